From an optimization exercise on the open Yosys and OpenROAD flow, aimed at small area; shortcuts taken in it are not production practice.
At most, simulation tests tie the RTL to the original design; equivalence was not proved.
Runs are listed by start time; runs that overlapped did not see each other's results, and the first one shown may already differ from the original design.
Not every run is shown, and edits may drop behaviour that the tests do not exercise.
No functional check of the RTL was part of runs 3, 4, 7 and 10.
Power figures rest on the tool's default switching activity, not on a simulated workload.

File: design.v
module dso100fb_registers (
    input CLK,
    input RST_N,
    input      [31:0] PADDR,
    input             PENABLE,
    output reg [31:0] PRDATA,
    output            PREADY,
    output            PSLVERR,    
    input             PSEL,
    input      [31:0] PWDATA,
    input             PWRITE,
    output            INTR,
    output reg        START,
    output reg        STOP,
    input             STARTED,
    input             STOPPED,
    input       [1:0] STATE,
    output reg [31:0] FETCH_FB_BASE,
    output reg [22:0] FETCH_FB_LENGTH,
    output reg [11:0] TIMING_WIDTHBEFOREOVERLAY,
    output reg [11:0] TIMING_WIDTHOVERLAY,
    output reg [11:0] TIMING_WIDTHAFTEROVERLAY,
    output reg [11:0] TIMING_HFRONTPORCH,
    output reg [11:0] TIMING_HSYNCPULSE,
    output reg [11:0] TIMING_HBACKPORCH,
    output reg [11:0] TIMING_HEIGHTBEFOREOVERLAY,
    output reg [11:0] TIMING_HEIGHTOVERLAY,
    output reg [11:0] TIMING_HEIGHTAFTEROVERLAY,
    output reg [11:0] TIMING_VFRONTPORCH,
    output reg [11:0] TIMING_VSYNCPULSE,
    output reg [11:0] TIMING_VBACKPORCH,
    output reg        HSYNC_POLARITY,
    output reg        VSYNC_POLARITY,
    output reg        DE_POLARITY
);
    reg [1:0] isr;
    reg [1:0] imr;
    assign PREADY = 1'b1;
    assign PSLVERR = 1'b0;
    always @ (posedge CLK or negedge RST_N)
        if(!RST_N)
        begin
            PRDATA <= 32'b0;
            START <= 1'b0;
            STOP <= 1'b0;
            isr <= 2'b00;
            imr <= 2'b00;
            FETCH_FB_BASE <= 32'b0;
            FETCH_FB_LENGTH <= 23'b0;
            TIMING_WIDTHBEFOREOVERLAY <= 12'b0;
            TIMING_WIDTHOVERLAY <= 12'b0;
            TIMING_WIDTHAFTEROVERLAY <= 12'b0;
            TIMING_HFRONTPORCH <= 12'b0;
            TIMING_HSYNCPULSE <= 12'b0;
            TIMING_HBACKPORCH <= 12'b0;
            TIMING_HEIGHTBEFOREOVERLAY <= 12'b0;
            TIMING_HEIGHTOVERLAY <= 12'b0;
            TIMING_HEIGHTAFTEROVERLAY <= 12'b0;
            TIMING_VFRONTPORCH <= 12'b0;
            TIMING_VSYNCPULSE <= 12'b0;
            TIMING_VBACKPORCH <= 12'b0;
            HSYNC_POLARITY <= 1'b0;
            VSYNC_POLARITY <= 1'b0;
            DE_POLARITY <= 1'b0;
        end
        else
        begin
            isr[0] <= isr[0] | STARTED;
            isr[1] <= isr[1] | STOPPED;
            START <= 1'b0;
            STOP <= 1'b0;
            if(PSEL)
            begin
                PRDATA <= 32'b0;
                case(PADDR[5:2])                
                4'd0:
                    PRDATA[3:2] <= STATE;
                4'd1:
                    PRDATA[1:0] <= isr;
                4'd2:
                    PRDATA[1:0] <= imr;
                4'd3:
                    PRDATA <= FETCH_FB_BASE;
                4'd4:
                    PRDATA[22:0] <= FETCH_FB_LENGTH;
                4'd5:
                begin
                    PRDATA[11:0] <= TIMING_WIDTHBEFOREOVERLAY;
                    PRDATA[27:16] <= TIMING_WIDTHOVERLAY;
                end
               4'd6:
               begin
                   PRDATA[11:0] <= TIMING_WIDTHAFTEROVERLAY;
                   PRDATA[27:16] <= TIMING_HFRONTPORCH;
               end
                4'd7:
                begin
                    PRDATA[11:0] <= TIMING_HSYNCPULSE;
                    PRDATA[27:16] <= TIMING_HBACKPORCH;
                end
                4'd8:
                begin
                    PRDATA[11:0] <= TIMING_HEIGHTBEFOREOVERLAY;
                    PRDATA[27:16] <= TIMING_HEIGHTOVERLAY;
                end
               4'd9:
               begin
                   PRDATA[11:0] <= TIMING_HEIGHTAFTEROVERLAY;
                   PRDATA[27:16] <= TIMING_VFRONTPORCH;
               end
                4'd10:
                begin
                    PRDATA[11:0] <= TIMING_VSYNCPULSE;
                    PRDATA[27:16] <= TIMING_VBACKPORCH;
                end
                4'd11:
                begin
                    PRDATA[1] <= HSYNC_POLARITY;
                    PRDATA[2] <= VSYNC_POLARITY;
                    PRDATA[0] <= DE_POLARITY;
                end
                default: ;
                endcase
                if(PWRITE & PENABLE)
                begin
                    case(PADDR[5:2])
                    4'd0:
                    begin
                        START <= PWDATA[0];
                        STOP <= PWDATA[1];
                    end
                    4'd1:
                        isr <= isr & PWDATA[1:0];
                    4'd2:
                        imr <= PWDATA[1:0];
                    4'd3:
                        FETCH_FB_BASE <= PWDATA;
                    4'd4:
                        FETCH_FB_LENGTH <= PWDATA[22:0];
                    4'd5:
                    begin
                        TIMING_WIDTHBEFOREOVERLAY <= PWDATA[11:0];
                        TIMING_WIDTHOVERLAY <= PWDATA[27:16];
                    end
                    4'd6:
                    begin
                        TIMING_WIDTHAFTEROVERLAY <= PWDATA[11:0];
                        TIMING_HFRONTPORCH <= PWDATA[27:16];
                    end
                    4'd7:
                    begin
                        TIMING_HSYNCPULSE <= PWDATA[11:0];
                        TIMING_HBACKPORCH <= PWDATA[27:16];
                    end
                    4'd8:
                    begin
                        TIMING_HEIGHTBEFOREOVERLAY <= PWDATA[11:0];
                        TIMING_HEIGHTOVERLAY <= PWDATA[27:16];
                    end
                    4'd9:
                    begin
                        TIMING_HEIGHTAFTEROVERLAY <= PWDATA[11:0];
                        TIMING_VFRONTPORCH <= PWDATA[27:16];
                    end
                    4'd10:
                    begin
                        TIMING_VSYNCPULSE <= PWDATA[11:0];
                        TIMING_VBACKPORCH <= PWDATA[27:16];
                    end
                    4'd11:
                    begin
                        HSYNC_POLARITY <= PWDATA[1];
                        VSYNC_POLARITY <= PWDATA[2];
                        DE_POLARITY <= PWDATA[0];
                    end
                    default: ;
                    endcase            
                end
            end
        end
    assign INTR = |(isr & imr);
endmodule
module dso100fb_startstop (
  input CLK,
  input RST_N,
  input START,
  input STOP,
  output reg STARTED,
  output reg STOPPED,
  output reg [1:0] STATE,
  output reg FETCH_EN,
  output reg LCD_ENABLE,
  output reg SYNC_ENABLE,
  input FRAME,
  output reg BL_ENABLE
);
    reg [2:0] internal_state;
    always @ (posedge CLK or negedge RST_N)
        if(!RST_N)
        begin
            STATE <= 2'b00;
            internal_state <= 3'b000;
            FETCH_EN <= 1'b0;
            LCD_ENABLE <= 1'b0;
            SYNC_ENABLE <= 1'b0;
            STARTED <= 1'b0;
            STOPPED <= 1'b0;
            BL_ENABLE <= 1'b0;
        end
        else
        begin
            STARTED <= 1'b0;
            STOPPED <= 1'b0;
            case(internal_state)
            3'b000:
                if(START)
                begin
                    STATE <= 2'b01;
                    FETCH_EN <= 1'b1;
                    internal_state <= 3'b001;
                    LCD_ENABLE <= 1'b1;
                    SYNC_ENABLE <= 1'b1;
                end
            3'b001:
                if(FRAME)
                    internal_state <= 3'b010;
            3'b010:
                if(FRAME)
                begin
                    BL_ENABLE <= 1'b1;
                    internal_state <= 3'b011;
                    STATE <= 2'b10;
                    STARTED <= 1'b1;
                end
            3'b011:
                if(STOP)
                begin
                    STATE <= 2'b11;
                    internal_state <= 3'b100;
                    BL_ENABLE <= 1'b0;
                end
            3'b100:
                if(FRAME)
                    internal_state <= 3'b101;
            3'b101:
                if(FRAME)
                begin
                    FETCH_EN <= 1'b0;
                    internal_state <= 3'b110;
                end
            3'b110:
                if(FRAME)
                begin
                    STATE <= 2'b00;
                    FETCH_EN <= 1'b0;
                    internal_state <= 3'b000;
                    LCD_ENABLE <= 1'b0;
                    SYNC_ENABLE <= 1'b0;
                    STOPPED <= 1'b1;
                end
            endcase
        end
endmodule
module dso100fb_fetch (
  input             CLK,
  input             RST_N,
  input             FETCH_EN,
  input      [31:0] FETCH_FB_BASE,
  input      [22:0] FETCH_FB_LENGTH,
  output        [71:0] MCMD_TDATA,
  input                MCMD_TREADY,
  output reg           MCMD_TVALID,
  input          [7:0] MSTS_TDATA,
  output               MSTS_TREADY,
  input                MSTS_TVALID
);
    assign MCMD_TDATA = {
        16'b0,
        FETCH_FB_BASE,
        9'b010000001,
        FETCH_FB_LENGTH
    };
    assign MSTS_TREADY = 1'b1;
    always @ (posedge CLK or negedge RST_N)
        if(!RST_N)
            MCMD_TVALID <= 1'b0;
        else
            MCMD_TVALID <= FETCH_EN && MCMD_TREADY;
endmodule
module async_fifo #(
    parameter WIDTH = 8,
    parameter DEPTH = 11,
    parameter WR_THRESHOLD = 1'b0,
    localparam WORDS = 1 << DEPTH
) (
    input                     RD_CLK,
    input                     RD_RST_N,
    input                     RD,
    output reg                RD_EMPTY,
    output reg [WIDTH - 1: 0] RD_DATA,
    input                     WR_CLK,
    input                     WR_RST_N,
    input                     WR,
    output reg                WR_FULL,
    input      [WIDTH - 1:0]  WR_DATA,
    output                    WR_LESS_THAN_HALF_FULL,
    output reg                WR_ABOVE_THRESHOLD
);
    reg [DEPTH:0] rptr;
    reg [DEPTH:0] wptr;
    wire [DEPTH - 1:0] wr_addr;
    wire [DEPTH - 1:0] rd_addr;
    reg [WIDTH - 1:0] mem [0:WORDS - 1];
    reg [DEPTH:0] wq1_rptr;
    reg [DEPTH:0] wq2_rptr;
    reg [DEPTH:0] rq1_wptr;
    reg [DEPTH:0] rq2_wptr;
    reg [DEPTH:0] rbin;
    wire [DEPTH:0] rgraynext, rbinnext;
    wire rempty_val;
    reg [DEPTH:0] wbin;
    wire [DEPTH:0] wgraynext, wbinnext;
    wire wfull_val;
    wire [DEPTH:0] wq2_rptr_bin;
    wire [DEPTH:0] wq2_rptr_fullval;        
    wire [DEPTH:0] wr_available;
    always @ (posedge WR_CLK)
    begin
        if(WR && !WR_FULL)
            mem[wr_addr] <= WR_DATA;
    end
    always @ (posedge RD_CLK)
        RD_DATA <= mem[rd_addr];
    always @ (posedge WR_CLK or negedge WR_RST_N)
        if(!WR_RST_N)
            { wq2_rptr, wq1_rptr } <= 0;
        else
            { wq2_rptr, wq1_rptr } <= { wq1_rptr, rptr };
    always @ (posedge RD_CLK or negedge RD_RST_N)
        if(!RD_RST_N)
            { rq2_wptr, rq1_wptr } <= 0;
        else
            { rq2_wptr, rq1_wptr } <= { rq1_wptr, wptr };
    always @ (posedge RD_CLK or negedge RD_RST_N)
        if(!RD_RST_N)
            { rbin, rptr } <= 0;
        else
            { rbin, rptr } <= { rbinnext, rgraynext };
    assign rd_addr = rbin[DEPTH - 1:0];
    assign rbinnext = rbin + (RD & ~RD_EMPTY);
    assign rgraynext = (rbinnext >> 1) ^ rbinnext;
    assign rempty_val = (rgraynext == rq2_wptr);
    always @ (posedge RD_CLK or negedge RD_RST_N)
        if(!RD_RST_N)
            RD_EMPTY <= 1'b1;
        else
            RD_EMPTY <= rempty_val;
    always @ (posedge WR_CLK or negedge WR_RST_N)
        if(!WR_RST_N)
            { wbin, wptr } <= 0;
        else
            { wbin, wptr } <= { wbinnext, wgraynext };
    assign wr_addr = wbin[DEPTH - 1:0];
    assign wbinnext = wbin + (WR & ~WR_FULL);
    assign wgraynext = (wbinnext >> 1) ^ wbinnext;
    assign wq2_rptr_fullval = { ~wq2_rptr[DEPTH:DEPTH - 1], wq2_rptr[DEPTH - 2:0] };
    assign wfull_val = wgraynext == wq2_rptr_fullval;
    assign WR_LESS_THAN_HALF_FULL = (wgraynext[DEPTH] ^ wq2_rptr[DEPTH]) == 1'b0;
    always @ (posedge WR_CLK or negedge WR_RST_N)
        if(!WR_RST_N)
            WR_FULL <= 1'b0;
        else
            WR_FULL <= wfull_val;
    genvar i;
    generate
        for(i = 0; i <= DEPTH; i = i + 1)
        begin : gray2bin
            assign wq2_rptr_bin[i] = ^(wq2_rptr_fullval >> i);
        end
    endgenerate
    assign wr_available = wq2_rptr_bin - wbin;
    always @ (posedge WR_CLK or negedge WR_RST_N)
        if(!WR_RST_N)
            WR_ABOVE_THRESHOLD <= 1'b0;
        else
            WR_ABOVE_THRESHOLD <= wr_available > WR_THRESHOLD;
endmodule
module dso100fb_sync (
    input        CLK,
    input        VIDCLK,
    input        RST_N,
    input        VID_RST_N,
    input        EN,
    output reg   VID_DE,
    output reg   VID_HSYNC,
    output reg   VID_VSYNC,
    output       VIDEO_FETCH,
    output       OVERLAY_EN,
    output       OVERLAY_SYNC,
    input [11:0] WIDTHBEFOREOVERLAY,
    input [11:0] WIDTHOVERLAY,
    input [11:0] WIDTHAFTEROVERLAY,
    input [11:0] HFRONTPORCH,
    input [11:0] HSYNCPULSE,
    input [11:0] HBACKPORCH,
    input [11:0] HEIGHTBEFOREOVERLAY,
    input [11:0] HEIGHTOVERLAY,
    input [11:0] HEIGHTAFTEROVERLAY,
    input [11:0] VFRONTPORCH,
    input [11:0] VSYNCPULSE,
    input [11:0] VBACKPORCH,
    input        HSYNC_POLARITY,
    input        VSYNC_POLARITY,
    input        DE_POLARITY,
    output       FRAME
);
    reg en_sync, en_video;
    reg [2:0] hstate;
    reg [2:0] vstate;
    reg frame;
    reg line;
    reg [11:0] hcounter;
    reg [11:0] vcounter;
    wire hcounter_end;
    wire vcounter_end;
    wire de;
    reg hde;
    reg vde;
    reg hsync;
    reg vsync;
    reg v_overlay_en;
    reg h_overlay_en;
    wire de_pol;
    wire hsync_pol;
    wire vsync_pol;
    reg frame_req;
    reg frame_sync, frame_main, frame_delayed;
    reg frame_ack_sync, frame_ack_video;
    reg [11:0] WIDTHBEFOREOVERLAY_vid;
    reg [11:0] WIDTHOVERLAY_vid;
    reg [11:0] WIDTHAFTEROVERLAY_vid;
    reg [11:0] HFRONTPORCH_vid;
    reg [11:0] HSYNCPULSE_vid;
    reg [11:0] HBACKPORCH_vid;
    reg [11:0] HEIGHTBEFOREOVERLAY_vid;
    reg [11:0] HEIGHTOVERLAY_vid;
    reg [11:0] HEIGHTAFTEROVERLAY_vid;
    reg [11:0] VFRONTPORCH_vid;
    reg [11:0] VSYNCPULSE_vid;
    reg [11:0] VBACKPORCH_vid;
    reg        HSYNC_POLARITY_vid;
    reg        VSYNC_POLARITY_vid;
    reg        DE_POLARITY_vid;
    always @ (posedge VIDCLK or negedge VID_RST_N)
        if(!VID_RST_N)
        begin
            WIDTHBEFOREOVERLAY_vid <= 12'b0;
            WIDTHOVERLAY_vid <= 12'b0;
            WIDTHAFTEROVERLAY_vid <= 12'b0;
            HFRONTPORCH_vid <= 12'b0;
            HSYNCPULSE_vid <= 12'b0;
            HBACKPORCH_vid <= 12'b0;
            HEIGHTBEFOREOVERLAY_vid <= 12'b0;
            HEIGHTOVERLAY_vid <= 12'b0;
            HEIGHTAFTEROVERLAY_vid <= 12'b0;
            VFRONTPORCH_vid <= 12'b0;
            VSYNCPULSE_vid <= 12'b0;
            VBACKPORCH_vid <= 12'b0;
            HSYNC_POLARITY_vid <= 1'b0;
            VSYNC_POLARITY_vid <= 1'b0;
            DE_POLARITY_vid <= 1'b0;
        end
        else
        begin
            WIDTHBEFOREOVERLAY_vid <= WIDTHBEFOREOVERLAY;
            WIDTHOVERLAY_vid <= WIDTHOVERLAY;
            WIDTHAFTEROVERLAY_vid <= WIDTHAFTEROVERLAY;
            HFRONTPORCH_vid <= HFRONTPORCH;
            HSYNCPULSE_vid <= HSYNCPULSE;
            HBACKPORCH_vid <= HBACKPORCH;
            HEIGHTBEFOREOVERLAY_vid <= HEIGHTBEFOREOVERLAY;
            HEIGHTOVERLAY_vid <= HEIGHTOVERLAY;
            HEIGHTAFTEROVERLAY_vid <= HEIGHTAFTEROVERLAY;
            VFRONTPORCH_vid <= VFRONTPORCH;
            VSYNCPULSE_vid <= VSYNCPULSE;
            VBACKPORCH_vid <= VBACKPORCH;
            HSYNC_POLARITY_vid <= HSYNC_POLARITY;
            VSYNC_POLARITY_vid <= VSYNC_POLARITY;
            DE_POLARITY_vid <= DE_POLARITY;
        end
    always @ (posedge VIDCLK or negedge VID_RST_N)
        if(!VID_RST_N)
            frame_req <= 1'b0;
        else
            frame_req <= (frame_req || frame) && !frame_ack_video;
    always @ (posedge CLK or negedge RST_N)
        if(!RST_N)
            { frame_delayed, frame_main, frame_sync } <= 3'b000;
        else
            { frame_delayed, frame_main, frame_sync } <= { frame_main, frame_sync, frame_req };
    always @ (posedge VIDCLK or negedge VID_RST_N)
        if(!VID_RST_N)
            { frame_ack_video, frame_ack_sync } <= 2'b00;
        else
            { frame_ack_video, frame_ack_sync } <= { frame_ack_sync, frame_main };
    assign FRAME = frame_main && !frame_delayed;
    assign de = hde && vde;
    assign OVERLAY_EN = h_overlay_en && v_overlay_en;
    always @ (posedge VIDCLK or negedge VID_RST_N)
        if(!VID_RST_N)
            { en_video, en_sync } <= 2'b00;
        else
            { en_video, en_sync } <= { en_sync, EN };
    always @ (posedge VIDCLK or negedge VID_RST_N)
        if(!VID_RST_N)
        begin
            hstate <= 3'b000;
            hcounter <= 12'b0;
            hsync <= 1'b0;
            hde <= 1'b0;
            h_overlay_en <= 1'b0;
            line <= 1'b0;
        end
        else
        begin
            line <= 1'b0; 
            if(hcounter_end || !en_video)
                case(hstate)
                3'b000:
                    if(en_video)
                    begin
                        hstate <= 3'b001;
                        hcounter <= HFRONTPORCH_vid;
                    end
                3'b001:
                    if(en_video)
                    begin
                        hstate <= 3'b010;
                        hsync <= 1'b1;
                        hcounter <= HSYNCPULSE_vid;
                        line <= 1'b1;
                    end
                    else
                    begin
                        hstate <= 3'b000;
                    end
                3'b010:
                begin
                    hstate <= 3'b011;
                    hsync <= 1'b0;
                    hcounter <= HBACKPORCH_vid;
                end
                3'b011:
                begin
                    hde <= 1'b1;
                    if(|WIDTHBEFOREOVERLAY_vid)
                    begin
                        hstate <= 3'b100;
                        hcounter <= WIDTHBEFOREOVERLAY_vid;
                    end
                    else if(|WIDTHOVERLAY_vid)
                    begin
                        hstate <= 3'b101;
                        hcounter <= WIDTHOVERLAY_vid;
                        h_overlay_en <= 1'b1;                    
                    end
                    else
                    begin
                        hstate <= 3'b110;
                        hcounter <= WIDTHAFTEROVERLAY_vid;                    
                    end
                end
                3'b100:
                    if(|WIDTHOVERLAY_vid)
                    begin
                        hstate <= 3'b101;
                        hcounter <= WIDTHOVERLAY_vid;
                        h_overlay_en <= 1'b1;
                    end
                    else if(|WIDTHAFTEROVERLAY_vid)
                    begin
                        hstate <= 3'b110;
                        hcounter <= WIDTHAFTEROVERLAY_vid;     
                    end
                    else
                    begin
                        hde <= 1'b0;
                        hstate <= 3'b001;
                        hcounter <= HFRONTPORCH_vid;                        
                    end
                3'b101:
                begin
                    h_overlay_en <= 1'b0;
                    if(|WIDTHAFTEROVERLAY_vid)
                    begin
                        hstate <= 3'b110;
                        hcounter <= WIDTHAFTEROVERLAY_vid;     
                    end
                    else
                    begin
                        hde <= 1'b0;
                        hstate <= 3'b001;
                        hcounter <= HFRONTPORCH_vid;                        
                    end
                end
                3'b110:
                begin
                    hde <= 1'b0;
                    hstate <= 3'b001;
                    hcounter <= HFRONTPORCH_vid;    
                end
            endcase
            else
                hcounter <= hcounter - 1'b1;
        end
    always @ (posedge VIDCLK or negedge VID_RST_N)
    if(!VID_RST_N)
    begin
        vstate <= 3'b000;
        vcounter <= 12'b0;
        vsync <= 1'b0;
        vde <= 1'b0;
        v_overlay_en <= 1'b0;
        frame <= 1'b0;
    end
    else
    begin
        frame <= 1'b0; 
        if(line || !en_video)
        begin           
            if(vcounter_end || !en_video)
                case(vstate)
                3'b000:
                    if(en_video)
                    begin
                        vstate <= 3'b001;
                        vcounter <= HFRONTPORCH_vid;
                    end
                3'b001:
                begin
                    frame <= 1'b1;
                    if(en_video)
                    begin
                        vstate <= 3'b010;
                        vsync <= 1'b1;
                        vcounter <= VSYNCPULSE_vid;
                    end
                    else
                    begin
                        vstate <= 3'b000;
                    end
                end
                3'b010:
                begin
                    vstate <= 3'b011;
                    vsync <= 1'b0;
                    vcounter <= VBACKPORCH_vid;
                end
                3'b011:
                begin
                    vde <= 1'b1;
                    if(|HEIGHTBEFOREOVERLAY_vid)
                    begin
                        vstate <= 3'b100;
                        vcounter <= HEIGHTBEFOREOVERLAY_vid;
                    end
                    else if(|HEIGHTOVERLAY_vid)
                    begin
                        vstate <= 3'b101;
                        vcounter <= HEIGHTOVERLAY_vid;
                        v_overlay_en <= 1'b1;                    
                    end
                    else
                    begin
                        vstate <= 3'b110;
                        vcounter <= HEIGHTAFTEROVERLAY_vid;                    
                    end
                end
                3'b100:
                    if(|HEIGHTOVERLAY_vid)
                    begin
                        vstate <= 3'b101;
                        vcounter <= HEIGHTOVERLAY_vid;
                        v_overlay_en <= 1'b1;
                    end
                    else if(|HEIGHTAFTEROVERLAY_vid)
                    begin
                        vstate <= 3'b110;
                        vcounter <= HEIGHTAFTEROVERLAY_vid;     
                    end
                    else
                    begin
                        vde <= 1'b0;
                        vstate <= 3'b001;
                        vcounter <= VFRONTPORCH_vid;                        
                    end
                3'b101:
                begin
                    v_overlay_en <= 1'b0;
                    if(|HEIGHTAFTEROVERLAY_vid)
                    begin
                        vstate <= 3'b110;
                        vcounter <= HEIGHTAFTEROVERLAY_vid;     
                    end
                    else
                    begin
                        vde <= 1'b0;
                        vstate <= 3'b001;
                        vcounter <= VFRONTPORCH_vid;                        
                    end
                end
                3'b110:
                begin
                    vde <= 1'b0;
                    vstate <= 3'b001;
                    vcounter <= VFRONTPORCH_vid;    
                end
                endcase
            else
              vcounter <= vcounter - 1'b1;
        end
    end
    assign hcounter_end = !(|hcounter[11:1]);
    assign vcounter_end = !(|vcounter[11:1]);
    assign de_pol = de ^ DE_POLARITY_vid; 
    assign hsync_pol = hsync ^ HSYNC_POLARITY_vid;
    assign vsync_pol = vsync ^ VSYNC_POLARITY_vid;
    always @ (posedge VIDCLK or negedge VID_RST_N)
        if(!VID_RST_N)
        begin
            VID_DE <= 1'b0;
            VID_HSYNC <= 1'b0;
            VID_VSYNC <= 1'b0;
        end
        else
        begin
            VID_DE <= de_pol;
            VID_HSYNC <= hsync_pol;
            VID_VSYNC <= vsync_pol;
        end
    assign VIDEO_FETCH = de;
    assign OVERLAY_SYNC = frame;
endmodule
module dso100fb_video_mix_saturating_add (
    input [7:0] A,
    input [7:0] B,
    output [7:0] O
);
    wire [8:0] sum;
    assign sum = { 1'b0, A } + { 1'b0, B };
    assign O = sum[7:0] | { 8 { sum[8] } };
endmodule
module dso100fb_video_mix (
    input             VIDCLK,
    input             RST_N,
    input             VIDEO_FETCH,
    input             VIDEO_EMPTY,
    input      [31:0] VIDEO_DATA,
    input             OVERLAY_EN,
    input             OVERLAY_VALID,
    input      [31:0] OVERLAY_DATA,
    input             DE,
    input             HSYNC,
    input             VSYNC,
    output reg [31:0] VID_DATA,
    output reg        VID_DE,
    output reg        VID_HSYNC,
    output reg        VID_VSYNC
);
    reg video_valid, video_valid2;
    reg [31:0] video_data_delayed;
    wire [31:0] video_data;
    reg overlay_valid, overlay_valid2;
    reg [31:0] overlay_data_delayed;
    wire [31:0] overlay_data;
    wire [31:0] mixed_data;
    reg de2, hsync2, vsync2;
    always @ (posedge VIDCLK or negedge RST_N)
        if(!RST_N)
            { video_valid2, video_valid } <= 2'b0;
        else
            { video_valid2, video_valid } <= { video_valid, VIDEO_FETCH && !VIDEO_EMPTY };
    always @ (posedge VIDCLK or negedge RST_N)
        if(!RST_N)
            { overlay_valid2, overlay_valid } <= 2'b00;
        else
            { overlay_valid2, overlay_valid } <= { overlay_valid, OVERLAY_EN && OVERLAY_VALID };
    always @ (posedge VIDCLK or negedge RST_N)
        if(!RST_N)
            video_data_delayed <= 32'b0;
        else
            video_data_delayed <= VIDEO_DATA;
    always @ (posedge VIDCLK or negedge RST_N)
        if(!RST_N)
            overlay_data_delayed <= 32'b0;
        else
            overlay_data_delayed <= OVERLAY_DATA;
    assign video_data = (video_valid2 && de2) ? video_data_delayed : 32'b0;
    assign overlay_data = (overlay_valid2 && de2) ? overlay_data_delayed : 32'b0;
    genvar byte_i;
    generate
        for(byte_i = 0; byte_i < 4; byte_i = byte_i + 1)
        begin : add_byte
            dso100fb_video_mix_saturating_add add (
                .A(video_data[(byte_i + 1) * 8 - 1:(byte_i * 8)]),
                .B(overlay_data[(byte_i + 1) * 8 - 1:(byte_i * 8)]),
                .O(mixed_data[(byte_i + 1) * 8 - 1:(byte_i * 8)])
            );
        end
    endgenerate
    always @ (posedge VIDCLK or negedge RST_N)
        if(!RST_N)
        begin
            VID_DATA <= 32'b0;
            { VID_DE, de2 } <= 2'b0;
            { VID_HSYNC, hsync2 } <= 2'b0;
            { VID_VSYNC, vsync2 } <= 2'b0;
        end
        else
        begin
            VID_DATA <= mixed_data;
            { VID_DE, de2 } <= { de2, DE };
            { VID_HSYNC, hsync2 } <= { hsync2, HSYNC };
            { VID_VSYNC, vsync2 } <= { vsync2, VSYNC };
        end
endmodule
module dso100fb (
    (* X_INTERFACE_INFO = "xilinx.com:signal:clock:1.0 clock_intf CLK" *)
    (* X_INTERFACE_PARAMETER = "ASSOCIATED_ASYNC_RESET RST_N, ASSOCIATED_BUSIF MCMD_AXIS:MSTS_AXIS:MDATA_AXIS" *)
    input         CLK,
    (* X_INTERFACE_INFO = "xilinx.com:signal:reset:1.0 reset_intf RST" *)
    input         RST_N,
    (* X_INTERFACE_INFO = "xilinx.com:interface:apb:1.0 APB PADDR" *)
    input  [31:0] PADDR,
    (* X_INTERFACE_INFO = "xilinx.com:interface:apb:1.0 APB PENABLE" *)
    input         PENABLE,
    (* X_INTERFACE_INFO = "xilinx.com:interface:apb:1.0 APB PRDATA" *)
    output [31:0] PRDATA,
    (* X_INTERFACE_INFO = "xilinx.com:interface:apb:1.0 APB PREADY" *)
    output        PREADY,
    (* X_INTERFACE_INFO = "xilinx.com:interface:apb:1.0 APB PSLVERR" *)
    output        PSLVERR,        
    (* X_INTERFACE_INFO = "xilinx.com:interface:apb:1.0 APB PSEL" *)
    input         PSEL,
    (* X_INTERFACE_INFO = "xilinx.com:interface:apb:1.0 APB PWDATA" *)
    input  [31:0] PWDATA,
    (* X_INTERFACE_INFO = "xilinx.com:interface:apb:1.0 APB PWRITE" *)
    input         PWRITE,
    (* X_INTERFACE_INFO = "xilinx.com:interface:axis:1.0 MCMD_AXIS TDATA" *)
    output        [71:0] MCMD_TDATA,
    (* X_INTERFACE_INFO = "xilinx.com:interface:axis:1.0 MCMD_AXIS TREADY" *)
    input                MCMD_TREADY,
    (* X_INTERFACE_INFO = "xilinx.com:interface:axis:1.0 MCMD_AXIS TVALID" *)
    output               MCMD_TVALID,
    (* X_INTERFACE_INFO = "xilinx.com:interface:axis:1.0 MSTS_AXIS TDATA" *)
    input          [7:0] MSTS_TDATA,
    (* X_INTERFACE_INFO = "xilinx.com:interface:axis:1.0 MSTS_AXIS TREADY" *)
    output               MSTS_TREADY,
    (* X_INTERFACE_INFO = "xilinx.com:interface:axis:1.0 MSTS_AXIS TVALID" *)
    input                MSTS_TVALID,
    (* X_INTERFACE_INFO = "xilinx.com:interface:axis:1.0 MDATA_AXIS TDATA" *)
    input         [31:0] MDATA_TDATA,
    (* X_INTERFACE_INFO = "xilinx.com:interface:axis:1.0 MDATA_AXIS TREADY" *)
    output               MDATA_TREADY,
    (* X_INTERFACE_INFO = "xilinx.com:interface:axis:1.0 MDATA_AXIS TVALID" *)
    input                MDATA_TVALID,
    (* X_INTERFACE_INFO = "xilinx.com:interface:vid_io_rtl:1.0 VIDEO DATA" *)
    output [31:0] VID_DATA,
    (* X_INTERFACE_INFO = "xilinx.com:interface:vid_io_rtl:1.0 VIDEO ACTIVE_VIDEO" *)
    output        VID_DE,
    (* X_INTERFACE_INFO = "xilinx.com:interface:vid_io_rtl:1.0 VIDEO HSYNC" *)
    output        VID_HSYNC,
    (* X_INTERFACE_INFO = "xilinx.com:interface:vid_io_rtl:1.0 VIDEO VSYNC" *)
    output        VID_VSYNC,
    (* X_INTERFACE_INFO = "xilinx.com:signal:interrupt_rtl:1.0 INTR INTERRUPT" *)
    (* X_INTERFACE_PARAMETER = "SENSITIVITY LEVEL_HIGH" *)
    output        INTR,
    output        LCD_ENABLE,
    output        BL_ENABLE,
    output        OVERLAY_EN,
    input         OVERLAY_VALID,
    input  [31:0] OVERLAY_DATA,
    output        OVERLAY_SYNC,
    output        VID_RST_N          
);
    wire start;
    wire stop;
    wire started;
    wire stopped;
    wire [1:0] state;
    wire fetch_en;
    wire [31:0] fetch_fb_base;
    wire [22:0] fetch_fb_length;
    wire fifo_full;
    wire [11:0] timing_widthbeforeoverlay;
    wire [11:0] timing_widthoverlay;
    wire [11:0] timing_widthafteroverlay;
    wire [11:0] timing_hfrontporch;
    wire [11:0] timing_hsyncpulse;
    wire [11:0] timing_hbackporch;
    wire [11:0] timing_heightbeforeoverlay;
    wire [11:0] timing_heightoverlay;
    wire [11:0] timing_heightafteroverlay;
    wire [11:0] timing_vfrontporch;
    wire [11:0] timing_vsyncpulse;
    wire [11:0] timing_vbackporch;
    wire hsync_polarity;
    wire vsync_polarity;
    wire de_polarity;    
    wire sync_enable;
    wire video_fetch;
    wire frame;
    wire video_empty;
    wire [31:0] video_pixel;
    wire de;
    wire hsync;
    wire vsync;
    wire VIDCLK = CLK;
    reg vid_rst_n;
    reg vid_rst_sync;
    always @ (posedge VIDCLK or negedge RST_N)
        if(!RST_N)
            { vid_rst_n, vid_rst_sync } <= 2'b00;
        else
            { vid_rst_n, vid_rst_sync } <= { vid_rst_sync, 1'b1 };
    assign VID_RST_N = vid_rst_n;
    dso100fb_registers regs (
        .CLK(CLK),
        .RST_N(RST_N),
        .PADDR(PADDR),
        .PENABLE(PENABLE),
        .PRDATA(PRDATA),
        .PREADY(PREADY),
        .PSEL(PSEL),
        .PSLVERR(PSLVERR),
        .PWDATA(PWDATA),
        .PWRITE(PWRITE),
        .INTR(INTR),
        .START(start),
        .STOP(stop),
        .STARTED(started),
        .STOPPED(stopped),
        .STATE(state),
        .FETCH_FB_BASE(fetch_fb_base),
        .FETCH_FB_LENGTH(fetch_fb_length),
        .TIMING_WIDTHBEFOREOVERLAY(timing_widthbeforeoverlay),
        .TIMING_WIDTHOVERLAY(timing_widthoverlay),
        .TIMING_WIDTHAFTEROVERLAY(timing_widthafteroverlay),
        .TIMING_HFRONTPORCH(timing_hfrontporch),
        .TIMING_HSYNCPULSE(timing_hsyncpulse),
        .TIMING_HBACKPORCH(timing_hbackporch),
        .TIMING_HEIGHTBEFOREOVERLAY(timing_heightbeforeoverlay),
        .TIMING_HEIGHTOVERLAY(timing_heightoverlay),
        .TIMING_HEIGHTAFTEROVERLAY(timing_heightafteroverlay),
        .TIMING_VFRONTPORCH(timing_vfrontporch),
        .TIMING_VSYNCPULSE(timing_vsyncpulse),
        .TIMING_VBACKPORCH(timing_vbackporch),
        .HSYNC_POLARITY(hsync_polarity),
        .VSYNC_POLARITY(vsync_polarity),
        .DE_POLARITY(de_polarity)
    );
    dso100fb_startstop startstop (
        .CLK(CLK),
        .RST_N(RST_N),
        .START(start),
        .STOP(stop),
        .STARTED(started),
        .STOPPED(stopped),
        .STATE(state),
        .FETCH_EN(fetch_en),
        .LCD_ENABLE(LCD_ENABLE),
        .SYNC_ENABLE(sync_enable),
        .FRAME(frame),
        .BL_ENABLE(BL_ENABLE)
    );
    dso100fb_fetch fetch (
        .CLK(CLK),
        .RST_N(RST_N),
        .FETCH_EN(fetch_en),
        .FETCH_FB_BASE(fetch_fb_base),
        .FETCH_FB_LENGTH(fetch_fb_length),
        .MCMD_TDATA(MCMD_TDATA),
        .MCMD_TREADY(MCMD_TREADY),
        .MCMD_TVALID(MCMD_TVALID),
        .MSTS_TDATA(MSTS_TDATA),
        .MSTS_TVALID(MSTS_TVALID),
        .MSTS_TREADY(MSTS_TREADY)
    );
    async_fifo #(
        .WIDTH(32),
        .DEPTH(5),
        .WR_THRESHOLD(9'd16)
    ) fb_fifo (
        .RD_CLK(VIDCLK),
        .RD_RST_N(vid_rst_n),
        .RD(video_fetch),
        .RD_EMPTY(video_empty),
        .RD_DATA(video_pixel),
        .WR_CLK(CLK),
        .WR_RST_N(RST_N),
        .WR(MDATA_TVALID),
        .WR_FULL(fifo_full),
        .WR_DATA(MDATA_TDATA),
        .WR_LESS_THAN_HALF_FULL(),
        .WR_ABOVE_THRESHOLD()
    );
    assign MDATA_TREADY = !fifo_full;
    dso100fb_sync sync (
        .CLK(CLK),
        .VIDCLK(VIDCLK),
        .RST_N(RST_N),
        .VID_RST_N(vid_rst_n),
        .EN(sync_enable),
        .VID_DE(de),
        .VID_HSYNC(hsync),
        .VID_VSYNC(vsync),
        .VIDEO_FETCH(video_fetch),
        .OVERLAY_EN(OVERLAY_EN),
        .OVERLAY_SYNC(OVERLAY_SYNC),
        .WIDTHBEFOREOVERLAY(timing_widthbeforeoverlay),
        .WIDTHOVERLAY(timing_widthoverlay),
        .WIDTHAFTEROVERLAY(timing_widthafteroverlay),
        .HFRONTPORCH(timing_hfrontporch),
        .HSYNCPULSE(timing_hsyncpulse),
        .HBACKPORCH(timing_hbackporch),
        .HEIGHTBEFOREOVERLAY(timing_heightbeforeoverlay),
        .HEIGHTOVERLAY(timing_heightoverlay),
        .HEIGHTAFTEROVERLAY(timing_heightafteroverlay),
        .VFRONTPORCH(timing_vfrontporch),
        .VSYNCPULSE(timing_vsyncpulse),
        .VBACKPORCH(timing_vbackporch),
        .HSYNC_POLARITY(hsync_polarity),
        .VSYNC_POLARITY(vsync_polarity),
        .DE_POLARITY(de_polarity),
        .FRAME(frame)
    );
    dso100fb_video_mix mixer (
        .VIDCLK(VIDCLK),
        .RST_N(vid_rst_n),
        .VIDEO_FETCH(video_fetch),
        .VIDEO_EMPTY(video_empty),
        .VIDEO_DATA(video_pixel),
        .OVERLAY_EN(OVERLAY_EN),
        .OVERLAY_VALID(OVERLAY_VALID),
        .OVERLAY_DATA(OVERLAY_DATA),
        .DE(de),
        .HSYNC(hsync),
        .VSYNC(vsync),
        .VID_DATA(VID_DATA),
        .VID_DE(VID_DE),
        .VID_HSYNC(VID_HSYNC),
        .VID_VSYNC(VID_VSYNC)
    );
endmodule
File: run.sh
#!/bin/bash
# synth_recipe.tcl (not shown) runs the flow's synth.tcl, then flattens the netlist and writes it again
# the make line also repeats each setting of config.mk as NAME=value (left out here)
make -C /OpenROAD-flow-scripts/flow DESIGN_CONFIG=/design/flow/config.mk WORK_HOME=/design/flow/orfs CLKGATE_MAP_FILE= SYNTH_SCRIPT=/design/flow/synth_recipe.tcl finish
File: config.mk
export PLATFORM = sky130hd
export DESIGN_NAME = dso100fb
export DESIGN_NICKNAME = dso100fb
export VERILOG_FILES = /design/flow/design.v
export SDC_FILE = /design/flow/constraint.sdc
export NUM_CORES = 4
export LEC_CHECK = 0
export CAP_MARGIN = 20
export CORE_MARGIN = 2
export CORE_UTILIZATION = 40
export SLEW_MARGIN = 20
File: constraint.sdc
create_clock -name core_clock -period 10.0 [get_ports {CLK}]
set_input_delay 2.0000 -clock core_clock [delete_from_list [all_inputs] [get_ports {CLK}]]
set_output_delay 2.0000 -clock core_clock [all_outputs]
set_load 0.01 [all_outputs]
==> results of run 1 <==
[registers in the layout, summed over array words and instances, names as in the netlist, 23 cells and up]
name                        flops
mixer.video_data_delayed       32
mixer.VID_DATA                 32
regs.FETCH_FB_LENGTH           23
regs.PRDATA                    32
regs.FETCH_FB_BASE             32
mixer.overlay_data_delayed     32
fb_fifo.RD_DATA                32
fb_fifo.mem                  1024
[how the worst max path moves through the flow]
stage          cells past startpoint         start  slack, ns                   to
2_1_floorplan                      0     vid_rst_n       0.19      fb_fifo.rbin[0]
3_3_place_gp                       5  MDATA_TVALID       4.41  fb_fifo.mem[12][16]
3_5_place_dp                       5  MDATA_TVALID       4.38  fb_fifo.mem[12][18]
4_1_cts                            5  MDATA_TVALID       5.22  fb_fifo.mem[12][13]
5_1_grt                            5  MDATA_TVALID       5.10  fb_fifo.mem[12][13]
6_report                           5  MDATA_TVALID       5.31  fb_fifo.mem[12][15]
[cells in the mapped netlist, types with 42 or more instances]
cell type	count
a21oi_1	62
a22oi_1	92
and3_1	82
buf_2	49
clkbuf_1	135
dfrtp_1	602
edfxtp_1	1024
ha_1	42
inv_1	68
mux2_2	245
mux4_2	320
nand2_1	80
nor2_1	118
nor3_1	42
o21ai_0	125
[layout make-up]
cell class / count / area [sq um] / area share
repair buffers: 316 / 2970 / 0.0394
clock inverters: 76 / 825 / 0.0109
flip-flops and latches: 1659 / 46500 / 0.616
diodes: 2 / 5.00 / 0.0000663
clock buffers: 240 / 4910 / 0.0650
well taps: 2160 / 2700 / 0.0358
multi-input cells: 1677 / 17400 / 0.230
inverters: 69 / 259 / 0.00343
[power breakdown]
group	internal (uW)	switching, uW	leakage, uW
Sequential	7930	445	0.0174
Clock	3770	2660	0.00281
Combinational	885	1250	0.00707
[metrics by stage]
stage	util	hold slack (ns)	setup slack [ns]	area (sq um)	cells
floorplan	-	0.316	0.191	64900	3624
global placement	0.434	0.320	4.41	69800	5880
detailed placement	0.434	0.320	4.38	69800	5880
CTS	0.470	0.309	5.22	75500	6196
global route	0.470	0.321	5.10	75500	6197
finish	0.470	0.312	5.31	75500	6199
[placed cells by master (no fill, tap or decap), types with 20 or more instances in the layout]
cell type | Yosys | final
ha_1 | 42 | 42
clkbuf_16 | 0 | 177
inv_1 | 68 | 68
a21oi_1 | 62 | 62
o21a_1 | 27 | 27
clkdlybuf4s50_1 | 0 | 229
conb_1 | 2 | 21
o21ai_0 | 125 | 125
clkbuf_1 | 135 | 39
clkbuf_8 | 2 | 24
nor2b_1 | 24 | 24
clkinv_2 | 0 | 22
and3_1 | 82 | 78
mux4_2 | 320 | 320
xor2_1 | 22 | 22
dfrtp_1 | 602 | 595
nor2_4 | 0 | 28
edfxtp_1 | 1024 | 1024
nor2_1 | 118 | 90
nand3_1 | 40 | 40
a22oi_1 | 92 | 92
dfxtp_1 | 32 | 32
nor4_1 | 20 | 20
nor3_1 | 42 | 38
mux2_2 | 245 | 245
buf_4 | 22 | 76
nand2_1 | 80 | 80
clkinv_1 | 1 | 26
[cell families (layout without fill, tap and decap cells)]
logic type	after synthesis	after routing	synth area share
adders and majority gates	47	47	0.00950
AOI/OAI and AO/OA	508	508	0.0538
other	2	23	0.000116
xor gates and xnor gates	37	37	0.00500
and+or+nand+nor	487	487	0.0390
muxes	577	577	0.156
buffers and inverters	288	701	0.0196
DFF	1659	1659	0.717
[metal layers]
metal  GRT usage  wire length [um]  vias to the layer above  share of wire
li1            -                 -                    14800              -
met4      0.0654              4840                       12          0.028
met2       0.325             80800                     1196           0.47
met5           0                77                        -        0.00045
met1       0.300             75800                    18800           0.44
met3      0.0378             10700                      280          0.062
[critical path: cells and delay by family]
family | cells | cell delay [ns]
buffers and inverters | 2 | 1.10
AND/OR/NAND/NOR | 3 | 1.97
==> flow_summary.toml, run 1 <==
[outcome]
status = "finished clean"

[logic_synthesis]
synthesis.area_sq_um = 64800
ys_warn_count = 7
async_flop_share = 0.363
yosys.area.top_type = "edfxtp_1"
yosysTopAreaCellShare = 0.475
synth-seq-cells = 1659
yosysUniqueCellTypes = 85
synth_area_per_cell_sq_um = 18.0
netlist_instances = 3605
synth_ff_type = "edfxtp_1"
ys_top_cells_by_area = "edfxtp_1 (47%), dfrtp_1 (23%), mux4_2 (11%)"
yosysSeqAreaShare = 0.717
synth_edf_count = 1024

[critical_path]
rr_worst_depth = 6
cp.arrival_ns = 5.11
path_cells = "clkdlybuf4s50_1 -> nor2b_1 -> or3b_2 -> nor3_2 -> buf_4"
crit_path_max_fanout = 24
worst-setup-path-type = "in -> reg"
crit_path_end_kind = "flop"
r2r_start = "fb_fifo.rbin[0]"
worst_r2r_endpoint = "fb_fifo.RD_DATA[26]"
rrSetupSlack_ns = 5.86
worstPathRequired_ns = 10.42
cp_slowest_cell = "nor3_2"
cp-start-kind = "primary input"
slowest_delay_ns = 0.81

[global_route]
grt-ovfl-total = 0
grt_pass1_vias = 35500
antenna_found_initial = 16
grt_pass1_wl_um = 250000
groute.usage.overall = 0.209
grt_max_degree = 150

[timing]
finalSetupTns_ns = 0
skew_ns = 0.0461
min_period_over_period = 0.469
fmax_ghz = 0.213
worst_pin_slew_ns = 1.10
finalMaxSlewViolations = 0
hold_viol_final = 0
setup_viol = 0
rsz0062_at_grt = "false"
slew_headroom = 0.267
post-route-min-period_ns = 4.69

[power_and_ir_drop]
p_leak_uw = 0.0272
ir_drop_mv = 0.190
pwr_density_cell_nw_per_um2 = 224
power_uw = 16900

[clock_network]
post_cts.repair.setup_buffers = 0
cts_made_buffers = 170
root_buffer = "clkbuf_16"
h-tree-depth = 4
clk_pin_slew_worst_paths_ns = 0.07
clockBufferDepth = 3
clock_latency_ns = 0.81
post_cts_resized = 0
hold_buffers = 0
clkSinkCount = 1659
cts_tree = "yes"

[detailed_routing]
drt-initial-drc-count = 3794
ant_nets = 0
wire_per_inst_um = 27.8
drt-total-wl_um = 172000
drcViolationCount = 0
vias = 35100
first_pass_iters = 6
vias_per_cell = 5.66

[final_layout]
fillCellCount = 13600
syn_to_final_growth_pct = 16.6
drive_gt1_frac = 0.241
layout.nets = 4084

[floorplan]
dieArea_sq_um = 165000
fp.coreArea_sq_um = 161000
rows = 147
die_y_um = 406
ios = 295
start_util = 0.403
die_w_um = 406

[flow_run]
maxCapViolCount = 0

[worst_hold_path]
min_delay_worst_endpoint = "mixer.video_data_delayed[8]"
min_from = "fb_fifo.RD_DATA[8]"
hold_depth = 0
holdCritPathClass = "reg -> reg"

[placement]
hpwl_um = 104000
place_congestion = 0.924
numPortBuffers = 237
==> run 2: changes to the inputs <==
==> design.v (replaced) <==
module dso100fb_registers (
    input CLK,
    input RST_N,
    input      [31:0] PADDR,
    input             PENABLE,
    output reg [31:0] PRDATA,
    output            PREADY,
    output            PSLVERR,
    input             PSEL,
    input      [31:0] PWDATA,
    input             PWRITE,
    output            INTR,
    output reg        START,
    output reg        STOP,
    input             STARTED,
    input             STOPPED,
    input       [1:0] STATE,
    output reg [31:0] FETCH_FB_BASE,
    output reg [22:0] FETCH_FB_LENGTH,
    output    [143:0] TIMING,
    output reg  [2:0] POL
);
    reg [1:0] isr;
    reg [1:0] imr;
    reg [23:0] creg [0:5];
    reg [23:0] pend_data;
    reg  [2:0] pcode;
    assign PREADY = 1'b1;
    assign PSLVERR = 1'b0;
    wire [3:0] idx = PADDR[5:2];
    wire       wr = PSEL & PENABLE & PWRITE;
    wire       idx_timing = (idx >= 4'd5) && (idx <= 4'd10);
    wire       phit = idx_timing && (pcode == idx[2:0]);
    genvar j;
    generate
        for(j = 0; j < 6; j = j + 1)
        begin : tregs
            localparam [2:0] CODE = (j + 5) & 7;
            always @ (posedge CLK or negedge RST_N)
                if(!RST_N)
                    creg[j] <= 24'b0;
                else if(pcode == CODE)
                    creg[j] <= pend_data;
            assign TIMING[24 * j +: 24] = creg[j];
        end
    endgenerate
    always @ (posedge CLK)
        pend_data <= { PWDATA[27:16], PWDATA[11:0] };
    always @ (posedge CLK or negedge RST_N)
        if(!RST_N)
            pcode <= 3'd3;
        else if(wr && idx_timing)
            pcode <= idx[2:0];
        else
            pcode <= 3'd3;
    reg [2:0] jsel;
    always @*
        case(idx[2:0])
        3'd5: jsel = 3'd0;
        3'd6: jsel = 3'd1;
        3'd7: jsel = 3'd2;
        3'd0: jsel = 3'd3;
        3'd1: jsel = 3'd4;
        default: jsel = 3'd5;
        endcase
    wire [23:0] tv = phit ? pend_data : creg[jsel];
    reg [31:0] rd;
    always @*
    begin
        rd = 32'b0;
        case(idx)
        4'd0: rd[3:2] = STATE;
        4'd1: rd[1:0] = isr;
        4'd2: rd[1:0] = imr;
        4'd3: rd = FETCH_FB_BASE;
        4'd4: rd[22:0] = FETCH_FB_LENGTH;
        4'd5, 4'd6, 4'd7, 4'd8, 4'd9, 4'd10:
            rd = { 4'b0, tv[23:12], 4'b0, tv[11:0] };
        4'd11: rd[2:0] = POL;
        default: ;
        endcase
    end
    always @ (posedge CLK or negedge RST_N)
        if(!RST_N)
        begin
            PRDATA <= 32'b0;
            START <= 1'b0;
            STOP <= 1'b0;
            isr <= 2'b00;
            imr <= 2'b00;
            FETCH_FB_BASE <= 32'b0;
            FETCH_FB_LENGTH <= 23'b0;
            POL <= 3'b0;
        end
        else
        begin
            START <= wr && (idx == 4'd0) && PWDATA[0];
            STOP <= wr && (idx == 4'd0) && PWDATA[1];
            if(PSEL)
                PRDATA <= rd;
            if(wr && idx == 4'd1)
                isr <= isr & PWDATA[1:0];
            else
                isr <= isr | { STOPPED, STARTED };
            if(wr && idx == 4'd2)
                imr <= PWDATA[1:0];
            if(wr && idx == 4'd3)
                FETCH_FB_BASE <= PWDATA;
            if(wr && idx == 4'd4)
                FETCH_FB_LENGTH <= PWDATA[22:0];
            if(wr && idx == 4'd11)
                POL <= PWDATA[2:0];
        end
    assign INTR = |(isr & imr);
endmodule
module dso100fb_startstop (
  input CLK,
  input RST_N,
  input START,
  input STOP,
  output STARTED,
  output STOPPED,
  output reg [1:0] STATE,
  output FETCH_EN,
  output LCD_ENABLE,
  output SYNC_ENABLE,
  input FRAME,
  output BL_ENABLE
);
    localparam S_IDLE     = 3'd0;
    localparam S_PU1      = 3'd1;
    localparam S_PU2      = 3'd2;
    localparam S_RUN      = 3'd3;
    localparam S_PD1      = 3'd4;
    localparam S_PD2      = 3'd5;
    localparam S_RUNDOWN  = 3'd6;
    reg [2:0] st;
    reg pulse;
    always @ (posedge CLK or negedge RST_N)
        if(!RST_N)
        begin
            st <= S_IDLE;
            pulse <= 1'b0;
        end
        else
        begin
            pulse <= 1'b0;
            case(st)
            S_IDLE:    if(START) st <= S_PU1;
            S_PU1:     if(FRAME) st <= S_PU2;
            S_PU2:     if(FRAME) begin st <= S_RUN; pulse <= 1'b1; end
            S_RUN:     if(STOP)  st <= S_PD1;
            S_PD1:     if(FRAME) st <= S_PD2;
            S_PD2:     if(FRAME) st <= S_RUNDOWN;
            S_RUNDOWN: if(FRAME) begin st <= S_IDLE; pulse <= 1'b1; end
            default: ;
            endcase
        end
    always @*
        case(st)
        S_IDLE:         STATE = 2'd0;
        S_PU1, S_PU2:   STATE = 2'd1;
        S_RUN:          STATE = 2'd2;
        default:        STATE = 2'd3;
        endcase
    assign LCD_ENABLE = (st != S_IDLE);
    assign SYNC_ENABLE = (st != S_IDLE);
    assign FETCH_EN = (st != S_IDLE) && (st != S_RUNDOWN);
    assign BL_ENABLE = (st == S_RUN);
    assign STARTED = pulse && (st != S_IDLE);
    assign STOPPED = pulse && (st == S_IDLE);
endmodule
module dso100fb_fetch (
  input             CLK,
  input             RST_N,
  input             FETCH_EN,
  input      [31:0] FETCH_FB_BASE,
  input      [22:0] FETCH_FB_LENGTH,
  output     [71:0] MCMD_TDATA,
  input             MCMD_TREADY,
  output reg        MCMD_TVALID,
  input       [7:0] MSTS_TDATA,
  output            MSTS_TREADY,
  input             MSTS_TVALID
);
    assign MCMD_TDATA = { 16'b0, FETCH_FB_BASE, 9'b010000001, FETCH_FB_LENGTH };
    assign MSTS_TREADY = 1'b1;
    always @ (posedge CLK or negedge RST_N)
        if(!RST_N)
            MCMD_TVALID <= 1'b0;
        else
            MCMD_TVALID <= FETCH_EN && MCMD_TREADY;
endmodule
module async_fifo (
    input             CLK,
    input             RD_RST_N,
    input             RD,
    output reg        RD_EMPTY,
    output reg        RD_VALID,
    output     [31:0] RD_DATA,
    input             WR_RST_N,
    input             WR,
    output reg        WR_FULL,
    input      [31:0] WR_DATA
);
    reg [5:0] rbin, wbin;
    reg [5:0] wq1_rbin, wq2_rbin;
    reg [5:0] rq1_wbin, rq2_wbin;
    wire wr_en = WR & ~WR_FULL;
    wire rd_en = RD & ~RD_EMPTY;
    wire [5:0] wbinnext = wbin + wr_en;
    wire [5:0] rbinnext = rbin + rd_en;
    always @ (posedge CLK or negedge WR_RST_N)
        if(!WR_RST_N)
        begin
            wbin <= 6'b0;
            { wq2_rbin, wq1_rbin } <= 12'b0;
            WR_FULL <= 1'b0;
        end
        else
        begin
            wbin <= wbinnext;
            { wq2_rbin, wq1_rbin } <= { wq1_rbin, rbin };
            WR_FULL <= (wbinnext == { ~wq2_rbin[5], wq2_rbin[4:0] });
        end
    always @ (posedge CLK or negedge RD_RST_N)
        if(!RD_RST_N)
        begin
            rbin <= 6'b0;
            { rq2_wbin, rq1_wbin } <= 12'b0;
            RD_EMPTY <= 1'b1;
            RD_VALID <= 1'b0;
        end
        else
        begin
            rbin <= rbinnext;
            { rq2_wbin, rq1_wbin } <= { rq1_wbin, wbin };
            RD_EMPTY <= (rbinnext == rq2_wbin);
            RD_VALID <= rd_en;
        end
    reg [31:0] mem [0:31];
    wire [4:0] wslot = wbin[4:0] + 5'd1;
    genvar p;
    generate
        for(p = 0; p < 32; p = p + 1)
        begin : slot
            always @ (posedge CLK)
                if(wr_en && wslot == p)
                    mem[p] <= WR_DATA;
        end
    endgenerate
    reg [31:0] rdata;
    integer k;
    always @*
    begin
        rdata = 32'b0;
        for(k = 0; k < 32; k = k + 1)
            rdata = rdata | (mem[k] & {32{RD_VALID && rbin[4:0] == k}});
    end
    assign RD_DATA = rdata;
endmodule
module dso100fb_sync (
    input        CLK,
    input        RST_N,
    input        VID_RST_N,
    input        EN,
    output reg   VID_DE,
    output reg   VID_HSYNC,
    output reg   VID_VSYNC,
    output       VIDEO_FETCH,
    output       OVERLAY_EN,
    output       OVERLAY_SYNC,
    input [143:0] TIMING,
    input   [2:0] POL,
    output       FRAME
);
    localparam H_IDLE    = 3'd0;
    localparam H_FP      = 3'd1;
    localparam H_SYNC    = 3'd2;
    localparam H_BP      = 3'd3;
    localparam H_BEFORE  = 3'd4;
    localparam H_OVERLAY = 3'd5;
    localparam H_AFTER   = 3'd6;
    localparam H_SYNC1   = 3'd7;
    localparam V_IDLE    = 3'd0;
    localparam V_FP      = 3'd1;
    localparam V_SYNC    = 3'd2;
    localparam V_BP      = 3'd3;
    localparam V_BEFORE  = 3'd4;
    localparam V_OVERLAY = 3'd5;
    localparam V_AFTER   = 3'd6;
    wire [11:0] WIDTHBEFOREOVERLAY  = TIMING[0   +: 12];
    wire [11:0] WIDTHOVERLAY        = TIMING[12  +: 12];
    wire [11:0] WIDTHAFTEROVERLAY   = TIMING[24  +: 12];
    wire [11:0] HFRONTPORCH         = TIMING[36  +: 12];
    wire [11:0] HSYNCPULSE          = TIMING[48  +: 12];
    wire [11:0] HBACKPORCH          = TIMING[60  +: 12];
    wire [11:0] HEIGHTBEFOREOVERLAY = TIMING[72  +: 12];
    wire [11:0] HEIGHTOVERLAY       = TIMING[84  +: 12];
    wire [11:0] HEIGHTAFTEROVERLAY  = TIMING[96  +: 12];
    wire [11:0] VFRONTPORCH         = TIMING[108 +: 12];
    wire [11:0] VSYNCPULSE          = TIMING[120 +: 12];
    wire [11:0] VBACKPORCH          = TIMING[132 +: 12];
    reg en_sync, en_video;
    reg [2:0] hstate;
    reg [2:0] vstate;
    reg frame;
    reg [11:0] hcounter;
    reg [11:0] vcounter;
    reg [2:0] pol_vid;
    reg frame_req;
    reg frame_sync, frame_main, frame_delayed;
    reg frame_ack_sync, frame_ack_video;
    wire line = (hstate == H_SYNC1);
    wire hsync = (hstate == H_SYNC) || (hstate == H_SYNC1);
    wire hde = hstate[2] && (hstate != H_SYNC1);
    wire h_overlay_en = (hstate == H_OVERLAY);
    wire vsync = (vstate == V_SYNC);
    wire vde = vstate[2];
    wire v_overlay_en = (vstate == V_OVERLAY);
    wire hcounter_end = !(|hcounter[11:1]);
    wire vcounter_end = !(|vcounter[11:1]);
    wire de = hde && vde;
    always @ (posedge CLK or negedge VID_RST_N)
        if(!VID_RST_N)
            pol_vid <= 3'b0;
        else
            pol_vid <= POL;
    always @ (posedge CLK or negedge VID_RST_N)
        if(!VID_RST_N)
            frame_req <= 1'b0;
        else
            frame_req <= (frame_req || frame) && !frame_ack_video;
    always @ (posedge CLK or negedge RST_N)
        if(!RST_N)
            { frame_delayed, frame_main, frame_sync } <= 3'b000;
        else
            { frame_delayed, frame_main, frame_sync } <= { frame_main, frame_sync, frame_req };
    always @ (posedge CLK or negedge VID_RST_N)
        if(!VID_RST_N)
            { frame_ack_video, frame_ack_sync } <= 2'b00;
        else
            { frame_ack_video, frame_ack_sync } <= { frame_ack_sync, frame_main };
    assign FRAME = frame_main && !frame_delayed;
    assign OVERLAY_EN = h_overlay_en && v_overlay_en;
    always @ (posedge CLK or negedge VID_RST_N)
        if(!VID_RST_N)
            { en_video, en_sync } <= 2'b00;
        else
            { en_video, en_sync } <= { en_sync, EN };
    always @ (posedge CLK or negedge VID_RST_N)
        if(!VID_RST_N)
        begin
            hstate <= H_IDLE;
            hcounter <= 12'b0;
        end
        else
        begin
            if(hcounter_end || !en_video)
                case(hstate)
                H_IDLE:
                    if(en_video)
                    begin
                        hstate <= H_FP;
                        hcounter <= HFRONTPORCH;
                    end
                H_FP:
                    if(en_video)
                    begin
                        hstate <= H_SYNC1;
                        hcounter <= HSYNCPULSE;
                    end
                    else
                        hstate <= H_IDLE;
                H_SYNC, H_SYNC1:
                begin
                    hstate <= H_BP;
                    hcounter <= HBACKPORCH;
                end
                H_BP:
                    if(|WIDTHBEFOREOVERLAY)
                    begin
                        hstate <= H_BEFORE;
                        hcounter <= WIDTHBEFOREOVERLAY;
                    end
                    else if(|WIDTHOVERLAY)
                    begin
                        hstate <= H_OVERLAY;
                        hcounter <= WIDTHOVERLAY;
                    end
                    else
                    begin
                        hstate <= H_AFTER;
                        hcounter <= WIDTHAFTEROVERLAY;
                    end
                H_BEFORE:
                    if(|WIDTHOVERLAY)
                    begin
                        hstate <= H_OVERLAY;
                        hcounter <= WIDTHOVERLAY;
                    end
                    else if(|WIDTHAFTEROVERLAY)
                    begin
                        hstate <= H_AFTER;
                        hcounter <= WIDTHAFTEROVERLAY;
                    end
                    else
                    begin
                        hstate <= H_FP;
                        hcounter <= HFRONTPORCH;
                    end
                H_OVERLAY:
                    if(|WIDTHAFTEROVERLAY)
                    begin
                        hstate <= H_AFTER;
                        hcounter <= WIDTHAFTEROVERLAY;
                    end
                    else
                    begin
                        hstate <= H_FP;
                        hcounter <= HFRONTPORCH;
                    end
                default:  
                begin
                    hstate <= H_FP;
                    hcounter <= HFRONTPORCH;
                end
                endcase
            else
            begin
                hcounter <= hcounter - 1'b1;
                if(hstate == H_SYNC1)
                    hstate <= H_SYNC;
            end
        end
    always @ (posedge CLK or negedge VID_RST_N)
        if(!VID_RST_N)
        begin
            vstate <= V_IDLE;
            vcounter <= 12'b0;
            frame <= 1'b0;
        end
        else
        begin
            frame <= 1'b0;
            if(line || !en_video)
            begin
                if(vcounter_end || !en_video)
                    case(vstate)
                    V_IDLE:
                        if(en_video)
                        begin
                            vstate <= V_FP;
                            vcounter <= HFRONTPORCH;
                        end
                    V_FP:
                    begin
                        frame <= 1'b1;
                        if(en_video)
                        begin
                            vstate <= V_SYNC;
                            vcounter <= VSYNCPULSE;
                        end
                        else
                            vstate <= V_IDLE;
                    end
                    V_SYNC:
                    begin
                        vstate <= V_BP;
                        vcounter <= VBACKPORCH;
                    end
                    V_BP:
                        if(|HEIGHTBEFOREOVERLAY)
                        begin
                            vstate <= V_BEFORE;
                            vcounter <= HEIGHTBEFOREOVERLAY;
                        end
                        else if(|HEIGHTOVERLAY)
                        begin
                            vstate <= V_OVERLAY;
                            vcounter <= HEIGHTOVERLAY;
                        end
                        else
                        begin
                            vstate <= V_AFTER;
                            vcounter <= HEIGHTAFTEROVERLAY;
                        end
                    V_BEFORE:
                        if(|HEIGHTOVERLAY)
                        begin
                            vstate <= V_OVERLAY;
                            vcounter <= HEIGHTOVERLAY;
                        end
                        else if(|HEIGHTAFTEROVERLAY)
                        begin
                            vstate <= V_AFTER;
                            vcounter <= HEIGHTAFTEROVERLAY;
                        end
                        else
                        begin
                            vstate <= V_FP;
                            vcounter <= VFRONTPORCH;
                        end
                    V_OVERLAY:
                        if(|HEIGHTAFTEROVERLAY)
                        begin
                            vstate <= V_AFTER;
                            vcounter <= HEIGHTAFTEROVERLAY;
                        end
                        else
                        begin
                            vstate <= V_FP;
                            vcounter <= VFRONTPORCH;
                        end
                    V_AFTER:
                    begin
                        vstate <= V_FP;
                        vcounter <= VFRONTPORCH;
                    end
                    default: ;
                    endcase
                else
                    vcounter <= vcounter - 1'b1;
            end
        end
    always @ (posedge CLK or negedge VID_RST_N)
        if(!VID_RST_N)
        begin
            VID_DE <= 1'b0;
            VID_HSYNC <= 1'b0;
            VID_VSYNC <= 1'b0;
        end
        else
        begin
            VID_DE <= de ^ pol_vid[0];
            VID_HSYNC <= hsync ^ pol_vid[1];
            VID_VSYNC <= vsync ^ pol_vid[2];
        end
    assign VIDEO_FETCH = de;
    assign OVERLAY_SYNC = frame;
endmodule
module dso100fb_video_mix_saturating_add (
    input [7:0] A,
    input [7:0] B,
    output [7:0] O
);
    wire [8:0] sum;
    assign sum = { 1'b0, A } + { 1'b0, B };
    assign O = sum[7:0] | { 8 { sum[8] } };
endmodule
module dso100fb_video_mix (
    input             VIDCLK,
    input             RST_N,
    input             VIDEO_VALID,
    input      [31:0] VIDEO_DATA,
    input             OVERLAY_EN,
    input             OVERLAY_VALID,
    input      [31:0] OVERLAY_DATA,
    input             DE,
    input             HSYNC,
    input             VSYNC,
    output reg [31:0] VID_DATA,
    output reg        VID_DE,
    output reg        VID_HSYNC,
    output reg        VID_VSYNC
);
    reg overlay_valid;
    reg [31:0] mix;
    wire [31:0] video_data;
    wire [31:0] overlay_data;
    wire [31:0] mixed_data;
    reg de2, hsync2, vsync2;
    always @ (posedge VIDCLK or negedge RST_N)
        if(!RST_N)
            overlay_valid <= 1'b0;
        else
            overlay_valid <= OVERLAY_EN && OVERLAY_VALID;
    assign video_data = VIDEO_DATA;
    assign overlay_data = overlay_valid ? OVERLAY_DATA : 32'b0;
    genvar byte_i;
    generate
        for(byte_i = 0; byte_i < 4; byte_i = byte_i + 1)
        begin : add_byte
            dso100fb_video_mix_saturating_add add (
                .A(video_data[(byte_i + 1) * 8 - 1:(byte_i * 8)]),
                .B(overlay_data[(byte_i + 1) * 8 - 1:(byte_i * 8)]),
                .O(mixed_data[(byte_i + 1) * 8 - 1:(byte_i * 8)])
            );
        end
    endgenerate
    always @ (posedge VIDCLK)
        mix <= mixed_data;
    always @ (posedge VIDCLK or negedge RST_N)
        if(!RST_N)
        begin
            VID_DATA <= 32'b0;
            { VID_DE, de2 } <= 2'b0;
            { VID_HSYNC, hsync2 } <= 2'b0;
            { VID_VSYNC, vsync2 } <= 2'b0;
        end
        else
        begin
            VID_DATA <= de2 ? mix : 32'b0;
            { VID_DE, de2 } <= { de2, DE };
            { VID_HSYNC, hsync2 } <= { hsync2, HSYNC };
            { VID_VSYNC, vsync2 } <= { vsync2, VSYNC };
        end
endmodule
module dso100fb (
    input         CLK,
    input         RST_N,
    input  [31:0] PADDR,
    input         PENABLE,
    output [31:0] PRDATA,
    output        PREADY,
    output        PSLVERR,
    input         PSEL,
    input  [31:0] PWDATA,
    input         PWRITE,
    output [71:0] MCMD_TDATA,
    input         MCMD_TREADY,
    output        MCMD_TVALID,
    input   [7:0] MSTS_TDATA,
    output        MSTS_TREADY,
    input         MSTS_TVALID,
    input  [31:0] MDATA_TDATA,
    output        MDATA_TREADY,
    input         MDATA_TVALID,
    output [31:0] VID_DATA,
    output        VID_DE,
    output        VID_HSYNC,
    output        VID_VSYNC,
    output        INTR,
    output        LCD_ENABLE,
    output        BL_ENABLE,
    output        OVERLAY_EN,
    input         OVERLAY_VALID,
    input  [31:0] OVERLAY_DATA,
    output        OVERLAY_SYNC,
    output        VID_RST_N
);
    wire start, stop, started, stopped;
    wire [1:0] state;
    wire fetch_en, sync_enable, frame;
    wire [31:0] fetch_fb_base;
    wire [22:0] fetch_fb_length;
    wire [143:0] timing;
    wire [2:0] pol;
    wire fifo_full, video_empty, video_fetch;
    wire de, hsync, vsync;
    wire [4:0] rd_slot;
    wire [31:0] video_pixel;
    wire video_valid;
    reg vid_rst_n;
    reg vid_rst_sync;
    always @ (posedge CLK or negedge RST_N)
        if(!RST_N)
            { vid_rst_n, vid_rst_sync } <= 2'b00;
        else
            { vid_rst_n, vid_rst_sync } <= { vid_rst_sync, 1'b1 };
    assign VID_RST_N = vid_rst_n;
    dso100fb_registers regs (
        .CLK(CLK), .RST_N(RST_N),
        .PADDR(PADDR), .PENABLE(PENABLE), .PRDATA(PRDATA), .PREADY(PREADY),
        .PSEL(PSEL), .PSLVERR(PSLVERR), .PWDATA(PWDATA), .PWRITE(PWRITE),
        .INTR(INTR),
        .START(start), .STOP(stop), .STARTED(started), .STOPPED(stopped), .STATE(state),
        .FETCH_FB_BASE(fetch_fb_base), .FETCH_FB_LENGTH(fetch_fb_length),
        .TIMING(timing), .POL(pol)
    );
    dso100fb_startstop startstop (
        .CLK(CLK), .RST_N(RST_N),
        .START(start), .STOP(stop), .STARTED(started), .STOPPED(stopped), .STATE(state),
        .FETCH_EN(fetch_en), .LCD_ENABLE(LCD_ENABLE), .SYNC_ENABLE(sync_enable),
        .FRAME(frame), .BL_ENABLE(BL_ENABLE)
    );
    dso100fb_fetch fetch (
        .CLK(CLK), .RST_N(RST_N),
        .FETCH_EN(fetch_en), .FETCH_FB_BASE(fetch_fb_base), .FETCH_FB_LENGTH(fetch_fb_length),
        .MCMD_TDATA(MCMD_TDATA), .MCMD_TREADY(MCMD_TREADY), .MCMD_TVALID(MCMD_TVALID),
        .MSTS_TDATA(MSTS_TDATA), .MSTS_TVALID(MSTS_TVALID), .MSTS_TREADY(MSTS_TREADY)
    );
    async_fifo fb_fifo (
        .CLK(CLK),
        .RD_RST_N(vid_rst_n),
        .RD(video_fetch),
        .RD_EMPTY(video_empty),
        .RD_VALID(video_valid),
        .RD_DATA(video_pixel),
        .WR_RST_N(RST_N),
        .WR(MDATA_TVALID),
        .WR_FULL(fifo_full),
        .WR_DATA(MDATA_TDATA)
    );
    assign MDATA_TREADY = !fifo_full;
    dso100fb_sync sync (
        .CLK(CLK), .RST_N(RST_N), .VID_RST_N(vid_rst_n), .EN(sync_enable),
        .VID_DE(de), .VID_HSYNC(hsync), .VID_VSYNC(vsync),
        .VIDEO_FETCH(video_fetch), .OVERLAY_EN(OVERLAY_EN), .OVERLAY_SYNC(OVERLAY_SYNC),
        .TIMING(timing), .POL(pol),
        .FRAME(frame)
    );
    dso100fb_video_mix mixer (
        .VIDCLK(CLK), .RST_N(vid_rst_n),
        .VIDEO_VALID(video_valid), .VIDEO_DATA(video_pixel),
        .OVERLAY_EN(OVERLAY_EN), .OVERLAY_VALID(OVERLAY_VALID), .OVERLAY_DATA(OVERLAY_DATA),
        .DE(de), .HSYNC(hsync), .VSYNC(vsync),
        .VID_DATA(VID_DATA), .VID_DE(VID_DE), .VID_HSYNC(VID_HSYNC), .VID_VSYNC(VID_VSYNC)
    );
endmodule
==> flow_summary.toml, run 2 <==
[outcome]
status = "finished clean"

[worst_hold_path]
holdCritPathClass = "reg -> reg"

[final_layout]
reg_top3 = "fb_fifo.mem (1024), regs.creg (144)"
largest_reg_flops = 1024
layout.nets = 4377
seq_area_sq_um = 41200
final_common_cell = "edfxtp_1"
fillCellCount = 12300
fin_cells = 6221
multi_input_comb_area_sq_um = 15600
max_flop_register = "fb_fifo.mem"
syn_to_final_growth_pct = 17.8
finalCoreUtilization = 0.473
post-route-cell-area_sq_um = 67700
drive_gt1_frac = 0.148
layout_common_cells = "edfxtp_1 (1,024), a22oi_1 (534), dfrtp_1 (369)"

[timing]
worst_pin_slew_ns = 1.10
finalSetupTns_ns = 0
finalMaxSlewViolations = 0
post-route-min-period_ns = 5.44
fmax_ghz = 0.184
setup_ws_ns = 4.56
rsz0062_at_grt = "false"
skew_ns = 0.0606
hold_viol_final = 0
min_period_over_period = 0.544
setup_viol = 0
slew_headroom = 0.264

[power_and_ir_drop]
p_leak_uw = 0.0241
clock_power_share = 0.367
p_seq_frac = 0.484
power_frac_comb = 0.149
ir_drop_mv = 0.212
internal_power_uw = 11000
power_switching_uw = 4340
switching_share = 0.283
pwr_density_cell_nw_per_um2 = 227

[placement]
place_area_sq_um = 62600
dpl_worst_slack_ns = 4.70
hpwl_um = 116000
place_congestion = 0.942
dp.cells = 5937
numPortBuffers = 237

[clock_network]
post_cts.repair.setup_buffers = 0
clkSinkCount = 1453
h-tree-depth = 4
clockBufferDepth = 3
clock_latency_ns = 0.81
clk_pin_slew_worst_paths_ns = 0.06
post_cts_resized = 0
root_buffer = "clkbuf_16"
cts_made_buffers = 154
cts_tree = "yes"
hold_buffers = 0

[logic_synthesis]
ys_top_cells_by_area = "edfxtp_1 (54%), dfrtp_1 (16%), a22oi_1 (7.0%)"
synth_compound_area_frac = 0.127
yosysTopAreaCellShare = 0.535
synth_area_per_cell_sq_um = 14.7
synth-seq-cells = 1453
async_flop_share = 0.257
yosysSeqAreaShare = 0.718
synth_mux_area_frac = 0.0438
ys_warn_count = 9
synthesis.area_sq_um = 57400
synth-xor-area-share = 0.00732
synth_top_family_by_area = "compound AO/OA/AOI/OAI gates"
yosys.area_share.adder = 0.00985
synth_ff_type = "edfxtp_1"
netlist_instances = 3895
yosysUniqueCellTypes = 90
ys_top_cells_by_count = "edfxtp_1 (1,024), a22oi_1 (534), dfrtp_1 (370)"
yosys.area.top_type = "edfxtp_1"
yosysMostFrequentCell = "edfxtp_1"
synth-simple-area-share = 0.0734
synth_edf_count = 1024

[global_route]
groute.usage.overall = 0.274
grt_pass1_wl_um = 285000
grt-ovfl-total = 0
grt_max_degree = 96
grt_pass1_vias = 36500
antenna_found_initial = 21

[floorplan]
die_w_um = 383
dieArea_sq_um = 147000
rows = 139
ios = 295
start_util = 0.401
fp.coreArea_sq_um = 143000
die_y_um = 383

[detailed_routing]
drt-total-wl_um = 203000
vias_per_cell = 6.20
vias = 38600
wire_per_inst_um = 32.6
first_pass_iters = 6
ant_nets = 0
drt-initial-drc-count = 5313
drcViolationCount = 0

[critical_path]
cp.arrival_ns = 3.44
cp-start-kind = "flop"
crit_path_max_fanout = 28
worst-setup-path-type = "reg -> out"
crit_path_end_kind = "primary output"
worstPathRequired_ns = 8.00

[flow_run]
maxCapViolCount = 0
-- run 2: changes by cell type after synthesis, sizes merged, moves of 44 or more --
cell	delta
a22oi	+442
mux4	-320
dfrtp	-232
nand4	+126
nor2	+120
nand2	+77
and3	-70
and2	+57
a21oi	+44
-- run 2: area by class of cell --
class / count / area share
multi-input cells: 2166 / 0.230
repair buffers: 355 / 0.0478
diodes: 4 / 0.000148
clock inverters: 76 / 0.0127
inverters: 60 / 0.00333
clock buffers: 204 / 0.0617
well taps: 1903 / 0.0352
flip-flops and latches: 1453 / 0.609
-- run 2: path summary, 6_finish.rpt --
path,from,endpoint,slack [ns],depth (start not counted)
worst min-delay path,mixer.vsync2,mixer.VID_VSYNC,0.34,0
worst max register to register,fb_fifo.rbin[2],mixer.mix[13],4.68,15
max in group asynchronous,RST_N,regs.creg[0][23],6.79,3
worst min register to register,mixer.vsync2,mixer.VID_VSYNC,0.34,0
worst max-delay path,sync.vstate[2],OVERLAY_EN,4.56,5
min in group asynchronous,vid_rst_n,fb_fifo.rbin[1],0.41,0
-- run 2: worst max-delay path, stage by stage, from the launching register on --
cell and delay [ns]:
dfrtp_1 0.32, buf_4 0.33, inv_1 0.31, nor2_1 0.69
and3_1 0.41, clkdlybuf4s50_1 0.58
-- run 2: cell families (layout without fill, tap and decap cells) --
| family | count (synthesis) | count (layout) |
|---|---|---|
| DFF | 1453 | 1453 |
| AOI/OAI and AO/OA | 1006 | 1006 |
| and+or+nand+nor | 823 | 823 |
| buffers and inverters | 295 | 695 |
| muxes | 225 | 225 |
| xor gates and xnor gates | 48 | 48 |
| adders and majority gates | 43 | 43 |
| other | 2 | 25 |
-- run 2: power by group through the flow --
stage | logic (uW) | registers [uW] | clock network [uW]
6_report | 2280 | 7420 | 5630
5_1_grt | 2420 | 7480 | 5940
4_1_cts | 2250 | 7410 | 5700
3_5_place_dp | 2240 | 7530 | 0
3_3_place_gp | 2220 | 7510 | 0
2_1_floorplan | 1250 | 7420 | 0
-- run 2: metrics by stage --
stage | hold WS, ns | total power, uW
after floorplan | 0.331 | 8670
after global placement | 0.333 | 9740
after detailed placement | 0.335 | 9770
after CTS | 0.345 | 15400
after global routing | 0.354 | 15800
final | 0.339 | 15300
-- run 2: metal layers --
metal	global-route usage	up-vias	wire, um
met2	0.423	2405	92200
met3	0.0594	376	22900
met4	0.0847	16	6720
li1	-	15900	-
met5	0	-	108
met1	0.387	19900	81200
==> run 3: changes to the inputs <==
--- a/design.v
+++ b/design.v
@@ -36,11 +36,9 @@
         for(j = 0; j < 6; j = j + 1)
         begin : tregs
             localparam [2:0] CODE = (j + 5) & 7;
-            always @ (posedge CLK or negedge RST_N)
-                if(!RST_N)
-                    creg[j] <= 24'b0;
-                else if(pcode == CODE)
-                    creg[j] <= pend_data;
+            always @ (posedge CLK)
+                if(pcode == CODE || !RST_N)
+                    creg[j] <= pend_data & {24{RST_N}};
             assign TIMING[24 * j +: 24] = creg[j];
         end
     endgenerate
==> flow/run.sh (new file) <==
#!/bin/bash
set -euo pipefail
export BUFFER_PORTS_ARGS="-buffer_cell sky130_fd_sc_hd__buf_1"
bash standard.sh finish > standard_flow.log 2>&1
==> standard.sh (new file) <==
#!/bin/bash
# synth_recipe.tcl (not shown) runs the flow's synth.tcl, then flattens the netlist and writes it again
# the make line also repeats each setting of config.mk as NAME=value (left out here)
make -C /OpenROAD-flow-scripts/flow DESIGN_CONFIG=/design/flow/config.mk WORK_HOME=/design/flow/orfs CLKGATE_MAP_FILE= SYNTH_SCRIPT=/design/flow/synth_recipe.tcl "${@:-finish}"
removed: run.sh
==> flow_summary.toml, run 3 <==
[outcome]
status = "finished clean"

[critical_path]
cp.arrival_ns = 5.92
critPathBufInv = 1
slowest_delay_ns = 0.68
worst-setup-path-type = "reg -> reg"
critPathLaunch = "fb_fifo.rbin[3]"
path_cells = "nand4b_1 -> nor2_4 -> buf_4 -> a22o_1 -> a221oi_1 -> nand3_1 -> or4_1 -> ha_1 -> fa_1 -> a21o_1 -> a21oi_1 -> o21bai_1 -> a21oi_1 -> o21a_1 -> o21ai_0"
crit_path_max_fanout = 22
crit_top_cell = "a21oi_1"
crit_path_end_kind = "flop"
r2r_start = "fb_fifo.rbin[3]"
cp_top_family = "compound AO/OA/AOI/OAI gates"
cp_slowest_cell = "or4_1"
cp-start-kind = "flop"
rrSetupSlack_ns = 4.71
worstPathRequired_ns = 10.63

[logic_synthesis]
yosysSeqAreaShare = 0.742
netlist_instances = 3678
ys_warn_count = 9
synthesis.area_sq_um = 56500
synth_area_per_cell_sq_um = 15.4
yosysUniqueCellTypes = 90
async_flop_share = 0.158
yosys.area.top_type = "edfxtp_1"
synth_ff_type = "edfxtp_1"
yosysMostFrequentCell = "edfxtp_1"
ys_top_cells_by_area = "edfxtp_1 (62%), dfrtp_1 (10%), a22oi_1 (6.6%)"
synth-seq-cells = 1453
synth_edf_count = 1168
ys_top_cells_by_count = "edfxtp_1 (1,168), a22oi_1 (494), dfrtp_1 (226)"
yosysTopAreaCellShare = 0.620

[detailed_routing]
drcViolationCount = 0
vias = 37300
wl_met1_um = 76800
dr_wl_met2_um = 90300
drt-initial-drc-count = 5235
dr.max_layer_used = "met5"
ant_nets = 0
drt-total-wl_um = 193000
vias_per_cell = 6.25
wire_per_inst_um = 32.3
first_pass_iters = 9
wl_met3_um = 20200

[placement]
numPortBuffers = 237
dp.cells = 5691
place_congestion = 0.960
place_area_sq_um = 60200
dpl_worst_slack_ns = 4.60
hpwl_um = 110000

[final_layout]
post-route-cell-area_sq_um = 65000
max_flop_register = "fb_fifo.mem"
final_common_cell = "edfxtp_1"
finalCoreUtilization = 0.465
layout.nets = 4157
fin_cells = 5970
largest_reg_flops = 1024
syn_to_final_growth_pct = 15.0
layout_common_cells = "edfxtp_1 (1,168), a22oi_1 (494), dfrtp_1 (225)"
fillCellCount = 12200
reg_top3 = "fb_fifo.mem (1024), regs.creg (144)"
drive_gt1_frac = 0.127

[floorplan]
fp.coreArea_sq_um = 140000
rows = 137
start_util = 0.404
die_y_um = 380
ios = 295
die_w_um = 380
dieArea_sq_um = 144000

[clock_network]
root_buffer = "clkbuf_16"
clkSinkCount = 1453
clk_pin_slew_worst_paths_ns = 0.06
post_cts_resized = 0
hold_buffers = 0
cts_tree = "yes"
clock_latency_ns = 0.80
post_cts.repair.setup_buffers = 0
clockBufferDepth = 3
h-tree-depth = 4
cts_made_buffers = 151

[timing]
hold_viol_final = 0
setup_ws_ns = 4.71
skew_ns = 0.0616
worst_pin_slew_ns = 1.14
finalSetupTns_ns = 0
slew_headroom = 0.241
min_period_over_period = 0.529
finalMaxSlewViolations = 0
post-route-min-period_ns = 5.29
fmax_ghz = 0.189
setup_viol = 0
rsz0062_at_grt = "false"

[global_route]
antenna_found_initial = 14
grt_max_degree = 81
grt_pass1_wl_um = 269000
grt_pass1_vias = 35300
grt-ovfl-total = 0
groute.usage.overall = 0.261

[flow_run]
maxCapViolCount = 0

[worst_hold_path]
holdCritPathClass = "reg -> async"

[power_and_ir_drop]
pwr_density_cell_nw_per_um2 = 222
ir_drop_mv = 0.143
p_leak_uw = 0.0221
==> run 3: cell types whose count changed in the layout (fill, tap and decap cells not counted), moves of 66 or more <==
cell             change
clkdlybuf4s50_1    -231
buf_1              +202
dfrtp_1            -144
edfxtp_1           +144
mux2_2             -129
nand2_1             -66
==> run 3: cells by family (layout without fill, tap and decap cells) <==
logic type,after synthesis,after routing,share of synthesized area
adders and majority gates,42,42,0.00983
DFF,1453,1453,0.742
buffers and inverters,285,678,0.0214
AOI/OAI and AO/OA,1019,1019,0.131
xor gates and xnor gates,50,50,0.00775
and+or+nand+nor,731,731,0.0700
muxes,96,96,0.0186
other,2,25,0.000133
==> run 3: worst reg2reg max path: stages, from the launching register on <==
cell	delay, ns
dfrtp_1	0.53
nand4b_1	0.45
nor2_4	0.24
buf_4	0.38
a22o_1	0.25
a221oi_1	0.29
nand3_1	0.17
or4_1	0.68
ha_1	0.29
fa_1	0.46
a21o_1	0.23
a21oi_1	0.26
o21bai_1	0.09
a21oi_1	0.28
o21a_1	0.41
o21ai_0	0.17
==> run 3: worst paths after layout <==
path / to / depth (start not counted)
worst max register to register: mixer.mix[5] / 15
max in group asynchronous: startstop.st[0] / 3
min in group core_clock: sync.frame_ack_video / 0
worst max-delay path: mixer.mix[5] / 15
worst min register to register: fb_fifo.rq1_wbin[5] / 0
worst min-delay path: fb_fifo.rq1_wbin[5] / 0
==> run 3: power by group <==
group	internal, uW	switching (uW)
Clock	2970	2410
Sequential	7110	299
Combinational	458	1180
Total	10500	3890
==> run 3: metal layers <==
| metal | vias to the layer above | track usage |
|---|---|---|
| met5 | - | 0 |
| met1 | 19300 | 0.364 |
| met2 | 2310 | 0.416 |
| met3 | 380 | 0.0504 |
| li1 | 15300 | - |
| met4 | 6 | 0.0761 |
==> run 3: cell type report <==
cell class	instances	area, sq um	share of cell area
sequential	1453	41900	0.645
multi-input combinational	1959	14000	0.215
clock buffer	203	4140	0.0637
tap	1876	2350	0.0361
timing repair buffer	348	1800	0.0276
clock inverter	70	593	0.00913
inverter	57	214	0.00329
antenna	4	10.0	0.000154
==> run 3: per-stage QoR <==
| stage | total power, uW | hold slack [ns] |
|---|---|---|
| global placement | 9090 | 0.291 |
| finish | 14400 | 0.248 |
| global route | 14900 | 0.288 |
| detailed placement | 9130 | 0.294 |
| floorplan | 8360 | 0.331 |
| CTS | 14400 | 0.268 |
==> run 4: changes to the inputs <==
--- a/config.mk
+++ b/config.mk
@@ -8,4 +8,5 @@
 export CAP_MARGIN = 20
 export CORE_MARGIN = 2
 export CORE_UTILIZATION = 40
+export CTS_BUF_LIST = sky130_fd_sc_hd__clkbuf_8
 export SLEW_MARGIN = 20
==> flow_summary.toml, run 4 <==
[floorplan]
fp.coreArea_sq_um = 140000
start_util = 0.404
die_w_um = 380
dieArea_sq_um = 144000
ios = 295
rows = 137
die_y_um = 380

[detailed_routing]
drt-total-wl_um = 194000
ant_nets = 0
drt-initial-drc-count = 4987
vias = 37700
drcViolationCount = 0
wire_per_inst_um = 31.7
vias_per_cell = 6.17
first_pass_iters = 9

[critical_path]
cp.arrival_ns = 6.10
crit_path_end_kind = "flop"
worst_r2r_endpoint = "mixer.mix[5]"
cp-start-kind = "flop"
crit_path_max_fanout = 22
worstPathRequired_ns = 10.81
r2r_start = "fb_fifo.rbin[3]"
worst-setup-path-type = "reg -> reg"
rr_worst_depth = 15
rrSetupSlack_ns = 4.71

[logic_synthesis]
synthesis.area_sq_um = 56500
yosysSeqAreaShare = 0.742
yosysMostFrequentCell = "edfxtp_1"
synth_area_per_cell_sq_um = 15.4
yosysUniqueCellTypes = 90
netlist_instances = 3678
synth-seq-cells = 1453
synth_edf_count = 1168
async_flop_share = 0.158
ys_top_cells_by_area = "edfxtp_1 (62%), dfrtp_1 (10%), a22oi_1 (6.6%)"
ys_top_cells_by_count = "edfxtp_1 (1,168), a22oi_1 (494), dfrtp_1 (226)"
ys_warn_count = 9
synth_ff_type = "edfxtp_1"
yosysTopAreaCellShare = 0.620
yosys.area.top_type = "edfxtp_1"

[worst_hold_path]
holdCritPathClass = "reg -> async"

[power_and_ir_drop]
clock_power_share = 0.341
switching_share = 0.283
ir_drop_mv = 0.110
p_leak_uw = 0.0223
pwr_density_cell_nw_per_um2 = 213
power_switching_uw = 3880
power_frac_comb = 0.119
p_seq_frac = 0.540
internal_power_uw = 9840

[clock_network]
clockBufferDepth = 3
cts_tree = "yes"
root_buffer = "clkbuf_8"
clk_pin_slew_worst_paths_ns = 0.07
post_cts_resized = 0
post_cts.repair.setup_buffers = 0
clock_latency_ns = 0.97
h-tree-depth = 4
clkSinkCount = 1453
cts_made_buffers = 229
hold_buffers = 0

[final_layout]
max_flop_register = "fb_fifo.mem"
layout_common_cells = "edfxtp_1 (1,168), a22oi_1 (494), clkbuf_8 (240)"
drive_gt1_frac = 0.139
largest_reg_flops = 1024
reg_top3 = "fb_fifo.mem (1024), regs.creg (144)"
syn_to_final_growth_pct = 14.1
layout.nets = 4234
final_common_cell = "edfxtp_1"

[timing]
finalSetupTns_ns = 0
fmax_ghz = 0.189
min_period_over_period = 0.529
finalMaxSlewViolations = 0
worst_pin_slew_ns = 1.17
setup_viol = 0
hold_viol_final = 0
post-route-min-period_ns = 5.29
skew_ns = 0.0844
rsz0062_at_grt = "false"
hold_ws_ns = 0.232
slew_headroom = 0.221

[global_route]
groute.usage.overall = 0.262
grt_pass1_wl_um = 270000
grt_max_degree = 81
antenna_found_initial = 16
grt-ovfl-total = 0
grt_pass1_vias = 35900

[placement]
place_congestion = 0.960
numPortBuffers = 237
hpwl_um = 110000

[flow_run]
maxCapViolCount = 0

[outcome]
status = "finished clean"
[run 4: cell type report]
cell class / count / area, sq um
antenna: 6 / 15.0
clock buffer: 240 / 3300
clock inverter: 170 / 942
fill: 12300 / 75400
inverter: 57 / 214
multi-input combinational: 1959 / 14000
sequential: 1453 / 41900
tap: 1876 / 2350
timing repair buffer: 347 / 1780
[run 4: cells by family after synthesis]
group / synth area share
other: 0.000133
multiplexers: 0.0186
flip-flops: 0.742
AO/OA/AOI/OAI: 0.131
adder cells (fa/ha/maj): 0.00983
AND/OR/NAND/NOR: 0.0700
XOR/XNOR: 0.00775
buffers and inverters: 0.0214
[run 4: power by group through the flow]
| stage | Clock (uW) | Sequential [uW] | Combinational (uW) |
|---|---|---|---|
| 6_report | 4680 | 7410 | 1640 |
| 5_1_grt | 4990 | 7450 | 1740 |
| 4_1_cts | 4730 | 7400 | 1610 |
| 3_5_place_dp | 0 | 7520 | 1610 |
| 3_3_place_gp | 0 | 7500 | 1590 |
| 2_1_floorplan | 0 | 7440 | 919 |
[run 4: per-stage QoR]
| step | util | total power [uW] | cell area (sq um) | worst slack (ns) | cells |
|---|---|---|---|---|---|
| 6_report | 0.461 | 13700 | 64500 | 4.71 | 6108 |
| 5_1_grt | 0.461 | 14200 | 64500 | 4.49 | 6106 |
| 4_1_cts | 0.460 | 13700 | 64400 | 4.62 | 6101 |
| 3_5_place_dp | 0.430 | 9130 | 60200 | 4.60 | 5691 |
| 3_3_place_gp | 0.430 | 9090 | 60200 | 4.48 | 5691 |
| 2_1_floorplan | - | 8360 | 56600 | 4.76 | 3697 |
[run 4: worst max-delay path, stage by stage, from the launching register on]
cell and delay (ns):
dfrtp_1 0.53, nand4b_1 0.45, nor2_4 0.24, buf_4 0.38, a22o_1 0.24, a221oi_1 0.29
nand3_1 0.16, or4_1 0.69, ha_1 0.29, fa_1 0.46, a21o_1 0.23, a21oi_1 0.26
o21bai_1 0.09, a21oi_1 0.28, o21a_1 0.40, o21ai_0 0.17
[run 4: worst max path at each step]
stage / start / end / depth (start not counted)
6_report: fb_fifo.rbin[3] / mixer.mix[5] / 15
5_1_grt: fb_fifo.rbin[3] / mixer.mix[5] / 15
4_1_cts: fb_fifo.rbin[3] / mixer.mix[5] / 15
3_5_place_dp: PADDR[2] / regs.PRDATA[4] / 9
3_3_place_gp: PADDR[2] / regs.PRDATA[5] / 8
2_1_floorplan: MDATA_TVALID / fb_fifo.mem[4][0] / 4
[run 4: routing by layer]
| layer | vias up | track usage | share of wire |
|---|---|---|---|
| li1 | 15500 | - | - |
| met1 | 19400 | 0.362 | 0.39 |
| met2 | 2442 | 0.413 | 0.46 |
| met3 | 386 | 0.0541 | 0.11 |
| met4 | 10 | 0.0850 | 0.032 |
| met5 | - | 0 | 0.00035 |
==> run 5: changes to the inputs <==
--- a/design.v
+++ b/design.v
@@ -542,9 +542,18 @@
     input [7:0] B,
     output [7:0] O
 );
-    wire [8:0] sum;
-    assign sum = { 1'b0, A } + { 1'b0, B };
-    assign O = sum[7:0] | { 8 { sum[8] } };
+    wire [8:0] c;
+    wire [7:0] s;
+    assign c[0] = 1'b0;
+    genvar i;
+    generate
+        for(i = 0; i < 8; i = i + 1)
+        begin : rca
+            assign s[i] = A[i] ^ B[i] ^ c[i];
+            assign c[i + 1] = (A[i] & B[i]) | (c[i] & (A[i] ^ B[i]));
+        end
+    endgenerate
+    assign O = s | { 8 { c[8] } };
 endmodule
 module dso100fb_video_mix (
     input             VIDCLK,
--- a/config.mk
+++ b/config.mk
@@ -8,5 +8,7 @@
 export CAP_MARGIN = 20
 export CORE_MARGIN = 2
 export CORE_UTILIZATION = 40
-export CTS_BUF_LIST = sky130_fd_sc_hd__clkbuf_8
+export CTS_BUF_LIST = sky130_fd_sc_hd__clkbuf_16
+export CTS_CLUSTER_DIAMETER = 80
+export CTS_CLUSTER_SIZE = 26
 export SLEW_MARGIN = 20
==> flow_summary.toml, run 5 <==
[global_route]
grt_pass1_vias = 33700
grt_pass1_wl_um = 260000
antenna_found_initial = 15
grt-ovfl-total = 0
groute.usage.overall = 0.257
grt_max_degree = 76

[detailed_routing]
drt-initial-drc-count = 4994
first_pass_iters = 7
vias_per_cell = 6.27
wire_per_inst_um = 32.5
drcViolationCount = 0
drt-total-wl_um = 188000
vias = 36200
ant_nets = 0

[logic_synthesis]
yosys.area.top_type = "edfxtp_1"
ys_top_cells_by_area = "edfxtp_1 (63%), dfrtp_1 (10%), a22oi_1 (7.1%)"
synth-seq-cells = 1453
yosysSeqAreaShare = 0.749
async_flop_share = 0.158
synthesis.area_sq_um = 56000
synth_area_per_cell_sq_um = 15.5
netlist_instances = 3616
yosysTopAreaCellShare = 0.627
synth_ff_type = "edfxtp_1"
ys_warn_count = 9
synth_edf_count = 1168
yosysUniqueCellTypes = 86
ys_top_cells_by_count = "edfxtp_1 (1,168), a22oi_1 (531), nor2_1 (228)"
yosysMostFrequentCell = "edfxtp_1"

[clock_network]
post_cts_resized = 0
h-tree-depth = 3
clock_latency_ns = 0.72
clkSinkCount = 1453
cts_tree = "yes"
clockBufferDepth = 3
post_cts.repair.setup_buffers = 0
clk_pin_slew_worst_paths_ns = 0.09
root_buffer = "clkbuf_16"
cts_made_buffers = 74
hold_buffers = 0

[floorplan]
rows = 137
start_util = 0.402
die_y_um = 378
die_w_um = 378
dieArea_sq_um = 143000
fp.coreArea_sq_um = 139000
ios = 295

[final_layout]
layout.nets = 4033
reg_top3 = "fb_fifo.mem (1024), regs.creg (144)"
layout_common_cells = "edfxtp_1 (1,168), a22oi_1 (531), dfrtp_1 (224)"
finalCoreUtilization = 0.448
final_common_cell = "edfxtp_1"
syn_to_final_growth_pct = 11.4
fin_cells = 5778
largest_reg_flops = 1024
max_flop_register = "fb_fifo.mem"
drive_gt1_frac = 0.120
fillCellCount = 12400

[timing]
min_period_over_period = 0.685
fmax_ghz = 0.146
finalSetupTns_ns = 0
skew_ns = 0.0605
hold_viol_final = 0
hold_ws_ns = 0.303
slew_headroom = 0.243
setup_viol = 0
finalMaxSlewViolations = 0
rsz0062_at_grt = "false"
worst_pin_slew_ns = 1.13
post-route-min-period_ns = 6.85

[power_and_ir_drop]
pwr_density_cell_nw_per_um2 = 203
power_uw = 12700
ir_drop_mv = 0.122
p_leak_uw = 0.0208

[placement]
hpwl_um = 110000
dp.cells = 5649
numPortBuffers = 237
place_congestion = 0.979

[critical_path]
crit_path_max_fanout = 19
crit_path_end_kind = "flop"
worstPathRequired_ns = 10.61
cp.arrival_ns = 7.47
worst-setup-path-type = "reg -> reg"
cp-start-kind = "flop"

[flow_run]
maxCapViolCount = 0

[outcome]
status = "finished clean"

[worst_hold_path]
holdCritPathClass = "reg -> async"
run 5: cell count changes after synthesis, moves of 19 or more:
cell / before / now
a22oi_1: 494 / 531
nand4_1: 113 / 132
nor2_1: 166 / 228
or2_2: 4 / 36
a22o_1: 33 / 4
xnor2_1: 35 / 16
ha_1: 38 / 10
a222oi_1: 19 / 0
fa_1: 4 / 28
run 5: layout make-up:
type	count	area [sq um]	share of cell area
antenna	6	15.0	0.000241
clock buffer	75	1880	0.0301
clock inverter	47	576	0.00923
inverter	39	146	0.00235
multi-input combinational	1919	13600	0.217
sequential	1453	41900	0.672
tap	1876	2350	0.0376
timing repair buffer	363	1900	0.0305
run 5: metal layers:
metal | wire length (um) | global-route usage | share of wire
met1 | 75400 | 0.369 | 0.40
met2 | 84500 | 0.394 | 0.45
met3 | 21400 | 0.0498 | 0.11
met4 | 6320 | 0.0820 | 0.034
met5 | 7 | 0 | 0.000037
run 5: worst max-delay path, cell delays in order, from the launching register on:
cell,delay [ns]
dfrtp_1,0.46
nand2b_1,0.73
nor2_4,0.40
buf_4,0.37
a22oi_1,0.18
nand4_1,0.10
or4_1,0.74
ha_1,0.31
fa_1,0.46
fa_1,0.46
fa_1,0.46
fa_1,0.46
fa_1,0.42
inv_1,0.09
fa_1,0.18
inv_1,0.06
fa_1,0.51
or2_2,0.32
run 5: path summary, 6_finish.rpt:
| kind | from | end | slack [ns] | cells past startpoint |
|---|---|---|---|---|
| setup / recovery | fb_fifo.rbin[4] | mixer.mix[13] | 3.15 | 17 |
| hold / removal | vid_rst_n | fb_fifo.rq2_wbin[5] | 0.30 | 0 |
| setup reg to reg | fb_fifo.rbin[4] | mixer.mix[13] | 3.15 | 17 |
| hold reg to reg | vid_rst_n | fb_fifo.rq2_wbin[5] | 0.30 | 0 |
| max in group asynchronous | RST_N | regs.FETCH_FB_BASE[1] | 7.41 | 2 |
| min in group core_clock | fb_fifo.rq1_wbin[5] | fb_fifo.rq2_wbin[5] | 0.35 | 0 |
run 5: power breakdown:
group | switching, uW | internal [uW]
Clock | 2060 | 1530
Combinational | 1210 | 477
Sequential | 327 | 7060
run 5: cell families (layout without fill, tap and decap cells):
family / count (synthesis) / after routing / share of synthesized area
fa+ha+maj: 38 / 38 / 0.0123
other cells: 2 / 27 / 0.000134
xor+xnor: 30 / 30 / 0.00469
flops: 1453 / 1453 / 0.749
compound gates: 954 / 954 / 0.122
mux: 85 / 85 / 0.0168
simple gates: 791 / 791 / 0.0747
buf+inv: 263 / 524 / 0.0199
run 5: per-stage QoR:
step / worst slack (ns) / cell area, sq um
finish: 3.15 / 62400
global route: 2.85 / 62300
CTS: 3.11 / 62300
detailed placement: 3.14 / 59800
global placement: 3.20 / 59800
floorplan: 4.25 / 56000
==> run 6: changes to the inputs <==
--- a/config.mk
+++ b/config.mk
@@ -8,7 +8,7 @@
 export CAP_MARGIN = 20
 export CORE_MARGIN = 2
 export CORE_UTILIZATION = 40
-export CTS_BUF_LIST = sky130_fd_sc_hd__clkbuf_16
-export CTS_CLUSTER_DIAMETER = 80
-export CTS_CLUSTER_SIZE = 26
+export CTS_BUF_LIST = sky130_fd_sc_hd__clkbuf_8
+export CTS_CLUSTER_DIAMETER = 70
+export CTS_CLUSTER_SIZE = 15
 export SLEW_MARGIN = 20
==> flow_summary.toml, run 6 <==
[outcome]
status = "finished clean"

[final_layout]
drive_gt1_frac = 0.125
syn_to_final_growth_pct = 10.5
final_common_cell = "edfxtp_1"
layout.nets = 4070
reg_top3 = "fb_fifo.mem (1024), regs.creg (144)"
layout_common_cells = "edfxtp_1 (1,168), a22oi_1 (531), dfrtp_1 (224)"
max_flop_register = "fb_fifo.mem"
largest_reg_flops = 1024
post-route-cell-area_sq_um = 61800

[placement]
place_area_sq_um = 59800
hpwl_um = 110000
place_congestion = 0.979
numPortBuffers = 237

[clock_network]
clock_latency_ns = 0.87
cts_made_buffers = 111
hold_buffers = 0
h-tree-depth = 3
post_cts.repair.setup_buffers = 0
root_buffer = "clkbuf_8"
cts_tree = "yes"
post_cts_resized = 0
clkSinkCount = 1453
clockBufferDepth = 3
clk_pin_slew_worst_paths_ns = 0.11

[critical_path]
slowest_delay_ns = 0.77
worst-setup-path-type = "reg -> reg"
worstPathRequired_ns = 10.76
rrSetupSlack_ns = 3.11
cp-start-kind = "flop"
r2r_start = "fb_fifo.rbin[4]"
crit_end = "mixer.mix[13]"
cp.arrival_ns = 7.66
critPathBufInv = 3
cp.depth = 17
crit_top_cell = "fa_1"
rr_worst_depth = 17
path_cells = "nand2b_1 -> nor2_4 -> buf_4 -> a22oi_1 -> nand4_1 -> or4_1 -> ha_1 -> fa_1 -> fa_1 -> fa_1 -> fa_1 -> fa_1 -> inv_1 -> fa_1 -> inv_1 -> fa_1 -> or2_2"
cp_slowest_cell = "or4_1"
crit_path_max_fanout = 19
worst_r2r_endpoint = "mixer.mix[13]"
critPathLaunch = "fb_fifo.rbin[4]"
crit_path_end_kind = "flop"
cp_top_family = "adder cells"

[floorplan]
dieArea_sq_um = 143000
ios = 295
rows = 137
start_util = 0.402
die_y_um = 378
fp.coreArea_sq_um = 139000
die_w_um = 378

[worst_hold_path]
holdCritPathClass = "reg -> async"

[timing]
min_period_over_period = 0.689
skew_ns = 0.0784
worst_pin_slew_ns = 1.14
slew_headroom = 0.238
finalSetupTns_ns = 0
setup_viol = 0
hold_ws_ns = 0.281
rsz0062_at_grt = "false"
hold_viol_final = 0
fmax_ghz = 0.145
finalMaxSlewViolations = 0
post-route-min-period_ns = 6.89

[logic_synthesis]
async_flop_share = 0.158
yosys.area.top_type = "edfxtp_1"
yosysMostFrequentCell = "edfxtp_1"
ys_top_cells_by_area = "edfxtp_1 (63%), dfrtp_1 (10%), a22oi_1 (7.1%)"
synth_area_per_cell_sq_um = 15.5
synthesis.area_sq_um = 56000
netlist_instances = 3616
synth-seq-cells = 1453
yosysUniqueCellTypes = 86
ys_top_cells_by_count = "edfxtp_1 (1,168), a22oi_1 (531), nor2_1 (228)"
yosysTopAreaCellShare = 0.627
synth_edf_count = 1168
yosysSeqAreaShare = 0.749
ys_warn_count = 9
synth_ff_type = "edfxtp_1"

[power_and_ir_drop]
pwr_density_cell_nw_per_um2 = 196
clock_power_share = 0.252
power_frac_comb = 0.139
p_seq_frac = 0.609
ir_drop_mv = 0.101
switching_share = 0.290
internal_power_uw = 8610
p_leak_uw = 0.0207
power_switching_uw = 3520

[global_route]
grt_pass1_wl_um = 262000
groute.usage.overall = 0.258
antenna_found_initial = 14
grt-ovfl-total = 0
grt_pass1_vias = 34100
grt_max_degree = 76

[flow_run]
maxCapViolCount = 0

[detailed_routing]
drcViolationCount = 0
vias = 36500
ant_nets = 0
vias_per_cell = 6.27
drt-total-wl_um = 189000
first_pass_iters = 8
drt-initial-drc-count = 5075
wire_per_inst_um = 32.4
-- run 6: through the flow --
stage                     total power, uW  std cells  worst slack (ns)  utilization
after detailed placement             9160       5649              3.14        0.430
final                               12100       5831              3.11        0.444
after CTS                           12100       5825              3.11        0.444
after floorplan                      8350       3635              4.25            -
after global routing                12500       5828              2.85        0.444
after global placement               9130       5648              3.20        0.430
-- run 6: layer usage --
layer,GRT usage,part of all wire,vias up,wire (um)
met5,0,0,-,0
met4,0.0831,0.034,0,6500
met3,0.0515,0.12,390,22000
met2,0.394,0.45,2450,84600
met1,0.372,0.40,18900,75600
li1,-,-,14800,-
-- run 6: worst reg2reg max path, delay by kind of cell (launching register included) --
kind            cells  cell delay, ns
compound gates      1            0.19
fa+ha+maj           8            3.29
buf+inv             3            0.52
flops               1            0.47
simple gates        5            2.32
-- run 6: how the worst min path moves through the flow --
stage / slack, ns / end
6_report: 0.28 / fb_fifo.rq1_wbin[1]
5_1_grt: 0.34 / fb_fifo.rq2_wbin[2]
4_1_cts: 0.32 / fb_fifo.rq2_wbin[2]
3_5_place_dp: 0.32 / fb_fifo.rq1_wbin[5]
3_3_place_gp: 0.32 / fb_fifo.rq1_wbin[5]
2_1_floorplan: 0.33 / fb_fifo.rq2_wbin[0]
-- run 6: power by group through the flow --
stage | Clock [uW] | Sequential (uW) | Combinational (uW)
after floorplan | 0 | 7400 | 951
after global placement | 0 | 7500 | 1630
after detailed placement | 0 | 7520 | 1650
after CTS | 3090 | 7380 | 1650
after global routing | 3300 | 7440 | 1790
final | 3060 | 7390 | 1690
-- run 6: logic make-up after synthesis --
group | synth area share
XOR/XNOR | 0.00469
other | 0.000134
adder cells (fa/ha/maj) | 0.0123
buffers and inverters | 0.0199
flip-flops | 0.749
AND/OR/NAND/NOR | 0.0747
multiplexers | 0.0168
AO/OA/AOI/OAI | 0.122
-- run 6: cell type report --
class                           count  area [sq um]
Fill cell                       12400         77400
Sequential cell                  1453         41900
Multi-Input combinational cell   1919         13600
Tap cell                         1876          2350
Timing Repair Buffer              363          1900
Clock buffer                      113          1560
Clock inverter                     63           374
Inverter                           39           146
Antenna cell                        5          12.5
==> run 7: changes to the inputs <==
--- a/design.v
+++ b/design.v
@@ -238,13 +238,20 @@
         end
     reg [31:0] mem [0:31];
     wire [4:0] wslot = wbin[4:0] + 5'd1;
+    reg [4:0] wslot2;
+    always @ (posedge CLK or negedge WR_RST_N)
+        if(!WR_RST_N)
+            wslot2 <= 5'd1;
+        else
+            wslot2 <= wslot2 + wr_en;
     genvar p;
     generate
         for(p = 0; p < 32; p = p + 1)
         begin : slot
+            wire we = wr_en && wslot == p;
+            wire hold = ~(wr_en && wslot2 == p);
             always @ (posedge CLK)
-                if(wr_en && wslot == p)
-                    mem[p] <= WR_DATA;
+                mem[p] <= (WR_DATA & {32{we}}) | (mem[p] & {32{hold}});
         end
     endgenerate
     reg [31:0] rdata;
==> flow_summary.toml, run 7 <==
[logic_synthesis]
synth-seq-cells = 1458
yosysMostFrequentCell = "dfxtp_1"
yosysTopAreaCellShare = 0.383
synth_area_per_cell_sq_um = 11.2
ys_top_cells_by_area = "dfxtp_1 (38%), a22o_1 (16%), dfrtp_1 (10%)"
synthesis.area_sq_um = 56500
async_flop_share = 0.160
yosysUniqueCellTypes = 85
ys_top_cells_by_count = "dfxtp_1 (1,080), a22o_1 (1,043), a22oi_1 (524)"
synth_ff_type = "dfxtp_1"
yosysSeqAreaShare = 0.563
synth_edf_count = 144
ys_warn_count = 9
netlist_instances = 5037
yosys.area.top_type = "dfxtp_1"

[power_and_ir_drop]
pwr_density_cell_nw_per_um2 = 264
p_leak_uw = 0.0236
ir_drop_mv = 0.126

[flow_run]
maxCapViolCount = 0

[timing]
post-route-min-period_ns = 6.74
skew_ns = 0.117
finalMaxSlewViolations = 0
setup_ws_ns = 3.26
hold_ws_ns = 0.226
fmax_ghz = 0.148
setup_viol = 0
slew_headroom = 0.124
worst_pin_slew_ns = 1.31
hold_viol_final = 0
min_period_over_period = 0.674
rsz0062_at_grt = "false"
finalSetupTns_ns = 0

[detailed_routing]
ant_nets = 0
vias_per_cell = 6.83
wire_per_inst_um = 34.4
drt-initial-drc-count = 7590
first_pass_iters = 6
drt-total-wl_um = 241000
vias = 47700
drcViolationCount = 0

[final_layout]
reg_top3 = "fb_fifo.mem (1024), regs.creg (144)"
layout.nets = 5244
syn_to_final_growth_pct = 9.14
layout_common_cells = "dfxtp_1 (1,080), a22o_1 (1,043), a22oi_1 (524)"
post-route-cell-area_sq_um = 61600
largest_reg_flops = 1024
finalCoreUtilization = 0.441
final_common_cell = "dfxtp_1"
drive_gt1_frac = 0.107
max_flop_register = "fb_fifo.mem"
fillCellCount = 13300

[clock_network]
cts_made_buffers = 111
clk_pin_slew_worst_paths_ns = 0.10
clkSinkCount = 1458
clockBufferDepth = 3
post_cts.repair.setup_buffers = 0
root_buffer = "clkbuf_8"
hold_buffers = 0
cts_tree = "yes"
post_cts_resized = 0
h-tree-depth = 3
clock_latency_ns = 0.96

[critical_path]
crit_path_end_kind = "flop"
worst-setup-path-type = "reg -> reg"
cp.arrival_ns = 7.59
crit_path_max_fanout = 17
cp_slowest_cell = "nand2b_1"
slowest_delay_ns = 0.70
crit_top_cell = "fa_1"
worstPathRequired_ns = 10.85
cp-start-kind = "flop"
path_cells = "nand2b_1 -> nor2_4 -> buf_4 -> a22oi_1 -> nand4_1 -> nor2_1 -> nand2_1 -> ha_1 -> fa_1 -> fa_1 -> fa_1 -> fa_1 -> fa_1 -> inv_1 -> fa_1 -> inv_1 -> fa_1 -> or2_2"

[global_route]
grt_max_degree = 66
grt_pass1_vias = 44600
antenna_found_initial = 8
grt_pass1_wl_um = 336000
groute.usage.overall = 0.319
grt-ovfl-total = 0

[floorplan]
die_w_um = 380
dieArea_sq_um = 144000
ios = 295
start_util = 0.404
fp.coreArea_sq_um = 140000
die_y_um = 380
rows = 137

[outcome]
status = "finished clean"

[placement]
place_congestion = 0.929
numPortBuffers = 237
place_area_sq_um = 59700
hpwl_um = 135000
dpl_worst_slack_ns = 3.28

[worst_hold_path]
holdCritPathClass = "reg -> async"
==> run 7: changes by cell type in the layout (fill, tap and decap cells not counted), moves of 24 or more <==
cell and delta:
o22ai_1 +34, clkbuf_2 -27, buf_1 +28, nand2_2 +24, a22o_1 +1039, edfxtp_1 -1024, dfxtp_1 +1024, a221oi_1 -24
buf_4 +48
==> run 7: logic make-up (layout without fill, tap and decap cells) <==
logic type	after synthesis	after routing	share of synthesized area
multiplexers	86	86	0.0170
AO/OA/AOI/OAI	1978	1978	0.281
XOR/XNOR	31	31	0.00481
AND/OR/NAND/NOR	857	857	0.0792
adder cells (fa/ha/maj)	40	40	0.0126
buffers and inverters	585	631	0.0417
flip-flops	1458	1458	0.563
other	2	26	0.000133
==> run 7: final cells by class <==
type / instances / area (sq um) / area share
diodes: 5 / 12.5 / 0.000203
flip-flops and latches: 1458 / 31800 / 0.516
inverters: 64 / 240 / 0.00390
clock inverters: 43 / 402 / 0.00652
well taps: 1876 / 2350 / 0.0381
multi-input cells: 3013 / 23000 / 0.374
repair buffers: 411 / 2220 / 0.0361
clock buffers: 113 / 1560 / 0.0252
==> run 7: metrics by stage <==
step | instances | total power [uW]
floorplan | 5056 | 11700
global placement | 6820 | 12900
detailed placement | 6822 | 13000
CTS | 6978 | 16100
global route | 6979 | 17000
finish | 6983 | 16300
==> run 7: path summary, 6_finish.rpt <==
check	slack, ns	endpoint	startpoint	cells after the start
min in group core_clock	0.34	vid_rst_n	vid_rst_sync	0
max in group asynchronous	7.54	vid_rst_n	RST_N	2
worst max-delay path	3.26	mixer.mix[29]	fb_fifo.rbin[2]	18
worst min-delay path	0.23	mixer.VID_DATA[30]	vid_rst_n	0
worst max register to register	3.26	mixer.mix[29]	fb_fifo.rbin[2]	18
worst min register to register	0.23	mixer.VID_DATA[30]	vid_rst_n	0
==> run 7: where the power goes <==
group          internal [uW]  switching, uW
combinational           1920           2000
clock                   1180           2040
sequential              7940           1200
==> run 7: worst max-delay path, delay by kind of cell, from the launching register on <==
family	cells	cell delay, ns
adder cells (fa/ha/maj)	8	3.30
AO/OA/AOI/OAI	1	0.29
buffers and inverters	3	0.56
flip-flops	1	0.49
AND/OR/NAND/NOR	6	2.06
==> run 7: routing by layer <==
layer / vias up / wire [um] / global-route usage
met4: 6 / 14200 / 0.163
met5: - / 296 / 0.0129
met1: 23800 / 93500 / 0.434
met3: 885 / 33500 / 0.0964
li1: 19300 / - / -
met2: 3679 / 99100 / 0.456
==> run 8: changes to the inputs <==
--- a/design.v
+++ b/design.v
@@ -238,20 +238,13 @@
         end
     reg [31:0] mem [0:31];
     wire [4:0] wslot = wbin[4:0] + 5'd1;
-    reg [4:0] wslot2;
-    always @ (posedge CLK or negedge WR_RST_N)
-        if(!WR_RST_N)
-            wslot2 <= 5'd1;
-        else
-            wslot2 <= wslot2 + wr_en;
     genvar p;
     generate
         for(p = 0; p < 32; p = p + 1)
         begin : slot
-            wire we = wr_en && wslot == p;
-            wire hold = ~(wr_en && wslot2 == p);
             always @ (posedge CLK)
-                mem[p] <= (WR_DATA & {32{we}}) | (mem[p] & {32{hold}});
+                if(wr_en && wslot == p)
+                    mem[p] <= WR_DATA;
         end
     endgenerate
     reg [31:0] rdata;
--- a/config.mk
+++ b/config.mk
@@ -5,10 +5,10 @@
 export SDC_FILE = /design/flow/constraint.sdc
 export NUM_CORES = 4
 export LEC_CHECK = 0
-export CAP_MARGIN = 20
+export CAP_MARGIN = 5
 export CORE_MARGIN = 2
 export CORE_UTILIZATION = 40
 export CTS_BUF_LIST = sky130_fd_sc_hd__clkbuf_8
 export CTS_CLUSTER_DIAMETER = 70
 export CTS_CLUSTER_SIZE = 15
-export SLEW_MARGIN = 20
+export SLEW_MARGIN = 5
==> flow_summary.toml, run 8 <==
[detailed_routing]
drt-initial-drc-count = 5037
drt-total-wl_um = 188000
ant_nets = 0
vias_per_cell = 6.25
wire_per_inst_um = 32.2
first_pass_iters = 6
drcViolationCount = 0
vias = 36400

[timing]
worst_pin_slew_ns = 1.31
hold_ws_ns = 0.235
finalSetupTns_ns = 0
min_period_over_period = 0.691
skew_ns = 0.110
hold_viol_final = 0
fmax_ghz = 0.145
post-route-min-period_ns = 6.91
setup_viol = 0
finalMaxSlewViolations = 0
slew_headroom = 0.130
rsz0062_at_grt = "false"

[critical_path]
critPathBufInv = 3
cp-start-kind = "flop"
worst-setup-path-type = "reg -> reg"
rrSetupSlack_ns = 3.09
cp.arrival_ns = 7.62
worstPathRequired_ns = 10.71
crit_path_max_fanout = 19
crit_top_cell = "fa_1"
crit_path_end_kind = "flop"
path_cells = "nand2b_1 -> nor2_4 -> buf_4 -> a22oi_1 -> nand4_1 -> or4_1 -> ha_1 -> fa_1 -> fa_1 -> fa_1 -> fa_1 -> fa_1 -> inv_1 -> fa_1 -> inv_1 -> fa_1 -> or2_2"
cp_top_family = "adder cells"
slowest_delay_ns = 0.78
cp_slowest_cell = "or4_1"

[final_layout]
layout_common_cells = "edfxtp_1 (1,168), a22oi_1 (531), buf_1 (231)"
syn_to_final_growth_pct = 10.5
seq_area_sq_um = 41900
max_flop_register = "fb_fifo.mem"
layout.nets = 4070
multi_input_comb_area_sq_um = 13600
drive_gt1_frac = 0.118
largest_reg_flops = 1024
reg_top3 = "fb_fifo.mem (1024), regs.creg (144)"
final_common_cell = "edfxtp_1"
fillCellCount = 12500

[clock_network]
root_buffer = "clkbuf_8"
clkSinkCount = 1453
clk_pin_slew_worst_paths_ns = 0.09
clockBufferDepth = 3
post_cts_resized = 0
cts_made_buffers = 112
cts_tree = "yes"
post_cts.repair.setup_buffers = 0
hold_buffers = 0
clock_latency_ns = 0.93
h-tree-depth = 3

[global_route]
groute.usage.overall = 0.258
grt_pass1_wl_um = 261000
grt-ovfl-total = 0
grt_pass1_vias = 33900
antenna_found_initial = 19
grt_max_degree = 76

[placement]
place_congestion = 0.979
numPortBuffers = 237
hpwl_um = 110000

[power_and_ir_drop]
ir_drop_mv = 0.112
power_uw = 12200
p_leak_uw = 0.0207
pwr_density_cell_nw_per_um2 = 197

[logic_synthesis]
synth_ff_type = "edfxtp_1"
synth-seq-cells = 1453
ys_top_cells_by_area = "edfxtp_1 (63%), dfrtp_1 (10%), a22oi_1 (7.1%)"
netlist_instances = 3616
async_flop_share = 0.158
ys_top_cells_by_count = "edfxtp_1 (1,168), a22oi_1 (531), nor2_1 (228)"
yosysSeqAreaShare = 0.749
yosysTopAreaCellShare = 0.627
yosys.area.top_type = "edfxtp_1"
synthesis.area_sq_um = 56000
yosysUniqueCellTypes = 86
yosysMostFrequentCell = "edfxtp_1"
synth_edf_count = 1168
ys_warn_count = 9
synth_area_per_cell_sq_um = 15.5

[floorplan]
start_util = 0.402
die_w_um = 378
dieArea_sq_um = 143000
ios = 295
rows = 137
die_y_um = 378
fp.coreArea_sq_um = 139000

[worst_hold_path]
holdCritPathClass = "reg -> async"

[outcome]
status = "finished clean"

[flow_run]
maxCapViolCount = 0
-- run 8: metal layers --
layer	track usage	routed length, um
met1	0.370	75100
met2	0.391	84100
met3	0.0565	22000
met4	0.0831	6740
met5	0	34
-- run 8: final cells by class --
| cell class | count | share of cell area |
|---|---|---|
| Sequential cell | 1453 | 0.678 |
| Multi-Input combinational cell | 1919 | 0.219 |
| Tap cell | 1876 | 0.0379 |
| Timing Repair Buffer | 362 | 0.0300 |
| Clock buffer | 115 | 0.0256 |
| Clock inverter | 63 | 0.00670 |
| Inverter | 39 | 0.00237 |
| Antenna cell | 7 | 0.000283 |
-- run 8: logic make-up (layout without fill, tap and decap cells) --
family,after synthesis,count (layout),share of synthesized area
buf+inv,263,579,0.0199
xor+xnor,30,30,0.00469
compound gates,954,954,0.122
simple gates,791,791,0.0747
mux,85,85,0.0168
flops,1453,1453,0.749
other cells,2,28,0.000134
fa+ha+maj,38,38,0.0123
-- run 8: power by group --
part           total (uW)  switching, uW  internal [uW]
sequential           7390            325           7060
clock                3100           1980           1120
combinational        1680           1200            475
total               12200           3510           8660
-- run 8: stage by stage --
| step | std cells | instance area (sq um) | util | setup WS [ns] |
|---|---|---|---|---|
| finish | 5834 | 61900 | 0.444 | 3.09 |
| global route | 5830 | 61800 | 0.444 | 2.80 |
| floorplan | 3635 | 56000 | - | 4.25 |
| CTS | 5826 | 61800 | 0.444 | 3.10 |
| global placement | 5648 | 59800 | 0.430 | 3.20 |
| detailed placement | 5648 | 59800 | 0.430 | 3.13 |
-- run 8: worst register-to-register path, cell delays in order, from the launching register on --
cell	delay [ns]
dfrtp_1	0.48
nand2b_1	0.73
nor2_4	0.39
buf_4	0.38
a22oi_1	0.18
nand4_1	0.10
or4_1	0.78
ha_1	0.33
fa_1	0.46
fa_1	0.46
fa_1	0.46
fa_1	0.46
fa_1	0.42
inv_1	0.09
fa_1	0.17
inv_1	0.06
fa_1	0.52
or2_2	0.32
-- run 8: worst paths after layout --
path,start,to,cells past startpoint
worst max-delay path,fb_fifo.rbin[4],mixer.mix[15],17
worst min-delay path,vid_rst_n,mixer.VID_DATA[29],0
worst max register to register,fb_fifo.rbin[4],mixer.mix[15],17
worst min register to register,vid_rst_n,mixer.VID_DATA[29],0
max in group asynchronous,RST_N,regs.FETCH_FB_BASE[3],2
min in group core_clock,fb_fifo.rq1_wbin[5],fb_fifo.rq2_wbin[5],0
==> run 9: changes to the inputs <==
==> config.mk (replaced) <==
export PLATFORM = sky130hd
export DESIGN_NAME = dso100fb
export DESIGN_NICKNAME = dso100fb
export VERILOG_FILES = /design/flow/design.v
export SDC_FILE = /design/flow/constraint.sdc
export NUM_CORES = 4
export LEC_CHECK = 0
export CAP_MARGIN = 20
export CORE_MARGIN = 2
export CORE_UTILIZATION = 60
export CTS_BUF_LIST = sky130_fd_sc_hd__clkbuf_8
export CTS_CLUSTER_DIAMETER = 70
export CTS_CLUSTER_SIZE = 15
export PLACE_DENSITY = 0.75
export SLEW_MARGIN = 20
==> flow_summary.toml, run 9 <==
[global_route]
grt_pass1_wl_um = 249000
groute.usage.overall = 0.371
grt-ovfl-total = 0
antenna_found_initial = 17
grt_max_degree = 90
grt_pass1_vias = 35100

[logic_synthesis]
ys_warn_count = 9
netlist_instances = 3616
synth_edf_count = 1168
ys_top_cells_by_area = "edfxtp_1 (63%), dfrtp_1 (10%), a22oi_1 (7.1%)"
yosys.area.top_type = "edfxtp_1"
synth_ff_type = "edfxtp_1"
synthesis.area_sq_um = 56000
async_flop_share = 0.158
ys_top_cells_by_count = "edfxtp_1 (1,168), a22oi_1 (531), nor2_1 (228)"
yosysSeqAreaShare = 0.749
yosysTopAreaCellShare = 0.627
synth_area_per_cell_sq_um = 15.5
synth-seq-cells = 1453
yosysUniqueCellTypes = 86
yosysMostFrequentCell = "edfxtp_1"

[floorplan]
start_util = 0.602
die_w_um = 309
dieArea_sq_um = 95700
die_y_um = 309
ios = 295
rows = 112
fp.coreArea_sq_um = 92900

[final_layout]
post-route-cell-area_sq_um = 60800
multi_input_comb_area_sq_um = 13500
syn_to_final_growth_pct = 8.65
max_flop_register = "fb_fifo.mem"
drive_gt1_frac = 0.121
final_common_cell = "edfxtp_1"
reg_top3 = "fb_fifo.mem (1024), regs.creg (144)"
largest_reg_flops = 1024
fillCellCount = 6437
layout.nets = 4057
layout_common_cells = "edfxtp_1 (1,168), a22oi_1 (531), dfrtp_1 (224)"
seq_area_sq_um = 41900

[clock_network]
post_cts_resized = 0
root_buffer = "clkbuf_8"
h-tree-depth = 3
clockBufferDepth = 3
cts_tree = "yes"
clkSinkCount = 1453
cts_made_buffers = 108
post_cts.repair.setup_buffers = 0
clock_latency_ns = 0.86
clk_pin_slew_worst_paths_ns = 0.11
hold_buffers = 0

[timing]
setup_ws_ns = 2.96
finalSetupTns_ns = 0
slew_headroom = 0.226
rsz0062_at_grt = "false"
hold_viol_final = 0
min_period_over_period = 0.704
post-route-min-period_ns = 7.04
worst_pin_slew_ns = 1.16
fmax_ghz = 0.142
skew_ns = 0.0699
finalMaxSlewViolations = 0
setup_viol = 0

[critical_path]
critPathLaunch = "fb_fifo.rbin[4]"
critPathBufInv = 3
r2r_start = "fb_fifo.rbin[4]"
crit_path_end_kind = "flop"
cp-start-kind = "flop"
path_cells = "nand2b_1 -> nor2_4 -> buf_4 -> a22oi_1 -> nand4_1 -> or4_1 -> ha_1 -> fa_1 -> fa_1 -> fa_1 -> fa_1 -> fa_1 -> inv_1 -> fa_1 -> inv_1 -> fa_1 -> or2_2"
worstPathRequired_ns = 10.68
slowest_delay_ns = 0.78
cp_top_family = "adder cells"
cp.depth = 17
crit_path_max_fanout = 23
worst-setup-path-type = "reg -> reg"
rr_worst_depth = 17
cp_slowest_cell = "nand2b_1"
crit_top_cell = "fa_1"
cp.arrival_ns = 7.72

[placement]
dpl_worst_slack_ns = 3.07
place_area_sq_um = 58900
place_congestion = 1.03
numPortBuffers = 237
hpwl_um = 107000

[detailed_routing]
wire_per_inst_um = 34.4
drt-initial-drc-count = 5808
first_pass_iters = 9
vias_per_cell = 7.08
ant_nets = 0
vias = 36600
drt-total-wl_um = 178000
drcViolationCount = 0

[power_and_ir_drop]
ir_drop_mv = 0.135
p_leak_uw = 0.0206
power_uw = 12000
pwr_density_cell_nw_per_um2 = 197

[flow_run]
maxCapViolCount = 0

[worst_hold_path]
holdCritPathClass = "reg -> async"

[outcome]
status = "finished clean"
==> run 9: cell count changes in the layout (fill, tap and decap cells not counted), sizes merged <==
cell,change
buf,-38
clkbuf,+24
clkinv,-2
clkinvlp,-2
diode,-1
inv,-17
==> run 9: worst register-to-register path, stage by stage, from the launching register on <==
cell	delay (ns)
dfrtp_1	0.48
nand2b_1	0.78
nor2_4	0.24
buf_4	0.41
a22oi_1	0.26
nand4_1	0.11
or4_1	0.75
ha_1	0.31
fa_1	0.45
fa_1	0.46
fa_1	0.48
fa_1	0.46
fa_1	0.50
inv_1	0.12
fa_1	0.17
inv_1	0.06
fa_1	0.55
or2_2	0.34
==> run 9: final timing paths <==
path,to,slack (ns)
worst max-delay path,mixer.mix[13],2.96
worst min-delay path,fb_fifo.RD_VALID,0.27
worst max register to register,mixer.mix[13],2.96
worst min register to register,fb_fifo.RD_VALID,0.27
max in group asynchronous,regs.PRDATA[29],7.14
min in group core_clock,mixer.VID_VSYNC,0.35
==> run 9: report_power, final <==
part           switching (uW)  internal, uW  total (uW)
sequential                335          7060        7400
clock                    1860          1040        2900
combinational            1220           480        1700
total                    3410          8590       12000
==> run 9: through the flow <==
stage | util | hold slack, ns | std cells
after global routing | 0.655 | 0.330 | 5175
after global placement | 0.634 | 0.306 | 5016
after detailed placement | 0.634 | 0.312 | 5016
after floorplan | - | 0.331 | 3635
final | 0.655 | 0.271 | 5176
after CTS | 0.653 | 0.299 | 5168
==> run 9: logic make-up (layout without fill, tap and decap cells) <==
kind of cell,count (synthesis),count (layout),share of synthesized area
and+or+nand+nor,791,791,0.0747
xor gates and xnor gates,30,30,0.00469
other,2,27,0.000134
AOI/OAI and AO/OA,954,954,0.122
buffers and inverters,263,544,0.0199
muxes,85,85,0.0168
adders and majority gates,38,38,0.0123
DFF,1453,1453,0.749
==> run 9: area by class of cell <==
| type | count | share of cell area |
|---|---|---|
| sequential | 1453 | 0.690 |
| multi-input combinational | 1919 | 0.223 |
| timing repair buffer | 353 | 0.0302 |
| tap | 1254 | 0.0258 |
| clock buffer | 110 | 0.0249 |
| clock inverter | 42 | 0.00414 |
| inverter | 39 | 0.00241 |
| antenna | 6 | 0.000247 |
==> run 9: metal layers <==
metal / track usage / routed length [um]
met5: 0 / 86
met1: 0.469 / 57400
met4: 0.227 / 13500
met2: 0.561 / 79500
met3: 0.122 / 27400
==> run 10: changes to the inputs <==
--- a/design.v
+++ b/design.v
@@ -195,6 +195,7 @@
     input             RD,
     output reg        RD_EMPTY,
     output reg        RD_VALID,
+    input             RD_GATE,
     output     [31:0] RD_DATA,
     input             WR_RST_N,
     input             WR,
@@ -202,6 +203,7 @@
     input      [31:0] WR_DATA
 );
     reg [5:0] rbin, wbin;
+    reg WR_FULL2;
     reg [5:0] wq1_rbin, wq2_rbin;
     reg [5:0] rq1_wbin, rq2_wbin;
     wire wr_en = WR & ~WR_FULL;
@@ -214,12 +216,14 @@
             wbin <= 6'b0;
             { wq2_rbin, wq1_rbin } <= 12'b0;
             WR_FULL <= 1'b0;
+            WR_FULL2 <= 1'b0;
         end
         else
         begin
             wbin <= wbinnext;
             { wq2_rbin, wq1_rbin } <= { wq1_rbin, rbin };
             WR_FULL <= (wbinnext == { ~wq2_rbin[5], wq2_rbin[4:0] });
+            WR_FULL2 <= (wbinnext[4:0] == wq2_rbin[4:0]) && (wbinnext[5] != wq2_rbin[5]);
         end
     always @ (posedge CLK or negedge RD_RST_N)
         if(!RD_RST_N)
@@ -234,7 +238,7 @@
             rbin <= rbinnext;
             { rq2_wbin, rq1_wbin } <= { rq1_wbin, wbin };
             RD_EMPTY <= (rbinnext == rq2_wbin);
-            RD_VALID <= rd_en;
+            RD_VALID <= rd_en && RD_GATE;
         end
     reg [31:0] mem [0:31];
     wire [4:0] wslot = wbin[4:0] + 5'd1;
@@ -242,9 +246,11 @@
     generate
         for(p = 0; p < 32; p = p + 1)
         begin : slot
+            wire sel = (wslot == p);
+            wire we = WR & ~WR_FULL & sel;
+            wire hold = ~(WR & ~WR_FULL2 & sel);
             always @ (posedge CLK)
-                if(wr_en && wslot == p)
-                    mem[p] <= WR_DATA;
+                mem[p] <= (WR_DATA & {32{we}}) | (mem[p] & {32{hold}});
         end
     endgenerate
     reg [31:0] rdata;
@@ -270,7 +276,8 @@
     output       OVERLAY_SYNC,
     input [143:0] TIMING,
     input   [2:0] POL,
-    output       FRAME
+    output       FRAME,
+    output       DE_NEXT
 );
     localparam H_IDLE    = 3'd0;
     localparam H_FP      = 3'd1;
@@ -530,11 +537,12 @@
         end
         else
         begin
-            VID_DE <= de ^ pol_vid[0];
+            VID_DE <= DE_NEXT;
             VID_HSYNC <= hsync ^ pol_vid[1];
             VID_VSYNC <= vsync ^ pol_vid[2];
         end
     assign VIDEO_FETCH = de;
+    assign DE_NEXT = de ^ pol_vid[0];
     assign OVERLAY_SYNC = frame;
 endmodule
 module dso100fb_video_mix_saturating_add (
@@ -564,6 +572,7 @@
     input             OVERLAY_VALID,
     input      [31:0] OVERLAY_DATA,
     input             DE,
+    input             DE_NEXT,
     input             HSYNC,
     input             VSYNC,
     output reg [31:0] VID_DATA,
@@ -581,7 +590,7 @@
         if(!RST_N)
             overlay_valid <= 1'b0;
         else
-            overlay_valid <= OVERLAY_EN && OVERLAY_VALID;
+            overlay_valid <= OVERLAY_EN && OVERLAY_VALID && DE_NEXT;
     assign video_data = VIDEO_DATA;
     assign overlay_data = overlay_valid ? OVERLAY_DATA : 32'b0;
     genvar byte_i;
@@ -607,7 +616,7 @@
         end
         else
         begin
-            VID_DATA <= de2 ? mix : 32'b0;
+            VID_DATA <= mix;
             { VID_DE, de2 } <= { de2, DE };
             { VID_HSYNC, hsync2 } <= { hsync2, HSYNC };
             { VID_VSYNC, vsync2 } <= { vsync2, VSYNC };
@@ -658,6 +667,7 @@
     wire [4:0] rd_slot;
     wire [31:0] video_pixel;
     wire video_valid;
+    wire de_next;
     reg vid_rst_n;
     reg vid_rst_sync;
     always @ (posedge CLK or negedge RST_N)
@@ -693,6 +703,7 @@
         .RD(video_fetch),
         .RD_EMPTY(video_empty),
         .RD_VALID(video_valid),
+        .RD_GATE(de_next),
         .RD_DATA(video_pixel),
         .WR_RST_N(RST_N),
         .WR(MDATA_TVALID),
@@ -705,13 +716,14 @@
         .VID_DE(de), .VID_HSYNC(hsync), .VID_VSYNC(vsync),
         .VIDEO_FETCH(video_fetch), .OVERLAY_EN(OVERLAY_EN), .OVERLAY_SYNC(OVERLAY_SYNC),
         .TIMING(timing), .POL(pol),
-        .FRAME(frame)
+        .FRAME(frame),
+        .DE_NEXT(de_next)
     );
     dso100fb_video_mix mixer (
         .VIDCLK(CLK), .RST_N(vid_rst_n),
         .VIDEO_VALID(video_valid), .VIDEO_DATA(video_pixel),
         .OVERLAY_EN(OVERLAY_EN), .OVERLAY_VALID(OVERLAY_VALID), .OVERLAY_DATA(OVERLAY_DATA),
-        .DE(de), .HSYNC(hsync), .VSYNC(vsync),
+        .DE(de), .DE_NEXT(de_next), .HSYNC(hsync), .VSYNC(vsync),
         .VID_DATA(VID_DATA), .VID_DE(VID_DE), .VID_HSYNC(VID_HSYNC), .VID_VSYNC(VID_VSYNC)
     );
 endmodule
--- a/config.mk
+++ b/config.mk
@@ -7,9 +7,8 @@
 export LEC_CHECK = 0
 export CAP_MARGIN = 20
 export CORE_MARGIN = 2
-export CORE_UTILIZATION = 60
+export CORE_UTILIZATION = 40
 export CTS_BUF_LIST = sky130_fd_sc_hd__clkbuf_8
 export CTS_CLUSTER_DIAMETER = 70
 export CTS_CLUSTER_SIZE = 15
-export PLACE_DENSITY = 0.75
 export SLEW_MARGIN = 20
==> flow_summary.toml, run 10 <==
[final_layout]
layout_common_cells = "dfxtp_1 (1,080), a22o_1 (1,027), a22oi_1 (543)"
reg_top3 = "fb_fifo.mem (1024), regs.creg (144)"
final_common_cell = "dfxtp_1"
drive_gt1_frac = 0.111
finalCoreUtilization = 0.441
max_flop_register = "fb_fifo.mem"
syn_to_final_growth_pct = 9.59
layout.nets = 5221
largest_reg_flops = 1024
fillCellCount = 13100
multi_input_comb_area_sq_um = 23000
seq_area_sq_um = 31700

[placement]
dpl_worst_slack_ns = 3.27
hpwl_um = 138000
place_congestion = 0.926
numPortBuffers = 237

[floorplan]
start_util = 0.403
ios = 295
die_w_um = 379
dieArea_sq_um = 143000
rows = 137
die_y_um = 379
fp.coreArea_sq_um = 139000

[logic_synthesis]
synthesis.area_sq_um = 56100
synth_edf_count = 144
yosysUniqueCellTypes = 85
ys_top_cells_by_count = "dfxtp_1 (1,080), a22o_1 (1,027), a22oi_1 (543)"
netlist_instances = 4997
yosysMostFrequentCell = "dfxtp_1"
ys_top_cells_by_area = "dfxtp_1 (39%), a22o_1 (16%), dfrtp_1 (10%)"
synth_area_per_cell_sq_um = 11.2
ys_warn_count = 9
synth_ff_type = "dfxtp_1"
async_flop_share = 0.158
synth-seq-cells = 1454
yosys.area.top_type = "dfxtp_1"
yosysSeqAreaShare = 0.565
yosysTopAreaCellShare = 0.385

[clock_network]
cts_made_buffers = 114
hold_buffers = 0
cts_tree = "yes"
clock_latency_ns = 0.94
post_cts_resized = 0
clkSinkCount = 1454
h-tree-depth = 3
clockBufferDepth = 3
root_buffer = "clkbuf_8"
post_cts.repair.setup_buffers = 0
clk_pin_slew_worst_paths_ns = 0.10

[power_and_ir_drop]
power_frac_comb = 0.230
clock_power_share = 0.206
ir_drop_mv = 0.134
p_leak_uw = 0.0235
pwr_density_cell_nw_per_um2 = 263
switching_share = 0.318
p_seq_frac = 0.564
internal_power_uw = 11000
power_switching_uw = 5150

[global_route]
antenna_found_initial = 13
grt-ovfl-total = 0
groute.usage.overall = 0.325
grt_pass1_wl_um = 336000
grt_max_degree = 80
grt_pass1_vias = 44300

[detailed_routing]
drcViolationCount = 0
first_pass_iters = 6
ant_nets = 0
drt-total-wl_um = 239000
drt-initial-drc-count = 7202
vias_per_cell = 6.79
vias = 47300
wire_per_inst_um = 34.3

[flow_run]
maxCapViolCount = 0

[critical_path]
worstPathRequired_ns = 10.84
crit_path_max_fanout = 14
cp.arrival_ns = 7.77
slowest_delay_ns = 0.71
crit_top_cell = "fa_1"
cp_slowest_cell = "nand2_1"
cp-start-kind = "flop"
cp.depth = 18
worst-setup-path-type = "reg -> reg"
path_cells = "nand2_1 -> nor2_4 -> buf_4 -> buf_4 -> a22oi_1 -> and4_1 -> nand3_1 -> ha_1 -> fa_1 -> fa_1 -> fa_1 -> fa_1 -> fa_1 -> inv_1 -> fa_1 -> inv_1 -> fa_1 -> or2_2"
cp_top_family = "adder cells"
rr_worst_depth = 18
critPathBufInv = 4
crit_path_end_kind = "flop"

[outcome]
status = "finished clean"

[timing]
finalMaxSlewViolations = 0
finalSetupTns_ns = 0
setup_ws_ns = 3.07
skew_ns = 0.113
hold_viol_final = 0
setup_viol = 0
worst_pin_slew_ns = 1.16
slew_headroom = 0.222
post-route-min-period_ns = 6.93
fmax_ghz = 0.144
min_period_over_period = 0.693
rsz0062_at_grt = "false"

[worst_hold_path]
holdCritPathClass = "reg -> async"
==> run 10: cell count changes in the layout (fill, tap and decap cells not counted), moves of 24 or more <==
| cell | delta |
|---|---|
| dfxtp_1 | +1024 |
| edfxtp_1 | -1024 |
| a22o_1 | +1023 |
| nand2_1 | +77 |
| buf_4 | +64 |
| a221oi_1 | -34 |
| buf_1 | +31 |
| clkbuf_2 | -31 |
| nor2_1 | -31 |
| and2_1 | -30 |
| nand2_2 | +24 |
==> run 10: cells by family after synthesis <==
group	share of synthesized area
flip-flops	0.565
buffers and inverters	0.0392
AND/OR/NAND/NOR	0.0759
AO/OA/AOI/OAI	0.284
other	0.000134
XOR/XNOR	0.00531
multiplexers	0.0185
adder cells (fa/ha/maj)	0.0126
==> run 10: through the flow <==
stage	power (uW)	cells	instance area [sq um]	hold slack [ns]
after floorplan	11500	5016	56200	0.316
after global placement	12600	6798	59400	0.284
after detailed placement	12800	6798	59400	0.290
after CTS	16000	6964	61500	0.302
after global routing	16800	6965	61500	0.323
final	16200	6969	61500	0.267
==> run 10: area by class of cell <==
cell class / count / area share
diodes: 5 / 0.000203
repair buffers: 417 / 0.0368
clock inverters: 47 / 0.00749
flip-flops and latches: 1454 / 0.515
multi-input cells: 3017 / 0.373
clock buffers: 119 / 0.0266
inverters: 34 / 0.00207
well taps: 1876 / 0.0382
==> run 10: worst paths after layout <==
kind | from | to | slack (ns)
worst max-delay path | fb_fifo.rbin[3] | mixer.mix[0] | 3.07
worst min-delay path | vid_rst_n | sync.VID_HSYNC | 0.27
worst max register to register | fb_fifo.rbin[3] | mixer.mix[0] | 3.07
worst min register to register | vid_rst_n | sync.VID_HSYNC | 0.27
max in group asynchronous | RST_N | regs.FETCH_FB_LENGTH[12] | 7.75
min in group core_clock | mixer.mix[4] | mixer.VID_DATA[4] | 0.33
==> run 10: metal layers <==
layer  track usage  wire [um]  vias to the layer above  part of all wire
met3         0.105      34200                      754              0.14
met2         0.460      98000                     3604              0.41
met1         0.448      94800                    23700              0.40
li1              -          -                    19300                 -
met5             0         94                        -           0.00039
met4         0.146      12300                       14             0.051
==> run 10: power by group through the flow <==
stage	sequential, uW	combinational [uW]	clock (uW)
2_1_floorplan	8850	2660	0
3_5_place_dp	9170	3620	0
4_1_cts	9070	3630	3350
5_1_grt	9320	3970	3560
3_3_place_gp	9130	3520	0
6_report	9120	3720	3340
==> run 10: worst reg2reg max path: cells and delay by family, from the launching register on <==
family          cells  cell delay, ns
fa+ha+maj           8            3.44
simple gates        5            1.91
buf+inv             4            0.79
flops               1            0.49
compound gates      1            0.22
==> run 11: changes to the inputs <==
--- a/design.v
+++ b/design.v
@@ -203,41 +203,45 @@
     input      [31:0] WR_DATA
 );
     reg [5:0] rbin, wbin;
+    reg       rv1, rv2;
+    reg [1:0] h, h1;
     reg WR_FULL2;
-    reg [5:0] wq1_rbin, wq2_rbin;
-    reg [5:0] rq1_wbin, rq2_wbin;
     wire wr_en = WR & ~WR_FULL;
     wire rd_en = RD & ~RD_EMPTY;
-    wire [5:0] wbinnext = wbin + wr_en;
-    wire [5:0] rbinnext = rbin + rd_en;
+    wire [5:0] n = wbin - rbin;
+    wire [5:0] wseen = n + { 5'b0, rv1 } + { 5'b0, rv2 };
     always @ (posedge CLK or negedge WR_RST_N)
         if(!WR_RST_N)
         begin
             wbin <= 6'b0;
-            { wq2_rbin, wq1_rbin } <= 12'b0;
+            rv1 <= 1'b0;
+            rv2 <= 1'b0;
+            h <= 2'b0;
+            h1 <= 2'b0;
             WR_FULL <= 1'b0;
             WR_FULL2 <= 1'b0;
         end
         else
         begin
-            wbin <= wbinnext;
-            { wq2_rbin, wq1_rbin } <= { wq1_rbin, rbin };
-            WR_FULL <= (wbinnext == { ~wq2_rbin[5], wq2_rbin[4:0] });
-            WR_FULL2 <= (wbinnext[4:0] == wq2_rbin[4:0]) && (wbinnext[5] != wq2_rbin[5]);
+            wbin <= wbin + wr_en;
+            rv1 <= rd_en;
+            rv2 <= rv1;
+            h <= (RD_RST_N ? h1 : h) + wr_en;
+            h1 <= (RD_RST_N ? 2'b0 : h1) + wr_en;
+            WR_FULL <= (wseen + wr_en == 6'd32);
+            WR_FULL2 <= wr_en ? (wseen == 6'd31) : (wseen == 6'd32);
         end
     always @ (posedge CLK or negedge RD_RST_N)
         if(!RD_RST_N)
         begin
             rbin <= 6'b0;
-            { rq2_wbin, rq1_wbin } <= 12'b0;
             RD_EMPTY <= 1'b1;
             RD_VALID <= 1'b0;
         end
         else
         begin
-            rbin <= rbinnext;
-            { rq2_wbin, rq1_wbin } <= { rq1_wbin, wbin };
-            RD_EMPTY <= (rbinnext == rq2_wbin);
+            rbin <= rbin + rd_en;
+            RD_EMPTY <= (n - { 4'b0, h } == { 5'b0, rd_en });
             RD_VALID <= rd_en && RD_GATE;
         end
     reg [31:0] mem [0:31];
--- a/config.mk
+++ b/config.mk
@@ -7,8 +7,9 @@
 export LEC_CHECK = 0
 export CAP_MARGIN = 20
 export CORE_MARGIN = 2
-export CORE_UTILIZATION = 40
+export CORE_UTILIZATION = 70
 export CTS_BUF_LIST = sky130_fd_sc_hd__clkbuf_8
 export CTS_CLUSTER_DIAMETER = 70
 export CTS_CLUSTER_SIZE = 15
+export PLACE_DENSITY = 0.85
 export SLEW_MARGIN = 20
==> flow_summary.toml, run 11 <==
[logic_synthesis]
yosysTopAreaCellShare = 0.387
yosysUniqueCellTypes = 84
synth_area_per_cell_sq_um = 11.2
netlist_instances = 5011
yosys.area_share.adder = 0.0160
synth-xor-area-share = 0.00548
synth-seq-cells = 1436
synth_top_family_by_area = "compound AO/OA/AOI/OAI gates"
synth_compound_area_frac = 0.285
async_flop_share = 0.148
synth_edf_count = 144
synthesis.area_sq_um = 55900
synth_ff_type = "dfxtp_1"
yosysSeqAreaShare = 0.559
ys_top_cells_by_count = "dfxtp_1 (1,080), a22o_1 (1,056), a22oi_1 (483)"
synth_mux_area_frac = 0.0196
ys_warn_count = 9
yosys.area.top_type = "dfxtp_1"
ys_top_cells_by_area = "dfxtp_1 (39%), a22o_1 (17%), dfrtp_1 (9.4%)"
yosysMostFrequentCell = "dfxtp_1"
synth-simple-area-share = 0.0744

[timing]
worst_pin_slew_ns = 1.25
finalMaxSlewViolations = 0
skew_ns = 0.0397
finalSetupTns_ns = 0
rsz0062_at_grt = "false"
fmax_ghz = 0.144
setup_viol = 0
slew_headroom = 0.157
hold_viol_final = 0
post-route-min-period_ns = 6.93
setup_ws_ns = 3.07
min_period_over_period = 0.693

[critical_path]
cp.arrival_ns = 7.65
crit_path_end_kind = "flop"
rr_worst_depth = 19
crit_path_max_fanout = 24
cp-start-kind = "flop"
r2r_start = "fb_fifo.rbin[1]"
worst_r2r_endpoint = "mixer.mix[3]"
rrSetupSlack_ns = 3.07
critPathLaunch = "fb_fifo.rbin[1]"
crit_end = "mixer.mix[3]"
worstPathRequired_ns = 10.72
worst-setup-path-type = "reg -> reg"

[global_route]
groute.usage.overall = 0.520
grt_pass1_vias = 46700
grt-ovfl-total = 0
antenna_found_initial = 10
grt_max_degree = 65
grt_pass1_wl_um = 313000

[detailed_routing]
wire_per_inst_um = 35.8
vias = 50200
ant_nets = 0
drt-total-wl_um = 220000
vias_per_cell = 8.17
first_pass_iters = 11
drt-initial-drc-count = 11000
drcViolationCount = 0

[worst_hold_path]
holdCritPathClass = "reg -> reg"

[placement]
numPortBuffers = 237
dpl_worst_slack_ns = 3.24
place_congestion = 1.04
hpwl_um = 124000
place_area_sq_um = 58100

[floorplan]
ios = 295
fp.coreArea_sq_um = 79000
start_util = 0.708
die_y_um = 287
dieArea_sq_um = 82100
rows = 103
die_w_um = 287

[clock_network]
post_cts.repair.setup_buffers = 0
root_buffer = "clkbuf_8"
clk_pin_slew_worst_paths_ns = 0.11
hold_buffers = 0
clockBufferDepth = 3
clkSinkCount = 1436
cts_tree = "yes"
clock_latency_ns = 0.83
cts_made_buffers = 106
h-tree-depth = 3
post_cts_resized = 0

[final_layout]
final_common_cell = "dfxtp_1"
largest_reg_flops = 1024
layout_common_cells = "dfxtp_1 (1,080), a22o_1 (1,056), a22oi_1 (483)"
fillCellCount = 5277
layout.nets = 5238
reg_top3 = "fb_fifo.mem (1024), regs.creg (144)"
finalCoreUtilization = 0.758
max_flop_register = "fb_fifo.mem"
drive_gt1_frac = 0.104
syn_to_final_growth_pct = 7.11
post-route-cell-area_sq_um = 59900

[outcome]
status = "finished clean"

[power_and_ir_drop]
ir_drop_mv = 0.197
p_leak_uw = 0.0234
power_uw = 15900
pwr_density_cell_nw_per_um2 = 265

[flow_run]
maxCapViolCount = 0
[run 11: power by group]
| part | switching (uW) | internal (uW) | leakage, uW |
|---|---|---|---|
| logic | 2010 | 1920 | 0.00927 |
| registers | 1240 | 7820 | 0.0131 |
| clock network | 1900 | 1000 | 0.00103 |
| total | 5150 | 10700 | 0.0234 |
[run 11: layer usage]
layer	track usage	up-vias	routed length (um)
met5	0.00756	-	109
met4	0.328	8	19300
met3	0.263	1621	44500
met2	0.687	5356	84000
met1	0.669	23900	72400
li1	-	19300	-
[run 11: worst max-delay path: stages, from the launching register on]
cell	delay [ns]
dfrtp_1	0.50
inv_1	0.16
nand3_1	0.45
nor2_4	0.23
buf_4	0.39
a22o_1	0.26
a221oi_1	0.24
nand3_1	0.10
or4_1	0.73
ha_1	0.29
fa_1	0.45
fa_1	0.46
fa_1	0.46
fa_1	0.46
fa_1	0.42
inv_1	0.08
fa_1	0.17
inv_1	0.06
fa_1	0.52
or2_2	0.34
[run 11: cell families (layout without fill, tap and decap cells)]
logic type,count (synthesis),count (layout)
DFF,1436,1436
AOI/OAI and AO/OA,2014,2014
adders and majority gates,53,53
buffers and inverters,560,618
and+or+nand+nor,814,814
other,2,28
xor gates and xnor gates,32,32
muxes,100,100
[run 11: worst min-delay path by stage]
stage                  startpoint                  to  slack [ns]  cells past startpoint
floorplan            mixer.mix[0]   mixer.VID_DATA[0]        0.32                      0
global placement    mixer.mix[14]  mixer.VID_DATA[14]        0.32                      0
detailed placement  mixer.mix[14]  mixer.VID_DATA[14]        0.32                      0
CTS                 mixer.mix[29]  mixer.VID_DATA[29]        0.33                      0
global route        mixer.mix[15]  mixer.VID_DATA[15]        0.32                      0
finish              mixer.mix[29]  mixer.VID_DATA[29]        0.32                      0
[run 11: cell type report]
class | instances | area, sq um | area share
diodes | 7 | 17.5 | 0.000293
multi-input cells | 3034 | 23100 | 0.386
well taps | 1050 | 1310 | 0.0219
clock buffers | 108 | 1490 | 0.0248
inverters | 50 | 188 | 0.00313
flip-flops and latches | 1436 | 31300 | 0.522
repair buffers | 412 | 2230 | 0.0373
clock inverters | 48 | 239 | 0.00399
[run 11: stage by stage]
step | hold WS (ns) | cells
2_1_floorplan | 0.316 | 5030
3_3_place_gp | 0.316 | 5980
3_5_place_dp | 0.320 | 5982
4_1_cts | 0.326 | 6138
5_1_grt | 0.322 | 6142
6_report | 0.316 | 6145
==> run 12: changes to the inputs <==
--- a/config.mk
+++ b/config.mk
@@ -7,9 +7,9 @@
 export LEC_CHECK = 0
 export CAP_MARGIN = 20
 export CORE_MARGIN = 2
-export CORE_UTILIZATION = 70
+export CORE_UTILIZATION = 60
 export CTS_BUF_LIST = sky130_fd_sc_hd__clkbuf_8
 export CTS_CLUSTER_DIAMETER = 70
 export CTS_CLUSTER_SIZE = 15
-export PLACE_DENSITY = 0.85
+export PLACE_DENSITY = 0.75
 export SLEW_MARGIN = 20
==> flow_summary.toml, run 12 <==
[logic_synthesis]
netlist_instances = 5011
synth_ff_type = "dfxtp_1"
ys_warn_count = 9
yosysMostFrequentCell = "dfxtp_1"
ys_top_cells_by_area = "dfxtp_1 (39%), a22o_1 (17%), dfrtp_1 (9.4%)"
synth_edf_count = 144
async_flop_share = 0.148
synth-seq-cells = 1436
ys_top_cells_by_count = "dfxtp_1 (1,080), a22o_1 (1,056), a22oi_1 (483)"
yosysSeqAreaShare = 0.559
synth_area_per_cell_sq_um = 11.2
synthesis.area_sq_um = 55900
yosysTopAreaCellShare = 0.387
yosys.area.top_type = "dfxtp_1"
yosysUniqueCellTypes = 84

[global_route]
grt-ovfl-total = 0
grt_pass1_wl_um = 316000
grt_max_degree = 57
groute.usage.overall = 0.456
antenna_found_initial = 14
grt_pass1_vias = 45500

[power_and_ir_drop]
ir_drop_mv = 0.163
p_leak_uw = 0.0233
pwr_density_cell_nw_per_um2 = 263

[timing]
post-route-min-period_ns = 7.03
finalMaxSlewViolations = 0
setup_viol = 0
setup_ws_ns = 2.97
rsz0062_at_grt = "false"
min_period_over_period = 0.703
skew_ns = 0.0614
slew_headroom = 0.188
fmax_ghz = 0.142
worst_pin_slew_ns = 1.21
hold_viol_final = 0
finalSetupTns_ns = 0

[clock_network]
root_buffer = "clkbuf_8"
cts_tree = "yes"
post_cts_resized = 0
hold_buffers = 0
clockBufferDepth = 3
post_cts.repair.setup_buffers = 0
clkSinkCount = 1436
clock_latency_ns = 0.88
cts_made_buffers = 106
clk_pin_slew_worst_paths_ns = 0.10
h-tree-depth = 3

[final_layout]
largest_reg_flops = 1024
fin_cells = 6343
layout_common_cells = "dfxtp_1 (1,080), a22o_1 (1,056), a22oi_1 (483)"
final_common_cell = "dfxtp_1"
layout.nets = 5243
max_flop_register = "fb_fifo.mem"
syn_to_final_growth_pct = 7.42
finalCoreUtilization = 0.653
reg_top3 = "fb_fifo.mem (1024), regs.creg (144)"
drive_gt1_frac = 0.104

[detailed_routing]
vias = 48800
dr_wl_met2_um = 87000
wl_met1_um = 78200
drt-total-wl_um = 223000
wire_per_inst_um = 35.2
first_pass_iters = 9
dr.max_layer_used = "met5"
wl_met3_um = 40200
ant_nets = 0
drcViolationCount = 0
drt-initial-drc-count = 9012
vias_per_cell = 7.69

[floorplan]
start_util = 0.608
dieArea_sq_um = 95600
fp.coreArea_sq_um = 91900
ios = 295
die_w_um = 309
rows = 111
die_y_um = 309

[flow_run]
maxCapViolCount = 0

[critical_path]
cp.arrival_ns = 7.76
crit_path_max_fanout = 23
cp-start-kind = "flop"
worstPathRequired_ns = 10.73
crit_path_end_kind = "flop"
worst-setup-path-type = "reg -> reg"

[placement]
dp.cells = 6180
numPortBuffers = 237
dpl_worst_slack_ns = 3.18
place_congestion = 0.987
hpwl_um = 124000

[worst_hold_path]
holdCritPathClass = "reg -> async"

[outcome]
status = "finished clean"
==> run 12: cell counts after synthesis <==
No cell type changed its count.
==> run 12: cell families (layout without fill, tap and decap cells) <==
family,count (synthesis),in the layout,share of synthesized area
adder cells (fa/ha/maj),53,53,0.0160
AND/OR/NAND/NOR,814,814,0.0744
multiplexers,100,100,0.0196
buffers and inverters,560,616,0.0403
AO/OA/AOI/OAI,2014,2014,0.285
other,2,35,0.000134
flip-flops,1436,1436,0.559
XOR/XNOR,32,32,0.00548
==> run 12: routing by layer <==
| layer | up-vias | global-route usage |
|---|---|---|
| met5 | - | 0.00354 |
| met4 | 10 | 0.286 |
| met3 | 1277 | 0.195 |
| met2 | 4641 | 0.614 |
| met1 | 23500 | 0.598 |
| li1 | 19300 | - |
==> run 12: final timing paths <==
kind                            startpoint  cells after the start                 end  slack, ns
setup / recovery           fb_fifo.rbin[2]                     17       mixer.mix[26]       2.97
max in group asynchronous            RST_N                      2     regs.PRDATA[26]       7.63
hold reg to reg                  vid_rst_n                      0      sync.frame_req       0.23
setup reg to reg           fb_fifo.rbin[2]                     17       mixer.mix[26]       2.97
hold / removal                   vid_rst_n                      0      sync.frame_req       0.23
min in group core_clock      mixer.mix[19]                      0  mixer.VID_DATA[19]       0.33
==> run 12: stage by stage <==
stage	hold slack, ns	area (sq um)	power, uW
5_1_grt	0.249	60000	16400
2_1_floorplan	0.316	56000	11500
4_1_cts	0.241	60000	15600
6_report	0.227	60000	15800
3_5_place_dp	0.225	58300	12800
3_3_place_gp	0.222	58300	12600
==> run 12: final cells by class <==
type / count / area [sq um]
clock inverters: 41 / 188
flip-flops and latches: 1436 / 31300
well taps: 1243 / 1560
inverters: 50 / 188
repair buffers: 417 / 2250
fillers: 7280 / 31900
multi-input cells: 3034 / 23100
diodes: 14 / 35.0
clock buffers: 108 / 1490
==> run 12: power by group <==
group	switching, uW	internal, uW
Combinational	1970	1920
Clock	1910	991
Sequential	1200	7820
==> run 12: worst max-delay path, cell delays in order (launching register included) <==
cell and delay (ns):
dfrtp_1 0.46, nand2_1 0.62, nor2_4 0.26, buf_4 0.45
a22oi_1 0.29, nand4_1 0.12, or4_1 0.69, ha_1 0.28
fa_1 0.47, fa_1 0.47, fa_1 0.46, fa_1 0.52
fa_1 0.55, inv_1 0.13, fa_1 0.18, inv_1 0.06
fa_1 0.52, or2_2 0.33
==> run 13: changes to the inputs <==
==> flow/run.sh (replaced) <==
#!/bin/bash
set -euo pipefail
export BUFFER_PORTS_ARGS="-buffer_cell sky130_fd_sc_hd__buf_1"
export RECOVER_POWER=100
bash standard.sh finish > standard_flow.log 2>&1
==> flow_summary.toml, run 13 <==
[timing]
finalMaxSlewViolations = 1664
rsz0062_at_grt = "false"
skew_ns = 0.0664
finalSetupTns_ns = 0
hold_viol_final = 0
setup_ws_ns = 2.56
fmax_ghz = 0.134
post-route-min-period_ns = 7.44
worst_pin_slew_ns = 4.63
slew_headroom = -2.12
setup_viol = 0
hold_ws_ns = 0.329
min_period_over_period = 0.744

[clock_network]
clk_pin_slew_worst_paths_ns = 0.10
root_buffer = "clkbuf_8"
post_cts.repair.setup_buffers = 0
cts_tree = "yes"
clkSinkCount = 1436
clockBufferDepth = 3
hold_buffers = 0
h-tree-depth = 3
clock_latency_ns = 0.88
cts_made_buffers = 106
post_cts_resized = 0

[logic_synthesis]
yosysMostFrequentCell = "dfxtp_1"
synth_edf_count = 144
async_flop_share = 0.148
synth-xor-area-share = 0.00548
ys_top_cells_by_area = "dfxtp_1 (39%), a22o_1 (17%), dfrtp_1 (9.4%)"
synth_compound_area_frac = 0.285
yosys.area_share.adder = 0.0160
synthesis.area_sq_um = 55900
yosys.area.top_type = "dfxtp_1"
yosysTopAreaCellShare = 0.387
ys_warn_count = 9
synth_mux_area_frac = 0.0196
synth-seq-cells = 1436
netlist_instances = 5011
synth-simple-area-share = 0.0744
ys_top_cells_by_count = "dfxtp_1 (1,080), a22o_1 (1,056), a22oi_1 (483)"
synth_area_per_cell_sq_um = 11.2
yosysSeqAreaShare = 0.559
yosysUniqueCellTypes = 84
synth_ff_type = "dfxtp_1"
synth_top_family_by_area = "compound AO/OA/AOI/OAI gates"

[final_layout]
layout.nets = 5243
reg_top3 = "fb_fifo.mem (1024), regs.creg (144)"
multi_input_comb_area_sq_um = 23000
final_common_cell = "dfxtp_1"
layout_common_cells = "dfxtp_1 (1,080), a22o_1 (1,056), a22oi_1 (483)"
seq_area_sq_um = 31300
drive_gt1_frac = 0.0908
fillCellCount = 7356
largest_reg_flops = 1024
fin_cells = 6341
max_flop_register = "fb_fifo.mem"
syn_to_final_growth_pct = 6.92

[global_route]
grt_pass1_wl_um = 316000
grt-ovfl-total = 0
grt_pass1_vias = 45500
groute.usage.overall = 0.456
antenna_found_initial = 14
grt_max_degree = 57

[floorplan]
rows = 111
start_util = 0.608
die_w_um = 309
die_y_um = 309
fp.coreArea_sq_um = 91900
dieArea_sq_um = 95600
ios = 295

[critical_path]
path_cells = "nand2_1 -> nor2_4 -> clkbuf_1 -> a22o_1 -> a221oi_1 -> nand3_1 -> or4_1 -> ha_1 -> fa_1 -> fa_1 -> fa_1 -> fa_1 -> fa_1 -> inv_1 -> fa_1 -> inv_1 -> fa_1 -> or2_2"
slowest_delay_ns = 0.96
cp-start-kind = "flop"
critPathLaunch = "fb_fifo.rbin[2]"
r2r_start = "fb_fifo.rbin[2]"
cp.arrival_ns = 8.17
crit_top_cell = "fa_1"
worstPathRequired_ns = 10.73
cp_slowest_cell = "clkbuf_1"
crit_path_end_kind = "flop"
rrSetupSlack_ns = 2.56
crit_path_max_fanout = 18
worst-setup-path-type = "reg -> reg"

[detailed_routing]
wire_per_inst_um = 35.2
vias_per_cell = 7.70
drt-total-wl_um = 223000
drcViolationCount = 0
first_pass_iters = 9
vias = 48800
drt-initial-drc-count = 8810
ant_nets = 0

[outcome]
failed_checks = "capacitance limit, slew limit"
status = "complete, but fails checks"

[worst_hold_path]
min_from = "mixer.mix[19]"
holdCritPathClass = "reg -> reg"

[placement]
place_congestion = 0.987
numPortBuffers = 237
dp.cells = 6180
dpl_worst_slack_ns = 3.18
hpwl_um = 124000

[power_and_ir_drop]
power_uw = 15800
pwr_density_cell_nw_per_um2 = 265
ir_drop_mv = 0.163
p_leak_uw = 0.0231

[flow_run]
maxCapViolCount = 51
==> run 13: final cells by class <==
| class | count | share of cell area |
|---|---|---|
| inverters | 50 | 0.00314 |
| flip-flops and latches | 1436 | 0.523 |
| repair buffers | 417 | 0.0344 |
| clock inverters | 41 | 0.00314 |
| clock buffers | 108 | 0.0249 |
| multi-input cells | 3034 | 0.385 |
| diodes | 12 | 0.000502 |
| well taps | 1243 | 0.0260 |
==> run 13: power by group <==
part | switching, uW | internal (uW)
combinational | 1960 | 1940
clock | 1910 | 991
sequential | 1200 | 7820
==> run 13: final timing paths <==
check                                           end  cells past startpoint
worst max-delay path                  mixer.mix[19]                     18
worst min-delay path             mixer.VID_DATA[19]                      0
worst max register to register        mixer.mix[19]                     18
worst min register to register   mixer.VID_DATA[19]                      0
max in group asynchronous           regs.PRDATA[23]                      2
min in group asynchronous       sync.frame_ack_sync                      0
==> run 13: logic make-up after synthesis <==
kind of cell	Yosys count
xor+xnor	32
compound gates	2014
other cells	2
simple gates	814
flops	1436
buf+inv	560
mux	100
fa+ha+maj	53
==> run 13: through the flow <==
stage / util / instance area (sq um)
global route: 0.650 / 59800
detailed placement: 0.635 / 58300
finish: 0.650 / 59800
CTS: 0.653 / 60000
global placement: 0.635 / 58300
floorplan: - / 56000
==> run 13: worst max-delay path, delay by kind of cell (launching register included) <==
kind                     cells  cell delay (ns)
adder cells (fa/ha/maj)      8             3.20
AND/OR/NAND/NOR              5             1.78
buffers and inverters        3             1.10
AO/OA/AOI/OAI                2             0.76
flip-flops                   1             0.46
==> run 13: layer usage <==
layer	wire length, um	GRT usage	up-vias
met4	18000	0.286	12
li1	-	-	19300
met1	77700	0.598	23500
met2	86500	0.614	4689
met5	123	0.00354	-
met3	40700	0.195	1305
==> run 14: changes to the inputs <==
==> flow/run.sh (replaced) <==
#!/bin/bash
set -euo pipefail
export BUFFER_PORTS_ARGS="-buffer_cell sky130_fd_sc_hd__buf_1"
bash standard.sh finish > standard_flow.log 2>&1
--- a/config.mk
+++ b/config.mk
@@ -9,7 +9,7 @@
 export CORE_MARGIN = 2
 export CORE_UTILIZATION = 60
 export CTS_BUF_LIST = sky130_fd_sc_hd__clkbuf_8
-export CTS_CLUSTER_DIAMETER = 70
-export CTS_CLUSTER_SIZE = 15
+export CTS_CLUSTER_DIAMETER = 55
+export CTS_CLUSTER_SIZE = 18
 export PLACE_DENSITY = 0.75
 export SLEW_MARGIN = 20
==> flow_summary.toml, run 14 <==
[logic_synthesis]
yosys.area_share.adder = 0.0160
ys_warn_count = 9
synth_ff_type = "dfxtp_1"
yosysUniqueCellTypes = 84
synth-simple-area-share = 0.0744
synth_edf_count = 144
synth_area_per_cell_sq_um = 11.2
yosysMostFrequentCell = "dfxtp_1"
synth-seq-cells = 1436
netlist_instances = 5011
synth-xor-area-share = 0.00548
synth_mux_area_frac = 0.0196
ys_top_cells_by_count = "dfxtp_1 (1,080), a22o_1 (1,056), a22oi_1 (483)"
yosys.area.top_type = "dfxtp_1"
async_flop_share = 0.148
synthesis.area_sq_um = 55900
synth_top_family_by_area = "compound AO/OA/AOI/OAI gates"
synth_compound_area_frac = 0.285
yosysTopAreaCellShare = 0.387
yosysSeqAreaShare = 0.559
ys_top_cells_by_area = "dfxtp_1 (39%), a22o_1 (17%), dfrtp_1 (9.4%)"

[timing]
finalSetupTns_ns = 0
min_period_over_period = 0.699
worst_pin_slew_ns = 1.34
hold_viol_final = 0
setup_viol = 0
finalMaxSlewViolations = 0
skew_ns = 0.0631
setup_ws_ns = 3.01
rsz0062_at_grt = "false"
slew_headroom = 0.101
fmax_ghz = 0.143
post-route-min-period_ns = 6.99

[floorplan]
die_y_um = 309
die_w_um = 309
dieArea_sq_um = 95600
fp.coreArea_sq_um = 91900
ios = 295
start_util = 0.608
rows = 111

[global_route]
grt_pass1_wl_um = 316000
groute.usage.overall = 0.455
use_met1 = 0.597
grt_max_degree = 57
antenna_found_initial = 15
gr-usage-met3 = 0.199
grt-ovfl-total = 0
gr-max-usage-layer = "met2"
grt_pass1_vias = 45700
met2_usage = 0.614

[detailed_routing]
vias = 49000
ant_nets = 0
drt-total-wl_um = 223000
vias_per_cell = 7.67
first_pass_iters = 9
drcViolationCount = 0
drt-initial-drc-count = 9020
wire_per_inst_um = 34.9

[placement]
dpl_worst_slack_ns = 3.18
numPortBuffers = 237
hpwl_um = 124000
place_congestion = 0.987
dp.cells = 6180

[critical_path]
worstPathRequired_ns = 10.73
crit_path_end_kind = "flop"
crit_path_max_fanout = 23
worst-setup-path-type = "reg -> reg"
cp-start-kind = "flop"
cp.arrival_ns = 7.72
rrSetupSlack_ns = 3.01

[clock_network]
post_cts_resized = 0
clock_latency_ns = 0.87
cts_tree = "yes"
clk_pin_slew_worst_paths_ns = 0.10
clkSinkCount = 1436
hold_buffers = 0
clockBufferDepth = 3
cts_made_buffers = 108
root_buffer = "clkbuf_8"
h-tree-depth = 3
post_cts.repair.setup_buffers = 0

[worst_hold_path]
holdCritPathClass = "reg -> async"

[final_layout]
layout.nets = 5245
fillCellCount = 7168
drive_gt1_frac = 0.115
fin_cells = 6388
reg_top3 = "fb_fifo.mem (1024), regs.creg (144)"
layout_common_cells = "dfxtp_1 (1,080), a22o_1 (1,056), a22oi_1 (483)"
final_common_cell = "dfxtp_1"
syn_to_final_growth_pct = 8.73
max_flop_register = "fb_fifo.mem"
largest_reg_flops = 1024

[power_and_ir_drop]
pwr_density_cell_nw_per_um2 = 270
p_seq_frac = 0.550
power_frac_comb = 0.237
clock_power_share = 0.213
power_switching_uw = 5260
p_leak_uw = 0.0236
switching_share = 0.320
ir_drop_mv = 0.172
internal_power_uw = 11100

[flow_run]
maxCapViolCount = 0

[outcome]
status = "finished clean"
==> run 14: cell counts after synthesis <==
No cell type changed its count.
==> run 14: layout make-up <==
class                   count  area, sq um  share of cell area
well taps                1243         1560              0.0256
inverters                  50          188             0.00309
diodes                     12         30.0            0.000494
clock buffers             120         1650              0.0272
flip-flops and latches   1436        31300               0.514
multi-input cells        3034        23100               0.380
repair buffers            417         2250              0.0370
clock inverters            76          759              0.0125
==> run 14: metal layers <==
metal / wire [um] / vias to the layer above
met5: 88 / -
met4: 17200 / 12
met3: 40200 / 1298
met2: 87200 / 4689
met1: 78400 / 23600
li1: - / 19400
==> run 14: path summary, 6_finish.rpt <==
path	startpoint	to	cells past startpoint
setup / recovery	fb_fifo.rbin[2]	mixer.mix[26]	17
hold / removal	vid_rst_n	sync.frame_ack_sync	0
setup reg to reg	fb_fifo.rbin[2]	mixer.mix[26]	17
hold reg to reg	vid_rst_n	sync.frame_ack_sync	0
max in group asynchronous	RST_N	regs.PRDATA[23]	2
min in group core_clock	mixer.mix[17]	mixer.VID_DATA[17]	0
==> run 14: metrics by stage <==
stage | hold WS, ns | utilization | instance area (sq um) | total power [uW]
after global routing | 0.244 | 0.661 | 60800 | 17000
final | 0.224 | 0.661 | 60800 | 16400
after detailed placement | 0.225 | 0.635 | 58300 | 12800
after floorplan | 0.316 | - | 56000 | 11500
after global placement | 0.222 | 0.635 | 58300 | 12600
after CTS | 0.232 | 0.661 | 60800 | 16200
==> run 14: kinds of logic after synthesis <==
logic type	Yosys count
buf+inv	560
compound gates	2014
mux	100
flops	1436
other cells	2
fa+ha+maj	53
xor+xnor	32
simple gates	814
==> run 14: worst max-delay path: stages, from the launching register on <==
cell and delay (ns):
dfrtp_1 0.46, nand2_1 0.62, nor2_4 0.25, buf_4 0.44
a22oi_1 0.30, nand4_1 0.13, or4_1 0.68, ha_1 0.28
fa_1 0.47, fa_1 0.47, fa_1 0.46, fa_1 0.53
fa_1 0.55, inv_1 0.13, fa_1 0.18, inv_1 0.06
fa_1 0.52, or2_2 0.34
==> run 14: power by group through the flow <==
stage / sequential (uW) / combinational (uW) / clock, uW
floorplan: 8740 / 2790 / 0
global placement: 9000 / 3620 / 0
detailed placement: 9060 / 3750 / 0
CTS: 8950 / 3770 / 3460
global route: 9200 / 4120 / 3670
finish: 9020 / 3900 / 3490
==> run 15: changes to the inputs <==
--- a/design.v
+++ b/design.v
@@ -357,91 +357,109 @@
             { en_video, en_sync } <= 2'b00;
         else
             { en_video, en_sync } <= { en_sync, EN };
+    wire nz_wbo = |WIDTHBEFOREOVERLAY;
+    wire nz_wo  = |WIDTHOVERLAY;
+    wire nz_wao = |WIDTHAFTEROVERLAY;
+    wire nz_hbo = |HEIGHTBEFOREOVERLAY;
+    wire nz_ho  = |HEIGHTOVERLAY;
+    wire nz_hao = |HEIGHTAFTEROVERLAY;
+    wire h_step = hcounter_end || !en_video;
+    reg [2:0] hnext;
+    reg h_ld_fp, h_ld_sync, h_ld_bp, h_ld_wbo, h_ld_wo, h_ld_wao;
+    always @*
+    begin
+        hnext = hstate;
+        { h_ld_fp, h_ld_sync, h_ld_bp, h_ld_wbo, h_ld_wo, h_ld_wao } = 6'b0;
+        case(hstate)
+        H_IDLE:
+            if(en_video) begin hnext = H_FP; h_ld_fp = 1'b1; end
+        H_FP:
+            if(en_video) begin hnext = H_SYNC1; h_ld_sync = 1'b1; end
+            else hnext = H_IDLE;
+        H_SYNC, H_SYNC1:
+            begin hnext = H_BP; h_ld_bp = 1'b1; end
+        H_BP:
+            if(nz_wbo) begin hnext = H_BEFORE; h_ld_wbo = 1'b1; end
+            else if(nz_wo) begin hnext = H_OVERLAY; h_ld_wo = 1'b1; end
+            else begin hnext = H_AFTER; h_ld_wao = 1'b1; end
+        H_BEFORE:
+            if(nz_wo) begin hnext = H_OVERLAY; h_ld_wo = 1'b1; end
+            else if(nz_wao) begin hnext = H_AFTER; h_ld_wao = 1'b1; end
+            else begin hnext = H_FP; h_ld_fp = 1'b1; end
+        H_OVERLAY:
+            if(nz_wao) begin hnext = H_AFTER; h_ld_wao = 1'b1; end
+            else begin hnext = H_FP; h_ld_fp = 1'b1; end
+        default:  
+            begin hnext = H_FP; h_ld_fp = 1'b1; end
+        endcase
+    end
+    wire h_ld = h_ld_fp | h_ld_sync | h_ld_bp | h_ld_wbo | h_ld_wo | h_ld_wao;
+    wire [11:0] h_load = ({12{h_ld_fp}}   & HFRONTPORCH)
+                       | ({12{h_ld_sync}} & HSYNCPULSE)
+                       | ({12{h_ld_bp}}   & HBACKPORCH)
+                       | ({12{h_ld_wbo}}  & WIDTHBEFOREOVERLAY)
+                       | ({12{h_ld_wo}}   & WIDTHOVERLAY)
+                       | ({12{h_ld_wao}}  & WIDTHAFTEROVERLAY);
     always @ (posedge CLK or negedge VID_RST_N)
         if(!VID_RST_N)
         begin
             hstate <= H_IDLE;
             hcounter <= 12'b0;
         end
+        else if(h_step)
+        begin
+            hstate <= hnext;
+            if(h_ld)
+                hcounter <= h_load;
+        end
         else
         begin
-            if(hcounter_end || !en_video)
-                case(hstate)
-                H_IDLE:
-                    if(en_video)
-                    begin
-                        hstate <= H_FP;
-                        hcounter <= HFRONTPORCH;
-                    end
-                H_FP:
-                    if(en_video)
-                    begin
-                        hstate <= H_SYNC1;
-                        hcounter <= HSYNCPULSE;
-                    end
-                    else
-                        hstate <= H_IDLE;
-                H_SYNC, H_SYNC1:
-                begin
-                    hstate <= H_BP;
-                    hcounter <= HBACKPORCH;
-                end
-                H_BP:
-                    if(|WIDTHBEFOREOVERLAY)
-                    begin
-                        hstate <= H_BEFORE;
-                        hcounter <= WIDTHBEFOREOVERLAY;
-                    end
-                    else if(|WIDTHOVERLAY)
-                    begin
-                        hstate <= H_OVERLAY;
-                        hcounter <= WIDTHOVERLAY;
-                    end
-                    else
-                    begin
-                        hstate <= H_AFTER;
-                        hcounter <= WIDTHAFTEROVERLAY;
-                    end
-                H_BEFORE:
-                    if(|WIDTHOVERLAY)
-                    begin
-                        hstate <= H_OVERLAY;
-                        hcounter <= WIDTHOVERLAY;
-                    end
-                    else if(|WIDTHAFTEROVERLAY)
-                    begin
-                        hstate <= H_AFTER;
-                        hcounter <= WIDTHAFTEROVERLAY;
-                    end
-                    else
-                    begin
-                        hstate <= H_FP;
-                        hcounter <= HFRONTPORCH;
-                    end
-                H_OVERLAY:
-                    if(|WIDTHAFTEROVERLAY)
-                    begin
-                        hstate <= H_AFTER;
-                        hcounter <= WIDTHAFTEROVERLAY;
-                    end
-                    else
-                    begin
-                        hstate <= H_FP;
-                        hcounter <= HFRONTPORCH;
-                    end
-                default:  
-                begin
-                    hstate <= H_FP;
-                    hcounter <= HFRONTPORCH;
-                end
-                endcase
-            else
-            begin
-                hcounter <= hcounter - 1'b1;
-                if(hstate == H_SYNC1)
-                    hstate <= H_SYNC;
-            end
+            hcounter <= hcounter - 1'b1;
+            if(hstate == H_SYNC1)
+                hstate <= H_SYNC;
+        end
+    wire v_step = vcounter_end || !en_video;
+    reg [2:0] vnext;
+    reg v_ld_hfp, v_ld_vfp, v_ld_sync, v_ld_bp, v_ld_hbo, v_ld_ho, v_ld_hao, v_frame;
+    always @*
+    begin
+        vnext = vstate;
+        { v_ld_hfp, v_ld_vfp, v_ld_sync, v_ld_bp, v_ld_hbo, v_ld_ho, v_ld_hao, v_frame } = 8'b0;
+        case(vstate)
+        V_IDLE:
+            if(en_video) begin vnext = V_FP; v_ld_hfp = 1'b1; end
+        V_FP:
+        begin
+            v_frame = 1'b1;
+            if(en_video) begin vnext = V_SYNC; v_ld_sync = 1'b1; end
+            else vnext = V_IDLE;
         end
+        V_SYNC:
+            begin vnext = V_BP; v_ld_bp = 1'b1; end
+        V_BP:
+            if(nz_hbo) begin vnext = V_BEFORE; v_ld_hbo = 1'b1; end
+            else if(nz_ho) begin vnext = V_OVERLAY; v_ld_ho = 1'b1; end
+            else begin vnext = V_AFTER; v_ld_hao = 1'b1; end
+        V_BEFORE:
+            if(nz_ho) begin vnext = V_OVERLAY; v_ld_ho = 1'b1; end
+            else if(nz_hao) begin vnext = V_AFTER; v_ld_hao = 1'b1; end
+            else begin vnext = V_FP; v_ld_vfp = 1'b1; end
+        V_OVERLAY:
+            if(nz_hao) begin vnext = V_AFTER; v_ld_hao = 1'b1; end
+            else begin vnext = V_FP; v_ld_vfp = 1'b1; end
+        V_AFTER:
+            begin vnext = V_FP; v_ld_vfp = 1'b1; end
+        default: ;
+        endcase
+    end
+    wire v_ld = v_ld_hfp | v_ld_vfp | v_ld_sync | v_ld_bp | v_ld_hbo | v_ld_ho | v_ld_hao;
+    wire [11:0] v_load = ({12{v_ld_hfp}}  & HFRONTPORCH)
+                       | ({12{v_ld_vfp}}  & VFRONTPORCH)
+                       | ({12{v_ld_sync}} & VSYNCPULSE)
+                       | ({12{v_ld_bp}}   & VBACKPORCH)
+                       | ({12{v_ld_hbo}}  & HEIGHTBEFOREOVERLAY)
+                       | ({12{v_ld_ho}}   & HEIGHTOVERLAY)
+                       | ({12{v_ld_hao}}  & HEIGHTAFTEROVERLAY);
     always @ (posedge CLK or negedge VID_RST_N)
         if(!VID_RST_N)
         begin
@@ -451,83 +469,15 @@
         end
         else
         begin
-            frame <= 1'b0;
+            frame <= (line || !en_video) && v_step && v_frame;
             if(line || !en_video)
             begin
-                if(vcounter_end || !en_video)
-                    case(vstate)
-                    V_IDLE:
-                        if(en_video)
-                        begin
-                            vstate <= V_FP;
-                            vcounter <= HFRONTPORCH;
-                        end
-                    V_FP:
-                    begin
-                        frame <= 1'b1;
-                        if(en_video)
-                        begin
-                            vstate <= V_SYNC;
-                            vcounter <= VSYNCPULSE;
-                        end
-                        else
-                            vstate <= V_IDLE;
-                    end
-                    V_SYNC:
-                    begin
-                        vstate <= V_BP;
-                        vcounter <= VBACKPORCH;
-                    end
-                    V_BP:
-                        if(|HEIGHTBEFOREOVERLAY)
-                        begin
-                            vstate <= V_BEFORE;
-                            vcounter <= HEIGHTBEFOREOVERLAY;
-                        end
-                        else if(|HEIGHTOVERLAY)
-                        begin
-                            vstate <= V_OVERLAY;
-                            vcounter <= HEIGHTOVERLAY;
-                        end
-                        else
-                        begin
-                            vstate <= V_AFTER;
-                            vcounter <= HEIGHTAFTEROVERLAY;
-                        end
-                    V_BEFORE:
-                        if(|HEIGHTOVERLAY)
-                        begin
-                            vstate <= V_OVERLAY;
-                            vcounter <= HEIGHTOVERLAY;
-                        end
-                        else if(|HEIGHTAFTEROVERLAY)
-                        begin
-                            vstate <= V_AFTER;
-                            vcounter <= HEIGHTAFTEROVERLAY;
-                        end
-                        else
-                        begin
-                            vstate <= V_FP;
-                            vcounter <= VFRONTPORCH;
-                        end
-                    V_OVERLAY:
-                        if(|HEIGHTAFTEROVERLAY)
-                        begin
-                            vstate <= V_AFTER;
-                            vcounter <= HEIGHTAFTEROVERLAY;
-                        end
-                        else
-                        begin
-                            vstate <= V_FP;
-                            vcounter <= VFRONTPORCH;
-                        end
-                    V_AFTER:
-                    begin
-                        vstate <= V_FP;
-                        vcounter <= VFRONTPORCH;
-                    end
-                    default: ;
-                    endcase
+                if(v_step)
+                begin
+                    vstate <= vnext;
+                    if(v_ld)
+                        vcounter <= v_load;
+                end
                 else
                     vcounter <= vcounter - 1'b1;
             end
--- a/config.mk
+++ b/config.mk
@@ -9,7 +9,7 @@
 export CORE_MARGIN = 2
 export CORE_UTILIZATION = 60
 export CTS_BUF_LIST = sky130_fd_sc_hd__clkbuf_8
-export CTS_CLUSTER_DIAMETER = 55
-export CTS_CLUSTER_SIZE = 18
+export CTS_CLUSTER_DIAMETER = 70
+export CTS_CLUSTER_SIZE = 15
 export PLACE_DENSITY = 0.75
 export SLEW_MARGIN = 20
==> flow_summary.toml, run 15 <==
[logic_synthesis]
synth-seq-cells = 1436
async_flop_share = 0.148
yosysUniqueCellTypes = 74
yosysSeqAreaShare = 0.566
synth_ff_type = "dfxtp_1"
ys_warn_count = 9
ys_top_cells_by_count = "a22o_1 (1,154), dfxtp_1 (1,080), clkbuf_1 (454)"
synth_area_per_cell_sq_um = 11.5
synth_edf_count = 144
yosysTopAreaCellShare = 0.392
netlist_instances = 4819
yosysMostFrequentCell = "a22o_1"
synthesis.area_sq_um = 55200
ys_top_cells_by_area = "dfxtp_1 (39%), a22o_1 (18%), dfrtp_1 (9.5%)"
yosys.area.top_type = "dfxtp_1"

[critical_path]
rr_worst_depth = 19
crit_path_max_fanout = 16
worstPathRequired_ns = 10.71
worst_r2r_endpoint = "mixer.mix[13]"
rrSetupSlack_ns = 2.76
r2r_start = "fb_fifo.rbin[1]"
cp-start-kind = "flop"
cp.arrival_ns = 7.94
crit_path_end_kind = "flop"
worst-setup-path-type = "reg -> reg"

[timing]
worst_pin_slew_ns = 1.26
skew_ns = 0.0574
slew_headroom = 0.158
hold_viol_final = 0
setup_viol = 0
hold_ws_ns = 0.324
post-route-min-period_ns = 7.24
min_period_over_period = 0.724
finalMaxSlewViolations = 0
rsz0062_at_grt = "false"
finalSetupTns_ns = 0
fmax_ghz = 0.138

[detailed_routing]
drt-initial-drc-count = 8110
drcViolationCount = 0
first_pass_iters = 10
wire_per_inst_um = 36.0
vias = 47300
ant_nets = 0
drt-total-wl_um = 219000
vias_per_cell = 7.78

[power_and_ir_drop]
p_leak_uw = 0.0231
ir_drop_mv = 0.201
pwr_density_cell_nw_per_um2 = 269

[final_layout]
layout.nets = 5042
syn_to_final_growth_pct = 7.59
final_common_cell = "a22o_1"
drive_gt1_frac = 0.109
layout_common_cells = "a22o_1 (1,154), dfxtp_1 (1,080), a22oi_1 (335)"
largest_reg_flops = 1024
reg_top3 = "fb_fifo.mem (1024), regs.creg (144)"
post-route-cell-area_sq_um = 59400
max_flop_register = "fb_fifo.mem"

[placement]
numPortBuffers = 237
hpwl_um = 121000
place_area_sq_um = 57700
place_congestion = 0.972

[floorplan]
die_w_um = 307
rows = 111
die_y_um = 307
fp.coreArea_sq_um = 91400
dieArea_sq_um = 94500
start_util = 0.604
ios = 295

[worst_hold_path]
min_delay_worst_endpoint = "mixer.VID_DATA[21]"
hold_depth = 0
min_from = "mixer.mix[21]"
holdCritPathClass = "reg -> reg"

[clock_network]
clk_pin_slew_worst_paths_ns = 0.10
cts_made_buffers = 108
clockBufferDepth = 3
cts_tree = "yes"
post_cts_resized = 0
h-tree-depth = 3
clkSinkCount = 1436
hold_buffers = 0
clock_latency_ns = 0.85
root_buffer = "clkbuf_8"
post_cts.repair.setup_buffers = 0

[flow_run]
maxCapViolCount = 0

[global_route]
grt_pass1_vias = 44600
grt_pass1_wl_um = 312000
grt-ovfl-total = 0
grt_max_degree = 80
antenna_found_initial = 3
groute.usage.overall = 0.452

[outcome]
status = "finished clean"
==> run 15: metrics by stage <==
| step | cells | setup WS [ns] | total power, uW | util |
|---|---|---|---|---|
| floorplan | 4838 | 4.25 | 11600 | - |
| global placement | 5919 | 2.95 | 12800 | 0.631 |
| detailed placement | 5919 | 2.89 | 13000 | 0.631 |
| CTS | 6072 | 2.86 | 15800 | 0.650 |
| global route | 6074 | 2.50 | 16600 | 0.650 |
| finish | 6079 | 2.76 | 16000 | 0.650 |
==> run 15: critical path, stage by stage (launching register included) <==
cell      delay, ns
dfrtp_1        0.47
inv_1          0.13
nand2_1        0.62
nor2_4         0.05
buf_4          0.31
a22o_1         0.29
a221oi_1       0.22
nand4_1        0.25
or3_1          0.49
ha_1           0.22
fa_1           0.46
fa_1           0.47
fa_1           0.46
fa_1           0.67
fa_1           0.50
inv_1          0.09
fa_1           0.17
inv_1          0.07
fa_1           0.73
or2_2          0.41
==> run 15: worst max-delay path by stage <==
stage | from | to | slack (ns) | cells after the start
after floorplan | OVERLAY_DATA[0] | mixer.mix[0] | 4.25 | 12
after global placement | fb_fifo.rbin[1] | mixer.mix[8] | 2.95 | 19
after detailed placement | fb_fifo.rbin[1] | mixer.mix[10] | 2.89 | 19
after CTS | fb_fifo.rbin[1] | mixer.mix[10] | 2.86 | 19
after global routing | fb_fifo.rbin[1] | mixer.mix[13] | 2.50 | 19
final | fb_fifo.rbin[1] | mixer.mix[13] | 2.76 | 19
==> run 15: per-layer routing <==
layer	share of wire	up-vias	global-route usage
met1	0.35	23000	0.586
met5	0.000082	-	0.00258
met2	0.41	4368	0.635
met3	0.17	1209	0.168
li1	-	18700	-
met4	0.079	2	0.285
==> run 15: logic make-up after synthesis <==
group | share of synthesized area
fa+ha+maj | 0.0162
mux | 0.0159
other cells | 0.000136
xor+xnor | 0.00460
buf+inv | 0.0404
simple gates | 0.0656
compound gates | 0.291
flops | 0.566
==> run 15: power by group <==
| group | internal, uW | switching (uW) | leakage (uW) |
|---|---|---|---|
| clock network | 1020 | 1940 | 0.00101 |
| logic | 1960 | 2080 | 0.00898 |
| registers | 7800 | 1220 | 0.0131 |
==> run 15: layout make-up <==
type	instances	area [sq um]
Antenna cell	6	15.0
Clock buffer	110	1510
Clock inverter	43	219
Fill cell	7135	32000
Inverter	62	233
Multi-Input combinational cell	2831	22500
Sequential cell	1436	31300
Tap cell	1186	1480
Timing Repair Buffer	405	2180
==> run 16: changes to the inputs <==
--- a/config.mk
+++ b/config.mk
@@ -11,5 +11,5 @@
 export CTS_BUF_LIST = sky130_fd_sc_hd__clkbuf_8
 export CTS_CLUSTER_DIAMETER = 70
 export CTS_CLUSTER_SIZE = 15
-export PLACE_DENSITY = 0.75
+export PLACE_DENSITY = 0.85
 export SLEW_MARGIN = 20
==> flow_summary.toml, run 16 <==
[clock_network]
h-tree-depth = 3
cts_tree = "yes"
clk_pin_slew_worst_paths_ns = 0.10
cts_made_buffers = 106
post_cts_resized = 0
hold_buffers = 0
root_buffer = "clkbuf_8"
clock_latency_ns = 0.86
clkSinkCount = 1436
post_cts.repair.setup_buffers = 0
clockBufferDepth = 3

[logic_synthesis]
synthesis.area_sq_um = 55200
yosysTopAreaCellShare = 0.392
synth_ff_type = "dfxtp_1"
yosys.area.top_type = "dfxtp_1"
ys_top_cells_by_count = "a22o_1 (1,154), dfxtp_1 (1,080), clkbuf_1 (454)"
async_flop_share = 0.148
synth_area_per_cell_sq_um = 11.5
yosysSeqAreaShare = 0.566
synth_edf_count = 144
synth-seq-cells = 1436
ys_top_cells_by_area = "dfxtp_1 (39%), a22o_1 (18%), dfrtp_1 (9.5%)"
netlist_instances = 4819
ys_warn_count = 9
yosysMostFrequentCell = "a22o_1"
yosysUniqueCellTypes = 74

[timing]
fmax_ghz = 0.145
min_period_over_period = 0.691
setup_viol = 0
hold_ws_ns = 0.332
finalMaxSlewViolations = 0
post-route-min-period_ns = 6.91
hold_viol_final = 0
worst_pin_slew_ns = 1.30
setup_ws_ns = 3.09
finalSetupTns_ns = 0
skew_ns = 0.0564
rsz0062_at_grt = "false"
slew_headroom = 0.129

[placement]
place_congestion = 0.993
hpwl_um = 121000
numPortBuffers = 237
dpl_worst_slack_ns = 3.20
dp.cells = 5913

[final_layout]
multi_input_comb_area_sq_um = 22500
seq_area_sq_um = 31300
fin_cells = 6077
layout_common_cells = "a22o_1 (1,154), dfxtp_1 (1,080), a22oi_1 (335)"
final_common_cell = "a22o_1"
fillCellCount = 6796
drive_gt1_frac = 0.108
syn_to_final_growth_pct = 7.50
largest_reg_flops = 1024
layout.nets = 5036
max_flop_register = "fb_fifo.mem"
reg_top3 = "fb_fifo.mem (1024), regs.creg (144)"

[detailed_routing]
wire_per_inst_um = 35.3
drt-total-wl_um = 215000
first_pass_iters = 21
drcViolationCount = 0
ant_nets = 0
drt-initial-drc-count = 10400
vias_per_cell = 7.95
vias = 48300

[power_and_ir_drop]
p_leak_uw = 0.0230
pwr_density_cell_nw_per_um2 = 270
power_uw = 16000
ir_drop_mv = 0.188

[global_route]
gr-max-usage-layer = "met2"
grt_pass1_vias = 45600
antenna_found_initial = 8
groute.usage.overall = 0.441
met2_usage = 0.603
use_met1 = 0.552
grt_pass1_wl_um = 307000
grt_max_degree = 71
grt-ovfl-total = 0
gr-usage-met3 = 0.204

[worst_hold_path]
holdCritPathClass = "reg -> reg"

[critical_path]
cp-start-kind = "flop"
worstPathRequired_ns = 10.74
worst-setup-path-type = "reg -> reg"
crit_path_max_fanout = 18
crit_path_end_kind = "flop"
cp.arrival_ns = 7.65

[floorplan]
start_util = 0.604
rows = 111
dieArea_sq_um = 94500
die_w_um = 307
fp.coreArea_sq_um = 91400
ios = 295
die_y_um = 307

[flow_run]
maxCapViolCount = 0

[outcome]
status = "finished clean"
## run 16: cell counts after synthesis
Identical to the previous run, type by type.
## run 16: logic make-up after synthesis
| kind of cell | synth area share |
|---|---|
| buf+inv | 0.0404 |
| mux | 0.0159 |
| other cells | 0.000136 |
| simple gates | 0.0656 |
| compound gates | 0.291 |
| xor+xnor | 0.00460 |
| flops | 0.566 |
| fa+ha+maj | 0.0162 |
## run 16: metal layers
| layer | routed length [um] | share of wire |
|---|---|---|
| met1 | 71100 | 0.33 |
| met2 | 82800 | 0.39 |
| met3 | 40100 | 0.19 |
| met4 | 20400 | 0.095 |
| met5 | 51 | 0.00024 |
## run 16: stage by stage
step / instance area [sq um] / utilization
after floorplan: 55300 / -
after global placement: 57600 / 0.630
after detailed placement: 57600 / 0.630
after global routing: 59300 / 0.649
final: 59400 / 0.650
after CTS: 59300 / 0.649
## run 16: final cells by class
class | count | share of cell area
sequential | 1436 | 0.527
timing repair buffer | 401 | 0.0361
clock buffer | 108 | 0.0250
clock inverter | 40 | 0.00356
inverter | 62 | 0.00392
multi-input combinational | 2831 | 0.379
tap | 1186 | 0.0250
antenna | 13 | 0.000548
## run 16: worst max-delay path, cell delays in order (launching register included)
cell and delay [ns]:
dfrtp_1 0.47, inv_1 0.13, nand2_1 0.59, nor2_4 0.32, buf_4 0.38, a221oi_1 0.47
nand3_1 0.12, or4_1 0.61, ha_1 0.24, fa_1 0.45, fa_1 0.46, fa_1 0.46
fa_1 0.46, fa_1 0.42, inv_1 0.09, fa_1 0.18, inv_1 0.06, fa_1 0.52
or2_2 0.33
## run 16: path summary, 6_finish.rpt
check | startpoint | to | slack (ns) | cells after the start
max | fb_fifo.rbin[1] | mixer.mix[21] | 3.09 | 18
max in group asynchronous | RST_N | vid_rst_n | 7.45 | 2
min in group asynchronous | vid_rst_n | fb_fifo.rbin[5] | 0.38 | 0
min | mixer.mix[9] | mixer.VID_DATA[9] | 0.33 | 0
min reg2reg | mixer.mix[9] | mixer.VID_DATA[9] | 0.33 | 0
max reg2reg | fb_fifo.rbin[1] | mixer.mix[21] | 3.09 | 18
## run 16: report_power, final
| group | switching, uW | internal (uW) | leakage (uW) |
|---|---|---|---|
| combinational | 2090 | 1960 | 0.00896 |
| sequential | 1250 | 7800 | 0.0131 |
| clock | 1890 | 1010 | 0.000981 |
| total | 5230 | 10800 | 0.0230 |
==> run 17: changes to the inputs <==
--- a/config.mk
+++ b/config.mk
@@ -9,7 +9,7 @@
 export CORE_MARGIN = 2
 export CORE_UTILIZATION = 60
 export CTS_BUF_LIST = sky130_fd_sc_hd__clkbuf_8
-export CTS_CLUSTER_DIAMETER = 70
-export CTS_CLUSTER_SIZE = 15
-export PLACE_DENSITY = 0.85
+export CTS_CLUSTER_DIAMETER = 60
+export CTS_CLUSTER_SIZE = 16
+export PLACE_DENSITY = 0.75
 export SLEW_MARGIN = 20
==> flow_summary.toml, run 17 <==
[timing]
min_period_over_period = 0.727
fmax_ghz = 0.137
worst_pin_slew_ns = 1.29
skew_ns = 0.0723
finalSetupTns_ns = 0
finalMaxSlewViolations = 0
slew_headroom = 0.143
hold_viol_final = 0
post-route-min-period_ns = 7.27
rsz0062_at_grt = "false"
setup_viol = 0

[power_and_ir_drop]
clock_power_share = 0.192
power_frac_comb = 0.250
p_leak_uw = 0.0232
ir_drop_mv = 0.173
internal_power_uw = 10900
pwr_density_cell_nw_per_um2 = 271
switching_share = 0.326
p_seq_frac = 0.558
power_uw = 16200
power_switching_uw = 5260

[floorplan]
die_w_um = 307
rows = 111
start_util = 0.604
die_y_um = 307
ios = 295
fp.coreArea_sq_um = 91400
dieArea_sq_um = 94500

[clock_network]
post_cts.repair.setup_buffers = 0
clock_latency_ns = 0.84
root_buffer = "clkbuf_8"
clockBufferDepth = 3
cts_made_buffers = 108
clk_pin_slew_worst_paths_ns = 0.11
h-tree-depth = 3
hold_buffers = 0
post_cts_resized = 0
clkSinkCount = 1436
cts_tree = "yes"

[detailed_routing]
vias = 47400
drcViolationCount = 0
ant_nets = 0
wire_per_inst_um = 35.7
drt-initial-drc-count = 7823
first_pass_iters = 9
drt-total-wl_um = 218000
vias_per_cell = 7.77

[final_layout]
largest_reg_flops = 1024
fillCellCount = 7131
drive_gt1_frac = 0.113
reg_top3 = "fb_fifo.mem (1024), regs.creg (144)"
final_common_cell = "a22o_1"
syn_to_final_growth_pct = 8.04
layout.nets = 5043
layout_common_cells = "a22o_1 (1,154), dfxtp_1 (1,080), a22oi_1 (335)"
fin_cells = 6095
max_flop_register = "fb_fifo.mem"

[flow_run]
maxCapViolCount = 0

[logic_synthesis]
yosysTopAreaCellShare = 0.392
synth_edf_count = 144
synth_compound_area_frac = 0.291
yosysSeqAreaShare = 0.566
yosys.area_share.adder = 0.0162
synthesis.area_sq_um = 55200
ys_top_cells_by_area = "dfxtp_1 (39%), a22o_1 (18%), dfrtp_1 (9.5%)"
synth-seq-cells = 1436
synth_ff_type = "dfxtp_1"
async_flop_share = 0.148
netlist_instances = 4819
synth_area_per_cell_sq_um = 11.5
synth_top_family_by_area = "compound AO/OA/AOI/OAI gates"
synth_mux_area_frac = 0.0159
yosysUniqueCellTypes = 74
ys_warn_count = 9
synth-xor-area-share = 0.00460
yosysMostFrequentCell = "a22o_1"
synth-simple-area-share = 0.0656
yosys.area.top_type = "dfxtp_1"
ys_top_cells_by_count = "a22o_1 (1,154), dfxtp_1 (1,080), clkbuf_1 (454)"

[critical_path]
worstPathRequired_ns = 10.68
crit_path_end_kind = "flop"
worst_r2r_endpoint = "mixer.mix[13]"
cp.arrival_ns = 7.95
rrSetupSlack_ns = 2.73
r2r_start = "fb_fifo.rbin[1]"
cp-start-kind = "flop"
rr_worst_depth = 19
crit_path_max_fanout = 16
worst-setup-path-type = "reg -> reg"

[placement]
hpwl_um = 121000
numPortBuffers = 237
dp.cells = 5919
place_congestion = 0.972

[global_route]
grt-ovfl-total = 0
antenna_found_initial = 6
grt_max_degree = 80
grt_pass1_vias = 44700
grt_pass1_wl_um = 311000
groute.usage.overall = 0.450

[worst_hold_path]
holdCritPathClass = "reg -> reg"
min_from = "mixer.mix[21]"
min_delay_worst_endpoint = "mixer.VID_DATA[21]"
hold_depth = 0

[outcome]
status = "finished clean"
[run 17: cell counts after synthesis]
No cell type changed its count.
[run 17: area by class of cell]
class                           count  area [sq um]  area share
Antenna cell                        7          17.5    0.000294
Multi-Input combinational cell   2831         22500       0.377
Timing Repair Buffer              406          2200      0.0368
Clock buffer                      116          1600      0.0268
Inverter                           62           233     0.00390
Tap cell                         1186          1480      0.0249
Clock inverter                     51           362     0.00606
Sequential cell                  1436         31300       0.524
[run 17: logic make-up after synthesis]
logic type / after synthesis
other cells: 2
fa+ha+maj: 53
xor+xnor: 29
flops: 1436
compound gates: 1954
mux: 78
simple gates: 696
buf+inv: 571
[run 17: power by group through the flow]
stage / logic, uW / registers [uW] / clock network (uW)
detailed placement: 3890 / 9060 / 0
global route: 4280 / 9210 / 3280
CTS: 3910 / 8960 / 3070
finish: 4030 / 9020 / 3100
global placement: 3770 / 9010 / 0
floorplan: 2890 / 8710 / 0
[run 17: worst max-delay path: stages (launching register included)]
cell and delay (ns):
dfrtp_1 0.48, inv_1 0.14, nand2_1 0.62, nor2_4 0.05, buf_4 0.31, a22o_1 0.28, a221oi_1 0.22, nand4_1 0.25
or3_1 0.50, ha_1 0.23, fa_1 0.47, fa_1 0.47, fa_1 0.46, fa_1 0.68, fa_1 0.50, inv_1 0.09
fa_1 0.17, inv_1 0.07, fa_1 0.71, or2_2 0.40
[run 17: layer usage]
layer / routed length [um] / track usage / vias up
met4: 18000 / 0.288 / 2
met5: 50 / 0.00103 / -
li1: - / - / 18700
met2: 87600 / 0.631 / 4350
met1: 76300 / 0.584 / 23000
met3: 35800 / 0.169 / 1277
[run 17: how the worst max path moves through the flow]
| stage | start | to | slack, ns | cells after the start |
|---|---|---|---|---|
| 4_1_cts | fb_fifo.rbin[1] | mixer.mix[10] | 2.87 | 19 |
| 6_report | fb_fifo.rbin[1] | mixer.mix[13] | 2.73 | 19 |
| 3_5_place_dp | fb_fifo.rbin[1] | mixer.mix[10] | 2.89 | 19 |
| 2_1_floorplan | OVERLAY_DATA[0] | mixer.mix[0] | 4.25 | 12 |
| 5_1_grt | fb_fifo.rbin[1] | mixer.mix[13] | 2.52 | 19 |
| 3_3_place_gp | fb_fifo.rbin[1] | mixer.mix[8] | 2.95 | 19 |
[run 17: stage by stage]
step | worst slack, ns | cell area (sq um) | hold slack [ns] | utilization
after CTS | 2.87 | 59600 | 0.315 | 0.652
after detailed placement | 2.89 | 57700 | 0.320 | 0.631
after global routing | 2.52 | 59600 | 0.314 | 0.653
after floorplan | 4.25 | 55300 | 0.316 | -
after global placement | 2.95 | 57600 | 0.317 | 0.631
final | 2.73 | 59700 | 0.312 | 0.653
==> run 18: changes to the inputs <==
--- a/design.v
+++ b/design.v
@@ -196,6 +196,7 @@
     output reg        RD_EMPTY,
     output reg        RD_VALID,
     input             RD_GATE,
+    input             RD_DE,
     output     [31:0] RD_DATA,
     input             WR_RST_N,
     input             WR,
@@ -251,19 +252,28 @@
         for(p = 0; p < 32; p = p + 1)
         begin : slot
             wire sel = (wslot == p);
-            wire we = WR & ~WR_FULL & sel;
-            wire hold = ~(WR & ~WR_FULL2 & sel);
+            wire we_lo = WR & ~WR_FULL & sel;
+            wire hold_lo = ~(WR & ~WR_FULL2 & sel);
+            wire we_hi = WR & ~WR_FULL2 & sel;
+            wire hold_hi = ~(WR & ~WR_FULL & sel);
             always @ (posedge CLK)
-                mem[p] <= (WR_DATA & {32{we}}) | (mem[p] & {32{hold}});
+            begin
+                mem[p][15:0] <= (WR_DATA[15:0] & {16{we_lo}}) | (mem[p][15:0] & {16{hold_lo}});
+                mem[p][31:16] <= (WR_DATA[31:16] & {16{we_hi}}) | (mem[p][31:16] & {16{hold_hi}});
+            end
         end
     endgenerate
+    wire rd_valid_hi = rv1 && RD_DE;
     reg [31:0] rdata;
     integer k;
     always @*
     begin
         rdata = 32'b0;
         for(k = 0; k < 32; k = k + 1)
-            rdata = rdata | (mem[k] & {32{RD_VALID && rbin[4:0] == k}});
+        begin
+            rdata[15:0] = rdata[15:0] | (mem[k][15:0] & {16{RD_VALID && rbin[4:0] == k}});
+            rdata[31:16] = rdata[31:16] | (mem[k][31:16] & {16{rd_valid_hi && rbin[4:0] == k}});
+        end
     end
     assign RD_DATA = rdata;
 endmodule
@@ -658,6 +668,7 @@
         .RD_EMPTY(video_empty),
         .RD_VALID(video_valid),
         .RD_GATE(de_next),
+        .RD_DE(de),
         .RD_DATA(video_pixel),
         .WR_RST_N(RST_N),
         .WR(MDATA_TVALID),
--- a/config.mk
+++ b/config.mk
@@ -9,7 +9,7 @@
 export CORE_MARGIN = 2
 export CORE_UTILIZATION = 60
 export CTS_BUF_LIST = sky130_fd_sc_hd__clkbuf_8
-export CTS_CLUSTER_DIAMETER = 60
-export CTS_CLUSTER_SIZE = 16
+export CTS_CLUSTER_DIAMETER = 70
+export CTS_CLUSTER_SIZE = 15
 export PLACE_DENSITY = 0.75
 export SLEW_MARGIN = 20
==> flow_summary.toml, run 18 <==
[final_layout]
reg_top3 = "fb_fifo.mem (1024), regs.creg (144)"
layout.nets = 5125
syn_to_final_growth_pct = 7.22
layout_common_cells = "a22o_1 (1,138), dfxtp_1 (1,080), a22oi_1 (308)"
final_common_cell = "a22o_1"
fillCellCount = 7177
max_flop_register = "fb_fifo.mem"
largest_reg_flops = 1024
fin_cells = 6158
drive_gt1_frac = 0.0966
finalCoreUtilization = 0.647

[logic_synthesis]
yosysUniqueCellTypes = 78
synthesis.area_sq_um = 55200
netlist_instances = 4818
ys_top_cells_by_count = "a22o_1 (1,138), dfxtp_1 (1,080), clkbuf_1 (348)"
async_flop_share = 0.148
ys_warn_count = 9
ys_top_cells_by_area = "dfxtp_1 (39%), a22o_1 (18%), dfrtp_1 (9.5%)"
synth_area_per_cell_sq_um = 11.5
synth_edf_count = 144
yosysTopAreaCellShare = 0.392
synth-seq-cells = 1436
yosysMostFrequentCell = "a22o_1"
synth_ff_type = "dfxtp_1"
yosys.area.top_type = "dfxtp_1"
yosysSeqAreaShare = 0.566

[clock_network]
hold_buffers = 0
cts_made_buffers = 106
cts_tree = "yes"
clockBufferDepth = 3
clk_pin_slew_worst_paths_ns = 0.10
post_cts_resized = 0
root_buffer = "clkbuf_8"
post_cts.repair.setup_buffers = 0
h-tree-depth = 3
clock_latency_ns = 0.89
clkSinkCount = 1436

[critical_path]
worstPathRequired_ns = 10.74
crit_top_cell = "fa_1"
worst-setup-path-type = "reg -> reg"
slowest_delay_ns = 0.62
cp.arrival_ns = 7.47
path_cells = "inv_1 -> nand2_1 -> nor2_1 -> buf_4 -> a22o_1 -> a221oi_1 -> nand4_1 -> or3_1 -> fa_1 -> fa_1 -> fa_1 -> fa_1 -> inv_1 -> fa_1 -> inv_1 -> fa_1 -> fa_1 -> or2_2"
crit_path_max_fanout = 16
cp_slowest_cell = "nand4_1"
cp-start-kind = "flop"
crit_path_end_kind = "flop"

[timing]
post-route-min-period_ns = 6.73
slew_headroom = 0.127
hold_viol_final = 0
setup_viol = 0
skew_ns = 0.0496
fmax_ghz = 0.149
worst_pin_slew_ns = 1.31
finalSetupTns_ns = 0
finalMaxSlewViolations = 0
rsz0062_at_grt = "false"
min_period_over_period = 0.673

[global_route]
grt_pass1_vias = 44100
groute.usage.overall = 0.441
grt_pass1_wl_um = 306000
grt-ovfl-total = 0
antenna_found_initial = 13
grt_max_degree = 71

[placement]
place_congestion = 0.994
dp.cells = 6000
hpwl_um = 129000
numPortBuffers = 237

[detailed_routing]
first_pass_iters = 9
vias = 46800
wire_per_inst_um = 34.7
drcViolationCount = 0
drt-initial-drc-count = 7729
vias_per_cell = 7.60
ant_nets = 0
drt-total-wl_um = 214000

[power_and_ir_drop]
p_leak_uw = 0.0237
power_uw = 16000
pwr_density_cell_nw_per_um2 = 270
ir_drop_mv = 0.168

[outcome]
status = "finished clean"

[floorplan]
start_util = 0.604
ios = 295
fp.coreArea_sq_um = 91400
rows = 111
die_y_um = 307
die_w_um = 307
dieArea_sq_um = 94400

[worst_hold_path]
holdCritPathClass = "reg -> async"

[flow_run]
maxCapViolCount = 0
-- run 18: cell count changes after synthesis, moves of 14 or more --
| cell | change |
|---|---|
| a21oi_1 | +22 |
| a22o_1 | -16 |
| a22oi_1 | -27 |
| buf_1 | -24 |
| buf_2 | +41 |
| clkbuf_1 | -106 |
| inv_1 | -25 |
| nand2_1 | +80 |
| nand3_1 | +19 |
| nand4_1 | -14 |
| nor2_1 | +70 |
| o22ai_1 | -25 |
| o2bb2ai_1 | +17 |
-- run 18: per-stage QoR --
stage / setup WS, ns / hold slack [ns] / instance area (sq um)
final: 3.27 / 0.275 / 59200
after floorplan: 4.25 / 0.316 / 55300
after global routing: 3.02 / 0.309 / 59200
after detailed placement: 3.37 / 0.284 / 57300
after global placement: 3.42 / 0.279 / 57300
after CTS: 3.35 / 0.296 / 59100
-- run 18: worst paths after layout --
kind,startpoint,end,slack (ns),cells past startpoint
worst max-delay path,fb_fifo.rbin[4],mixer.mix[2],3.27,18
worst min-delay path,vid_rst_n,mixer.VID_DATA[20],0.27,0
worst max register to register,fb_fifo.rbin[4],mixer.mix[2],3.27,18
worst min register to register,vid_rst_n,mixer.VID_DATA[20],0.27,0
max in group asynchronous,RST_N,regs.PRDATA[7],7.72,2
min in group core_clock,mixer.hsync2,mixer.VID_HSYNC,0.33,0
-- run 18: layer usage --
| metal | global-route usage | up-vias | share of wire |
|---|---|---|---|
| li1 | - | 19000 | - |
| met1 | 0.575 | 22600 | 0.36 |
| met2 | 0.613 | 4117 | 0.40 |
| met3 | 0.171 | 1101 | 0.16 |
| met4 | 0.277 | 14 | 0.083 |
| met5 | 0 | - | 0.00037 |
-- run 18: where the power goes --
group	leakage (uW)	internal (uW)	switching, uW
Clock	0.000992	1010	1910
Sequential	0.0131	7830	1230
Combinational	0.00966	1940	2030
-- run 18: logic make-up (layout without fill, tap and decap cells) --
logic type / after synthesis / count (layout) / share of synthesized area
flops: 1436 / 1436 / 0.566
fa+ha+maj: 53 / 53 / 0.0162
xor+xnor: 31 / 31 / 0.00531
mux: 84 / 84 / 0.0169
other cells: 2 / 25 / 0.000136
compound gates: 1909 / 1909 / 0.286
buf+inv: 455 / 586 / 0.0332
simple gates: 848 / 848 / 0.0760
-- run 18: worst max-delay path, delay by kind of cell, from the launching register on --
kind,cells,cell delay (ns)
adder cells (fa/ha/maj),7,2.93
flip-flops,1,0.44
buffers and inverters,4,0.55
AND/OR/NAND/NOR,5,2.04
AO/OA/AOI/OAI,2,0.63
-- run 18: cell type report --
class,instances,area (sq um),area share
Tap cell,1186,1480,0.0251
Sequential cell,1436,31300,0.528
Inverter,37,139,0.00235
Clock buffer,111,1530,0.0258
Multi-Input combinational cell,2946,22400,0.378
Antenna cell,4,10.0,0.000169
Timing Repair Buffer,400,2190,0.0371
Clock inverter,38,179,0.00302

==> what the ideal ports hide <==
The flow's constraints put no driver on any port. The routed layouts listed below were extracted and timed again, unchanged, in two steps.
Step 1 sets driving cells, clkbuf_16 on the clock port and buf_2 on the other inputs (assumed; they add their load-dependent delay and slew).
Step 2, shift: input delay + t, output delay - t, t = (earliest + latest rising clock arrival at the registers) / 2. This alone moves slack from input paths to output paths.
Three values: ideal ports, drivers, drivers and shift; two values: the first two.
run | shift t [ns] | setup slack, ns | worst hold slack (ns) | worst register clock-pin slew, ns | worst data-port slew with drivers (ns)
run 1 | 0.859 | 5.308 / 5.314 / 4.455 | 0.312 / 0.312 / 0.312 | 0.07 / 0.07 | 0.15
run 2 | 0.850 | 4.558 / 4.487 / 4.680 | 0.339 / 0.339 / 0.339 | 0.06 / 0.06 | 0.18
run 3 | 0.841 | 4.712 / 4.712 / 4.508 | 0.248 / 0.248 / 0.248 | 0.07 / 0.07 | 0.19
run 4 | 1.014 | 4.708 / 4.708 / 4.525 | 0.232 / 0.232 / 0.232 | 0.07 / 0.07 | 0.20
run 5 | 0.769 | 3.148 / 3.148 / 3.148 | 0.303 / 0.303 / 0.303 | 0.10 / 0.10 | 0.21
run 6 | 0.918 | 3.105 / 3.105 / 3.105 | 0.281 / 0.281 / 0.281 | 0.11 / 0.11 | 0.21
run 7 | 0.976 | 3.260 / 3.260 / 3.260 | 0.226 / 0.226 / 0.226 | 0.11 / 0.11 | 0.11
run 8 | 0.942 | 3.092 / 3.092 / 3.092 | 0.235 / 0.235 / 0.235 | 0.11 / 0.11 | 0.18
run 9 | 0.888 | 2.960 / 2.960 / 2.960 | 0.271 / 0.271 / 0.271 | 0.11 / 0.11 | 0.16
run 10 | 0.960 | 3.069 / 3.069 / 3.069 | 0.267 / 0.267 / 0.267 | 0.11 / 0.11 | 0.09
run 11 | 0.880 | 3.066 / 3.066 / 3.066 | 0.316 / 0.316 / 0.316 | 0.11 / 0.11 | 0.13
run 12 | 0.922 | 2.971 / 2.971 / 2.971 | 0.227 / 0.227 / 0.227 | 0.12 / 0.12 | 0.12
run 13 | 0.918 | 2.565 / 2.565 / 2.061 | 0.329 / 0.329 / 0.329 | 0.12 / 0.12 | 0.11
run 14 | 0.917 | 3.012 / 3.012 / 3.012 | 0.224 / 0.224 / 0.224 | 0.12 / 0.12 | 0.12
run 15 | 0.894 | 2.765 / 2.765 / 2.765 | 0.324 / 0.324 / 0.324 | 0.12 / 0.12 | 0.07
run 16 | 0.915 | 3.087 / 3.087 / 3.087 | 0.332 / 0.332 / 0.332 | 0.11 / 0.11 | 0.09
run 17 | 0.871 | 2.727 / 2.727 / 2.727 | 0.312 / 0.312 / 0.312 | 0.11 / 0.11 | 0.07
run 18 | 0.926 | 3.273 / 3.273 / 3.273 | 0.275 / 0.275 / 0.275 | 0.11 / 0.11 | 0.11
For run 1, which loses most, drivers alone change the setup slack by +0.006 ns; drivers and shift together by -0.853 ns.
